From an optimization exercise on the open Yosys and OpenROAD flow, aimed at small area; shortcuts taken in it are not production practice. Where RTL was checked, it was by simulation tests only, not by an equivalence proof against the original. Runs are listed by start time; runs that overlapped did not see each other's results, and the first one shown may already differ from the original design. The series may have gaps, and a smaller design here may also do less where the tests do not look. Only the layout flow was run in runs 10, 16 and 17; the RTL was not checked for function there. In runs 14 to 20 the design's own scripts or RTL, not TritonCTS, make the clock network. The flow treats the clock pin as an ideal source. Dropping or thinning the clock tree relies on that and would not hold on a real chip.

[flow/design.v]
`timescale 1ns / 1ps
module Clock(clk, reset, clk1, clk2, tick1, tick2);
input clk, reset;
output clk1, clk2;
output tick1, tick2;
reg clk1, clk2;
reg [24:0] counter1, counter2;
always@(posedge reset or posedge clk)
begin
    if (reset == 1'b1)
        begin
            clk1 <= 0;
				clk2 <= 0;
            counter1 <= 0;
				counter2 <= 0;
        end
    else
        begin
            counter1 <= counter1 + 1;
				counter2 <= counter2 + 1;
            if ( counter1 == 25)
                begin
                    counter1 <= 0;
                    clk1 <= ~clk1;
                end
				if ( counter2 == 100)
                begin
                    counter2 <= 0;
                    clk2 <= ~clk2;
                end
 end
end
assign tick1 = (counter1 == 25) && (clk1 == 1'b0);
assign tick2 = (counter2 == 100) && (clk2 == 1'b0);
endmodule   
`timescale 1ns / 1ps
module counter(clk, tick2, reset, sec_chuc, sec_dv, min_chuc, min_dv, hour_chuc, hour_dv);
input clk, tick2, reset;
output reg [3:0]sec_chuc, sec_dv, min_chuc, min_dv, hour_chuc, hour_dv;
reg [7:0] sec_o, min_o, hour_o;
always @ (posedge clk or posedge reset) begin
	if (reset) begin 
		sec_chuc=0; sec_dv=0; min_chuc=0; min_dv=0; hour_chuc=0; hour_dv=0;
		sec_o=0; min_o=0; hour_o=0;
	end
	else if (tick2) begin
		if(sec_o == 60) begin
			sec_chuc = 0; sec_dv=0; sec_o=0;
		end
		else begin
			if (sec_o>=50) begin sec_chuc = 5; sec_dv = sec_o - 50; end
			else if (sec_o>=40) begin sec_chuc = 4; sec_dv = sec_o - 40; end
			else if (sec_o>=30) begin sec_chuc = 3; sec_dv = sec_o - 30; end
			else if (sec_o>=20) begin sec_chuc = 2; sec_dv = sec_o - 20; end
			else if (sec_o>=10) begin sec_chuc = 1; sec_dv = sec_o - 10; end
			else begin sec_chuc = 0; sec_dv = sec_o; end
		end
		if(min_o == 60) begin
			min_chuc = 0; min_dv=0; min_o=0;
		end
		else begin
			if (min_o>=50) begin min_chuc = 5; min_dv = min_o - 50; end
			else if (min_o>=40) begin min_chuc = 4; min_dv = min_o - 40; end
			else if (min_o>=30) begin min_chuc = 3; min_dv = min_o - 30; end
			else if (min_o>=20) begin min_chuc = 2; min_dv = min_o - 20; end
			else if (min_o>=10) begin min_chuc = 1; min_dv = min_o - 10; end
			else begin min_chuc = 0; min_dv = min_o; end
		end
if(hour_o == 24) begin
			hour_chuc = 0; hour_dv=0; hour_o=0;
		end
		else begin
			if (hour_o>=20) begin hour_chuc = 2; hour_dv = hour_o - 20; end
			else if (hour_o>=10) begin hour_chuc = 1; hour_dv = hour_o - 10; end
			else begin hour_chuc = 0; hour_dv = hour_o; end
		end
		sec_o = sec_o +1;
		if (sec_o==60) begin min_o = min_o +1; end
		if (min_o==60) begin hour_o = hour_o +1; end
	end
end
endmodule
`timescale 1ns / 1ps
module tm1638(clk, tick1, reset, stb, dio, sclk, data_check, sec_chuc, sec_dv, min_chuc, min_dv, hour_chuc, hour_dv);
input clk, tick1, reset;
output reg stb, dio, sclk;
output reg [7:0] data_check;
input [3:0] sec_chuc, sec_dv, min_chuc, min_dv, hour_chuc, hour_dv;
wire [7:0] sseg1, sseg2, sseg3, sseg4, sseg5, sseg6;
function [7:0] decode_sseg1;
	input [3:0] sec_chuc;
		case(sec_chuc)
			4'd0: decode_sseg1 = 8'h3f;
			4'd1: decode_sseg1 = 8'h06;
			4'd2: decode_sseg1 = 8'h5b;
			4'd3: decode_sseg1 = 8'h4f;
			4'd4: decode_sseg1 = 8'h66;
			4'd5: decode_sseg1 = 8'h6d;
			4'd6: decode_sseg1 = 8'h7d;
			4'd7: decode_sseg1 = 8'h07;
			4'd8: decode_sseg1 = 8'h7f;
			4'd9: decode_sseg1 = 8'h6f;
        endcase
endfunction
function [7:0] decode_sseg2;
	input [3:0] sec_dv;
		case(sec_dv)
			4'd0: decode_sseg2 = 8'h3f;
			4'd1: decode_sseg2 = 8'h06;
			4'd2: decode_sseg2 = 8'h5b;
			4'd3: decode_sseg2 = 8'h4f;
			4'd4: decode_sseg2 = 8'h66;
			4'd5: decode_sseg2 = 8'h6d;
			4'd6: decode_sseg2 = 8'h7d;
			4'd7: decode_sseg2 = 8'h07;
			4'd8: decode_sseg2 = 8'h7f;
			4'd9: decode_sseg2 = 8'h6f;
        endcase
endfunction
function [7:0] decode_sseg3;
	input [3:0] min_chuc;
		case(min_chuc)
			4'd0: decode_sseg3 = 8'h3f;
			4'd1: decode_sseg3 = 8'h06;
			4'd2: decode_sseg3 = 8'h5b;
			4'd3: decode_sseg3 = 8'h4f;
			4'd4: decode_sseg3 = 8'h66;
			4'd5: decode_sseg3 = 8'h6d;
			4'd6: decode_sseg3 = 8'h7d;
			4'd7: decode_sseg3 = 8'h07;
			4'd8: decode_sseg3 = 8'h7f;
			4'd9: decode_sseg3 = 8'h6f;
        endcase
endfunction
function [7:0] decode_sseg4;
	input [3:0] min_dv;
		case(min_dv)
			4'd0: decode_sseg4 = 8'h3f;
			4'd1: decode_sseg4 = 8'h06;
			4'd2: decode_sseg4 = 8'h5b;
			4'd3: decode_sseg4 = 8'h4f;
			4'd4: decode_sseg4 = 8'h66;
			4'd5: decode_sseg4 = 8'h6d;
			4'd6: decode_sseg4 = 8'h7d;
			4'd7: decode_sseg4 = 8'h07;
			4'd8: decode_sseg4 = 8'h7f;
			4'd9: decode_sseg4 = 8'h6f;
        endcase
endfunction
function [7:0] decode_sseg5;
input [3:0] hour_chuc;
 case (hour_chuc)
		4'd0: decode_sseg5 = 8'h3f;
		4'd1: decode_sseg5 = 8'h06;
		4'd2: decode_sseg5 = 8'h5b;
		4'd3: decode_sseg5 = 8'h4f;
		4'd4: decode_sseg5 = 8'h66;
		4'd5: decode_sseg5 = 8'h6d;
		4'd6: decode_sseg5 = 8'h7d;
		4'd7: decode_sseg5 = 8'h07;
		4'd8: decode_sseg5 = 8'h7f;
		4'd9: decode_sseg5 = 8'h6f;
	endcase
endfunction
function [7:0] decode_sseg6;
	input [3:0] hour_dv;
		case(hour_dv)
			4'd0: decode_sseg6 = 8'h3f;
			4'd1: decode_sseg6 = 8'h06;
			4'd2: decode_sseg6 = 8'h5b;
			4'd3: decode_sseg6 = 8'h4f;
			4'd4: decode_sseg6 = 8'h66;
			4'd5: decode_sseg6 = 8'h6d;
			4'd6: decode_sseg6 = 8'h7d;
			4'd7: decode_sseg6 = 8'h07;
			4'd8: decode_sseg6 = 8'h7f;
			4'd9: decode_sseg6 = 8'h6f;
        endcase
endfunction
assign sseg1 = decode_sseg1(sec_chuc);
assign sseg2 = decode_sseg2(sec_dv);
assign sseg3 = decode_sseg3(min_chuc);
assign sseg4 = decode_sseg4(min_dv);
assign sseg5 = decode_sseg5(hour_chuc);
assign sseg6 = decode_sseg6(hour_dv);
wire [47:0]data;
assign data[0*8+7:0*8+0]=sseg1;
assign data[1*8+7:1*8+0]=sseg2;
assign data[2*8+7:2*8+0]=sseg3;
assign data[3*8+7:3*8+0]=sseg4;
assign data[4*8+7:4*8+0]=sseg5;
assign data[5*8+7:5*8+0]=sseg6;
reg [47:0] data_hold;
reg [7:0] command_activate;  
reg [7:0] command_mode;  
reg [7:0] command_addr1;  
reg [7:0] command_addr2;  
reg [7:0] command_addr3;  
reg [7:0] command_addr4;  
reg [7:0] command_addr5;  
reg [7:0] command_addr6;  
integer cnt;
always @ (posedge clk or posedge reset) begin
if (reset) begin
	sclk = 1;
	stb = 1; 
	dio = 0;
	cnt = 0;
	data_check = 0;
end
else if (tick1) begin
	if (cnt == 0) begin 
		command_mode = 8'h44; command_activate = 8'h8f; command_addr1 = 8'hc0; command_addr2 = 8'hc2; command_addr3 = 8'hc4; command_addr4 = 8'hc6; command_addr5 = 8'hc8; command_addr6 = 8'hca;
		data_hold = data;
		stb = 0;
	end
	else if ((cnt >= 1) && (cnt <= 16)) begin  
		data_check = 8'h44;
		dio = command_mode[0];
		sclk = ~sclk;
		if (sclk) begin command_mode=command_mode>>1; end
	end
	else if (cnt == 17) begin  
		data_check = 0;
		stb = 1;
	end
	else if (cnt == 18) begin  
		stb = 0;
	end
	else if ((cnt>=19) && (cnt<=34)) begin  
		data_check = 8'hc0;
		dio = command_addr1[0];
		sclk = ~sclk;
		if (sclk) begin command_addr1 = command_addr1>>1; end
	end
	else if ((cnt>=35) && (cnt<=50)) begin  
		data_check = sseg1;
		dio = data_hold[0];
		sclk = ~ sclk;
		if (sclk) begin data_hold = data_hold >>1; end
	end
	else if (cnt == 51) begin  
		data_check = 0;
		stb = 1;
	end
	else if (cnt == 52) begin  
		stb = 0;
	end
	else if ((cnt>=53) && (cnt<=68)) begin  
		data_check = 8'hc2;
		dio = command_addr2[0];
		sclk = ~sclk;
		if (sclk) begin command_addr2 = command_addr2>>1; end
	end
	else if ((cnt>=69) && (cnt<=84)) begin  
		data_check = sseg2;
		dio = data_hold[0];
		sclk = ~ sclk;
		if (sclk) begin data_hold = data_hold >>1; end
	end
	else if (cnt == 85) begin  
		data_check = 0;
		stb = 1;
	end
	else if (cnt == 86) begin  
		stb = 0;
	end
	else if ((cnt>=87) && (cnt<=102)) begin  
		data_check = 8'hc4;
		dio = command_addr3[0];
		sclk = ~sclk;
		if (sclk) begin command_addr3 = command_addr3>>1; end
	end
	else if ((cnt>=103) && (cnt<=118)) begin  
		data_check = sseg3;
		dio = data_hold[0];
		sclk = ~ sclk;
		if (sclk) begin data_hold = data_hold >>1; end
	end
	else if (cnt == 119) begin  
		data_check = 0;
		stb = 1;
	end
	else if (cnt == 120) begin  
		stb = 0;
	end
	else if ((cnt>=121) && (cnt<=136)) begin  
		data_check = 8'hc6;
		dio = command_addr4[0];
		sclk = ~sclk;
		if (sclk) begin command_addr4 = command_addr4>>1; end
	end
	else if ((cnt>=137) && (cnt<=152)) begin  
		data_check = sseg4;
		dio = data_hold[0];
		sclk = ~ sclk;
		if (sclk) begin data_hold = data_hold >>1; end
	end
	else if (cnt == 153) begin  
		data_check = 0;
		stb = 1;
	end
	else if (cnt == 154) begin  
		stb = 0;
	end
	else if ((cnt>=155) && (cnt<=170)) begin  
		data_check = 8'hc8;
		dio = command_addr5[0];
		sclk = ~sclk;
		if (sclk) begin command_addr5 = command_addr5>>1; end
	end
	else if ((cnt>=171) && (cnt<=186)) begin  
		data_check = sseg5;
		dio = data_hold[0];
		sclk = ~ sclk;
		if (sclk) begin data_hold = data_hold >>1; end
	end
	else if (cnt == 187) begin  
		data_check = 0;
		stb = 1;
	end
	else if (cnt == 188) begin  
		stb = 0;
	end
	else if ((cnt>=189) && (cnt<=204)) begin  
		data_check = 8'hca;
		dio = command_addr6[0];
		sclk = ~sclk;
		if (sclk) begin command_addr6 = command_addr6>>1; end
	end
	else if ((cnt>=205) && (cnt<=220)) begin  
		data_check = sseg6;
		dio = data_hold[0];
		sclk = ~ sclk;
		if (sclk) begin data_hold = data_hold >>1; end
	end
	else if (cnt == 221) begin  
		data_check = 0;
		stb = 1;
	end
	else if (cnt == 222) begin  
		stb = 0;
	end
	else if ((cnt>=223) && (cnt<=238)) begin  
		data_check = 8'h8f;
		dio = command_activate[0];
		sclk = ~sclk;
		if (sclk) begin command_activate = command_activate>>1; end
	end
	else if (cnt == 239) begin  
		data_check = 0;
		stb = 1;
	end
	else if (cnt == 240) begin  
		cnt = -1;
		sclk = 1;
		dio = 0;
	end
	cnt = cnt +1;
end
end
endmodule 
`timescale 1ns / 1ps
module mainblock(clk_50M, reset, dio, sclk, stb, data_check, sec_chuc, sec_dv, min_chuc, min_dv, hour_chuc, hour_dv);
input clk_50M, reset;
wire clk1, clk2;
wire tick1, tick2;
output wire [3:0] sec_chuc, sec_dv, min_chuc, min_dv, hour_chuc, hour_dv;
output wire dio, stb, sclk;
output wire [7:0] data_check;
Clock Clock(clk_50M, reset, clk1, clk2, tick1, tick2);
tm1638 tm1638(clk_50M, tick1, reset, stb, dio, sclk, data_check, sec_chuc, sec_dv, min_chuc, min_dv, hour_chuc, hour_dv);
counter counter (clk_50M, tick2, reset, sec_chuc, sec_dv, min_chuc, min_dv, hour_chuc, hour_dv);
endmodule
[flow/run.sh]
#!/bin/bash
# synth_recipe.tcl (not shown) runs the flow's synth.tcl, then flattens the netlist and writes it again
# the make line also repeats each setting of config.mk as NAME=value (left out here)
make -C /OpenROAD-flow-scripts/flow DESIGN_CONFIG=/design/flow/config.mk WORK_HOME=/design/flow/orfs CLKGATE_MAP_FILE= SYNTH_SCRIPT=/design/flow/synth_recipe.tcl finish
[flow/config.mk]
export PLATFORM = sky130hd
export DESIGN_NAME = mainblock
export DESIGN_NICKNAME = mainblock
export VERILOG_FILES = /design/flow/design.v
export SDC_FILE = /design/flow/constraint.sdc
export NUM_CORES = 4
export LEC_CHECK = 0
export CAP_MARGIN = 20
export CORE_MARGIN = 2
export CORE_UTILIZATION = 40
export SLEW_MARGIN = 20
[flow/constraint.sdc]
create_clock -name core_clock -period 20.0 [get_ports {clk_50M}]
set_input_delay 4.0000 -clock core_clock [delete_from_list [all_inputs] [get_ports {clk_50M}]]
set_output_delay 4.0000 -clock core_clock [all_outputs]
set_load 0.01 [all_outputs]
==> run summary, run 1 <==
outcome=complete, no violations; critical path data arrival time=6.38 ns; layout overhead on the synthesized area=10.70%; DIE WIDTH=193.7 µm; Crit Path Max Fanout=5; Max stage delay cell, worst path=clkdlybuf4s50_1; Syn Std Cell Area=14400 µm²; hold_ws=0.4767 ns; most frequent cells in the layout=147 x nand2_1, 137 x dfrtp_1, 122 x nor2_1, 110 x edfxtp_1, 103 x o21ai_0; hold violation count in the final report=0; Max H-tree Level=1; DP HPWL=23.92 mm; Fill cells=3332; Yosys cell types=93; fin cells=1967; Post-CTS Resized=0; RR Endpoint=tm1638.cnt[16]; Ports=37; most common cell after layout, fill and taps aside=nand2_1; #FFs+latches synth=249; Worst-Skew Late Latency=0.55 ns; Nets=1523; CP top delay family=simple AND/OR/NAND/NOR gates; Post-synth ARST share=55.82%; Period Utilization, post-route=30.67%; share of cells above drive strength 1=6.574%; Slew Viols, Final=0; Critical path buffers and inverters=2; CTS root buf=clkbuf_16; CTS tree=done; placed instance count=1914; clock skew=0.02180 ns; register area share after synthesis=47.12%; Total GRT Usage=18.65%; final antenna diode count=0; initial drt markers=938; PortBufs=32; Worst setup EP type=flip-flop; Worst path max stage delay=0.48 ns; Tightest Hold Check Type=reg -> reg; WHS Path Cells=1; global placement routability congestion=0.8744; Routed Antenna Nets=0; vias in the first global route=10900; FF-to-FF Start=tm1638.cnt[10]; detailed-route DRC error count=0; Hold Buf Count CTS=0; Post CTS Setup Buffer Count=0; Worst Setup SP=reset; R2R depth=9; max_cap viols=0; initial core utilization=40.57%; GRT Residual Overflow=0; Worst-path clk slew=0.06 ns; cell depth of the worst setup path=6; final wirelength=35.24 mm; Worst setup SP type=input pin; hold_sp=Clock.counter2[24]; Setup Viol. Count Final=0; Synth top area share=23.81%; Rel. slew slack=36.42%; syn avg cell area=9.585 µm²; critical path, cell by cell=clkdlybuf4s50_1, nor2_1, o2111ai_1, nand2b_1, nor3_1, clkbuf_2; height of the die=193.7 µm; Synth area leaders=dfrtp_1 24%, edfxtp_1 23%, nand2_1 3.8%; first-pass GRT wire length=58.60 mm; Synth area leader=dfrtp_1; die footprint=37520 µm²; fin crit period=6.135 ns; Top FF cell, synth=dfrtp_1; Synth Instances=1502; Warnings, synthesis=3; Critical Path RT=20.24 ns; setup TNS=0 ns; DR WL/cell=17.91 µm; RSZ-0062 raised after global routing=false; via count=11332; Max Root-Sink Buffers=3; drt first pass iters=5; number of buffers created by CTS=28; R2R setup slack=15.61 ns; Num Clock Sinks=249; Max Clock Freq=163.0 MHz; hold worst-path end=Clock.counter2[24]; EDFF count, synth=110; initial antenna violation count=0; vias per inst=5.761; Least-Margin Pin Slew=0.9537 ns; Core Box Area=35480 µm²; row cnt=69; Setup CP Type=in -> reg; largest net degree at the start of global routing=89
-- cell usage after synthesis (5+ instances only) --
cell type  count
a211o_1        5
a22oi_1        5
nand2_1      147
buf_1         10
nand3_1       61
o22ai_1        5
o22a_1         6
a311oi_1       5
inv_1         38
nand2b_1      43
a21boi_0       5
o2111ai_1      8
and3_1        18
and2_1        56
nand4_1       36
xnor2_1       56
o221ai_1       5
and4_1        15
xor2_1        25
or4_1          5
o21ai_0      103
buf_2          7
a21o_1         7
o31ai_1       22
nor3_1        44
a2111oi_0      5
nor4b_1        8
nor3b_1        6
or3_1         11
nor2b_1       10
dfrtp_1      137
o211ai_1      14
mux2i_1        9
edfxtp_1     110
a211oi_1       9
a22o_1         6
nor2_1       122
nor4_1        16
ha_1          37
mux2_2        13
clkbuf_1      76
a21oi_1       60
a31oi_1       16
or2_2          7
-- metal layers --
| layer | wire length (µm) | up-vias | track usage [%] |
|---|---|---|---|
| met1 | 16260 | 5520 | 26.46 |
| met3 | 1939 | 62 | 3.218 |
| met2 | 16020 | 279 | 29.30 |
| met5 | 0 | - | 0 |
| li1 | - | 5471 | - |
| met4 | 1016 | 0 | 5.428 |
-- cells by family after synthesis --
| group | count (synthesis) | synth area share [%] |
|---|---|---|
| buffers and inverters | 137 | 3.789 |
| xor gates and xnor gates | 81 | 4.928 |
| other | 1 | 0.02605 |
| DFF | 249 | 47.12 |
| AOI/OAI and AO/OA | 338 | 15.75 |
| and+or+nand+nor | 632 | 23.14 |
| muxes | 26 | 1.956 |
| adders and majority gates | 38 | 3.285 |
-- stage by stage --
step                      setup WS [ns]  util, %  cell area, µm²
after floorplan                   12.28        -           14410
after global placement            13.07    42.43           15060
after detailed placement          13.03    42.43           15060
after CTS                         13.59    44.89           15930
after global routing              13.70    44.91           15940
final                             13.87    44.91           15940
-- flip-flops by register name (all words and copies together), names as in the netlist, 3 cells and up --
register / flops
counter.sec_chuc: 3
counter.min_o: 8
tm1638.data_check: 8
tm1638.command_mode: 7
tm1638.cnt: 32
counter.hour_dv: 4
Clock.counter1: 25
counter.hour_o: 8
counter.min_chuc: 3
counter.sec_o: 8
tm1638.command_addr6: 8
tm1638.command_addr5: 8
tm1638.command_addr4: 8
Clock.counter2: 25
tm1638.command_addr1: 8
tm1638.command_addr2: 8
tm1638.command_activate: 8
tm1638.command_addr3: 8
tm1638.data_hold: 47
counter.min_dv: 4
counter.sec_dv: 4
-- area by class of cell --
class,count,area [µm²],share of cell area [%]
clock buffer,35,726.9,4.562
inverter,39,151.4,0.9500
clock inverter,17,142.6,0.8950
tap,461,576.8,3.619
sequential,249,6784,42.57
multi-input combinational,1119,7124,44.70
timing repair buffer,47,430.4,2.701
-- worst max-delay path by stage --
stage	end	slack, ns
after floorplan	Clock.clk1	12.28
after global placement	tm1638.command_activate[4]	13.07
after detailed placement	tm1638.command_activate[5]	13.03
after CTS	tm1638.command_activate[4]	13.59
after global routing	tm1638.command_addr5[5]	13.70
final	tm1638.command_addr5[6]	13.87
Power of run 1 is not shown: the default activity estimate is doubtful for this run.
==> run 2, diff against run 1 <==
==> flow/design.v (replaced) <==
module Clock(clk, reset, tick1, tick2);
input clk, reset;
output tick1, tick2;
reg [5:0] p;
reg [7:0] q;
assign tick1 = (p == 6'd51);
assign tick2 = (q == 8'd201);
always @(posedge clk or posedge reset) begin
    if (reset) begin
        p <= 6'd26;
        q <= 8'd101;
    end else begin
        p <= tick1 ? 6'd0 : p + 6'd1;
        q <= tick2 ? 8'd0 : q + 8'd1;
    end
end
endmodule
module counter(clk, tick2, reset, sec_chuc, sec_dv, min_chuc, min_dv, hour_chuc, hour_dv);
input clk, tick2, reset;
output [3:0] sec_chuc, sec_dv, min_chuc, min_dv, hour_chuc, hour_dv;
reg [2:0] sc, mc;
reg [3:0] sd, md, hd;
reg [1:0] hc;
reg first;
assign sec_chuc = {1'b0, sc};
assign sec_dv = sd;
assign min_chuc = {1'b0, mc};
assign min_dv = md;
assign hour_chuc = {2'b00, hc};
assign hour_dv = hd;
wire sd9 = (sd == 4'd9);
wire sc5 = (sc == 3'd5);
wire md9 = (md == 4'd9);
wire mc5 = (mc == 3'd5);
wire hwrap = (hc == 2'd2) && (hd == 4'd3);
wire hd9 = (hd == 4'd9);
always @(posedge clk or posedge reset) begin
    if (reset) begin
        sc <= 0; sd <= 0; mc <= 0; md <= 0; hc <= 0; hd <= 0;
        first <= 1'b1;
    end else if (tick2) begin
        first <= 1'b0;
        if (!first) begin
            sd <= sd9 ? 4'd0 : sd + 4'd1;
            if (sd9) begin
                sc <= sc5 ? 3'd0 : sc + 3'd1;
                if (sc5) begin
                    md <= md9 ? 4'd0 : md + 4'd1;
                    if (md9) begin
                        mc <= mc5 ? 3'd0 : mc + 3'd1;
                        if (mc5) begin
                            if (hwrap) begin
                                hc <= 2'd0; hd <= 4'd0;
                            end else begin
                                hd <= hd9 ? 4'd0 : hd + 4'd1;
                                if (hd9) hc <= hc + 2'd1;
                            end
                        end
                    end
                end
            end
        end
    end
end
endmodule
module tm1638(clk, tick1, tick2, reset, stb, dio, sclk, data_check,
              sec_chuc, sec_dv, min_chuc, min_dv, hour_chuc, hour_dv);
input clk, tick1, tick2, reset;
output stb, dio, sclk;
output [7:0] data_check;
input [3:0] sec_chuc, sec_dv, min_chuc, min_dv, hour_chuc, hour_dv;
reg [2:0] g;
reg [1:0] s;
reg [3:0] u;
reg [3:0] sample;    
reg [2:0] lsc;       
reg [3:0] lsd;
reg roll;            
wire inbyte = ~s[1];
wire [2:0] b = u[3:1];
reg [3:0] x;
always @* begin
    case (g)
        3'd0: x = sec_chuc;
        3'd1: x = sec_dv;
        3'd2: x = min_chuc;
        3'd3: x = min_dv;
        3'd4: x = hour_chuc;
        3'd5: x = hour_dv;
        default: x = 4'd0;
    endcase
end
wire min0 = (min_chuc == 4'd0) && (min_dv == 4'd0);
wire hour0 = (hour_chuc == 4'd0) && (hour_dv == 4'd0);
reg [3:0] lx;
always @* begin
    case (g)
        3'd0: lx = {1'b0, lsc};
        3'd1: lx = lsd;
        3'd2: lx = (roll && min_dv == 4'd0) ? ((x == 4'd0) ? 4'd5 : x - 4'd1) : x;
        3'd3: lx = roll ? ((x == 4'd0) ? 4'd9 : x - 4'd1) : x;
        3'd4: lx = (roll && min0 && hour_dv == 4'd0) ? ((x == 4'd0) ? 4'd2 : x - 4'd1) : x;
        3'd5: lx = (roll && min0) ? ((x == 4'd0) ? (hour0 ? 4'd3 : 4'd9) : x - 4'd1) : x;
        default: lx = 4'd0;
    endcase
end
reg [7:0] cmd;
always @* begin
    case (g)
        3'd7: cmd = 8'h44;
        3'd6: cmd = 8'h8f;
        default: cmd = {4'hc, g, 1'b0};
    endcase
end
wire [7:0] dseg, cseg;
sseg sseg_d(lx, dseg);
sseg sseg_c(sample, cseg);
wire [7:0] byte_out = s[0] ? dseg : cmd;
assign stb = s[1] & ((u == 4'd0) | ((g == 3'd6) & (u == 4'd1)));
assign sclk = ~(inbyte & ~u[0]);
assign dio = inbyte ? byte_out[b] : (s[1] & (g == 3'd6) & (u == 4'd0));
assign data_check = s[1] ? 8'h00 : (s[0] ? cseg : cmd);
wire start_next = s[1] & (g == 3'd6) & (u == 4'd1);
always @(posedge clk or posedge reset) begin
    if (reset) begin
        g <= 3'd6; s <= 2'd2; u <= 4'd1;
    end else if (tick1) begin
        if (inbyte) begin
            u <= u + 4'd1;
            if (u == 4'd15)
                s <= (s[0] | g[2] & g[1]) ? 2'd2 : 2'd1;
        end else begin
            if ((u[0] & (g != 3'd6)) | u[1]) begin
                u <= 4'd0; s <= 2'd0; g <= g + 3'd1;
            end else
                u <= u + 4'd1;
        end
    end
end
always @(posedge clk) begin
    if (tick1) begin
        sample <= x;
        if (start_next) begin
            lsc <= sec_chuc[2:0];
            lsd <= sec_dv;
            roll <= 1'b0;
        end
    end else if (tick2 && sec_chuc == 4'd5 && sec_dv == 4'd9)
        roll <= 1'b1;
end
endmodule
module sseg(d, seg);
input [3:0] d;
output [7:0] seg;
assign seg[0] = d[3] | d[1] | ~(d[2] ^ d[0]);
assign seg[1] = ~d[2] | ~(d[1] ^ d[0]);
assign seg[2] = d[2] | ~d[1] | d[0];
assign seg[3] = d[3] | (~d[2] & ~d[0]) | (~d[2] & d[1]) | (d[1] & ~d[0]) | (d[2] & ~d[1] & d[0]);
assign seg[4] = ~d[0] & (~d[2] | d[1]);
assign seg[5] = d[3] | (~d[1] & ~d[0]) | (d[2] & ~d[1]) | (d[2] & ~d[0]);
assign seg[6] = d[3] | (d[2] ^ d[1]) | (d[1] & ~d[0]);
assign seg[7] = 1'b0;
endmodule
module mainblock(clk_50M, reset, dio, sclk, stb, data_check, sec_chuc, sec_dv, min_chuc, min_dv, hour_chuc, hour_dv);
input clk_50M, reset;
output wire [3:0] sec_chuc, sec_dv, min_chuc, min_dv, hour_chuc, hour_dv;
output wire dio, stb, sclk;
output wire [7:0] data_check;
wire tick1, tick2;
Clock Clock(clk_50M, reset, tick1, tick2);
tm1638 tm1638(clk_50M, tick1, tick2, reset, stb, dio, sclk, data_check, sec_chuc, sec_dv, min_chuc, min_dv, hour_chuc, hour_dv);
counter counter(clk_50M, tick2, reset, sec_chuc, sec_dv, min_chuc, min_dv, hour_chuc, hour_dv);
endmodule
--- a/flow/config.mk
+++ b/flow/config.mk
@@ -5,6 +5,7 @@
 export SDC_FILE = /design/flow/constraint.sdc
 export NUM_CORES = 4
 export LEC_CHECK = 0
+export ABC_AREA = 1
 export CAP_MARGIN = 20
 export CORE_MARGIN = 2
 export CORE_UTILIZATION = 40
==> run summary, run 2 <==
Post-DP Area=4471 µm² (was 15060 µm²); Ports=37 (unchanged); Worst Setup SP=tm1638.g[2] (was reset); largest family of logic cells by synthesized area=simple AND/OR/NAND/NOR gates (unchanged); RSZ-0062 raised after global routing=false (unchanged); Hold Buf Count CTS=0 (unchanged); #FFs+latches synth=56 (was 249); Post-CTS Resized=0 (unchanged); Setup Viol. Count Final=0 (unchanged); critical path data arrival time=4.31 ns (was 6.38 ns); Slew Viols, Final=0 (unchanged); Synth area leader=dfrtp_1 (unchanged); EDFF count, synth=12 (was 110); height of the die=104.4 µm (was 193.7 µm); Warnings, synthesis=3 (unchanged); DP HPWL=7.263 mm (was 23.92 mm); FF-to-FF Start=tm1638.g[1] (was tm1638.cnt[10]); Setup CP Type=reg -> out (was in -> reg); Max H-tree Level=2 (was 1); register area share after synthesis=36.59% (was 47.12%); Post-Synth Adder-Cell Area=9.302% (was 3.285%); hold violation count in the final report=0 (unchanged); Compound-Gate Fraction of Synth Area=11.75% (was 15.75%); R2R depth=6 (was 9); row cnt=36 (was 69); fin crit period=8.307 ns (was 6.135 ns); die footprint=10910 µm² (was 37520 µm²); WHS Path Cells=1 (unchanged); fin cells=699 (was 1967); placed instance count=691 (was 1914); most frequent cells in the layout=102 x nand2_1, 74 x inv_1, 59 x nor2_1, 38 x a21oi_1, 33 x nand3_1 (was 147 x nand2_1, 137 x dfrtp_1, 122 x nor2_1, 110 x edfxtp_1, 103 x o21ai_0); Post CTS Setup Buffer Count=0 (unchanged); Nets=597 (was 1523); global placement routability congestion=0.8899 (was 0.8744); syn avg cell area=7.585 µm² (was 9.585 µm²); clock skew=0.01937 ns (was 0.02180 ns); Worst-path clk slew=0.10 ns (was 0.06 ns); Worst-Skew Late Latency=0.32 ns (was 0.55 ns); max reg flops=8 (was 47); post-synthesis simple-gate area fraction=30.91% (was 23.14%); drt first pass iters=4 (was 5); Num Clock Sinks=56 (was 249); Synth top area share=19.84% (was 23.81%); first-pass GRT wire length=16.37 mm (was 58.60 mm); Core Box Area=9774 µm² (was 35480 µm²); Yosys cell types=44 (was 93); Least-Margin Pin Slew=0.8847 ns (was 0.9537 ns); Synth area leaders=dfrtp_1 20%, nand2_1 9.5%, ha_1 9.3% (was dfrtp_1 24%, edfxtp_1 23%, nand2_1 3.8%); detailed-route DRC error count=0 (unchanged); Worst setup EP type=primary output (was flip-flop); Synth Instances=532 (was 1502); Final Cell Area=4598 µm² (was 15940 µm²); Routed Antenna Nets=0 (unchanged); Post-synth ARST share=78.57% (was 55.82%); max_cap viols=0 (unchanged); Crit Path Max Fanout=15 (was 5); Max Root-Sink Buffers=2 (was 3); initial drt markers=181 (was 938); GRT Residual Overflow=0 (unchanged); layout overhead on the synthesized area=13.95% (was 10.70%); Critical Path RT=16.00 ns (was 20.24 ns); Total GRT Usage=18.16% (was 18.65%); CTS tree=done (unchanged); most numerous cell in the Yosys netlist=nand2_1 (unchanged); most common cell after layout, fill and taps aside=nand2_1 (unchanged); via count=3489 (was 11332); hold_sp=Clock.p[0] (was Clock.counter2[24]); number of buffers created by CTS=5 (was 28); initial core utilization=41.28% (was 40.57%); mux cell area share after synthesis=0% (was 1.956%); outcome=complete, no violations (unchanged); largest net degree at the start of global routing=45 (was 89); final antenna diode count=0 (unchanged); Tightest Hold Check Type=reg -> reg (unchanged); vias per inst=4.991 (was 5.761); vias in the first global route=3364 (was 10900); Syn Std Cell Area=4035 µm² (was 14400 µm²); Period Utilization, post-route=41.54% (was 30.67%); final worst slack=11.69 ns (was 13.87 ns); setup TNS=0 ns (unchanged); Max Clock Freq=120.4 MHz (was 163.0 MHz); DP Worst Slack=12.04 ns (was 13.03 ns); DR WL/cell=13.47 µm (was 17.91 µm); initial antenna violation count=0 (unchanged); CTS root buf=clkbuf_8 (was clkbuf_16); Rel. slew slack=40.57% (was 36.42%); Worst setup SP type=flip-flop (was input pin); final wirelength=9.414 mm (was 35.24 mm); share of cells above drive strength 1=12.90% (was 6.574%); most instantiated cells after synthesis=102 x nand2_1, 75 x inv_1, 59 x nor2_1, 38 x a21oi_1, 33 x nand3_1 (was 147 x nand2_1, 137 x dfrtp_1, 122 x nor2_1, 110 x edfxtp_1, 103 x o21ai_0); xor/xnor share of the synthesized area=1.519% (was 4.928%); Top FF cell, synth=dfrtp_1 (unchanged); PortBufs=32 (unchanged); DIE WIDTH=104.4 µm (was 193.7 µm)
[run 2: cell count changes after synthesis, sizes merged, moves of 49 or more]
cell    delta
and2      -56
clkbuf    -74
dfrtp    -105
edfxtp    -98
inv       +49
nor2      -56
o21ai     -80
xnor2     -56
[run 2: final timing paths]
check | end | slack [ns]
min in group asynchronous | counter.sd[3] | 4.12
max in group asynchronous | Clock.p[4] | 15.49
worst min-delay path | Clock.p[0] | 0.47
worst max register to register | tm1638.roll | 17.60
worst max-delay path | dio | 11.69
worst min register to register | Clock.p[0] | 0.47
[run 2: layer usage]
metal	vias up	share of wire (%)	global-route usage, %
met5	-	0	0
met4	0	0.40	3.378
met3	4	2.9	2.757
met2	60	47	29.41
met1	1638	50	25.87
li1	1787	-	-
[run 2: final cells by class]
type | count | area, µm²
Sequential cell | 56 | 1476
Timing Repair Buffer | 33 | 327.8
Tap cell | 133 | 166.4
Inverter | 87 | 326.6
Clock inverter | 1 | 30.03
Fill cell | 1001 | 5176
Clock buffer | 7 | 97.59
Multi-Input combinational cell | 382 | 2173
[run 2: critical path, cell delays in order, from the launching register on]
cell             delay, ns
dfstp_2               0.71
inv_2                 0.16
ha_1                  0.28
nand2_1               0.08
nand2_1               0.05
nor2_1                0.10
nand2_1               0.12
nand2_2               0.17
ha_1                  0.28
inv_1                 0.09
nand2_2               0.07
nand2_2               0.07
nand2_2               0.09
nand2_1               0.05
nand2_1               0.07
nand2_1               0.06
inv_2                 0.05
nand2_2               0.08
ha_1                  0.23
nor4_1                0.26
nand2_1               0.09
a21oi_1               0.16
a21oi_2               0.07
nand2_1               0.07
nand2_1               0.05
clkdlybuf4s50_1       0.47
[run 2: through the flow]
step | util (%) | hold slack [ns]
floorplan | - | 0.4329
global placement | 45.74 | 0.4540
detailed placement | 45.74 | 0.4646
CTS | 47.04 | 0.4815
global route | 47.04 | 0.4996
finish | 47.04 | 0.4729
[run 2: cell families after synthesis]
group                    count (synthesis)
AND/OR/NAND/NOR                        260
buffers and inverters                   97
AO/OA/AOI/OAI                           81
flip-flops                              56
adder cells (fa/ha/maj)                 30
XOR/XNOR                                 7
other                                    1
Power of run 2 is not shown: the default activity estimate is doubtful for this run.
==> run 3, diff against run 2 <==
--- a/flow/design.v
+++ b/flow/design.v
@@ -2,16 +2,16 @@
 input clk, reset;
 output tick1, tick2;
 reg [5:0] p;
-reg [7:0] q;
-assign tick1 = (p == 6'd51);
-assign tick2 = (q == 8'd201);
+reg [8:0] q;
+assign tick1 = ~p[0] & p[1] & p[2] & ~p[3] & p[4];
+assign tick2 = ~q[0] & q[1] & q[3] & ~q[4] & q[6] & q[7] & q[8];
 always @(posedge clk or posedge reset) begin
     if (reset) begin
-        p <= 6'd26;
-        q <= 8'd101;
+        p <= 6'b010001;
+        q <= 9'b101101011;
     end else begin
-        p <= tick1 ? 6'd0 : p + 6'd1;
-        q <= tick2 ? 8'd0 : q + 8'd1;
+        p <= {p[4:0], p[5] ^ p[0] ^ tick1};
+        q <= {q[7:0], q[8] ^ q[3] ^ tick2};
     end
 end
 endmodule
@@ -21,7 +21,6 @@
 reg [2:0] sc, mc;
 reg [3:0] sd, md, hd;
 reg [1:0] hc;
-reg first;
 assign sec_chuc = {1'b0, sc};
 assign sec_dv = sd;
 assign min_chuc = {1'b0, mc};
@@ -37,10 +36,8 @@
 always @(posedge clk or posedge reset) begin
     if (reset) begin
         sc <= 0; sd <= 0; mc <= 0; md <= 0; hc <= 0; hd <= 0;
-        first <= 1'b1;
     end else if (tick2) begin
-        first <= 1'b0;
-        if (!first) begin
+        begin
             sd <= sd9 ? 4'd0 : sd + 4'd1;
             if (sd9) begin
                 sc <= sc5 ? 3'd0 : sc + 3'd1;
==> run summary, run 3 <==
drt first pass iters=4 (unchanged); Worst setup EP type=primary output (unchanged); GR Util met3=1.932% (was 2.757%); CTS tree=done (unchanged); via count=3163 (was 3489); die footprint=10260 µm² (was 10910 µm²); initial antenna violation count=0 (unchanged); Syn Std Cell Area=3785 µm² (was 4035 µm²); Setup Viol. Count Final=0 (unchanged); CTS root buf=clkbuf_8 (unchanged); RSZ-0062 raised after global routing=false (unchanged); Worst-path clk slew=0.11 ns (was 0.10 ns); Yosys cell types=50 (was 44); final wirelength=8.426 mm (was 9.414 mm); max_cap viols=0 (unchanged); GR peak layer=met2 (unchanged); largest net degree at the start of global routing=45 (unchanged); register area share after synthesis=39.01% (was 36.59%); global placement routability congestion=0.9652 (was 0.8899); Nets=536 (was 597); hold violation count in the final report=0 (unchanged); initial core utilization=41.16% (was 41.28%); Crit Path Max Fanout=15 (unchanged); Tightest Hold Check Type=reg -> reg (unchanged); Period Utilization, post-route=42.39% (was 41.54%); #FFs+latches synth=56 (unchanged); Multi-input gate area=1962 µm² (was 2173 µm²); Total GRT Usage=17.55% (was 18.16%); DP HPWL=6.491 mm (was 7.263 mm); Top FF cell, synth=dfrtp_1 (unchanged); initial drt markers=166 (was 181); syn avg cell area=7.935 µm² (was 7.585 µm²); most instantiated cells after synthesis=90 x nand2_1, 61 x inv_1, 45 x nor2_1, 41 x nand3_1, 32 x dfrtp_1 (was 102 x nand2_1, 75 x inv_1, 59 x nor2_1, 38 x a21oi_1, 33 x nand3_1); Setup CP Type=reg -> out (unchanged); Post CTS Setup Buffer Count=0 (unchanged); Warnings, synthesis=3 (unchanged); critical path data arrival time=4.48 ns (was 4.31 ns); clock skew=0.004351 ns (was 0.01937 ns); Least-Margin Pin Slew=0.7581 ns (was 0.8847 ns); height of the die=101.3 µm (was 104.4 µm); Post-synth ARST share=78.57% (unchanged); Synth area leaders=dfrtp_1 21%, edfxtp_1 9.5%, ha_1 8.9% (was dfrtp_1 20%, nand2_1 9.5%, ha_1 9.3%); Routed Antenna Nets=0 (unchanged); detailed-route DRC error count=0 (unchanged); register cell area after layout=1476 µm² (unchanged); Synth area leader=dfrtp_1 (unchanged); Synth Instances=477 (was 532); Worst-Skew Late Latency=0.32 ns (about the same); first-pass GRT wire length=14.48 mm (was 16.37 mm); layout overhead on the synthesized area=12.69% (was 13.95%); Slew Viols, Final=0 (unchanged); fin crit period=8.479 ns (was 8.307 ns); Post-CTS Resized=0 (unchanged); final antenna diode count=0 (unchanged); met2 Usage GRT=29.19% (was 29.41%); setup TNS=0 ns (unchanged); grt met1 use=24.27% (was 25.87%); DIE WIDTH=101.3 µm (was 104.4 µm); share of cells above drive strength 1=13.19% (was 12.90%); Synth top area share=21.16% (was 19.84%); Num Clock Sinks=56 (unchanged); outcome=complete, no violations (unchanged); max reg flops=9 (was 8); most numerous cell in the Yosys netlist=nand2_1 (unchanged); GRT Residual Overflow=0 (unchanged); row cnt=35 (was 36); most common cell after layout, fill and taps aside=nand2_1 (unchanged); Worst setup SP type=flip-flop (unchanged); Max Clock Freq=117.9 MHz (was 120.4 MHz); Max Root-Sink Buffers=2 (unchanged); PortBufs=32 (unchanged); Hold Buf Count CTS=0 (unchanged); Critical Path RT=16.00 ns (about the same); number of buffers created by CTS=5 (unchanged); vias in the first global route=3109 (was 3364); most frequent cells in the layout=90 x nand2_1, 60 x inv_1, 45 x nor2_1, 41 x nand3_1 (was 102 x nand2_1, 74 x inv_1, 59 x nor2_1, 38 x a21oi_1, 33 x nand3_1); Fill cells=904 (was 1001); Max H-tree Level=2 (unchanged); vias per inst=5.110 (was 4.991); DR WL/cell=13.61 µm (was 13.47 µm); Core Box Area=9196 µm² (was 9774 µm²); EDFF count, synth=12 (unchanged); Rel. slew slack=49.07% (was 40.57%); Ports=37 (unchanged)
run 3: cell count changes after synthesis, moves of 7 or more:
cell	previous run	this run
inv_1	75	61
nand2_2	15	8
nand2_1	102	90
nand3_1	33	41
a21oi_1	38	30
nor2_1	59	45
run 3: worst paths after layout:
check | from | cells past startpoint | slack, ns | to
setup / recovery | tm1638.g[2] | 21 | 11.52 | dio
hold / removal | Clock.q[5] | 0 | 0.36 | Clock.q[6]
setup reg to reg | Clock.p[4] | 6 | 17.50 | tm1638.u[3]
hold reg to reg | Clock.q[5] | 0 | 0.36 | Clock.q[6]
max in group asynchronous | reset | 3 | 15.52 | Clock.p[0]
min in group asynchronous | reset | 3 | 4.11 | counter.md[3]
run 3: area by class of cell:
cell class / instances / share of cell area, %
clock buffers: 5 / 1.613
multi-input cells: 340 / 46.00
clock inverters: 3 / 0.5867
well taps: 111 / 3.256
repair buffers: 33 / 7.686
inverters: 71 / 6.248
flip-flops and latches: 56 / 34.61
run 3: cells by family (layout without fill, tap and decap cells):
group | Yosys count | count (layout) | synth area share [%]
compound gates | 63 | 63 | 9.356
xor+xnor | 7 | 7 | 1.818
fa+ha+maj | 27 | 27 | 8.926
buf+inv | 84 | 112 | 9.454
flops | 56 | 56 | 39.01
mux | 2 | 2 | 0.5950
other cells | 1 | 4 | 0.09908
simple gates | 237 | 237 | 30.74
run 3: layer usage:
metal	vias up	part of all wire (%)
met5	-	0
met4	0	1.1
met3	7	3.3
met2	69	47
met1	1471	49
li1	1616	-
run 3: through the flow:
step | area, µm² | hold slack, ns | cells | setup slack, ns | utilization, %
final | 4265 | 0.3637 | 619 | 11.52 | 46.38
after detailed placement | 4172 | 0.3426 | 611 | 11.91 | 45.36
after floorplan | 3796 | 0.3330 | 480 | 12.75 | -
after global placement | 4172 | 0.3392 | 611 | 12.02 | 45.36
after CTS | 4265 | 0.3651 | 619 | 11.53 | 46.38
after global routing | 4265 | 0.3670 | 619 | 11.18 | 46.38
run 3: worst max-delay path, stage by stage (launching register included):
cell	delay (ns)
dfstp_2	0.70
inv_2	0.18
ha_1	0.28
nand2_1	0.08
nand3_1	0.09
o21ai_2	0.46
nand3_2	0.26
nand2_1	0.15
nand3_1	0.07
nand3_1	0.08
nand3_1	0.15
ha_1	0.25
or3_1	0.37
a21oi_1	0.13
nand3_1	0.08
nand2_1	0.07
nand2_1	0.05
nand2_1	0.05
nand3_1	0.07
nand2_1	0.07
nand2_1	0.05
clkdlybuf4s50_1	0.47
Power of run 3 is not shown: the default activity estimate is doubtful for this run.
==> run 4, diff against run 3 <==
==> flow/flow/run.sh (new file) <==
#!/bin/bash
# Own layout flow: the standard synthesis, then its combinational logic
# re-mapped by ABC for area (registers kept as they are), then the standard
# layout with small port buffers. Each tool's output goes to a log here.
set -u
W=$(pwd)
R=$W/orfs/results/$FLOW_PLATFORM/mainblock/base
LIB=$FLOW_HOME/platforms/sky130hd/lib/sky130_fd_sc_hd__tt_025C_1v80.lib
YOSYS=$(command -v yosys || echo $FLOW_HOME/../tools/install/yosys/bin/yosys)

bash standard.sh synth > $W/log_1_standard_synth.log 2>&1 || exit 1
cp $R/1_2_yosys.v $W/std_1_2_yosys.v

sed -e "s|@LIB@|$LIB|g" -e "s|@IN@|$W/std_1_2_yosys.v|g" -e "s|@OUT@|$W/resynth.v|g" \
    -e "s|@ABC@|$W/flow/area.abc|g" $W/flow/resynth.ys > $W/resynth.ys
if timeout 600 $YOSYS -c /dev/null -s $W/resynth.ys > $W/log_2_resynth.log 2>&1 \
   && python3 $W/flow/sameregs.py $W/std_1_2_yosys.v $W/resynth.v > $W/log_3_sameregs.log 2>&1; then
    cp $W/resynth.v $R/1_2_yosys.v
    rm -f $R/1_synth.odb
    echo "using the re-mapped netlist" >> $W/log_3_sameregs.log
else
    echo "keeping the standard netlist" >> $W/log_3_sameregs.log
fi

export BUFFER_PORTS_ARGS="-buffer_cell sky130_fd_sc_hd__buf_1"
bash standard.sh finish > $W/log_4_standard_finish.log 2>&1 || exit 1
==> flow/flow/area.abc (new file) <==
strash
&get -n
&deepsyn -T 20
&put
&get -n
&dch -f
&nf -R 1000
&put
==> flow/flow/resynth.ys (new file) <==
read_liberty -ignore_miss_func -ignore_miss_dir @LIB@
read_verilog @IN@
hierarchy -top mainblock
setattr -mod -set keep_hierarchy 1 sky130_fd_sc_hd__df* sky130_fd_sc_hd__edf* sky130_fd_sc_hd__sdf* sky130_fd_sc_hd__dl*
flatten
rename -hide w:*.*
select mainblock
opt -purge
abc -liberty @LIB@ -dont_use *lpflow* -dont_use *probe* -script @ABC@
opt_clean -purge
setundef -zero
splitnets
opt_clean -purge
hilomap -hicell sky130_fd_sc_hd__conb_1 HI -locell sky130_fd_sc_hd__conb_1 LO
opt_clean -purge
write_verilog -noattr -nohex -nodec -selected @OUT@
==> flow/flow/sameregs.py (new file) <==
# Check that two netlists hold the same registers: same instance names and cell types.
import re, sys
def regs(path):
    t = open(path).read()
    return sorted(re.findall(r'^\s*(sky130_fd_sc_hd__(?:df|edf|sdf|dl)\w*)\s+(\S+)\s*\(', t, re.M))
a, b = regs(sys.argv[1]), regs(sys.argv[2])
print(len(a), "registers in the standard netlist,", len(b), "in the re-mapped one")
if a != b or not a:
    print("registers differ")
    sys.exit(1)
print("same registers")
==> flow/standard.sh (new file) <==
#!/bin/bash
# synth_recipe.tcl (not shown) runs the flow's synth.tcl, then flattens the netlist and writes it again
# the make line also repeats each setting of config.mk as NAME=value (left out here)
make -C /OpenROAD-flow-scripts/flow DESIGN_CONFIG=/design/flow/config.mk WORK_HOME=/design/flow/orfs CLKGATE_MAP_FILE= SYNTH_SCRIPT=/design/flow/synth_recipe.tcl "${@:-finish}"
removed: flow/run.sh
==> run summary, run 4 <==
max reg flops=9 (unchanged); Worst setup SP type=flip-flop (unchanged); final wirelength=8.366 mm (was 8.426 mm); vias per inst=5.076 (was 5.110); first-pass GRT wire length=14.23 mm (was 14.48 mm); mux cell area share after synthesis=0.5950% (unchanged); Synth Instances=477 (unchanged); outcome=complete, no violations (unchanged); Worst-Skew Late Latency=0.32 ns (about the same); row cnt=35 (unchanged); critical path data arrival time=4.08 ns (was 4.48 ns); CP top delay family=simple AND/OR/NAND/NOR gates (unchanged); #FFs+latches synth=56 (unchanged); initial core utilization=41.16% (unchanged); CTS root buf=clkbuf_8 (unchanged); Num Clock Sinks=56 (unchanged); Fill cells=938 (was 904); Multi-input gate area=1962 µm² (unchanged); DR WL/cell=13.52 µm (was 13.61 µm); initial antenna violation count=0 (unchanged); Post-Synth Adder-Cell Area=8.926% (unchanged); RSZ-0062 raised after global routing=false (unchanged); Syn Std Cell Area=3785 µm² (unchanged); Post-CTS Resized=0 (unchanged); most frequent cells in the layout=90 x nand2_1, 60 x inv_1, 45 x nor2_1, 41 x nand3_1 (unchanged); register area share after synthesis=39.01% (unchanged); GRT Residual Overflow=0 (unchanged); EDFF count, synth=12 (unchanged); Worst-path clk slew=0.11 ns (about the same); critical path, cell by cell=inv_2, ha_1, nor2_2, nand3_4, nand2_4, ha_1, nand3_2, nand2_1, nand3_1, nand3_1, nand3_1, ha_1, or3_1, a21oi_1, nand3_1, nand2_1, nand2_1, nand2_1, nand3_1, nand2_1, nand2_1, buf_1 (was inv_2, ha_1, nand2_1, nand3_1, o21ai_2, nand3_2, nand2_1, nand3_1, nand3_1, nand3_1, ha_1, or3_1, a21oi_1, nand3_1, nand2_1, nand2_1, nand2_1, nand3_1, nand2_1, nand2_1, clkdlybuf4s50_1); Max Clock Freq=123.8 MHz (was 117.9 MHz); Tightest Hold Check Type=reg -> reg (unchanged); fin crit period=8.081 ns (was 8.479 ns); largest net degree at the start of global routing=45 (unchanged); hold violation count in the final report=0 (unchanged); Synth top area share=21.16% (unchanged); drt first pass iters=5 (was 4); Routed Antenna Nets=0 (unchanged); DIE WIDTH=101.3 µm (unchanged); Core Box Area=9196 µm² (unchanged); most common cell after layout, fill and taps aside=nand2_1 (unchanged); Post-synth ARST share=78.57% (unchanged); DP Worst Slack=12.28 ns (was 11.91 ns); Synth area leader=dfrtp_1 (unchanged); xor/xnor share of the synthesized area=1.818% (unchanged); register cell area after layout=1476 µm² (unchanged); Setup CP Type=reg -> out (unchanged); Ports=37 (unchanged); Rel. slew slack=51.42% (was 49.07%); Top FF cell, synth=dfrtp_1 (unchanged); Post CTS Setup Buffer Count=0 (unchanged); Worst Setup SP=tm1638.g[2] (unchanged); syn avg cell area=7.935 µm² (unchanged); FF-to-FF Start=Clock.p[4] (unchanged); final antenna diode count=0 (unchanged); global placement routability congestion=0.9149 (was 0.9652); WHS Path Cells=0 (unchanged); share of cells above drive strength 1=13.19% (unchanged); hold_sp=Clock.q[5] (unchanged); Yosys cell types=50 (unchanged); max_cap viols=0 (unchanged); Setup Viol. Count Final=0 (unchanged); Nets=536 (unchanged); Critical path buffers and inverters=2 (unchanged); R2R setup slack=17.51 ns (was 17.50 ns); die footprint=10260 µm² (unchanged); height of the die=101.3 µm (unchanged); via count=3142 (was 3163); Hold Buf Count CTS=0 (unchanged); vias in the first global route=2940 (was 3109); Least-Margin Pin Slew=0.7232 ns (was 0.7581 ns); Top cell by count, worst path=nand2_1 (unchanged); hold worst-path end=Clock.q[6] (unchanged); number of buffers created by CTS=5 (unchanged); Period Utilization, post-route=40.40% (was 42.39%); Critical Path RT=16.00 ns (about the same); Worst setup EP type=primary output (unchanged); final worst slack=11.92 ns (was 11.52 ns); Max stage delay cell, worst path=dfstp_2 (unchanged); DP HPWL=6.529 mm (was 6.491 mm); Slew Viols, Final=0 (unchanged); Crit Path Max Fanout=15 (unchanged); Warnings, synthesis=3 (unchanged); Max Root-Sink Buffers=2 (unchanged); most instantiated cells after synthesis=90 x nand2_1, 61 x inv_1, 45 x nor2_1, 41 x nand3_1, 32 x dfrtp_1 (unchanged); Worst path max stage delay=0.69 ns (was 0.70 ns); Total GRT Usage=17.37% (was 17.55%); most numerous cell in the Yosys netlist=nand2_1 (unchanged); Compound-Gate Fraction of Synth Area=9.355% (unchanged); PortBufs=32 (unchanged); initial drt markers=187 (was 166); detailed-route DRC error count=0 (unchanged); post-synthesis simple-gate area fraction=30.74% (unchanged); RR Endpoint=tm1638.s[0] (was tm1638.u[3]); clock skew=0.008907 ns (was 0.004351 ns); setup TNS=0 ns (unchanged); R2R depth=6 (unchanged); Synth area leaders=dfrtp_1 21%, edfxtp_1 9.5%, ha_1 8.9% (unchanged); CTS tree=done (unchanged); Max H-tree Level=2 (unchanged); largest family of logic cells by synthesized area=simple AND/OR/NAND/NOR gates (unchanged); layout overhead on the synthesized area=7.405% (was 12.69%)
run 4: area by class of cell:
class / instances / share of cell area (%)
clock buffer: 5 / 1.693
sequential: 56 / 36.32
multi-input combinational: 340 / 48.26
clock inverter: 3 / 0.6156
tap: 111 / 3.416
timing repair buffer: 33 / 3.139
inverter: 71 / 6.556
run 4: worst max-delay path by stage:
stage	to	slack, ns	cells after the start
after floorplan	dio	12.75	22
after global placement	dio	12.39	22
after detailed placement	dio	12.28	22
after CTS	dio	11.90	22
after global routing	dio	11.52	24
final	dio	11.92	22
run 4: cell families after synthesis:
group | after synthesis
flip-flops | 56
multiplexers | 2
AND/OR/NAND/NOR | 237
other | 1
AO/OA/AOI/OAI | 63
XOR/XNOR | 7
adder cells (fa/ha/maj) | 27
buffers and inverters | 84
run 4: metrics by stage:
step | area [µm²] | instances | hold WS (ns) | utilization (%)
after floorplan | 3796 | 480 | 0.3330 | -
after global routing | 4065 | 619 | 0.3715 | 44.20
after CTS | 4065 | 619 | 0.3682 | 44.20
after global placement | 3971 | 611 | 0.3396 | 43.18
final | 4065 | 619 | 0.3639 | 44.20
after detailed placement | 3971 | 611 | 0.3418 | 43.18
run 4: routing by layer:
metal	share of wire (%)	up-vias	track usage, %
met2	47	62	27.31
met4	1.1	0	4.782
li1	-	1606	-
met5	0	-	0
met3	3.3	8	2.415
met1	48	1466	25.17
run 4: worst register-to-register path: stages, from the launching register on:
cell     delay [ns]
dfstp_2        0.55
and3_1         0.52
inv_1          0.29
nor3_1         0.62
inv_1          0.22
nand3_1        0.11
o21ai_0        0.08
Power of run 4 is not shown: the default activity estimate is doubtful for this run.
==> run 5, diff against run 4 <==
--- a/flow/flow/run.sh
+++ b/flow/flow/run.sh
@@ -13,7 +13,7 @@
 
 sed -e "s|@LIB@|$LIB|g" -e "s|@IN@|$W/std_1_2_yosys.v|g" -e "s|@OUT@|$W/resynth.v|g" \
     -e "s|@ABC@|$W/flow/area.abc|g" $W/flow/resynth.ys > $W/resynth.ys
-if timeout 600 $YOSYS -c /dev/null -s $W/resynth.ys > $W/log_2_resynth.log 2>&1 \
+if timeout 600 $YOSYS -s $W/resynth.ys > $W/log_2_resynth.log 2>&1 \
    && python3 $W/flow/sameregs.py $W/std_1_2_yosys.v $W/resynth.v > $W/log_3_sameregs.log 2>&1; then
     cp $W/resynth.v $R/1_2_yosys.v
     rm -f $R/1_synth.odb
==> run summary, run 5 <==
Max Clock Freq=118.4 MHz (was 123.8 MHz); Synth Instances=269 (was 477); final wirelength=5.621 mm (was 8.366 mm); largest net degree at the start of global routing=45 (unchanged); vias in the first global route=1874 (was 2940); setup TNS=0 ns (unchanged); wire length on met3=210 µm (was 279 µm); Post-CTS Resized=0 (unchanged); R2R setup slack=16.11 ns (was 17.51 ns); fin crit period=8.444 ns (was 8.081 ns); Rel. slew slack=53.59% (was 51.42%); Max Root-Sink Buffers=2 (unchanged); most common cell after layout, fill and taps aside=nor2_1 (was nand2_1); detailed-route DRC error count=0 (unchanged); DIE WIDTH=85.78 µm (was 101.3 µm); Setup CP Type=reg -> out (unchanged); Syn Std Cell Area=2675 µm² (was 3785 µm²); Routed Antenna Nets=0 (unchanged); syn avg cell area=9.944 µm² (was 7.935 µm²); outcome=complete, no violations (unchanged); Slew Viols, Final=0 (unchanged); Total GRT Usage=16.12% (was 17.37%); global placement routability congestion=0.8486 (was 0.9149); Max H-tree Level=2 (unchanged); number of buffers created by CTS=5 (unchanged); first-pass GRT wire length=9.315 mm (was 14.23 mm); Critical Path RT=16.00 ns (about the same); CTS tree=done (unchanged); drt first pass iters=20 (was 5); DP HPWL=4.040 mm (was 6.529 mm); Worst-path clk slew=0.11 ns (about the same); height of the die=85.78 µm (was 101.3 µm); hold violation count in the final report=0 (unchanged); DR WL met2=2.599 mm (was 3.954 mm); max reg flops=9 (unchanged); most frequent cells in the layout=40 x nor2_1, 32 x dfrtp_1, 32 x buf_1, 21 x a21oi_1, 20 x nand2_1 (was 90 x nand2_1, 60 x inv_1, 45 x nor2_1, 41 x nand3_1); CTS root buf=clkbuf_8 (unchanged); PortBufs=32 (unchanged); share of cells above drive strength 1=7.692% (was 13.19%); Num Clock Sinks=56 (unchanged); via count=2086 (was 3142); clock skew=0.006288 ns (was 0.008907 ns); Worst setup SP type=flip-flop (unchanged); Post CTS Setup Buffer Count=0 (unchanged); highest routed metal layer=met4 (unchanged); Setup Viol. Count Final=0 (unchanged); initial antenna violation count=0 (unchanged); Core Box Area=6422 µm² (was 9196 µm²); wire length on met1=2.781 mm (was 4.042 mm); Tightest Hold Check Type=reg -> reg (unchanged); die footprint=7358 µm² (was 10260 µm²); Least-Margin Pin Slew=0.6908 ns (was 0.7232 ns); Top cell by count, worst path=nor2_1 (was nand2_1); RSZ-0062 raised after global routing=false (unchanged); initial drt markers=137 (was 187); vias per inst=5.362 (was 5.076); Ports=37 (unchanged); initial core utilization=41.65% (was 41.16%); DR WL/cell=14.45 µm (was 13.52 µm); critical path, cell by cell=clkinv_1, nor3b_1, a22o_1, a221o_1, a221o_1, nor2_1, nand2_1, nor2_1, a211o_1, nor2b_1, xnor2_1, or2_0, nand2_1, a32oi_1, nor3_1, nor3_1, nor2_1, a311o_1, o31ai_1, buf_1 (was inv_2, ha_1, nor2_2, nand3_4, nand2_4, ha_1, nand3_2, nand2_1, nand3_1, nand3_1, nand3_1, ha_1, or3_1, a21oi_1, nand3_1, nand2_1, nand2_1, nand2_1, nand3_1, nand2_1, nand2_1, buf_1); Nets=313 (was 536); Max stage delay cell, worst path=dfstp_2 (unchanged); Crit Path Max Fanout=6 (was 15); Worst setup EP type=primary output (unchanged); Worst path max stage delay=0.60 ns (was 0.69 ns); max_cap viols=0 (unchanged); critical path data arrival time=4.44 ns (was 4.08 ns); layout overhead on the synthesized area=13.42% (was 7.405%); Warnings, synthesis=3 (unchanged); final antenna diode count=0 (unchanged); GRT Residual Overflow=0 (unchanged); row cnt=29 (was 35); Period Utilization, post-route=42.22% (was 40.40%); Hold Buf Count CTS=0 (unchanged); Worst-Skew Late Latency=0.32 ns (about the same)
==> run 5: per-layer routing <==
metal  vias to the layer above  GRT usage (%)
met4                         0          5.339
li1                       1062              -
met3                         2          3.272
met1                       976          22.93
met2                        46          24.79
met5                         -              0
==> run 5: worst max-delay path, delay by kind of cell (launching register included) <==
kind / cells / cell delay (ns)
compound gates: 7 / 1.41
buf+inv: 2 / 0.32
xor+xnor: 1 / 0.20
flops: 1 / 0.60
simple gates: 10 / 1.61
==> run 5: per-stage QoR <==
step	util [%]	cells	setup WS [ns]	hold WS, ns	instance area [µm²]
after detailed placement	45.47	381	11.93	0.3465	2920
final	47.24	389	11.56	0.3655	3034
after CTS	47.24	389	11.53	0.3675	3034
after floorplan	-	269	12.46	0.3330	2675
after global placement	45.47	381	12.10	0.3353	2920
after global routing	47.24	389	11.15	0.3686	3034
==> run 5: layout make-up <==
cell class | count | area, µm²
Fill cell | 648 | 3388
Multi-Input combinational cell | 204 | 1171
Tap cell | 77 | 96.34
Inverter | 9 | 33.78
Sequential cell | 56 | 1476
Timing Repair Buffer | 35 | 142.6
Clock inverter | 2 | 20.02
Clock buffer | 6 | 93.84
==> run 5: final timing paths <==
check | startpoint | endpoint | depth (start not counted)
max | tm1638.g[2] | dio | 20
min | Clock.q[5] | Clock.q[6] | 0
max reg2reg | Clock.q[1] | counter.hc[1] | 16
min reg2reg | Clock.q[5] | Clock.q[6] | 0
max in group asynchronous | reset | tm1638.g[1] | 3
min in group asynchronous | reset | Clock.p[3] | 3
Power of run 5 is not shown: the default activity estimate is doubtful for this run.
==> run 6, diff against run 5 <==
--- a/flow/flow/run.sh
+++ b/flow/flow/run.sh
@@ -23,4 +23,5 @@
 fi
 
 export BUFFER_PORTS_ARGS="-buffer_cell sky130_fd_sc_hd__buf_1"
+[ -f $W/flow/env.sh ] && source $W/flow/env.sh
 bash standard.sh finish > $W/log_4_standard_finish.log 2>&1 || exit 1
==> flow/flow/env.sh (new file) <==
# clock tree: one cluster of all registers, no dummy loads
export CTS_ARGS="-root_buf sky130_fd_sc_hd__clkbuf_16 -buf_list sky130_fd_sc_hd__clkbuf_16 -sink_clustering_enable -sink_clustering_size 60 -sink_clustering_max_diameter 500 -dont_use_dummy_load -repair_clock_nets"
==> run summary, run 6 <==
GR peak layer=met1 (was met2); vias in the first global route=1839 (was 1874); Ports=37 (unchanged); drt first pass iters=23 (was 20); clock skew=0.01799 ns (was 0.006288 ns); initial drt markers=138 (was 137); Worst-Skew Late Latency=0.30 ns (was 0.32 ns); Least-Margin Pin Slew=0.6815 ns (was 0.6908 ns); Setup Viol. Count Final=0 (unchanged); Rel. slew slack=54.22% (was 53.59%); Max stage delay cell, worst path=dfstp_2 (unchanged); largest net degree at the start of global routing=45 (unchanged); fin crit period=8.370 ns (was 8.444 ns); layout overhead on the synthesized area=13.84% (was 13.42%); Crit Path Max Fanout=6 (unchanged); Setup CP Type=reg -> out (unchanged); Hold Buf Count CTS=0 (unchanged); Tightest Hold Check Type=reg -> reg (unchanged); max_cap viols=0 (unchanged); Max Root-Sink Buffers=2 (unchanged); RSZ-0062 raised after global routing=false (unchanged); Worst setup EP type=primary output (unchanged); CTS tree=done (unchanged); PortBufs=32 (unchanged); DIE WIDTH=85.78 µm (unchanged); final worst slack=11.63 ns (was 11.56 ns); final antenna diode count=0 (unchanged); Worst path max stage delay=0.58 ns (was 0.60 ns); critical path, cell by cell=clkinv_1, nor3b_1, a22o_1, a221o_1, a221o_1, nor2_1, nand2_1, nor2_1, a211o_1, nor2b_1, xnor2_1, or2_0, nand2_1, a32oi_1, nor3_1, nor3_1, nor2_1, a311o_1, o31ai_1, buf_1 (unchanged); Warnings, synthesis=3 (unchanged); syn avg cell area=9.944 µm² (unchanged); Top cell by count, worst path=nor2_1 (unchanged); Num Clock Sinks=56 (unchanged); final core utilization=47.42% (was 47.24%); most common cell after layout, fill and taps aside=nor2_1 (unchanged); max reg flops=9 (unchanged); GR Util met3=3.272% (unchanged); Total GRT Usage=16.16% (was 16.12%); met2 Usage GRT=23.72% (was 24.79%); first-pass GRT wire length=9.301 mm (was 9.315 mm); CP top delay family=simple AND/OR/NAND/NOR gates (unchanged); final wirelength=5.593 mm (was 5.621 mm); row cnt=29 (unchanged); vias per inst=5.472 (was 5.362); share of cells above drive strength 1=6.796% (was 7.692%); DR WL/cell=14.49 µm (was 14.45 µm); CTS root buf=clkbuf_16 (was clkbuf_8); Routed Antenna Nets=0 (unchanged); Worst setup SP type=flip-flop (unchanged); Period Utilization, post-route=41.85% (was 42.22%); setup TNS=0 ns (unchanged); Slew Viols, Final=0 (unchanged); GRT Residual Overflow=0 (unchanged); height of the die=85.78 µm (unchanged); most frequent cells in the layout=40 x nor2_1, 32 x dfrtp_1, 32 x buf_1, 21 x a21oi_1, 20 x nand2_1 (unchanged); Core Box Area=6422 µm² (unchanged); DP Worst Slack=11.93 ns (unchanged); Synth Instances=269 (unchanged); critical path data arrival time=4.37 ns (was 4.44 ns); DP HPWL=4.040 mm (unchanged); Max Clock Freq=119.5 MHz (was 118.4 MHz); Syn Std Cell Area=2675 µm² (unchanged); Nets=313 (unchanged); global placement routability congestion=0.8486 (unchanged); Max H-tree Level=2 (unchanged); Critical Path RT=16.00 ns (about the same); detailed-route DRC error count=0 (unchanged); via count=2112 (was 2086); grt met1 use=23.99% (was 22.93%); Critical path buffers and inverters=2 (unchanged); Post CTS Setup Buffer Count=0 (unchanged); initial antenna violation count=0 (unchanged); initial core utilization=41.65% (unchanged); Post-CTS Resized=0 (unchanged); die footprint=7358 µm² (unchanged); number of buffers created by CTS=5 (unchanged); outcome=complete, no violations (unchanged); Worst-path clk slew=0.08 ns (was 0.11 ns); hold violation count in the final report=0 (unchanged)
-- run 6: worst reg2reg max path, stage by stage (launching register included) --
cell	delay (ns)
dfstp_2	0.53
nor4bb_1	0.25
and3_1	0.23
and3_1	0.28
nand2_1	0.13
nor3_1	0.18
and2_0	0.29
nand2_1	0.09
nor2_1	0.16
and2_0	0.33
and2_0	0.26
nand3_1	0.12
nor2_1	0.13
and2_0	0.29
nand2_1	0.14
nor3_1	0.22
a21oi_1	0.11
-- run 6: metal layers --
layer  routed length [µm]  part of all wire, %
met4                   72                  1.3
met3                  252                  4.5
met5                    0                    0
met1                 2732                   49
met2                 2536                   45
-- run 6: final cells by class --
cell class / count / area (µm²)
timing repair buffer: 35 / 142.6
multi-input combinational: 204 / 1171
clock buffer: 5 / 125.1
fill: 638 / 3377
sequential: 56 / 1476
inverter: 9 / 33.78
tap: 77 / 96.34
-- run 6: final timing paths --
check	start	end	slack, ns	depth (start not counted)
setup / recovery	tm1638.g[2]	dio	11.63	20
max in group asynchronous	reset	tm1638.g[2]	15.78	3
setup reg to reg	Clock.q[1]	counter.hd[2]	16.11	16
min in group asynchronous	reset	Clock.p[1]	3.80	3
hold reg to reg	Clock.q[2]	Clock.q[3]	0.36	0
hold / removal	Clock.q[2]	Clock.q[3]	0.36	0
-- run 6: through the flow --
| step | std cells | area [µm²] | hold slack [ns] |
|---|---|---|---|
| floorplan | 269 | 2675 | 0.3330 |
| global placement | 381 | 2920 | 0.3353 |
| detailed placement | 381 | 2920 | 0.3465 |
| CTS | 386 | 3045 | 0.3620 |
| global route | 386 | 3045 | 0.3629 |
| finish | 386 | 3045 | 0.3593 |
Power of run 6 is not shown: the default activity estimate is doubtful for this run.
==> run 7, diff against run 6 <==
--- a/flow/design.v
+++ b/flow/design.v
@@ -27,35 +27,31 @@
 assign min_dv = md;
 assign hour_chuc = {2'b00, hc};
 assign hour_dv = hd;
-wire sd9 = (sd == 4'd9);
-wire sc5 = (sc == 3'd5);
-wire md9 = (md == 4'd9);
-wire mc5 = (mc == 3'd5);
-wire hwrap = (hc == 2'd2) && (hd == 4'd3);
-wire hd9 = (hd == 4'd9);
+wire e0 = tick2;
+wire a0 = e0 & sd[0];
+wire e1 = a0 & sd[3];
+wire a1 = e1 & sc[0];
+wire e2 = a1 & sc[2];
+wire a2 = e2 & md[0];
+wire e3 = a2 & md[3];
+wire a3 = e3 & mc[0];
+wire e4 = a3 & mc[2];
+wire a4 = e4 & hd[0];
+wire e5 = a4 & hd[3];
+wire wrap = a4 & hd[1] & hc[1];    
 always @(posedge clk or posedge reset) begin
     if (reset) begin
         sc <= 0; sd <= 0; mc <= 0; md <= 0; hc <= 0; hd <= 0;
-    end else if (tick2) begin
-        begin
-            sd <= sd9 ? 4'd0 : sd + 4'd1;
-            if (sd9) begin
-                sc <= sc5 ? 3'd0 : sc + 3'd1;
-                if (sc5) begin
-                    md <= md9 ? 4'd0 : md + 4'd1;
-                    if (md9) begin
-                        mc <= mc5 ? 3'd0 : mc + 3'd1;
-                        if (mc5) begin
-                            if (hwrap) begin
-                                hc <= 2'd0; hd <= 4'd0;
-                            end else begin
-                                hd <= hd9 ? 4'd0 : hd + 4'd1;
-                                if (hd9) hc <= hc + 2'd1;
-                            end
-                        end
-                    end
-                end
-            end
+    end else begin
+        sd <= {a0 ? sd[1] & sd[2] : sd[3], sd[2] ^ (a0 & sd[1]), sd[1] ^ (a0 & ~sd[3]), sd[0] ^ e0};
+        sc <= {a1 ? sc[1] : sc[2], sc[1] ^ (a1 & ~sc[2]), sc[0] ^ e1};
+        md <= {a2 ? md[1] & md[2] : md[3], md[2] ^ (a2 & md[1]), md[1] ^ (a2 & ~md[3]), md[0] ^ e2};
+        mc <= {a3 ? mc[1] : mc[2], mc[1] ^ (a3 & ~mc[2]), mc[0] ^ e3};
+        if (wrap) begin
+            hd <= 4'd0; hc <= 2'd0;
+        end else begin
+            hd <= {a4 ? hd[1] & hd[2] : hd[3], hd[2] ^ (a4 & hd[1]), hd[1] ^ (a4 & ~hd[3]), hd[0] ^ e4};
+            hc <= {hc[1] | (e5 & hc[0]), hc[0] ^ e5};
         end
     end
 end
@@ -69,7 +65,7 @@
 reg [2:0] g;
 reg [1:0] s;
 reg [3:0] u;
-reg [3:0] sample;    
+reg inc;             
 reg [2:0] lsc;       
 reg [3:0] lsd;
 reg roll;            
@@ -87,20 +83,32 @@
         default: x = 4'd0;
     endcase
 end
+reg [3:0] dx;
+always @* begin
+    if (x == 4'd0) begin
+        case (g)
+            3'd0, 3'd2: dx = 4'd5;
+            3'd4: dx = 4'd2;
+            3'd5: dx = (hour_chuc == 4'd0) ? 4'd3 : 4'd9;
+            default: dx = 4'd9;
+        endcase
+    end else
+        dx = x - 4'd1;
+end
+wire sec0 = (sec_chuc == 4'd0) && (sec_dv == 4'd0);
 wire min0 = (min_chuc == 4'd0) && (min_dv == 4'd0);
-wire hour0 = (hour_chuc == 4'd0) && (hour_dv == 4'd0);
-reg [3:0] lx;
+reg carry_in;        
 always @* begin
     case (g)
-        3'd0: lx = {1'b0, lsc};
-        3'd1: lx = lsd;
-        3'd2: lx = (roll && min_dv == 4'd0) ? ((x == 4'd0) ? 4'd5 : x - 4'd1) : x;
-        3'd3: lx = roll ? ((x == 4'd0) ? 4'd9 : x - 4'd1) : x;
-        3'd4: lx = (roll && min0 && hour_dv == 4'd0) ? ((x == 4'd0) ? 4'd2 : x - 4'd1) : x;
-        3'd5: lx = (roll && min0) ? ((x == 4'd0) ? (hour0 ? 4'd3 : 4'd9) : x - 4'd1) : x;
-        default: lx = 4'd0;
+        3'd2: carry_in = (min_dv == 4'd0);
+        3'd4: carry_in = min0 && (hour_dv == 4'd0);
+        3'd5: carry_in = min0;
+        default: carry_in = 1'b1;
     endcase
 end
+wire [3:0] lx = (g == 3'd0) ? {1'b0, lsc} : (g == 3'd1) ? lsd : ((roll && carry_in) ? dx : x);
+wire cb = inc && carry_in && ((g == 3'd0) ? (sec_dv == 4'd0) : (g == 3'd1) ? 1'b1 : sec0);
+wire [3:0] cx = cb ? dx : x;
 reg [7:0] cmd;
 always @* begin
     case (g)
@@ -111,7 +119,7 @@
 end
 wire [7:0] dseg, cseg;
 sseg sseg_d(lx, dseg);
-sseg sseg_c(sample, cseg);
+sseg sseg_c(cx, cseg);
 wire [7:0] byte_out = s[0] ? dseg : cmd;
 assign stb = s[1] & ((u == 4'd0) | ((g == 3'd6) & (u == 4'd1)));
 assign sclk = ~(inbyte & ~u[0]);
@@ -136,14 +144,17 @@
 end
 always @(posedge clk) begin
     if (tick1) begin
-        sample <= x;
+        inc <= 1'b0;
         if (start_next) begin
             lsc <= sec_chuc[2:0];
             lsd <= sec_dv;
             roll <= 1'b0;
         end
-    end else if (tick2 && sec_chuc == 4'd5 && sec_dv == 4'd9)
-        roll <= 1'b1;
+    end else if (tick2) begin
+        inc <= 1'b1;
+        if (sec_chuc == 4'd5 && sec_dv == 4'd9)
+            roll <= 1'b1;
+    end
 end
 endmodule
 module sseg(d, seg);
==> flow/flow/env.sh (replaced) <==
# clock tree: clkbuf_8 buffers only, no dummy loads
export CTS_ARGS="-root_buf sky130_fd_sc_hd__clkbuf_8 -buf_list sky130_fd_sc_hd__clkbuf_8 -sink_clustering_enable -sink_clustering_size 60 -sink_clustering_max_diameter 500 -dont_use_dummy_load -repair_clock_nets"
--- a/flow/config.mk
+++ b/flow/config.mk
@@ -8,5 +8,5 @@
 export ABC_AREA = 1
 export CAP_MARGIN = 20
 export CORE_MARGIN = 2
-export CORE_UTILIZATION = 40
+export CORE_UTILIZATION = 65
 export SLEW_MARGIN = 20
==> run summary, run 7 <==
outcome=complete, no violations (unchanged); critical path data arrival time=4.88 ns (was 4.37 ns); detailed-route DRC error count=0 (unchanged); Tightest Hold Check Type=reg -> reg (unchanged); syn avg cell area=9.789 µm² (was 9.944 µm²); Max Clock Freq=112.6 MHz (was 119.5 MHz); Num Clock Sinks=53 (was 56); Top cell by count, worst path=a31oi_1 (was nor2_1); drt first pass iters=4 (was 23); max_cap viols=0 (unchanged); PortBufs=32 (unchanged); Worst-path clk slew=0.10 ns (was 0.08 ns); Worst setup EP type=primary output (unchanged); placed instance count=351 (was 381); Worst path max stage delay=0.72 ns (was 0.58 ns); Final Cell Area=2880 µm² (was 3045 µm²); DIE WIDTH=67.41 µm (was 85.78 µm); max reg flops=9 (unchanged); Post-DP Area=2811 µm² (was 2920 µm²); critical path, cell by cell=nor3_1, a32o_1, a221o_1, a221oi_1, and3_1, nand2_1, o21ai_0, o221ai_1, and2_0, nand2b_1, o31a_1, a2111oi_0, a31oi_1, nor2_1, a31oi_1, o22ai_1, o31ai_1, buf_1 (was clkinv_1, nor3b_1, a22o_1, a221o_1, a221o_1, nor2_1, nand2_1, nor2_1, a211o_1, nor2b_1, xnor2_1, or2_0, nand2_1, a32oi_1, nor3_1, nor3_1, nor2_1, a311o_1, o31ai_1, buf_1); Rel. slew slack=48.17% (was 54.22%); CTS root buf=clkbuf_8 (was clkbuf_16); initial drt markers=175 (was 138); Period Utilization, post-route=44.42% (was 41.85%); DP HPWL=4.013 mm (was 4.040 mm); via count=2192 (was 2112); row cnt=23 (was 29); fin crit period=8.884 ns (was 8.370 ns); Syn Std Cell Area=2614 µm² (was 2675 µm²); Max Root-Sink Buffers=2 (unchanged); most frequent cells in the layout=35 x nor2_1, 32 x dfrtp_1, 32 x buf_1, 24 x a21oi_1, 22 x nand2_1 (was 40 x nor2_1, 32 x dfrtp_1, 32 x buf_1, 21 x a21oi_1, 20 x nand2_1); Slew Viols, Final=0 (unchanged); most common cell after layout, fill and taps aside=nor2_1 (unchanged); Worst setup SP type=flip-flop (unchanged); fin cells=356 (was 386); largest net degree at the start of global routing=45 (unchanged); CP top delay family=compound AO/OA/AOI/OAI gates (was simple AND/OR/NAND/NOR gates); DR WL/cell=15.73 µm (was 14.49 µm); GRT Residual Overflow=0 (unchanged); height of the die=67.41 µm (was 85.78 µm); setup TNS=0 ns (unchanged); Post CTS Setup Buffer Count=0 (unchanged); Max stage delay cell, worst path=dfstp_2 (unchanged); number of buffers created by CTS=5 (unchanged); Critical Path RT=16.00 ns (about the same); Least-Margin Pin Slew=0.7667 ns (was 0.6815 ns); vias per inst=6.157 (was 5.472); Ports=37 (unchanged); Crit Path Max Fanout=16 (was 6); hold violation count in the final report=0 (unchanged); Warnings, synthesis=3 (unchanged); Hold Buf Count CTS=0 (unchanged); Post-CTS Resized=0 (unchanged); die footprint=4544 µm² (was 7358 µm²); CTS tree=done (unchanged); Nets=310 (was 313); Synth Instances=267 (was 269); Worst-Skew Late Latency=0.31 ns (was 0.30 ns); final wirelength=5.599 mm (was 5.593 mm); first-pass GRT wire length=9.190 mm (was 9.301 mm); initial antenna violation count=0 (unchanged); Critical path buffers and inverters=1 (was 2); share of cells above drive strength 1=6.209% (was 6.796%); layout overhead on the synthesized area=10.20% (was 13.84%); RSZ-0062 raised after global routing=false (unchanged); clock skew=0.02548 ns (was 0.01799 ns); final antenna diode count=0 (unchanged); Setup Viol. Count Final=0 (unchanged); Core Box Area=3943 µm² (was 6422 µm²); Setup CP Type=reg -> out (unchanged); Total GRT Usage=27.41% (was 16.16%); initial core utilization=66.30% (was 41.65%); Max H-tree Level=2 (unchanged); Routed Antenna Nets=0 (unchanged); global placement routability congestion=0.8777 (was 0.8486); vias in the first global route=1933 (was 1839)
## run 7: final cells by class
| class | instances | area (µm²) |
|---|---|---|
| sequential | 53 | 1376 |
| fill | 322 | 1062 |
| clock buffer | 5 | 68.82 |
| inverter | 10 | 37.54 |
| multi-input combinational | 204 | 1200 |
| timing repair buffer | 34 | 135.1 |
| tap | 50 | 62.56 |
## run 7: final timing paths
kind,end,startpoint,slack (ns),cells past startpoint
min reg2reg,Clock.q[6],Clock.q[5],0.38,0
max in group asynchronous,counter.mc[2],reset,15.83,3
max reg2reg,counter.hc[1],Clock.q[3],16.50,9
min,Clock.q[6],Clock.q[5],0.38,0
max,dio,tm1638.g[2],11.12,18
min in group asynchronous,Clock.p[5],reset,3.78,3
## run 7: through the flow
stage	setup slack [ns]	hold WS, ns	utilization, %
2_1_floorplan	12.17	0.3330	-
3_3_place_gp	11.59	0.3436	71.31
3_5_place_dp	11.54	0.3511	71.31
4_1_cts	11.19	0.3812	73.06
5_1_grt	10.73	0.3834	73.06
6_report	11.12	0.3782	73.06
## run 7: worst reg2reg max path: stages (launching register included)
cell	delay, ns
dfstp_2	0.56
nand4_1	0.09
nor4b_1	0.69
and2_0	0.35
and3_1	0.34
and3_1	0.31
and3_1	0.28
and3_1	0.31
nand2_1	0.12
mux2_1	0.30
## run 7: routing by layer
| metal | wire (µm) | vias up | share of wire [%] | track usage (%) |
|---|---|---|---|---|
| met3 | 276 | 9 | 4.9 | 3.833 |
| met2 | 2616 | 62 | 47 | 43.69 |
| met1 | 2623 | 1062 | 47 | 38.84 |
| met4 | 82 | 0 | 1.5 | 9.439 |
| met5 | 0 | - | 0 | 0 |
| li1 | - | 1059 | - | - |
Power of run 7 is not shown: the default activity estimate is doubtful for this run.
==> run 8, diff against run 7 <==
--- a/flow/config.mk
+++ b/flow/config.mk
@@ -8,5 +8,5 @@
 export ABC_AREA = 1
 export CAP_MARGIN = 20
 export CORE_MARGIN = 2
-export CORE_UTILIZATION = 65
+export CORE_UTILIZATION = 40
 export SLEW_MARGIN = 20
==> run summary, run 8 <==
detailed-route DRC error count=0 (unchanged); die footprint=7197 µm² (was 4544 µm²); CTS tree=done (unchanged); Tightest Hold Check Type=reg -> reg (unchanged); final wirelength=5.726 mm (was 5.599 mm); final core utilization=45.89% (was 73.06%); Num Clock Sinks=53 (unchanged); R2R depth=11 (was 9); Max Clock Freq=112.8 MHz (was 112.6 MHz); Critical Path RT=16.00 ns (about the same); Core Box Area=6350 µm² (was 3943 µm²); initial core utilization=41.16% (was 66.30%); R2R setup slack=16.50 ns (about the same); critical path data arrival time=4.86 ns (was 4.88 ns); share of cells above drive strength 1=6.209% (unchanged); Slew Viols, Final=0 (unchanged); Post CTS Setup Buffer Count=0 (unchanged); Worst setup EP type=primary output (unchanged); Setup CP Type=reg -> out (unchanged); drt first pass iters=5 (was 4); most frequent cells in the layout=35 x nor2_1, 32 x dfrtp_1, 32 x buf_1, 24 x a21oi_1, 22 x nand2_1 (unchanged); Rel. slew slack=44.28% (was 48.17%); first-pass GRT wire length=9.563 mm (was 9.190 mm); Crit Path Max Fanout=16 (unchanged); Warnings, synthesis=3 (unchanged); syn avg cell area=9.789 µm² (unchanged); hold worst-path end=Clock.q[6] (unchanged); largest net degree at the start of global routing=45 (unchanged); RR Endpoint=counter.hd[2] (was counter.hc[1]); vias in the first global route=1955 (was 1933); Nets=310 (unchanged); Worst-path clk slew=0.09 ns (was 0.10 ns); vias per inst=5.695 (was 6.157); DIE WIDTH=84.84 µm (was 67.41 µm); Worst setup SP type=flip-flop (unchanged); Fill cells=613 (was 322); height of the die=84.84 µm (was 67.41 µm); RSZ-0062 raised after global routing=false (unchanged); layout overhead on the synthesized area=11.49% (was 10.20%); row cnt=29 (was 23); FF-to-FF Start=Clock.q[3] (unchanged); Least-Margin Pin Slew=0.8242 ns (was 0.7667 ns); Post-CTS Resized=0 (unchanged); Syn Std Cell Area=2614 µm² (unchanged); clock skew=0.01545 ns (was 0.02548 ns); max_cap viols=0 (unchanged); Period Utilization, post-route=44.32% (was 44.42%); hold_sp=Clock.q[5] (unchanged); number of buffers created by CTS=5 (unchanged); fin crit period=8.865 ns (was 8.884 ns); PortBufs=32 (unchanged); Total GRT Usage=16.40% (was 27.41%); Max H-tree Level=2 (unchanged); Max Root-Sink Buffers=2 (unchanged); Ports=37 (unchanged); DR WL/cell=14.95 µm (was 15.73 µm); GRT Residual Overflow=0 (unchanged); final antenna diode count=0 (unchanged); DP HPWL=4.102 mm (was 4.013 mm); initial drt markers=195 (was 175); outcome=complete, no violations (unchanged); CTS root buf=clkbuf_8 (unchanged); via count=2181 (was 2192); initial antenna violation count=0 (unchanged); Worst-Skew Late Latency=0.30 ns (was 0.31 ns); Routed Antenna Nets=0 (unchanged); global placement routability congestion=0.8789 (was 0.8777); Hold Buf Count CTS=0 (unchanged); hold violation count in the final report=0 (unchanged); Synth Instances=267 (unchanged); setup TNS=0 ns (unchanged); Setup Viol. Count Final=0 (unchanged); max reg flops=9 (unchanged); WHS Path Cells=0 (unchanged); most common cell after layout, fill and taps aside=nor2_1 (unchanged)
## run 8: worst max path at each step
stage	startpoint	end	slack, ns	cells after the start
2_1_floorplan	tm1638.g[1]	dio	12.17	17
3_3_place_gp	tm1638.g[2]	dio	11.51	18
3_5_place_dp	tm1638.g[2]	dio	11.51	18
4_1_cts	tm1638.g[2]	dio	11.18	18
5_1_grt	tm1638.g[2]	dio	10.72	19
6_report	tm1638.g[2]	dio	11.14	18
## run 8: cell type report
| type | instances | area [µm²] | share of cell area (%) |
|---|---|---|---|
| inverters | 10 | 37.54 | 1.288 |
| repair buffers | 34 | 135.1 | 4.637 |
| well taps | 77 | 96.34 | 3.306 |
| clock buffers | 5 | 68.82 | 2.362 |
| flip-flops and latches | 53 | 1376 | 47.23 |
| multi-input cells | 204 | 1200 | 41.18 |
## run 8: critical path, stage by stage (launching register included)
cell       delay, ns
dfstp_2         0.71
nor3_1          0.17
a32o_1          0.24
a221o_1         0.27
a221oi_1        0.61
and3_1          0.32
nand2_1         0.08
o21ai_0         0.22
o221ai_1        0.24
and2_0          0.25
nand2b_1        0.17
o31a_1          0.32
a2111oi_0       0.36
a31oi_1         0.08
nor2_1          0.10
a31oi_1         0.05
o22ai_1         0.15
o31ai_1         0.10
buf_1           0.13
## run 8: metrics by stage
step,setup WS [ns],hold slack [ns],cells,cell area [µm²]
after floorplan,12.17,0.3330,267,2614
after global placement,11.51,0.3334,378,2845
after detailed placement,11.51,0.3471,378,2845
after CTS,11.18,0.3624,383,2914
after global routing,10.72,0.3648,383,2914
final,11.14,0.3610,383,2914
## run 8: routing by layer
layer  wire length, µm  track usage (%)  up-vias
met5                 0                0        -
met4                95            5.772        0
met3               294            2.821        9
met2              2436            23.05       65
met1              2899            25.52     1044
li1                  -                -     1063
Power of run 8 is not shown: the default activity estimate is doubtful for this run.
==> run 9, diff against run 8 <==
--- a/flow/design.v
+++ b/flow/design.v
@@ -4,14 +4,14 @@
 reg [5:0] p;
 reg [8:0] q;
 assign tick1 = ~p[0] & p[1] & p[2] & ~p[3] & p[4];
-assign tick2 = ~q[0] & q[1] & q[3] & ~q[4] & q[6] & q[7] & q[8];
+assign tick2 = q[0] & ~q[2] & q[4] & ~q[5] & q[6] & ~q[7] & q[8];
 always @(posedge clk or posedge reset) begin
     if (reset) begin
         p <= 6'b010001;
-        q <= 9'b101101011;
+        q <= 9'b001001000;
     end else begin
         p <= {p[4:0], p[5] ^ p[0] ^ tick1};
-        q <= {q[7:0], q[8] ^ q[3] ^ tick2};
+        q <= {q[7:0], q[8] ^ q[4] ^ tick2};
     end
 end
 endmodule
--- a/flow/flow/run.sh
+++ b/flow/flow/run.sh
@@ -11,15 +11,12 @@
 bash standard.sh synth > $W/log_1_standard_synth.log 2>&1 || exit 1
 cp $R/1_2_yosys.v $W/std_1_2_yosys.v
 
-sed -e "s|@LIB@|$LIB|g" -e "s|@IN@|$W/std_1_2_yosys.v|g" -e "s|@OUT@|$W/resynth.v|g" \
-    -e "s|@ABC@|$W/flow/area.abc|g" $W/flow/resynth.ys > $W/resynth.ys
-if timeout 600 $YOSYS -s $W/resynth.ys > $W/log_2_resynth.log 2>&1 \
-   && python3 $W/flow/sameregs.py $W/std_1_2_yosys.v $W/resynth.v > $W/log_3_sameregs.log 2>&1; then
+if python3 $W/flow/resynth.py $W/std_1_2_yosys.v $W/resynth.v $LIB $YOSYS $W > $W/log_2_resynth.log 2>&1; then
     cp $W/resynth.v $R/1_2_yosys.v
     rm -f $R/1_synth.odb
-    echo "using the re-mapped netlist" >> $W/log_3_sameregs.log
+    echo "using the re-mapped netlist" >> $W/log_2_resynth.log
 else
-    echo "keeping the standard netlist" >> $W/log_3_sameregs.log
+    echo "keeping the standard netlist" >> $W/log_2_resynth.log
 fi
 
 export BUFFER_PORTS_ARGS="-buffer_cell sky130_fd_sc_hd__buf_1"
==> flow/flow/resynth.py (new file) <==
# Re-map the combinational logic of the standard netlist with several ABC
# scripts (registers are kept as they are) and keep the smallest result.
# usage: resynth.py STD_NETLIST OUT_NETLIST LIB YOSYS WORKDIR
import os, re, subprocess, sys
from concurrent.futures import ThreadPoolExecutor

std, out, lib, yosys, work = sys.argv[1:6]
here = os.path.dirname(os.path.abspath(__file__))
template = open(os.path.join(here, 'resynth.ys')).read()

area = {}
for m in re.finditer(r'cell\s*\(\s*"?(\w+)"?\s*\)\s*\{(.*?)\barea\s*:\s*([\d.]+)', open(lib).read(), re.S):
    area[m.group(1)] = float(m.group(3))

def cells(path):
    return re.findall(r'^\s*(sky130_fd_sc_hd__\w+)\s+(\S+)\s*\(', open(path).read(), re.M)

def regs(path):
    return sorted(c for c in cells(path) if re.match(r'sky130_fd_sc_hd__(df|edf|sdf|dl)', c[0]))

def total(path):
    return sum(area[c] for c, _ in cells(path))

scripts = {}
for seed in range(8):
    scripts['deepsyn_s%d' % seed] = ('strash\n&get -n\n&deepsyn -S %d -T 20\n&put\n'
                                     '&get -n\n&dch -f\n&nf -R 1000\n&put\n' % seed)
scripts['dch_nf'] = 'strash\n&get -n\n&dch -f\n&nf -R 1000\n&put\n'

def run(name):
    abc = os.path.join(work, 'rs_%s.abc' % name)
    ys = os.path.join(work, 'rs_%s.ys' % name)
    v = os.path.join(work, 'rs_%s.v' % name)
    open(abc, 'w').write(scripts[name])
    open(ys, 'w').write(template.replace('@LIB@', lib).replace('@IN@', std)
                        .replace('@OUT@', v).replace('@ABC@', abc))
    with open(os.path.join(work, 'log_2_resynth_%s.log' % name), 'w') as log:
        r = subprocess.run(['timeout', '300', yosys, '-s', ys], stdout=log, stderr=subprocess.STDOUT)
    if r.returncode != 0 or not os.path.exists(v):
        return name, None, 'yosys failed'
    if regs(v) != regs(std) or not regs(std):
        return name, None, 'registers differ'
    return name, total(v), v

best = (total(std), std, 'standard')
print('standard netlist: %.1f um2' % best[0])
with ThreadPoolExecutor(max_workers=int(os.environ.get('NUM_CORES', '4'))) as ex:
    for name, a, info in ex.map(run, sorted(scripts)):
        print('%s: %s' % (name, '%.1f um2' % a if a is not None else info))
        if a is not None and a < best[0]:
            best = (a, info, name)
print('keeping %s (%.1f um2)' % (best[2], best[0]))
if best[1] != std:
    open(out, 'w').write(open(best[1]).read())
sys.exit(0 if best[1] != std else 1)
removed: flow/flow/area.abc
removed: flow/flow/sameregs.py
==> run summary, run 9 <==
Post CTS Setup Buffer Count=0 (unchanged); Least-Margin Pin Slew=0.9084 ns (was 0.8242 ns); met2 Usage GRT=25.70% (was 23.05%); via count=2179 (was 2181); Final Cell Area=2902 µm² (was 2914 µm²); Max Clock Freq=118.2 MHz (was 112.8 MHz); Ports=37 (unchanged); Warnings, synthesis=3 (unchanged); number of buffers created by CTS=5 (unchanged); layout overhead on the synthesized area=11.76% (was 11.49%); row cnt=29 (unchanged); Total GRT Usage=17.18% (was 16.40%); Routed Antenna Nets=0 (unchanged); hold_sp=Clock.q[1] (was Clock.q[5]); drt first pass iters=4 (was 5); WHS Path Cells=0 (unchanged); fin crit period=8.464 ns (was 8.865 ns); Slew Viols, Final=0 (unchanged); RSZ-0062 raised after global routing=false (unchanged); syn avg cell area=9.475 µm² (was 9.789 µm²); Max Root-Sink Buffers=2 (unchanged); Post-CTS Resized=0 (unchanged); Tightest Hold Check Type=reg -> reg (unchanged); first-pass GRT wire length=9.970 mm (was 9.563 mm); Num Clock Sinks=53 (unchanged); final wirelength=5.865 mm (was 5.726 mm); Core Box Area=6314 µm² (was 6350 µm²); share of cells above drive strength 1=5.112% (was 6.209%); Max H-tree Level=2 (unchanged); largest net degree at the start of global routing=45 (unchanged); most common cell after layout, fill and taps aside=nor2_1 (unchanged); clock skew=0.02493 ns (was 0.01545 ns); max_cap viols=0 (unchanged); FF-to-FF Start=Clock.q[6] (was Clock.q[3]); DP HPWL=4.145 mm (was 4.102 mm); most frequent cells in the layout=44 x nor2_1, 36 x dfrtp_1, 32 x buf_1, 27 x nand2_1, 25 x a21oi_1 (was 35 x nor2_1, 32 x dfrtp_1, 32 x buf_1, 24 x a21oi_1, 22 x nand2_1); initial core utilization=41.12% (was 41.16%); Crit Path Max Fanout=11 (was 16); hold_ws=0.3558 ns (was 0.3610 ns); Worst-Skew Late Latency=0.32 ns (was 0.30 ns); register cell area after layout=1371 µm² (was 1376 µm²); detailed-route DRC error count=0 (unchanged); vias per inst=5.587 (was 5.695); Fill cells=643 (was 613); DP Worst Slack=11.90 ns (was 11.51 ns); Period Utilization, post-route=42.32% (was 44.32%); hold worst-path end=Clock.q[2] (was Clock.q[6]); DIE WIDTH=84.57 µm (was 84.84 µm); initial drt markers=186 (was 195); GRT Residual Overflow=0 (unchanged); final worst slack=11.54 ns (was 11.14 ns); Worst setup EP type=primary output (unchanged); Worst-path clk slew=0.09 ns (about the same); grt met1 use=24.84% (was 25.52%); GR Util met3=3.540% (was 2.821%); R2R depth=11 (unchanged); RR Endpoint=counter.hd[2] (unchanged); Critical Path RT=16.00 ns (about the same); Synth Instances=274 (was 267); initial antenna violation count=0 (unchanged); global placement routability congestion=0.9357 (was 0.8789); height of the die=84.57 µm (was 84.84 µm); Syn Std Cell Area=2596 µm² (was 2614 µm²); Worst setup SP type=flip-flop (unchanged); Setup CP Type=reg -> out (unchanged); Setup Viol. Count Final=0 (unchanged); hold violation count in the final report=0 (unchanged); Hold Buf Count CTS=0 (unchanged); die footprint=7151 µm² (was 7197 µm²); final antenna diode count=0 (unchanged); CTS tree=done (unchanged); Multi-input gate area=1189 µm² (was 1200 µm²); GR peak layer=met2 (was met1); Post-DP Area=2828 µm² (was 2845 µm²); CTS root buf=clkbuf_8 (unchanged); vias in the first global route=2012 (was 1955); Rel. slew slack=38.97% (was 44.28%); Nets=317 (was 310); PortBufs=32 (unchanged); max reg flops=9 (unchanged); critical path data arrival time=4.46 ns (was 4.86 ns); R2R setup slack=16.57 ns (was 16.50 ns); outcome=complete, no violations (unchanged); DR WL/cell=15.04 µm (was 14.95 µm); setup TNS=0 ns (unchanged)
==> run 9: cell type report <==
class / count / area share [%]
inverter: 11 / 1.423
timing repair buffer: 34 / 4.657
sequential: 53 / 47.26
clock buffer: 5 / 2.372
multi-input combinational: 210 / 40.97
tap: 77 / 3.320
==> run 9: through the flow <==
stage | util, % | cells
floorplan | - | 274
global placement | 44.79 | 385
detailed placement | 44.79 | 385
CTS | 45.88 | 390
global route | 45.96 | 390
finish | 45.96 | 390
==> run 9: how the worst max path moves through the flow <==
stage,startpoint,slack (ns),endpoint,cells past startpoint
finish,tm1638.g[0],11.54,dio,18
global route,tm1638.g[0],10.92,dio,18
CTS,tm1638.g[0],11.57,dio,18
detailed placement,tm1638.g[0],11.90,dio,18
global placement,tm1638.g[0],12.04,dio,18
floorplan,tm1638.g[0],12.60,dio,17
==> run 9: layer usage <==
layer | vias up | share of wire, %
met1 | 1028 | 49
met5 | - | 0
met3 | 10 | 5.5
li1 | 1071 | -
met2 | 70 | 43
met4 | 0 | 1.9
==> run 9: critical path, cell delays in order, from the launching register on <==
cell	delay, ns
dfrtp_1	0.53
clkinv_1	0.26
nor3_1	0.75
a22oi_1	0.14
and3_1	0.28
nand3_1	0.17
xnor2_1	0.08
nand2_1	0.07
nor2_1	0.06
a221oi_1	0.44
nand2_1	0.17
nand2_1	0.13
o21ai_0	0.11
nor3_1	0.22
nor3_1	0.07
o311ai_0	0.33
a21o_1	0.16
o31ai_1	0.07
buf_1	0.13
Power of run 9 is not shown: the default activity estimate is doubtful for this run.
==> run 10, diff against run 9 <==
--- a/flow/design.v
+++ b/flow/design.v
@@ -62,9 +62,15 @@
 output stb, dio, sclk;
 output [7:0] data_check;
 input [3:0] sec_chuc, sec_dv, min_chuc, min_dv, hour_chuc, hour_dv;
-reg [2:0] g;
-reg [1:0] s;
-reg [3:0] u;
+reg [2:0] gr;
+reg [1:0] sr;
+reg [3:0] ur;
+wire [2:0] g = gr ^ 3'd6;
+wire [1:0] s = sr ^ 2'd2;
+wire [3:0] u = ur ^ 4'd1;
+reg [2:0] gn;
+reg [1:0] sn;
+reg [3:0] un;
 reg inc;             
 reg [2:0] lsc;       
 reg [3:0] lsd;
@@ -126,20 +132,24 @@
 assign dio = inbyte ? byte_out[b] : (s[1] & (g == 3'd6) & (u == 4'd0));
 assign data_check = s[1] ? 8'h00 : (s[0] ? cseg : cmd);
 wire start_next = s[1] & (g == 3'd6) & (u == 4'd1);
+always @* begin
+    gn = g; sn = s; un = u;
+    if (inbyte) begin
+        un = u + 4'd1;
+        if (u == 4'd15)
+            sn = (s[0] | g[2] & g[1]) ? 2'd2 : 2'd1;
+    end else begin
+        if ((u[0] & (g != 3'd6)) | u[1]) begin
+            un = 4'd0; sn = 2'd0; gn = g + 3'd1;
+        end else
+            un = u + 4'd1;
+    end
+end
 always @(posedge clk or posedge reset) begin
     if (reset) begin
-        g <= 3'd6; s <= 2'd2; u <= 4'd1;
+        gr <= 3'd0; sr <= 2'd0; ur <= 4'd0;
     end else if (tick1) begin
-        if (inbyte) begin
-            u <= u + 4'd1;
-            if (u == 4'd15)
-                s <= (s[0] | g[2] & g[1]) ? 2'd2 : 2'd1;
-        end else begin
-            if ((u[0] & (g != 3'd6)) | u[1]) begin
-                u <= 4'd0; s <= 2'd0; g <= g + 3'd1;
-            end else
-                u <= u + 4'd1;
-        end
+        gr <= gn ^ 3'd6; sr <= sn ^ 2'd2; ur <= un ^ 4'd1;
     end
 end
 always @(posedge clk) begin
==> run summary, run 10 <==
hold violation count in the final report=0 (unchanged); hold_sp=Clock.q[1] (unchanged); Total GRT Usage=16.77% (was 17.18%); detailed-route DRC error count=0 (unchanged); clock skew=0.01515 ns (was 0.02493 ns); Slew Viols, Final=0 (unchanged); Critical Path RT=16.00 ns (about the same); hold worst-path end=Clock.q[2] (unchanged); GRT Residual Overflow=0 (unchanged); Post-CTS Resized=0 (unchanged); Nets=316 (was 317); Post-DP Area=2838 µm² (was 2828 µm²); max reg flops=9 (unchanged); DR WL/cell=15.14 µm (was 15.04 µm); DIE WIDTH=84.72 µm (was 84.57 µm); Core Box Area=6314 µm² (unchanged); Synth Instances=273 (was 274); Syn Std Cell Area=2606 µm² (was 2596 µm²); fin crit period=8.140 ns (was 8.464 ns); Max Root-Sink Buffers=2 (unchanged); die footprint=7177 µm² (was 7151 µm²); CTS root buf=clkbuf_8 (unchanged); initial core utilization=41.28% (was 41.12%); Ports=37 (unchanged); layout overhead on the synthesized area=11.52% (was 11.76%); PortBufs=32 (unchanged); most common cell after layout, fill and taps aside=dfrtp_1 (was nor2_1); RSZ-0062 raised after global routing=false (unchanged); Worst setup EP type=primary output (unchanged); initial drt markers=225 (was 186); R2R depth=10 (was 11); R2R setup slack=16.56 ns (was 16.57 ns); Worst-Skew Late Latency=0.30 ns (was 0.32 ns); final wirelength=5.891 mm (was 5.865 mm); max_cap viols=0 (unchanged); Warnings, synthesis=3 (unchanged); final antenna diode count=0 (unchanged); Routed Antenna Nets=0 (unchanged); share of cells above drive strength 1=3.526% (was 5.112%); Post CTS Setup Buffer Count=0 (unchanged); DP HPWL=4.096 mm (was 4.145 mm); Multi-input gate area=1210 µm² (was 1189 µm²); initial antenna violation count=0 (unchanged); Crit Path Max Fanout=18 (was 11); Fill cells=636 (was 643); first-pass GRT wire length=9.715 mm (was 9.970 mm); Max H-tree Level=2 (unchanged); vias in the first global route=1924 (was 2012); register cell area after layout=1366 µm² (was 1371 µm²); largest net degree at the start of global routing=45 (unchanged); number of buffers created by CTS=5 (unchanged); Rel. slew slack=45.10% (was 38.97%); Least-Margin Pin Slew=0.8120 ns (was 0.9084 ns); global placement routability congestion=0.8753 (was 0.9357); Hold Buf Count CTS=0 (unchanged); Period Utilization, post-route=40.70% (was 42.32%); via count=2219 (was 2179); height of the die=84.72 µm (was 84.57 µm); critical path data arrival time=4.14 ns (was 4.46 ns); Tightest Hold Check Type=reg -> reg (unchanged); Setup CP Type=reg -> out (unchanged); Worst-path clk slew=0.09 ns (about the same); outcome=complete, no violations (unchanged); CTS tree=done (unchanged); Max Clock Freq=122.9 MHz (was 118.2 MHz); Worst setup SP type=flip-flop (unchanged); Setup Viol. Count Final=0 (unchanged); most frequent cells in the layout=40 x dfrtp_1, 35 x nor2_1, 32 x buf_1, 24 x nand2_1 (was 44 x nor2_1, 36 x dfrtp_1, 32 x buf_1, 27 x nand2_1, 25 x a21oi_1); Num Clock Sinks=53 (unchanged); setup TNS=0 ns (unchanged); drt first pass iters=4 (unchanged); WHS Path Cells=0 (unchanged); syn avg cell area=9.547 µm² (was 9.475 µm²); Final Cell Area=2907 µm² (was 2902 µm²); row cnt=29 (unchanged); RR Endpoint=counter.hd[2] (unchanged); vias per inst=5.704 (was 5.587); FF-to-FF Start=Clock.q[5] (was Clock.q[6])
run 10: routing by layer:
metal	up-vias	wire length, µm	global-route usage, %
met3	4	283	3.343
met2	62	2583	24.77
li1	1078	-	-
met4	0	49	5.195
met1	1075	2975	24.89
met5	-	0	0
run 10: worst max path at each step:
stage | start | endpoint | slack (ns) | cells after the start
2_1_floorplan | tm1638.gr[0] | dio | 12.71 | 14
3_3_place_gp | tm1638.gr[0] | dio | 12.27 | 15
3_5_place_dp | tm1638.gr[0] | dio | 12.21 | 15
4_1_cts | tm1638.gr[0] | dio | 11.86 | 15
5_1_grt | tm1638.gr[0] | dio | 11.37 | 15
6_report | tm1638.gr[0] | dio | 11.86 | 15
run 10: final cells by class:
type,count,area share [%]
clock buffers,5,2.368
inverters,8,1.033
multi-input cells,212,41.63
flip-flops and latches,53,47.01
well taps,77,3.315
repair buffers,34,4.649
run 10: worst max-delay path, stage by stage, from the launching register on:
cell and delay, ns:
dfrtp_1 0.72, nor2b_1 0.12, nor2b_1 0.19, a22oi_1 0.20, o21ai_0 0.17, a221o_1 0.36, a211o_1 0.28, nor2_1 0.10
o21ai_0 0.07, o21ai_0 0.35, nor2_1 0.15, xor2_1 0.18, o32a_1 0.36, o311ai_0 0.31, o21ai_0 0.14, buf_1 0.14
run 10: stage by stage:
step	hold slack, ns	setup WS [ns]	cells	utilization (%)
final	0.3549	11.86	389	46.04
after global routing	0.3764	11.37	389	46.04
after CTS	0.3566	11.86	389	46.04
after detailed placement	0.3347	12.21	384	44.95
after global placement	0.3394	12.27	384	44.95
after floorplan	0.3312	12.71	273	-
Power of run 10 is not shown: the default activity estimate is doubtful for this run.
==> run 11, diff against run 10 <==
--- a/flow/design.v
+++ b/flow/design.v
@@ -62,15 +62,9 @@
 output stb, dio, sclk;
 output [7:0] data_check;
 input [3:0] sec_chuc, sec_dv, min_chuc, min_dv, hour_chuc, hour_dv;
-reg [2:0] gr;
-reg [1:0] sr;
-reg [3:0] ur;
-wire [2:0] g = gr ^ 3'd6;
-wire [1:0] s = sr ^ 2'd2;
-wire [3:0] u = ur ^ 4'd1;
-reg [2:0] gn;
-reg [1:0] sn;
-reg [3:0] un;
+reg [2:0] g;
+reg [1:0] s;
+reg [3:0] u;
 reg inc;             
 reg [2:0] lsc;       
 reg [3:0] lsd;
@@ -132,24 +126,20 @@
 assign dio = inbyte ? byte_out[b] : (s[1] & (g == 3'd6) & (u == 4'd0));
 assign data_check = s[1] ? 8'h00 : (s[0] ? cseg : cmd);
 wire start_next = s[1] & (g == 3'd6) & (u == 4'd1);
-always @* begin
-    gn = g; sn = s; un = u;
-    if (inbyte) begin
-        un = u + 4'd1;
-        if (u == 4'd15)
-            sn = (s[0] | g[2] & g[1]) ? 2'd2 : 2'd1;
-    end else begin
-        if ((u[0] & (g != 3'd6)) | u[1]) begin
-            un = 4'd0; sn = 2'd0; gn = g + 3'd1;
-        end else
-            un = u + 4'd1;
-    end
-end
 always @(posedge clk or posedge reset) begin
     if (reset) begin
-        gr <= 3'd0; sr <= 2'd0; ur <= 4'd0;
+        g <= 3'd6; s <= 2'd2; u <= 4'd1;
     end else if (tick1) begin
-        gr <= gn ^ 3'd6; sr <= sn ^ 2'd2; ur <= un ^ 4'd1;
+        if (inbyte) begin
+            u <= u + 4'd1;
+            if (u == 4'd15)
+                s <= (s[0] | g[2] & g[1]) ? 2'd2 : 2'd1;
+        end else begin
+            if ((u[0] & (g != 3'd6)) | u[1]) begin
+                u <= 4'd0; s <= 2'd0; g <= g + 3'd1;
+            end else
+                u <= u + 4'd1;
+        end
     end
 end
 always @(posedge clk) begin
--- a/flow/flow/run.sh
+++ b/flow/flow/run.sh
@@ -21,4 +21,29 @@
 
 export BUFFER_PORTS_ARGS="-buffer_cell sky130_fd_sc_hd__buf_1"
 [ -f $W/flow/env.sh ] && source $W/flow/env.sh
-bash standard.sh finish > $W/log_4_standard_finish.log 2>&1 || exit 1
+
+# placement, then the clock buffers by hand (flow/cts.tcl), then the rest
+manual=0
+if [ -n "${MANUAL_CTS_BUFFERS:-}" ]; then
+    bash standard.sh place > $W/log_4_standard_place.log 2>&1 || exit 1
+    if bash standard.sh run RUN_SCRIPT=$W/flow/cts.tcl RUN_LOG_NAME_STEM=4_1_cts_manual > $W/log_5_manual_cts.log 2>&1 \
+       && [ -f $R/4_1_cts.odb ]; then
+        manual=1
+    else
+        rm -f $R/4_1_cts.odb $R/4_cts.odb $R/4_cts.sdc
+    fi
+fi
+bash standard.sh finish > $W/log_6_standard_finish.log 2>&1 || exit 1
+
+# if the hand-made clock tree leaves a register clock pin with too slow a
+# slew, lay out again from the clock tree step with ORFS's own
+if [ $manual = 1 ]; then
+    bash standard.sh run RUN_SCRIPT=$W/flow/clkslew.tcl RUN_LOG_NAME_STEM=6_clkslew > $W/log_7_clkslew.log 2>&1
+    slew=$(sed -n 's/^CLKSLEW //p' $W/log_7_clkslew.log | tail -1)
+    if ! python3 -c "import sys; sys.exit(0 if float('$slew') <= 0.120 else 1)" 2>/dev/null; then
+        echo "clock pin slew $slew too slow: standard clock tree" >> $W/log_7_clkslew.log
+        bash standard.sh clean_cts > $W/log_8_clean_cts.log 2>&1
+        rm -f $R/4_1_cts.odb $R/4_cts.odb $R/4_cts.sdc
+        bash standard.sh finish > $W/log_9_standard_finish_again.log 2>&1 || exit 1
+    fi
+fi
==> flow/flow/clkbufs.tcl (new file) <==
# Manual clock buffering: split the clock's register sinks into clusters by
# location (k-means) and drive each cluster from one clock buffer at its
# centre; the clock port then feeds only those buffers.
proc manual_clock_buffers { clkname nclusters bufcell } {
  set block [ord::get_db_block]
  set master [[ord::get_db] findMaster $bufcell]
  set clknet [$block findNet $clkname]
  set sinks [$clknet getITerms]
  set pts {}
  foreach it $sinks {
    set bb [[$it getInst] getBBox]
    lappend pts [list [expr {([$bb xMin] + [$bb xMax]) / 2.0}] [expr {([$bb yMin] + [$bb yMax]) / 2.0}]]
  }
  set n [llength $pts]
  # initial centres: sinks spread along x
  set order [lsort -real -index 0 [lmap p $pts {set p}]]
  set centres {}
  for {set k 0} {$k < $nclusters} {incr k} {
    lappend centres [lindex $order [expr {int(($k + 0.5) * $n / $nclusters)}]]
  }
  for {set iter 0} {$iter < 50} {incr iter} {
    # capacitated assignment: nearest pairs first, at most cap sinks per buffer
    set cap [expr {($n + $nclusters - 1) / $nclusters}]
    set pairs {}
    set i 0
    foreach p $pts {
      for {set k 0} {$k < $nclusters} {incr k} {
        set c [lindex $centres $k]
        lappend pairs [list [expr {abs([lindex $p 0] - [lindex $c 0]) + abs([lindex $p 1] - [lindex $c 1])}] $i $k]
      }
      incr i
    }
    set assign [lrepeat $n -1]
    set fill [lrepeat $nclusters 0]
    foreach pr [lsort -real -index 0 $pairs] {
      lassign $pr d i k
      if {[lindex $assign $i] < 0 && [lindex $fill $k] < $cap} {
        lset assign $i $k
        lset fill $k [expr {[lindex $fill $k] + 1}]
      }
    }
    set newc {}
    for {set k 0} {$k < $nclusters} {incr k} {
      set sx 0; set sy 0; set m 0
      foreach p $pts a $assign { if {$a == $k} { set sx [expr {$sx + [lindex $p 0]}]; set sy [expr {$sy + [lindex $p 1]}]; incr m } }
      if {$m > 0} { lappend newc [list [expr {$sx / $m}] [expr {$sy / $m}]] } else { lappend newc [lindex $centres $k] }
    }
    set centres $newc
  }
  for {set k 0} {$k < $nclusters} {incr k} {
    set inst [odb::dbInst_create $block $master "clkbuf_manual_$k"]
    set net [odb::dbNet_create $block "clknet_manual_$k"]
    $net setSigType CLOCK
    foreach it $sinks a $assign {
      if {$a == $k} { $it disconnect; $it connect $net }
    }
    [$inst findITerm A] connect $clknet
    [$inst findITerm X] connect $net
    set c [lindex $centres $k]
    $inst setLocation [expr {int([lindex $c 0])}] [expr {int([lindex $c 1])}]
    $inst setPlacementStatus PLACED
    puts "clock buffer $k: [llength [lsearch -all $assign $k]] sinks"
  }
  $clknet setSigType CLOCK
  global_connect
}
==> flow/flow/clkslew.tcl (new file) <==
# Largest slew at a register clock pin of the final layout (extracted parasitics).
set r $::env(RESULTS_DIR)
read_db $r/6_final.odb
foreach lib $::env(LIB_FILES) { read_liberty $lib }
read_sdc $r/6_final.sdc
read_spef $r/6_final.spef
set_propagated_clock [all_clocks]
set mx 0
foreach p [get_pins -hierarchical */CLK] { set s [get_property $p slew_max]; if {$s > $mx} { set mx $s } }
puts "CLKSLEW $mx"
exit
==> flow/flow/cts.tcl (new file) <==
# Clock tree step in place of ORFS's TritonCTS run: a few clock buffers, each
# driving a balanced cluster of registers, fed straight from the clock port.
# The rest follows ORFS's cts.tcl (legalise, repair timing, write results).
utl::set_metrics_stage "cts__{}"
source $::env(SCRIPTS_DIR)/load.tcl
erase_non_stage_variables cts
load_design 3_place.odb 3_place.sdc
source [file join [file dirname [info script]] clkbufs.tcl]
set_dont_use $::env(DONT_USE_CELLS)

set clkport [get_full_name [lindex [get_property [lindex [all_clocks] 0] sources] 0]]
manual_clock_buffers $clkport $::env(MANUAL_CTS_BUFFERS) $::env(MANUAL_CTS_CELL)

set_propagated_clock [all_clocks]
estimate_parasitics -placement
detailed_placement
estimate_parasitics -placement
repair_timing_helper
detailed_placement
check_placement -verbose
report_clock_skew
orfs_write_db $::env(RESULTS_DIR)/4_1_cts.odb
orfs_write_sdc $::env(RESULTS_DIR)/4_cts.sdc
exit
==> flow/flow/env.sh (replaced) <==
# clock tree: clkbuf_8 buffers only, no dummy loads
export CTS_ARGS="-root_buf sky130_fd_sc_hd__clkbuf_8 -buf_list sky130_fd_sc_hd__clkbuf_8 -sink_clustering_enable -sink_clustering_size 60 -sink_clustering_max_diameter 500 -dont_use_dummy_load -repair_clock_nets"
export MANUAL_CTS_BUFFERS=3
export MANUAL_CTS_CELL=sky130_fd_sc_hd__clkbuf_8
--- a/flow/config.mk
+++ b/flow/config.mk
@@ -8,5 +8,5 @@
 export ABC_AREA = 1
 export CAP_MARGIN = 20
 export CORE_MARGIN = 2
-export CORE_UTILIZATION = 40
+export CORE_UTILIZATION = 65
 export SLEW_MARGIN = 20
==> run summary, run 11 <==
via count=2201 (was 2219); PortBufs=32 (unchanged); share of cells above drive strength 1=5.112% (was 3.526%); GRT Residual Overflow=0 (unchanged); DR WL/cell=15.29 µm (was 15.14 µm); fin crit period=8.516 ns (was 8.140 ns); die footprint=4516 µm² (was 7177 µm²); Num Clock Sinks=53 (unchanged); Rel. slew slack=31.69% (was 45.10%); height of the die=67.20 µm (was 84.72 µm); Worst-Skew Late Latency=0.31 ns (was 0.30 ns); initial core utilization=69.35% (was 41.28%); detailed-route DRC error count=0 (unchanged); Worst-path clk slew=0.09 ns (about the same); critical path, cell by cell=clkinv_1, nor3_1, a22oi_1, and3_1, nand3_1, xnor2_1, nand2_1, nor2_1, a221oi_1, nand2_1, nand2_1, o21ai_0, nor3_1, nor3_1, o311ai_0, a21o_1, o31ai_1, buf_1 (was nor2b_1, nor2b_1, a22oi_1, o21ai_0, a221o_1, a211o_1, nor2_1, o21ai_0, o21ai_0, nor2_1, xor2_1, o32a_1, o311ai_0, o21ai_0, buf_1); DP HPWL=3.952 mm (was 4.096 mm); row cnt=22 (was 29); R2R depth=9 (was 10); outcome=complete, no violations (unchanged); first-pass GRT wire length=9.225 mm (was 9.715 mm); Routed Antenna Nets=0 (unchanged); Synth Instances=274 (was 273); clock skew=0.02419 ns (was 0.01515 ns); Max stage delay cell, worst path=nor3_1 (was dfrtp_1); DIE WIDTH=67.20 µm (was 84.72 µm); most frequent cells in the layout=44 x nor2_1, 36 x dfrtp_1, 32 x buf_1, 27 x nand2_1, 25 x a21oi_1 (was 40 x dfrtp_1, 35 x nor2_1, 32 x buf_1, 24 x nand2_1); CTS tree=done (unchanged); number of buffers created by CTS=5 (unchanged); final antenna diode count=0 (unchanged); Critical Path RT=16.00 ns (about the same); hold_ws=0.3560 ns (was 0.3549 ns); Core Box Area=3744 µm² (was 6314 µm²); Max Clock Freq=117.4 MHz (was 122.9 MHz); Slew Viols, Final=0 (unchanged); Nets=317 (was 316); Ports=37 (unchanged); CTS root buf=clkbuf_8 (unchanged); Tightest Hold Check Type=reg -> reg (unchanged); Syn Std Cell Area=2596 µm² (was 2606 µm²); Crit Path Max Fanout=11 (was 18); Setup CP Type=reg -> out (unchanged); initial antenna violation count=0 (unchanged); largest net degree at the start of global routing=45 (unchanged); Post CTS Setup Buffer Count=0 (unchanged); final wirelength=5.518 mm (was 5.891 mm); max reg flops=9 (unchanged); drt first pass iters=5 (was 4); layout overhead on the synthesized area=10.36% (was 11.52%); vias in the first global route=2001 (was 1924); Hold Buf Count CTS=0 (unchanged); RSZ-0062 raised after global routing=false (unchanged); vias per inst=6.097 (was 5.704); Total GRT Usage=27.31% (was 16.77%); setup TNS=0 ns (unchanged); Least-Margin Pin Slew=1.017 ns (was 0.8120 ns); hold violation count in the final report=0 (unchanged); Worst path max stage delay=0.82 ns (was 0.72 ns); Post-CTS Resized=0 (unchanged); Max H-tree Level=2 (unchanged); initial drt markers=164 (was 225); R2R setup slack=16.52 ns (was 16.56 ns); WHS Path Cells=0 (unchanged); syn avg cell area=9.475 µm² (was 9.547 µm²); max_cap viols=0 (unchanged); Worst setup SP type=flip-flop (unchanged); global placement routability congestion=0.9076 (was 0.8753); most common cell after layout, fill and taps aside=nor2_1 (was dfrtp_1); critical path data arrival time=4.52 ns (was 4.14 ns); Worst setup EP type=primary output (unchanged); Max Root-Sink Buffers=2 (unchanged); Setup Viol. Count Final=0 (unchanged); Warnings, synthesis=3 (unchanged); Period Utilization, post-route=42.58% (was 40.70%)
[run 11: cell count changes in the layout (fill, tap and decap cells not counted), sizes merged, moves of 3 or more]
cell,previous run,this run
a211oi,0,3
a22oi,4,7
nor2,35,44
nor2b,5,0
dfrtp,40,36
o21ai,21,6
a31oi,5,2
a21oi,21,25
dfstp,4,8
nand2,24,27
clkinv,8,11
[run 11: per-layer routing]
metal	GRT usage, %	share of wire, %	vias up
li1	-	-	1067
met1	39.57	49	1065
met2	41.58	46	64
met3	5.333	4.6	5
met4	9.184	0.91	0
met5	0	0	-
[run 11: cell type report]
cell class | instances | area [µm²]
Multi-Input combinational cell | 210 | 1189
Tap cell | 48 | 60.06
Fill cell | 295 | 878.3
Timing Repair Buffer | 34 | 135.1
Clock buffer | 5 | 68.82
Inverter | 11 | 41.29
Sequential cell | 53 | 1371
[run 11: path summary, 6_finish.rpt]
check / startpoint / end
setup / recovery: tm1638.g[0] / dio
hold / removal: Clock.q[1] / Clock.q[2]
setup reg to reg: Clock.q[6] / counter.hc[1]
hold reg to reg: Clock.q[1] / Clock.q[2]
max in group asynchronous: reset / tm1638.g[2]
min in group asynchronous: reset / Clock.p[5]
[run 11: worst max-delay path, delay by kind of cell, from the launching register on]
kind / cells / cell delay, ns
compound gates: 6 / 1.28
xor+xnor: 1 / 0.08
buf+inv: 2 / 0.38
flops: 1 / 0.54
simple gates: 9 / 1.97
[run 11: stage by stage]
step | setup slack [ns] | area (µm²) | util [%] | cells
floorplan | 12.60 | 2596 | - | 274
global placement | 12.09 | 2791 | 74.57 | 356
detailed placement | 11.89 | 2791 | 74.57 | 356
CTS | 11.58 | 2860 | 76.40 | 361
global route | 11.09 | 2865 | 76.54 | 361
finish | 11.48 | 2865 | 76.54 | 361
Power of run 11 is not shown: the default activity estimate is doubtful for this run.
==> run 12, diff against run 11 <==
--- a/flow/config.mk
+++ b/flow/config.mk
@@ -8,5 +8,5 @@
 export ABC_AREA = 1
 export CAP_MARGIN = 20
 export CORE_MARGIN = 2
-export CORE_UTILIZATION = 65
+export CORE_UTILIZATION = 40
 export SLEW_MARGIN = 20
==> run summary, run 12 <==
outcome=complete, no violations (unchanged); share of cells above drive strength 1=5.112% (unchanged); Crit Path Max Fanout=11 (unchanged); DR WL/cell=15.04 µm (was 15.29 µm); Post CTS Setup Buffer Count=0 (unchanged); RSZ-0062 raised after global routing=false (unchanged); RR Endpoint=counter.hd[2] (was counter.hc[1]); R2R setup slack=16.57 ns (was 16.52 ns); CTS root buf=clkbuf_8 (unchanged); Max stage delay cell, worst path=nor3_1 (unchanged); most common cell after layout, fill and taps aside=nor2_1 (unchanged); Worst-Skew Late Latency=0.32 ns (was 0.31 ns); Worst setup EP type=primary output (unchanged); height of the die=84.57 µm (was 67.20 µm); Post-CTS Resized=0 (unchanged); Slew Viols, Final=0 (unchanged); first-pass GRT wire length=9.970 mm (was 9.225 mm); FF-to-FF Start=Clock.q[6] (unchanged); Worst path max stage delay=0.75 ns (was 0.82 ns); initial core utilization=41.12% (was 69.35%); Total GRT Usage=17.18% (was 27.31%); most frequent cells in the layout=44 x nor2_1, 36 x dfrtp_1, 32 x buf_1, 27 x nand2_1, 25 x a21oi_1 (unchanged); die footprint=7151 µm² (was 4516 µm²); Routed Antenna Nets=0 (unchanged); Least-Margin Pin Slew=0.9084 ns (was 1.017 ns); setup TNS=0 ns (unchanged); clock skew=0.02493 ns (was 0.02419 ns); Max Clock Freq=118.2 MHz (was 117.4 MHz); WHS Path Cells=0 (unchanged); final worst slack=11.54 ns (was 11.48 ns); vias in the first global route=2012 (was 2001); drt first pass iters=4 (was 5); hold_sp=Clock.q[1] (unchanged); fin crit period=8.464 ns (was 8.516 ns); Critical Path RT=16.00 ns (about the same); critical path data arrival time=4.46 ns (was 4.52 ns); Synth Instances=274 (unchanged); critical path, cell by cell=clkinv_1, nor3_1, a22oi_1, and3_1, nand3_1, xnor2_1, nand2_1, nor2_1, a221oi_1, nand2_1, nand2_1, o21ai_0, nor3_1, nor3_1, o311ai_0, a21o_1, o31ai_1, buf_1 (unchanged); final antenna diode count=0 (unchanged); fin cells=390 (was 361); row cnt=29 (was 22); placed instance count=385 (was 356); Critical path buffers and inverters=2 (unchanged); detailed-route DRC error count=0 (unchanged); GRT Residual Overflow=0 (unchanged); DIE WIDTH=84.57 µm (was 67.20 µm); layout overhead on the synthesized area=11.76% (was 10.36%); Ports=37 (unchanged); Tightest Hold Check Type=reg -> reg (unchanged); DP Worst Slack=11.90 ns (was 11.89 ns); Num Clock Sinks=53 (unchanged); Core Box Area=6314 µm² (was 3744 µm²); R2R depth=11 (was 9); hold worst-path end=Clock.q[2] (unchanged); PortBufs=32 (unchanged); Setup CP Type=reg -> out (unchanged); syn avg cell area=9.475 µm² (unchanged); largest net degree at the start of global routing=45 (unchanged); Worst-path clk slew=0.09 ns (about the same); Rel. slew slack=38.97% (was 31.69%); hold violation count in the final report=0 (unchanged); Nets=317 (unchanged); DP HPWL=4.145 mm (was 3.952 mm); Hold Buf Count CTS=0 (unchanged); Max Root-Sink Buffers=2 (unchanged); max reg flops=9 (unchanged); Worst setup SP type=flip-flop (unchanged); Fill cells=643 (was 295); vias per inst=5.587 (was 6.097); CTS tree=done (unchanged); Setup Viol. Count Final=0 (unchanged); initial drt markers=186 (was 164); Warnings, synthesis=3 (unchanged); Syn Std Cell Area=2596 µm² (unchanged); Period Utilization, post-route=42.32% (was 42.58%); via count=2179 (was 2201); initial antenna violation count=0 (unchanged); global placement routability congestion=0.9357 (was 0.9076); number of buffers created by CTS=5 (unchanged); CP top delay family=simple AND/OR/NAND/NOR gates (unchanged); max_cap viols=0 (unchanged); Max H-tree Level=2 (unchanged); final wirelength=5.865 mm (was 5.518 mm)
run 12: cell counts in the layout (fill, tap and decap cells not counted):
No cell type changed its count.
run 12: worst max-delay path by stage:
stage                startpoint  end  depth (start not counted)
floorplan           tm1638.g[0]  dio                         17
detailed placement  tm1638.g[0]  dio                         18
global route        tm1638.g[0]  dio                         18
global placement    tm1638.g[0]  dio                         18
finish              tm1638.g[0]  dio                         18
CTS                 tm1638.g[0]  dio                         18
run 12: routing by layer:
layer | share of wire, % | up-vias | track usage, % | wire length [µm]
met5 | 0 | - | 0 | 0
met1 | 49 | 1028 | 24.84 | 2895
li1 | - | 1071 | - | -
met4 | 1.9 | 0 | 6.061 | 109
met3 | 5.5 | 10 | 3.540 | 325
met2 | 43 | 70 | 25.70 | 2534
run 12: cell type report:
class                   count  area [µm²]  area share, %
repair buffers             34       135.1          4.657
flip-flops and latches     53        1371          47.26
multi-input cells         210        1189          40.97
well taps                  77       96.34          3.320
clock buffers               5       68.82          2.372
inverters                  11       41.29          1.423
run 12: metrics by stage:
step / cell area (µm²) / hold slack (ns) / util, %
after CTS: 2897 / 0.3585 / 45.88
after floorplan: 2596 / 0.3312 / -
after global routing: 2902 / 0.3646 / 45.96
after detailed placement: 2828 / 0.3365 / 44.79
final: 2902 / 0.3558 / 45.96
after global placement: 2828 / 0.3353 / 44.79
run 12: worst reg2reg max path, cell delays in order (launching register included):
cell and delay (ns):
dfstp_2 0.54, nand4b_1 0.08, nor4b_1 0.68, and2_0 0.33, and3_1 0.31, and3_1 0.32, and3_1 0.28, and3_1 0.33
nand2_1 0.12, nor2_1 0.15, nor2_1 0.05, a31oi_1 0.13
Power of run 12 is not shown: the default activity estimate is doubtful for this run.
==> run 13, diff against run 12 <==
==> flow/flow/env.sh (replaced) <==
# clock tree: clkbuf_8 buffers only, no dummy loads
export CTS_ARGS="-root_buf sky130_fd_sc_hd__clkbuf_8 -buf_list sky130_fd_sc_hd__clkbuf_8 -sink_clustering_enable -sink_clustering_size 60 -sink_clustering_max_diameter 500 -dont_use_dummy_load -repair_clock_nets"
export MANUAL_CTS_BUFFERS=4
export MANUAL_CTS_CELL=sky130_fd_sc_hd__buf_4
--- a/flow/config.mk
+++ b/flow/config.mk
@@ -8,5 +8,5 @@
 export ABC_AREA = 1
 export CAP_MARGIN = 20
 export CORE_MARGIN = 2
-export CORE_UTILIZATION = 40
+export CORE_UTILIZATION = 80
 export SLEW_MARGIN = 20
==> run summary, run 13 <==
RSZ-0062 raised after global routing=false (unchanged); Max Clock Freq=109.2 MHz (was 118.2 MHz); Worst-path clk slew=0.09 ns (about the same); height of the die=60.97 µm (was 84.57 µm); Synth Instances=274 (unchanged); outcome=complete, no violations (unchanged); Max stage delay cell, worst path=nor3_1 (unchanged); initial antenna violation count=0 (unchanged); syn avg cell area=9.475 µm² (unchanged); Period Utilization, post-route=45.80% (was 42.32%); final core utilization=92.93% (was 45.96%); final wirelength=8.135 mm (was 5.865 mm); R2R setup slack=16.18 ns (was 16.57 ns); Warnings, synthesis=3 (unchanged); most common cell after layout, fill and taps aside=nor2_1 (unchanged); fin cells=357 (was 390); clock skew=0.02535 ns (was 0.02493 ns); Setup CP Type=reg -> out (unchanged); drt first pass iters=9 (was 4); number of buffers created by CTS=5 (unchanged); detailed-route DRC error count=0 (unchanged); Syn Std Cell Area=2596 µm² (unchanged); hold_ws=0.3982 ns (was 0.3558 ns); DP HPWL=4.626 mm (was 4.145 mm); Critical Path RT=16.00 ns (about the same); first-pass GRT wire length=12.76 mm (was 9.970 mm); Max Root-Sink Buffers=2 (unchanged); largest net degree at the start of global routing=45 (unchanged); initial drt markers=540 (was 186); WHS Path Cells=0 (unchanged); Post-CTS Resized=0 (unchanged); hold_sp=Clock.q[1] (unchanged); PortBufs=32 (unchanged); critical path data arrival time=5.16 ns (was 4.46 ns); Core Box Area=3078 µm² (was 6314 µm²); Fill cells=116 (was 643); Rel. slew slack=29.47% (was 38.97%); Setup Viol. Count Final=0 (unchanged); Slew Viols, Final=0 (unchanged); GRT Residual Overflow=0 (unchanged); Routed Antenna Nets=0 (unchanged); DR WL/cell=22.79 µm (was 15.04 µm); vias in the first global route=2416 (was 2012); critical path, cell by cell=clkinv_1, nor3_1, a22oi_1, and3_1, nand3_1, xnor2_1, nand2_1, nor2_1, a221oi_1, nand2_1, nand2_1, o21ai_0, nor3_1, nor3_1, o311ai_0, a21o_1, o31ai_1, buf_1 (unchanged); setup TNS=0 ns (unchanged); CTS root buf=clkbuf_8 (unchanged); global placement routability congestion=0.9589 (was 0.9357); DIE WIDTH=60.97 µm (was 84.57 µm); Worst-Skew Late Latency=0.31 ns (was 0.32 ns); die footprint=3717 µm² (was 7151 µm²); Tightest Hold Check Type=reg -> reg (unchanged); hold worst-path end=Clock.q[2] (unchanged); R2R depth=9 (was 11); fin crit period=9.161 ns (was 8.464 ns); most frequent cells in the layout=44 x nor2_1, 36 x dfrtp_1, 32 x buf_1, 27 x nand2_1, 25 x a21oi_1 (unchanged); FF-to-FF Start=Clock.q[6] (unchanged); Ports=37 (unchanged); via count=2659 (was 2179); Post CTS Setup Buffer Count=0 (unchanged); final antenna diode count=0 (unchanged); placed instance count=352 (was 385); Num Clock Sinks=53 (unchanged); max reg flops=9 (unchanged); RR Endpoint=counter.hc[1] (was counter.hd[2]); CTS tree=done (unchanged); row cnt=20 (was 29); Least-Margin Pin Slew=1.050 ns (was 0.9084 ns); Crit Path Max Fanout=11 (unchanged); Nets=317 (unchanged); max_cap viols=0 (unchanged); Worst path max stage delay=0.85 ns (was 0.75 ns); share of cells above drive strength 1=5.112% (unchanged); hold violation count in the final report=0 (unchanged); vias per inst=7.448 (was 5.587); layout overhead on the synthesized area=10.17% (was 11.76%); Worst setup SP type=flip-flop (unchanged); initial core utilization=84.35% (was 41.12%); Max H-tree Level=2 (unchanged); Total GRT Usage=49.41% (was 17.18%); Worst setup EP type=primary output (unchanged); Hold Buf Count CTS=0 (unchanged)
[run 13: worst max-delay path by stage]
stage / cells past startpoint / startpoint / end
4_1_cts: 18 / tm1638.g[0] / dio
5_1_grt: 18 / tm1638.g[0] / dio
2_1_floorplan: 17 / tm1638.g[0] / dio
6_report: 18 / tm1638.g[0] / dio
3_5_place_dp: 18 / tm1638.g[0] / dio
3_3_place_gp: 18 / tm1638.g[0] / dio
[run 13: through the flow]
| stage | worst slack [ns] | cell area, µm² |
|---|---|---|
| 6_report | 10.84 | 2860 |
| 5_1_grt | 10.64 | 2860 |
| 4_1_cts | 11.19 | 2855 |
| 3_5_place_dp | 11.87 | 2786 |
| 3_3_place_gp | 12.15 | 2786 |
| 2_1_floorplan | 12.60 | 2596 |
[run 13: final cells by class]
type	count	area, µm²	area share (%)
Timing Repair Buffer	34	135.1	4.724
Tap cell	44	55.05	1.925
Clock buffer	5	68.82	2.406
Multi-Input combinational cell	210	1189	41.56
Sequential cell	53	1371	47.94
Inverter	11	41.29	1.444
[run 13: worst max-delay path, delay by kind of cell, from the launching register on]
kind | cells | cell delay (ns)
compound gates | 6 | 1.50
simple gates | 9 | 2.30
xor+xnor | 1 | 0.15
buf+inv | 2 | 0.39
flops | 1 | 0.53
[run 13: metal layers]
layer | routed length, µm | vias up | track usage, %
li1 | - | 1065 | -
met1 | 2643 | 1191 | 59.08
met2 | 3617 | 304 | 75.73
met3 | 1100 | 99 | 20.68
met4 | 774 | 0 | 27.95
met5 | 0 | - | 0
Power of run 13 is not shown: the default activity estimate is doubtful for this run.
==> run 14, diff against run 13 <==
==> flow/flow/env.sh (replaced) <==
# clock tree: clkbuf_8 buffers only, no dummy loads
export CTS_ARGS="-root_buf sky130_fd_sc_hd__clkbuf_8 -buf_list sky130_fd_sc_hd__clkbuf_8 -sink_clustering_enable -sink_clustering_size 60 -sink_clustering_max_diameter 500 -dont_use_dummy_load -repair_clock_nets"
export MANUAL_CTS_BUFFERS=3
export MANUAL_CTS_CELL=sky130_fd_sc_hd__buf_8
--- a/flow/config.mk
+++ b/flow/config.mk
@@ -8,5 +8,5 @@
 export ABC_AREA = 1
 export CAP_MARGIN = 20
 export CORE_MARGIN = 2
-export CORE_UTILIZATION = 80
+export CORE_UTILIZATION = 65
 export SLEW_MARGIN = 20
==> run summary, run 14 <==
detailed-route DRC error count=0 (unchanged); initial core utilization=69.35% (was 84.35%); RSZ-0062 raised after global routing=false (unchanged); max reg flops=9 (unchanged); height of the die=67.20 µm (was 60.97 µm); hold violation count in the final report=0 (unchanged); syn avg cell area=9.475 µm² (unchanged); die footprint=4516 µm² (was 3717 µm²); placed instance count=356 (was 352); DIE WIDTH=67.20 µm (was 60.97 µm); most common cell after layout, fill and taps aside=nor2_1 (unchanged); Fill cells=298 (was 116); Rel. slew slack=31.20% (was 29.47%); GR Util met3=1.667% (was 20.68%); drt first pass iters=5 (was 9); met2 Usage GRT=42.08% (was 75.73%); grt met1 use=39.01% (was 59.08%); Crit Path Max Fanout=11 (unchanged); PortBufs=32 (unchanged); first-pass GRT wire length=9.197 mm (was 12.76 mm); register cell area after layout=1371 µm² (unchanged); Worst setup EP type=primary output (unchanged); share of cells above drive strength 1=4.502% (was 5.112%); Least-Margin Pin Slew=1.024 ns (was 1.050 ns); initial antenna violation count=0 (unchanged); Max stage delay cell, worst path=nor3_1 (unchanged); Max Clock Freq=119.1 MHz (was 109.2 MHz); Critical path buffers and inverters=2 (unchanged); most frequent cells in the layout=44 x nor2_1, 36 x dfrtp_1, 32 x buf_1, 27 x nand2_1, 25 x a21oi_1 (unchanged); Slew Viols, Final=0 (unchanged); hold_ws=0.3544 ns (was 0.3982 ns); Ports=37 (unchanged); Setup CP Type=reg -> out (unchanged); Critical Path RT=16.00 ns (about the same); via count=2186 (was 2659); largest net degree at the start of global routing=45 (unchanged); GRT Residual Overflow=0 (unchanged); critical path data arrival time=4.40 ns (was 5.16 ns); DR WL/cell=15.44 µm (was 22.79 µm); layout overhead on the synthesized area=9.446% (was 10.17%); Setup Viol. Count Final=0 (unchanged); Tightest Hold Check Type=reg -> reg (unchanged); setup TNS=0 ns (unchanged); critical path, cell by cell=clkinv_1, nor3_1, a22oi_1, and3_1, nand3_1, xnor2_1, nand2_1, nor2_1, a221oi_1, nand2_1, nand2_1, o21ai_0, nor3_1, nor3_1, o311ai_0, a21o_1, o31ai_1, buf_1 (unchanged); Post-DP Area=2791 µm² (was 2786 µm²); row cnt=22 (was 20); Worst setup SP type=flip-flop (unchanged); CP top delay family=simple AND/OR/NAND/NOR gates (unchanged); final wirelength=5.542 mm (was 8.135 mm); global placement routability congestion=0.9076 (was 0.9589); GR peak layer=met2 (unchanged); Period Utilization, post-route=41.98% (was 45.80%); Routed Antenna Nets=0 (unchanged); clock skew=0.02502 ns (was 0.02535 ns); Warnings, synthesis=3 (unchanged); Worst path max stage delay=0.83 ns (was 0.85 ns); vias per inst=6.089 (was 7.448); final antenna diode count=0 (unchanged); fin crit period=8.397 ns (was 9.161 ns); Multi-input gate area=1189 µm² (unchanged); Worst-Skew Late Latency=0.14 ns (was 0.31 ns); DP HPWL=3.952 mm (was 4.626 mm); initial drt markers=159 (was 540); Synth Instances=274 (unchanged); Total GRT Usage=25.83% (was 49.41%); fin cells=359 (was 357); vias in the first global route=2000 (was 2416); Worst-path clk slew=0.12 ns (was 0.09 ns); Core Box Area=3744 µm² (was 3078 µm²); Nets=315 (was 317); outcome=complete, no violations (unchanged); Final Cell Area=2841 µm² (was 2860 µm²); max_cap viols=0 (unchanged); Syn Std Cell Area=2596 µm² (unchanged)
-- run 14: layout make-up --
type / count / area share (%)
inverter: 11 / 1.453
timing repair buffer: 34 / 4.756
multi-input combinational: 210 / 41.83
buffer: 3 / 1.585
sequential: 53 / 48.26
tap: 48 / 2.114
-- run 14: worst paths after layout --
check | startpoint | end | depth (start not counted) | slack [ns]
worst max-delay path | tm1638.g[0] | dio | 18 | 11.60
worst min-delay path | Clock.q[1] | Clock.q[2] | 0 | 0.35
worst max register to register | Clock.q[6] | counter.hd[2] | 11 | 16.59
worst min register to register | Clock.q[1] | Clock.q[2] | 0 | 0.35
max in group asynchronous | reset | Clock.q[3] | 3 | 15.66
min in group asynchronous | reset | tm1638.u[2] | 3 | 3.94
-- run 14: metrics by stage --
stage          worst slack, ns  utilization (%)
2_1_floorplan            12.60                -
3_3_place_gp             12.09            74.57
3_5_place_dp             11.89            74.57
5_1_grt                  11.22            75.90
6_report                 11.60            75.90
-- run 14: routing by layer --
| metal | wire length [µm] | share of wire, % |
|---|---|---|
| met1 | 2698 | 49 |
| met4 | 43 | 0.78 |
| met3 | 267 | 4.8 |
| met2 | 2533 | 46 |
| met5 | 0 | 0 |
-- run 14: worst register-to-register path: stages (launching register included) --
cell and delay (ns):
dfstp_2 0.55, nand4b_1 0.09, nor4b_1 0.68, and2_0 0.35, and3_1 0.31, and3_1 0.31, and3_1 0.29, and3_1 0.33
nand2_1 0.12, nor2_1 0.14, nor2_1 0.06, a31oi_1 0.13
Power of run 14 is not shown: the default activity estimate is doubtful for this run.
==> run 15, diff against run 14 <==
==> flow/flow/env.sh (replaced) <==
# clock tree: clkbuf_8 buffers only, no dummy loads
export CTS_ARGS="-root_buf sky130_fd_sc_hd__clkbuf_8 -buf_list sky130_fd_sc_hd__clkbuf_8 -sink_clustering_enable -sink_clustering_size 60 -sink_clustering_max_diameter 500 -dont_use_dummy_load -repair_clock_nets"
export MANUAL_CTS_BUFFERS=4
export MANUAL_CTS_CELL=sky130_fd_sc_hd__buf_6
==> run summary, run 15 <==
RR Endpoint=counter.hd[2] (unchanged); FF-to-FF Start=Clock.q[6] (unchanged); syn avg cell area=9.475 µm² (unchanged); vias in the first global route=2001 (was 2000); Syn Std Cell Area=2596 µm² (unchanged); final antenna diode count=0 (unchanged); Total GRT Usage=25.90% (was 25.83%); DIE WIDTH=67.20 µm (unchanged); end point of the critical path=dio (unchanged); Warnings, synthesis=3 (unchanged); setup TNS=0 ns (unchanged); Routed Antenna Nets=0 (unchanged); layout overhead on the synthesized area=9.446% (unchanged); Tightest Hold Check Type=reg -> reg (unchanged); Crit Path Max Fanout=11 (unchanged); final wirelength=5.520 mm (was 5.542 mm); Synth Instances=274 (unchanged); Rel. slew slack=31.33% (was 31.20%); Setup Viol. Count Final=0 (unchanged); vias per inst=6.061 (was 6.089); drt first pass iters=5 (unchanged); R2R depth=11 (unchanged); GRT Residual Overflow=0 (unchanged); via count=2182 (was 2186); most common cell after layout, fill and taps aside=nor2_1 (unchanged); Worst-Skew Late Latency=0.12 ns (was 0.14 ns); PortBufs=32 (unchanged); critical path data arrival time=4.37 ns (was 4.40 ns); Setup CP Type=reg -> out (unchanged); Worst setup SP type=flip-flop (unchanged); row cnt=22 (unchanged); Multi-input gate area=1189 µm² (unchanged); DR WL/cell=15.33 µm (was 15.44 µm); Worst setup EP type=primary output (unchanged); Worst-path clk slew=0.09 ns (was 0.12 ns); Core Box Area=3744 µm² (unchanged); fin crit period=8.371 ns (was 8.397 ns); die footprint=4516 µm² (unchanged); global placement routability congestion=0.9076 (unchanged); RSZ-0062 raised after global routing=false (unchanged); largest net degree at the start of global routing=45 (unchanged); Critical Path RT=16.00 ns (about the same); first-pass GRT wire length=9.204 mm (was 9.197 mm); Max Clock Freq=119.5 MHz (was 119.1 MHz); max_cap viols=0 (unchanged); initial antenna violation count=0 (unchanged); DP HPWL=3.952 mm (unchanged); Period Utilization, post-route=41.85% (was 41.98%); Fill cells=300 (was 298); R2R setup slack=16.56 ns (was 16.59 ns); Worst Setup SP=tm1638.g[0] (unchanged); hold violation count in the final report=0 (unchanged); most frequent cells in the layout=44 x nor2_1, 36 x dfrtp_1, 32 x buf_1, 27 x nand2_1, 25 x a21oi_1 (unchanged); outcome=complete, no violations (unchanged); detailed-route DRC error count=0 (unchanged); share of cells above drive strength 1=4.808% (was 4.502%); height of the die=67.20 µm (unchanged); Ports=37 (unchanged); Slew Viols, Final=0 (unchanged); clock skew=0.009078 ns (was 0.02502 ns); max reg flops=9 (unchanged); Nets=316 (was 315); register cell area after layout=1371 µm² (unchanged); hold_ws=0.3549 ns (was 0.3544 ns); Least-Margin Pin Slew=1.022 ns (was 1.024 ns); initial drt markers=173 (was 159); initial core utilization=69.35% (unchanged)
run 15: cell type report:
class / instances / share of cell area, %
Sequential cell: 53 / 48.26
Multi-Input combinational cell: 210 / 41.83
Timing Repair Buffer: 34 / 4.756
Tap cell: 48 / 2.114
Buffer: 4 / 1.585
Inverter: 11 / 1.453
run 15: worst min path at each step:
| stage | from | endpoint | cells after the start |
|---|---|---|---|
| 2_1_floorplan | Clock.q[1] | Clock.q[2] | 0 |
| 3_3_place_gp | Clock.q[1] | Clock.q[2] | 0 |
| 3_5_place_dp | Clock.q[1] | Clock.q[2] | 0 |
| 5_1_grt | Clock.q[1] | Clock.q[2] | 0 |
| 6_report | Clock.q[1] | Clock.q[2] | 0 |
run 15: metal layers:
metal | track usage (%) | wire [µm] | vias to the layer above
met5 | 0 | 0 | -
met4 | 3.827 | 30 | 0
met3 | 1.833 | 261 | 4
met2 | 42.70 | 2527 | 59
met1 | 38.90 | 2700 | 1056
li1 | - | - | 1063
run 15: metrics by stage:
stage / std cells / cell area, µm² / util [%] / setup WS, ns
final: 360 / 2841 / 75.90 / 11.63
after global routing: 360 / 2841 / 75.90 / 11.24
after detailed placement: 356 / 2791 / 74.57 / 11.89
after global placement: 356 / 2791 / 74.57 / 12.09
after floorplan: 274 / 2596 / - / 12.60
run 15: critical path: stages (launching register included):
cell and delay (ns):
dfrtp_1 0.56, clkinv_1 0.25, nor3_1 0.83, a22oi_1 0.16, and3_1 0.29, nand3_1 0.16, xnor2_1 0.08, nand2_1 0.07
nor2_1 0.05, a221oi_1 0.46, nand2_1 0.17, nand2_1 0.14, o21ai_0 0.12, nor3_1 0.21, nor3_1 0.06, o311ai_0 0.33
a21o_1 0.16, o31ai_1 0.06, buf_1 0.13
Power of run 15 is not shown: the default activity estimate is doubtful for this run.
==> run 16, diff against run 15 <==
--- a/flow/design.v
+++ b/flow/design.v
@@ -148,14 +148,12 @@
         if (start_next) begin
             lsc <= sec_chuc[2:0];
             lsd <= sec_dv;
-            roll <= 1'b0;
         end
-    end else if (tick2) begin
+    end else if (tick2)
         inc <= 1'b1;
-        if (sec_chuc == 4'd5 && sec_dv == 4'd9)
-            roll <= 1'b1;
-    end
 end
+always @(posedge clk)
+    roll <= (tick2 & (sec_chuc == 4'd5) & (sec_dv == 4'd9)) | (roll & ~(tick1 & start_next));
 endmodule
 module sseg(d, seg);
 input [3:0] d;
--- a/flow/flow/resynth.py
+++ b/flow/flow/resynth.py
@@ -22,7 +22,7 @@
     return sum(area[c] for c, _ in cells(path))
 
 scripts = {}
-for seed in range(8):
+for seed in range(16):
     scripts['deepsyn_s%d' % seed] = ('strash\n&get -n\n&deepsyn -S %d -T 20\n&put\n'
                                      '&get -n\n&dch -f\n&nf -R 1000\n&put\n' % seed)
 scripts['dch_nf'] = 'strash\n&get -n\n&dch -f\n&nf -R 1000\n&put\n'
==> run summary, run 16 <==
outcome=complete, no violations (unchanged); global placement routability congestion=0.9967 (was 0.9076); WHS Path Cells=0 (unchanged); Syn Std Cell Area=2581 µm² (was 2596 µm²); DR WL/cell=15.16 µm (was 15.33 µm); PortBufs=32 (unchanged); DP HPWL=3.951 mm (was 3.952 mm); layout overhead on the synthesized area=9.016% (was 9.446%); Tightest Hold Check Type=reg -> reg (unchanged); R2R depth=11 (unchanged); first-pass GRT wire length=8.983 mm (was 9.204 mm); share of cells above drive strength 1=4.305% (was 4.808%); Critical Path RT=16.00 ns (about the same); most frequent cells in the layout=36 x dfrtp_1, 36 x nor2_1, 32 x buf_1, 25 x nand2_1, 25 x a21oi_1 (was 44 x nor2_1, 36 x dfrtp_1, 32 x buf_1, 27 x nand2_1, 25 x a21oi_1); Synth Instances=265 (was 274); Rel. slew slack=42.86% (was 31.33%); via count=2129 (was 2182); Max Clock Freq=118.7 MHz (was 119.5 MHz); Setup Viol. Count Final=0 (unchanged); final wirelength=5.307 mm (was 5.520 mm); initial antenna violation count=0 (unchanged); vias per inst=6.083 (was 6.061); GRT Residual Overflow=0 (unchanged); Warnings, synthesis=3 (unchanged); Crit Path Max Fanout=10 (was 11); Worst setup EP type=primary output (unchanged); largest net degree at the start of global routing=45 (unchanged); setup TNS=0 ns (unchanged); Max stage delay cell, worst path=dfstp_2 (was nor3_1); initial core utilization=68.95% (was 69.35%); CP top delay family=compound AO/OA/AOI/OAI gates (was simple AND/OR/NAND/NOR gates); hold violation count in the final report=0 (unchanged); Total GRT Usage=25.45% (was 25.90%); Slew Viols, Final=0 (unchanged); Least-Margin Pin Slew=0.8451 ns (was 1.022 ns); clock skew=0.01052 ns (was 0.009078 ns); height of the die=67.02 µm (was 67.20 µm); max_cap viols=0 (unchanged); Nets=306 (was 316); Critical path buffers and inverters=1 (was 2); critical path data arrival time=4.43 ns (was 4.37 ns); Worst path max stage delay=0.62 ns (was 0.83 ns); Worst setup SP type=flip-flop (unchanged); drt first pass iters=5 (unchanged); Fill cells=305 (was 300); max reg flops=9 (unchanged); Worst-path clk slew=0.09 ns (about the same); die footprint=4491 µm² (was 4516 µm²); fin crit period=8.427 ns (was 8.371 ns); initial drt markers=197 (was 173); Setup CP Type=reg -> out (unchanged); Ports=37 (unchanged); Worst-Skew Late Latency=0.12 ns (about the same); Routed Antenna Nets=0 (unchanged); row cnt=22 (unchanged); final antenna diode count=0 (unchanged); vias in the first global route=1897 (was 2001); DIE WIDTH=67.02 µm (was 67.20 µm); cell depth of the worst setup path=20 (was 18); RSZ-0062 raised after global routing=false (unchanged); syn avg cell area=9.740 µm² (was 9.475 µm²); critical path, cell by cell=nor2b_1, and2_0, a222oi_1, nand2_1, a221o_1, or2_0, nor2_1, o311ai_0, o21a_1, nand3_1, o21a_1, nand2_1, xor2_1, and2_0, nand2_1, a31oi_1, nor2_1, o41ai_1, o31ai_1, buf_1 (was clkinv_1, nor3_1, a22oi_1, and3_1, nand3_1, xnor2_1, nand2_1, nor2_1, a221oi_1, nand2_1, nand2_1, o21ai_0, nor3_1, nor3_1, o311ai_0, a21o_1, o31ai_1, buf_1); detailed-route DRC error count=0 (unchanged); Period Utilization, post-route=42.13% (was 41.85%); Core Box Area=3744 µm² (unchanged); Top cell by count, worst path=nand2_1
## run 16: cell types whose count changed in the layout (fill, tap and decap cells not counted), sizes merged, moves of 4 or more
| cell | previous run | this run |
|---|---|---|
| nor3 | 15 | 8 |
| nor2 | 44 | 36 |
| a211oi | 3 | 9 |
| clkinv | 11 | 7 |
| and2 | 3 | 7 |
| a22oi | 7 | 1 |
## run 16: worst register-to-register path, cell delays in order, from the launching register on
cell and delay [ns]:
dfstp_2 0.54, nand4b_1 0.08, nor4b_1 0.70, and2_0 0.34, and3_1 0.31, and3_1 0.31, and3_1 0.30, and3_1 0.28
and2_0 0.27, nor2b_1 0.20, nor2_1 0.06, a21oi_1 0.11
## run 16: worst paths after layout
| path | startpoint | to | slack [ns] |
|---|---|---|---|
| worst max register to register | Clock.q[6] | counter.hd[2] | 16.42 |
| worst min-delay path | Clock.q[1] | Clock.q[2] | 0.36 |
| min in group asynchronous | reset | tm1638.u[3] | 3.98 |
| worst min register to register | Clock.q[1] | Clock.q[2] | 0.36 |
| worst max-delay path | tm1638.g[1] | dio | 11.57 |
| max in group asynchronous | reset | tm1638.g[2] | 15.64 |
## run 16: cell type report
class	instances	area (µm²)	share of cell area, %
well taps	48	60.06	2.134
repair buffers	33	127.6	4.535
inverters	7	26.28	0.9337
plain buffers	4	45.04	1.601
flip-flops and latches	53	1361	48.38
multi-input cells	205	1194	42.42
## run 16: metrics by stage
stage	cells	instance area, µm²	util (%)	hold WS [ns]	setup WS (ns)
final	350	2814	75.17	0.3613	11.57
after detailed placement	346	2769	73.96	0.3418	11.77
after global placement	346	2769	73.96	0.3327	11.91
after floorplan	265	2581	-	0.3312	12.30
after global routing	350	2814	75.17	0.3740	11.26
## run 16: routing by layer
layer	track usage, %	up-vias	part of all wire, %
met5	0	-	0
met4	2.296	0	0.53
met3	2.027	2	5.2
met2	41.46	63	46
met1	38.83	1018	48
li1	-	1046	-
Power of run 16 is not shown: the default activity estimate is doubtful for this run.
==> run 17, diff against run 16 <==
--- a/flow/design.v
+++ b/flow/design.v
@@ -4,14 +4,14 @@
 reg [5:0] p;
 reg [8:0] q;
 assign tick1 = ~p[0] & p[1] & p[2] & ~p[3] & p[4];
-assign tick2 = q[0] & ~q[2] & q[4] & ~q[5] & q[6] & ~q[7] & q[8];
+assign tick2 = ~q[0] & q[1] & q[3] & ~q[4] & q[6] & q[7] & q[8];
 always @(posedge clk or posedge reset) begin
     if (reset) begin
         p <= 6'b010001;
-        q <= 9'b001001000;
+        q <= 9'b101101011;
     end else begin
         p <= {p[4:0], p[5] ^ p[0] ^ tick1};
-        q <= {q[7:0], q[8] ^ q[4] ^ tick2};
+        q <= {q[7:0], q[8] ^ q[3] ^ tick2};
     end
 end
 endmodule
==> run summary, run 17 <==
largest net degree at the start of global routing=45 (unchanged); PortBufs=32 (unchanged); drt first pass iters=4 (was 5); Total GRT Usage=26.42% (was 25.45%); Ports=37 (unchanged); initial drt markers=188 (was 197); Max Clock Freq=121.1 MHz (was 118.7 MHz); hold worst-path end=Clock.q[3] (was Clock.q[2]); final antenna diode count=0 (unchanged); Critical Path RT=16.00 ns (about the same); Tightest Hold Check Type=reg -> reg (unchanged); Final Cell Area=2810 µm² (was 2814 µm²); row cnt=22 (unchanged); vias in the first global route=1946 (was 1897); Fill cells=300 (was 305); fin crit period=8.256 ns (was 8.427 ns); DR WL/cell=15.26 µm (was 15.16 µm); final wirelength=5.510 mm (was 5.307 mm); FF-to-FF Start=Clock.q[3] (was Clock.q[6]); global placement routability congestion=0.9638 (was 0.9967); Crit Path Max Fanout=10 (unchanged); Worst-Skew Late Latency=0.13 ns (was 0.12 ns); share of cells above drive strength 1=5.431% (was 4.305%); Slew Viols, Final=0 (unchanged); RR Endpoint=counter.hc[1] (was counter.hd[2]); WHS Path Cells=0 (unchanged); Rel. slew slack=37.54% (was 42.86%); height of the die=66.97 µm (was 67.02 µm); Synth Instances=276 (was 265); max reg flops=9 (unchanged); critical path data arrival time=4.26 ns (was 4.43 ns); R2R depth=9 (was 11); fin cells=361 (was 350); RSZ-0062 raised after global routing=false (unchanged); Core Box Area=3744 µm² (unchanged); Worst Setup SP=tm1638.g[1] (unchanged); Nets=317 (was 306); hold violation count in the final report=0 (unchanged); max_cap viols=0 (unchanged); Worst-path clk slew=0.10 ns (was 0.09 ns); setup TNS=0 ns (unchanged); layout overhead on the synthesized area=9.029% (was 9.016%); syn avg cell area=9.339 µm² (was 9.740 µm²); Worst setup EP type=primary output (unchanged); DIE WIDTH=66.97 µm (was 67.02 µm); Syn Std Cell Area=2577 µm² (was 2581 µm²); Routed Antenna Nets=0 (unchanged); vias per inst=6.097 (was 6.083); Period Utilization, post-route=41.28% (was 42.13%); outcome=complete, no violations (unchanged); via count=2201 (was 2129); first-pass GRT wire length=9.204 mm (was 8.983 mm); clock skew=0.01129 ns (was 0.01052 ns); placed instance count=357 (was 346); Least-Margin Pin Slew=0.9298 ns (was 0.8451 ns); Warnings, synthesis=3 (unchanged); most common cell after layout, fill and taps aside=nor2_1; hold_sp=Clock.q[2] (was Clock.q[1]); Post-DP Area=2765 µm² (was 2769 µm²); detailed-route DRC error count=0 (unchanged); initial core utilization=68.85% (was 68.95%); GRT Residual Overflow=0 (unchanged); Setup CP Type=reg -> out (unchanged); most frequent cells in the layout=44 x nor2_1, 33 x nand2_1, 32 x dfrtp_1, 32 x buf_1, 28 x a21oi_1 (was 36 x dfrtp_1, 36 x nor2_1, 32 x buf_1, 25 x nand2_1, 25 x a21oi_1); R2R setup slack=16.57 ns (was 16.42 ns); initial antenna violation count=0 (unchanged); die footprint=4485 µm² (was 4491 µm²); DP HPWL=4.033 mm (was 3.951 mm); Setup Viol. Count Final=0 (unchanged); Worst setup SP type=flip-flop (unchanged)
[run 17: area by class of cell]
type | instances | area, µm² | area share (%)
Inverter | 10 | 37.54 | 1.336
Timing Repair Buffer | 33 | 127.6 | 4.541
Tap cell | 48 | 60.06 | 2.137
Sequential cell | 53 | 1366 | 48.62
Multi-Input combinational cell | 213 | 1174 | 41.76
Buffer | 4 | 45.04 | 1.603
[run 17: through the flow]
stage          hold slack [ns]  setup WS (ns)  utilization (%)
2_1_floorplan           0.3330          12.63                -
3_3_place_gp            0.3338          12.20            73.86
3_5_place_dp            0.3478          12.05            73.86
5_1_grt                 0.3519          11.34            75.07
6_report                0.3461          11.74            75.07
[run 17: critical path, cell delays in order, from the launching register on]
cell       delay, ns
dfstp_2         0.64
clkinv_1        0.13
nand2_1         0.14
nor2_1          0.11
a22oi_1         0.19
nand2_1         0.11
a221oi_1        0.44
nand2_1         0.15
nor2_1          0.24
o311ai_0        0.20
o21ai_0         0.19
nor3_1          0.11
a21oi_1         0.24
nand2_1         0.13
nor2_1          0.16
nor2_1          0.06
a41o_1          0.25
o2111ai_1       0.10
a21oi_1         0.09
a31oi_1         0.15
o22ai_1         0.10
nand2_1         0.07
buf_1           0.15
[run 17: worst max path at each step]
stage / endpoint / slack, ns / cells after the start
after floorplan: dio / 12.63 / 21
after global placement: dio / 12.20 / 22
after detailed placement: dio / 12.05 / 22
after global routing: dio / 11.34 / 22
final: dio / 11.74 / 22
[run 17: metal layers]
layer | share of wire [%] | track usage [%]
met1 | 48 | 40.32
met2 | 46 | 43.38
met3 | 5.6 | 2.027
met4 | 0.73 | 2.041
met5 | 0 | 0
Power of run 17 is not shown: the default activity estimate is doubtful for this run.
==> run 18, diff against run 17 <==
--- a/flow/design.v
+++ b/flow/design.v
@@ -97,7 +97,7 @@
 end
 wire sec0 = (sec_chuc == 4'd0) && (sec_dv == 4'd0);
 wire min0 = (min_chuc == 4'd0) && (min_dv == 4'd0);
-reg carry_in;        
+reg carry_in;
 always @* begin
     case (g)
         3'd2: carry_in = (min_dv == 4'd0);
--- a/flow/flow/run.sh
+++ b/flow/flow/run.sh
@@ -1,7 +1,10 @@
 #!/bin/bash
 # Own layout flow: the standard synthesis, then its combinational logic
-# re-mapped by ABC for area (registers kept as they are), then the standard
-# layout with small port buffers. Each tool's output goes to a log here.
+# re-mapped by ABC for area (flow/resynth.py; registers kept as they are),
+# then the standard layout with buf_1 port buffers and, in place of TritonCTS,
+# a few clock buffers each driving a cluster of registers (flow/cts.tcl),
+# with ORFS's own clock tree as the fallback. Each tool's output goes to a
+# log here.
 set -u
 W=$(pwd)
 R=$W/orfs/results/$FLOW_PLATFORM/mainblock/base
==> flow/flow/env.sh (replaced) <==
# ORFS clock tree, used only if the hand-made one fails: clkbuf_8 buffers
# only, no dummy loads
export CTS_ARGS="-root_buf sky130_fd_sc_hd__clkbuf_8 -buf_list sky130_fd_sc_hd__clkbuf_8 -sink_clustering_enable -sink_clustering_size 60 -sink_clustering_max_diameter 500 -dont_use_dummy_load -repair_clock_nets"
# hand-made clock tree: 4 buffers, each driving a quarter of the registers
export MANUAL_CTS_BUFFERS=4
export MANUAL_CTS_CELL=sky130_fd_sc_hd__buf_6
==> run summary, run 18 <==
vias in the first global route=1946 (unchanged); hold_sp=Clock.q[2] (unchanged); Worst setup SP type=flip-flop (unchanged); Nets=317 (unchanged); Worst Setup SP=tm1638.g[1] (unchanged); PortBufs=32 (unchanged); final wirelength=5.510 mm (unchanged); hold worst-path end=Clock.q[3] (unchanged); FF-to-FF Start=Clock.q[3] (unchanged); most common cell after layout, fill and taps aside=nor2_1 (unchanged); share of cells above drive strength 1=5.431% (unchanged); Max stage delay cell, worst path=dfstp_2 (unchanged); via count=2201 (unchanged); critical path, cell by cell=clkinv_1, nand2_1, nor2_1, a22oi_1, nand2_1, a221oi_1, nand2_1, nor2_1, o311ai_0, o21ai_0, nor3_1, a21oi_1, nand2_1, nor2_1, nor2_1, a41o_1, o2111ai_1, a21oi_1, a31oi_1, o22ai_1, nand2_1, buf_1 (unchanged); die footprint=4485 µm² (unchanged); final antenna diode count=0 (unchanged); initial core utilization=68.85% (unchanged); hold_ws=0.3461 ns (unchanged); global placement routability congestion=0.9638 (unchanged); row cnt=22 (unchanged); RSZ-0062 raised after global routing=false (unchanged); Tightest Hold Check Type=reg -> reg (unchanged); setup TNS=0 ns (unchanged); CP top delay family=compound AO/OA/AOI/OAI gates (unchanged); Synth Instances=276 (unchanged); Worst-path clk slew=0.10 ns (about the same); Multi-input gate area=1174 µm² (unchanged); first-pass GRT wire length=9.204 mm (unchanged); Worst setup EP type=primary output (unchanged); GRT Residual Overflow=0 (unchanged); initial antenna violation count=0 (unchanged); DP HPWL=4.033 mm (unchanged); syn avg cell area=9.339 µm² (unchanged); height of the die=66.97 µm (unchanged); DR WL/cell=15.26 µm (unchanged); most frequent cells in the layout=44 x nor2_1, 33 x nand2_1, 32 x dfrtp_1, 32 x buf_1, 28 x a21oi_1 (unchanged); vias per inst=6.097 (unchanged); RR Endpoint=counter.hc[1] (unchanged); Setup CP Type=reg -> out (unchanged); Core Box Area=3744 µm² (unchanged); Routed Antenna Nets=0 (unchanged); Syn Std Cell Area=2577 µm² (unchanged); Rel. slew slack=37.54% (unchanged); fin crit period=8.256 ns (unchanged); Fill cells=300 (unchanged); R2R depth=9 (unchanged); detailed-route DRC error count=0 (unchanged); fin cells=361 (unchanged); Warnings, synthesis=3 (unchanged); final worst slack=11.74 ns (unchanged); largest net degree at the start of global routing=45 (unchanged); Worst-Skew Late Latency=0.13 ns (about the same); max reg flops=9 (unchanged); outcome=complete, no violations (unchanged); Period Utilization, post-route=41.28% (unchanged); Least-Margin Pin Slew=0.9298 ns (unchanged); Crit Path Max Fanout=10 (unchanged); Critical path buffers and inverters=2 (unchanged); hold violation count in the final report=0 (unchanged); DP Worst Slack=12.05 ns (unchanged); R2R setup slack=16.57 ns (about the same); Worst path max stage delay=0.64 ns (about the same); WHS Path Cells=0 (unchanged); max_cap viols=0 (unchanged); Slew Viols, Final=0 (unchanged); drt first pass iters=4 (unchanged); initial drt markers=188 (unchanged); Top cell by count, worst path=nand2_1 (unchanged); Setup Viol. Count Final=0 (unchanged); Total GRT Usage=26.42% (unchanged); Max Clock Freq=121.1 MHz (unchanged); Critical Path RT=16.00 ns (about the same); register cell area after layout=1366 µm² (unchanged); layout overhead on the synthesized area=9.029% (unchanged); clock skew=0.01129 ns (unchanged); Ports=37 (unchanged); placed instance count=357 (unchanged); critical path data arrival time=4.26 ns (about the same); DIE WIDTH=66.97 µm (unchanged)
==> run 18: routing by layer <==
layer	global-route usage (%)	vias to the layer above	wire length, µm
li1	-	1070	-
met1	40.32	1052	2640
met2	43.38	74	2522
met3	2.027	5	307
met4	2.041	0	40
met5	0	-	0
==> run 18: worst max path at each step <==
stage	end	slack [ns]	cells after the start
6_report	dio	11.74	22
5_1_grt	dio	11.34	22
3_5_place_dp	dio	12.05	22
3_3_place_gp	dio	12.20	22
2_1_floorplan	dio	12.63	21
==> run 18: layout make-up <==
cell class	instances	share of cell area (%)
inverters	10	1.336
flip-flops and latches	53	48.62
repair buffers	33	4.541
plain buffers	4	1.603
well taps	48	2.137
multi-input cells	213	41.76
==> run 18: per-stage QoR <==
step                area [µm²]  utilization (%)
global placement          2765            73.86
detailed placement        2765            73.86
global route              2810            75.07
floorplan                 2577                -
finish                    2810            75.07
==> run 18: worst reg2reg max path, stage by stage, from the launching register on <==
cell and delay [ns]:
dfstp_2 0.57, nand4_1 0.08, nor4b_1 0.69, and2_0 0.33, and3_1 0.30, and3_1 0.31, and3_1 0.30, and3_1 0.33
nand2_1 0.12, mux2_1 0.29
Power of run 18 is not shown: the default activity estimate is doubtful for this run.
==> run 19, diff against run 18 <==
==> flow/flow/env.sh (replaced) <==
# ORFS clock tree, used only if the hand-made one fails: clkbuf_8 buffers
# only, no dummy loads
export CTS_ARGS="-root_buf sky130_fd_sc_hd__clkbuf_8 -buf_list sky130_fd_sc_hd__clkbuf_8 -sink_clustering_enable -sink_clustering_size 60 -sink_clustering_max_diameter 500 -dont_use_dummy_load -repair_clock_nets"
# hand-made clock tree: 2 buffers, each driving half of the registers
export MANUAL_CTS_BUFFERS=2
export MANUAL_CTS_CELL=sky130_fd_sc_hd__buf_12
--- a/flow/flow/resynth.py
+++ b/flow/flow/resynth.py
@@ -51,5 +51,9 @@
             best = (a, info, name)
 print('keeping %s (%.1f um2)' % (best[2], best[0]))
 if best[1] != std:
-    open(out, 'w').write(open(best[1]).read())
+    # inv_2 has inv_1's area but drives twice the load (e.g. the reset net of
+    # every register), so use it for every inverter
+    text = re.sub(r'^(\s*)sky130_fd_sc_hd__(?:clk)?inv_1(\s)', r'\1sky130_fd_sc_hd__inv_2\2', open(best[1]).read(), flags=re.M)
+    open(out, 'w').write(text)
+    print('inverters as inv_2: %.1f um2' % total(out))
 sys.exit(0 if best[1] != std else 1)
--- a/flow/config.mk
+++ b/flow/config.mk
@@ -8,5 +8,5 @@
 export ABC_AREA = 1
 export CAP_MARGIN = 20
 export CORE_MARGIN = 2
-export CORE_UTILIZATION = 65
+export CORE_UTILIZATION = 80
 export SLEW_MARGIN = 20
==> run summary, run 19 <==
Nets=314 (was 317); DR WL/cell=18.83 µm (was 15.26 µm); via count=2444 (was 2201); setup TNS=0 ns (unchanged); Fill cells=126 (was 300); Least-Margin Pin Slew=0.9302 ns (was 0.9298 ns); Period Utilization, post-route=44.15% (was 41.28%); syn avg cell area=9.339 µm² (unchanged); Warnings, synthesis=3 (unchanged); hold violation count in the final report=0 (unchanged); initial core utilization=84.43% (was 68.85%); outcome=complete, no violations (unchanged); DP Worst Slack=11.66 ns (was 12.05 ns); PortBufs=32 (unchanged); max_cap viols=0 (unchanged); detailed-route DRC error count=0 (unchanged); Slew Viols, Final=0 (unchanged); Crit Path Max Fanout=9 (was 10); layout overhead on the synthesized area=8.350% (was 9.029%); first-pass GRT wire length=10.51 mm (was 9.204 mm); Post-DP Area=2753 µm² (was 2765 µm²); initial drt markers=373 (was 188); most frequent cells in the layout=44 x nor2_1, 33 x nand2_1, 32 x dfrtp_1, 32 x buf_1, 28 x a21oi_1 (unchanged); Final Cell Area=2793 µm² (was 2810 µm²); fin crit period=8.829 ns (was 8.256 ns); CP top delay family=compound AO/OA/AOI/OAI gates (unchanged); Worst setup EP type=primary output (unchanged); Max Clock Freq=113.3 MHz (was 121.1 MHz); most common cell after layout, fill and taps aside=nor2_1 (unchanged); Worst-path clk slew=0.12 ns (was 0.10 ns); Setup Viol. Count Final=0 (unchanged); DIE WIDTH=60.76 µm (was 66.97 µm); vias in the first global route=2163 (was 1946); Tightest Hold Check Type=reg -> reg (unchanged); critical path data arrival time=4.83 ns (was 4.26 ns); RSZ-0062 raised after global routing=false (unchanged); drt first pass iters=6 (was 4); die footprint=3692 µm² (was 4485 µm²); Core Box Area=3053 µm² (was 3744 µm²); Critical Path RT=16.00 ns (about the same); share of cells above drive strength 1=7.742% (was 5.431%); initial antenna violation count=0 (unchanged); final wirelength=6.667 mm (was 5.510 mm); global placement routability congestion=1.055 (was 0.9638); final worst slack=11.17 ns (was 11.74 ns); DP HPWL=4.810 mm (was 4.033 mm); Max stage delay cell, worst path=dfstp_2 (unchanged); Worst-Skew Late Latency=0.15 ns (was 0.13 ns); Synth Instances=276 (unchanged); Rel. slew slack=37.51% (was 37.54%); Critical path buffers and inverters=1 (was 2); final antenna diode count=0 (unchanged); critical path, cell by cell=or2_0, nor2_1, a22oi_1, nand2_1, a221oi_1, nand2_1, nor2_1, o311ai_0, o21ai_0, nor3_1, a21oi_1, nand2_1, nor2_1, nor2_1, a41o_1, o2111ai_1, a21oi_1, a31oi_1, o22ai_1, nand2_1, buf_1 (was clkinv_1, nand2_1, nor2_1, a22oi_1, nand2_1, a221oi_1, nand2_1, nor2_1, o311ai_0, o21ai_0, nor3_1, a21oi_1, nand2_1, nor2_1, nor2_1, a41o_1, o2111ai_1, a21oi_1, a31oi_1, o22ai_1, nand2_1, buf_1); Ports=37 (unchanged); largest net degree at the start of global routing=45 (unchanged); GRT Residual Overflow=0 (unchanged); register cell area after layout=1366 µm² (unchanged); height of the die=60.76 µm (was 66.97 µm); row cnt=20 (was 22); Setup CP Type=reg -> out (unchanged); Routed Antenna Nets=0 (unchanged); Multi-input gate area=1174 µm² (unchanged); Worst path max stage delay=0.63 ns (was 0.64 ns); Worst setup SP type=flip-flop (unchanged); Syn Std Cell Area=2577 µm² (unchanged); max reg flops=9 (unchanged); Total GRT Usage=38.22% (was 26.42%); vias per inst=6.904 (was 6.097); clock skew=0.01683 ns (was 0.01129 ns)
==> run 19: cell types whose count changed in the layout (fill, tap and decap cells not counted), sizes merged <==
| cell | delta |
|---|---|
| inv | +10 |
| clkinv | -10 |
| buf | -3 |
==> run 19: worst register-to-register path, stage by stage, from the launching register on <==
cell     delay [ns]
dfstp_2        0.59
nand4_1        0.11
nor4b_1        0.71
and2_0         0.34
and3_1         0.31
and3_1         0.32
and3_1         0.31
and3_1         0.35
nand2_1        0.13
nor2_1         0.14
nor2_1         0.05
a31oi_1        0.14
==> run 19: path summary, 6_finish.rpt <==
check / start / endpoint / slack [ns] / cells after the start
worst min-delay path: Clock.q[0] / Clock.q[1] / 0.38 / 0
min in group asynchronous: reset / Clock.p[5] / 4.01 / 2
worst max-delay path: tm1638.g[2] / dio / 11.17 / 21
max in group asynchronous: reset / counter.md[3] / 15.42 / 2
worst max register to register: Clock.q[3] / counter.hd[2] / 16.43 / 11
worst min register to register: Clock.q[0] / Clock.q[1] / 0.38 / 0
==> run 19: final cells by class <==
type / instances / area share, %
Buffer: 2 / 1.434
Inverter: 10 / 1.344
Multi-Input combinational cell: 213 / 42.03
Sequential cell: 53 / 48.92
Tap cell: 44 / 1.971
Timing Repair Buffer: 32 / 4.301
==> run 19: per-stage QoR <==
step           hold WS [ns]  utilization [%]  instances
2_1_floorplan        0.3330                -        276
3_3_place_gp         0.3365            90.16        352
3_5_place_dp         0.3528            90.16        352
5_1_grt              0.3813            91.48        354
6_report             0.3753            91.48        354
==> run 19: routing by layer <==
layer / share of wire (%) / global-route usage [%] / vias to the layer above
li1: - / - / 1056
met1: 37 / 50.80 / 1131
met2: 49 / 65.28 / 204
met3: 9.3 / 4.691 / 53
met4: 4.6 / 13.66 / 0
met5: 0 / 0 / -
Power of run 19 is not shown: the default activity estimate is doubtful for this run.
==> run 20, diff against run 19 <==
==> flow/flow/env.sh (replaced) <==
# ORFS clock tree, used only if the hand-made one fails: clkbuf_8 buffers
# only, no dummy loads
export CTS_ARGS="-root_buf sky130_fd_sc_hd__clkbuf_8 -buf_list sky130_fd_sc_hd__clkbuf_8 -sink_clustering_enable -sink_clustering_size 60 -sink_clustering_max_diameter 500 -dont_use_dummy_load -repair_clock_nets"
# hand-made clock tree: 4 buffers, each driving a quarter of the registers
export MANUAL_CTS_BUFFERS=4
export MANUAL_CTS_CELL=sky130_fd_sc_hd__buf_6
--- a/flow/config.mk
+++ b/flow/config.mk
@@ -8,5 +8,5 @@
 export ABC_AREA = 1
 export CAP_MARGIN = 20
 export CORE_MARGIN = 2
-export CORE_UTILIZATION = 80
+export CORE_UTILIZATION = 65
 export SLEW_MARGIN = 20
==> run summary, run 20 <==
layout overhead on the synthesized area=8.738% (was 8.350%); Total GRT Usage=26.20% (was 38.22%); global placement routability congestion=0.9402 (was 1.055); drt first pass iters=5 (was 6); Setup Viol. Count Final=0 (unchanged); Warnings, synthesis=3 (unchanged); share of cells above drive strength 1=8.333% (was 7.742%); Synth Instances=276 (unchanged); final wirelength=5.558 mm (was 6.667 mm); syn avg cell area=9.339 µm² (unchanged); detailed-route DRC error count=0 (unchanged); Setup CP Type=reg -> out (unchanged); DP Worst Slack=12.08 ns (was 11.66 ns); outcome=complete, no violations (unchanged); final worst slack=11.85 ns (was 11.17 ns); Tightest Hold Check Type=reg -> reg (unchanged); max_cap viols=0 (unchanged); hold violation count in the final report=0 (unchanged); via count=2267 (was 2444); Crit Path Max Fanout=9 (unchanged); Worst setup EP type=primary output (unchanged); DP HPWL=4.000 mm (was 4.810 mm); clock skew=0.008603 ns (was 0.01683 ns); Critical Path RT=16.00 ns (about the same); met2 Usage GRT=42.75% (was 65.28%); Ports=37 (unchanged); die footprint=4485 µm² (was 3692 µm²); PortBufs=32 (unchanged); Syn Std Cell Area=2577 µm² (unchanged); most frequent cells in the layout=44 x nor2_1, 33 x nand2_1, 32 x dfrtp_1, 32 x buf_1, 28 x a21oi_1 (unchanged); Max Clock Freq=122.7 MHz (was 113.3 MHz); initial core utilization=68.85% (was 84.43%); GRT Residual Overflow=0 (unchanged); vias per inst=6.297 (was 6.904); fin crit period=8.153 ns (was 8.829 ns); max reg flops=9 (unchanged); final core utilization=74.87% (was 91.48%); DR WL/cell=15.44 µm (was 18.83 µm); Worst-Skew Late Latency=0.12 ns (was 0.15 ns); vias in the first global route=1937 (was 2163); Period Utilization, post-route=40.77% (was 44.15%); Worst setup SP type=flip-flop (unchanged); Core Box Area=3744 µm² (was 3053 µm²); Worst-path clk slew=0.08 ns (was 0.12 ns); Nets=316 (was 314); GR peak layer=met2 (unchanged); Slew Viols, Final=0 (unchanged); DIE WIDTH=66.97 µm (was 60.76 µm); row cnt=22 (was 20); initial antenna violation count=0 (unchanged); Rel. slew slack=41.12% (was 37.51%); Routed Antenna Nets=0 (unchanged); critical path data arrival time=4.15 ns (was 4.83 ns); GR Util met3=2.027% (was 4.691%); initial drt markers=155 (was 373); first-pass GRT wire length=9.239 mm (was 10.51 mm); most common cell after layout, fill and taps aside=nor2_1 (unchanged); height of the die=66.97 µm (was 60.76 µm); RSZ-0062 raised after global routing=false (unchanged); setup TNS=0 ns (unchanged); largest net degree at the start of global routing=45 (unchanged); grt met1 use=39.98% (was 50.80%); final antenna diode count=0 (unchanged); Least-Margin Pin Slew=0.8820 ns (was 0.9302 ns)
run 20: worst max-delay path, cell delays in order, from the launching register on:
cell and delay [ns]:
dfstp_2 0.62, or2_0 0.24, nor2_1 0.12, a22oi_1 0.20, nand2_1 0.10, a221oi_1 0.49
nand2_1 0.14, nor2_1 0.22, o311ai_0 0.16, o21ai_0 0.18, nor3_1 0.11, a21oi_1 0.22
nand2_1 0.12, nor2_1 0.15, nor2_1 0.05, a41o_1 0.25, o2111ai_1 0.11, a21oi_1 0.09
a31oi_1 0.15, o22ai_1 0.10, nand2_1 0.07, buf_1 0.15
run 20: through the flow:
stage	area (µm²)	hold WS, ns	std cells
after detailed placement	2758	0.3493	356
after global routing	2803	0.3654	360
after floorplan	2577	0.3330	276
after global placement	2758	0.3370	356
final	2803	0.3613	360
run 20: worst paths after layout:
path / from / endpoint / slack [ns] / cells after the start
worst max-delay path: tm1638.g[2] / dio / 11.85 / 21
worst min-delay path: Clock.q[5] / Clock.q[6] / 0.36 / 0
worst max register to register: Clock.q[3] / counter.hc[1] / 16.62 / 9
worst min register to register: Clock.q[5] / Clock.q[6] / 0.36 / 0
max in group asynchronous: reset / counter.sd[0] / 15.41 / 2
min in group asynchronous: reset / tm1638.u[2] / 4.04 / 2
run 20: routing by layer:
metal	wire length, µm	part of all wire [%]
met1	2572	46
met3	364	6.5
met5	0	0
met4	59	1.1
met2	2562	46
run 20: area by class of cell:
class	instances	area (µm²)
repair buffers	32	120.1
inverters	10	37.54
flip-flops and latches	53	1366
multi-input cells	213	1174
fillers	283	940.9
plain buffers	4	45.04
well taps	48	60.06
Power of run 20 is not shown: the default activity estimate is doubtful for this run.

static timing again, ports no longer ideal:
The results above use ideal ports. As a check the final layouts listed here were re-extracted and re-timed, cells and wires unchanged.
Step 1: set_driving_cell puts a clkbuf_16 on clk_50M and a buf_2 on each other input, an assumption about the parent block.
Step 2 adds t to the input delays and takes it off the output delays; t is the mean of the earliest and latest rising clock arrival at the registers after step 1. Input paths then give back, and output paths get back, about the clock's delay inside the block.
a / b / c = no drivers / after step 1 / after step 2; a / b = the first two.
run	t (ns)	slack for setup (ns)	worst setup path at the end	worst data-port slew with drivers (ns)
run 1	0.593	13.865 / 13.895 / 13.302	input to register	0.03
run 2	0.339	11.693 / 11.664 / 12.003	register to output	0.03
run 3	0.348	11.521 / 11.489 / 11.838	register to output	0.03
run 4	0.343	11.920 / 11.890 / 12.232	register to output	0.03
run 5	0.341	11.556 / 11.528 / 11.868	register to output	0.03
run 6	0.321	11.630 / 11.597 / 11.918	register to output	0.03
run 7	0.328	11.116 / 11.088 / 11.416	register to output	0.03
run 8	0.326	11.135 / 11.107 / 11.432	register to output	0.03
run 9	0.332	11.536 / 11.508 / 11.840	register to output	0.03
run 10	0.325	11.860 / 11.833 / 12.157	register to output	0.03
run 11	0.324	11.484 / 11.454 / 11.778	register to output	0.03
run 12	0.332	11.536 / 11.508 / 11.840	register to output	0.03
run 13	0.328	10.840 / 10.814 / 11.141	register to output	0.03
run 14	0.185	11.603 / 11.548 / 11.733	register to output	0.03
run 15	0.179	11.629 / 11.570 / 11.749	register to output	0.03
run 16	0.175	11.573 / 11.515 / 11.690	register to output	0.03
run 17	0.176	11.744 / 11.689 / 11.865	register to output	0.03
run 18	0.176	11.744 / 11.689 / 11.865	register to output	0.03
run 19	0.186	11.171 / 11.121 / 11.307	register to output	0.03
run 20	0.174	11.847 / 11.789 / 11.963	register to output	0.03
After both steps every run listed still meets setup and hold. The setup slack of run 1, which loses most, moves by +0.030 ns with the drivers and by -0.563 ns with both steps.
